From an optimization exercise on the open Yosys and OpenROAD flow, aimed at small area, a short achievable clock period and few clock cycles; shortcuts taken in it are not production practice. Where RTL was checked, it was by simulation tests only, not by an equivalence proof against the original. The runs stand in the order in which they began. Some may have run side by side, so a run need not build on the results above it, and the first need not be the original design. Some runs may be left out. An edit can pass the tests and still lose a function that they never use. Only the layout flow was run in runs 1 and 4 to 11; the RTL was not checked for function there.

`flow/config.mk`:
```
export PLATFORM = sky130hd
export DESIGN_NAME = rs_decoder
export DESIGN_NICKNAME = rs_decoder
export VERILOG_FILES = /design/flow/design.v
export SDC_FILE = /design/flow/constraint.sdc
export NUM_CORES = 4
export LEC_CHECK = 0
export CAP_MARGIN = 20
export CORE_MARGIN = 2
export CORE_UTILIZATION = 40
export PLACE_DENSITY = 0.6
export SLEW_MARGIN = 20
```
`flow/constraint.sdc`:
```
create_clock -name core_clock -period 11.0 [get_ports {clk}]
set_input_delay 2.2000 -clock core_clock [delete_from_list [all_inputs] [get_ports {clk}]]
set_output_delay 2.2000 -clock core_clock [all_outputs]
set_load 0.01 [all_outputs]
```
`flow/design.v`:
```
`timescale 1ns/100ps
module gf256mul(
      input [7:0] a,
      input [7:0] b,
      output [7:0] z
      );
assign z[0] = a[0]&b[0] ^ a[7]&b[1] ^ a[1]&b[7] ^ a[6]&b[2] ^ a[2]&b[6] ^ a[5]&b[3] ^ a[3]&b[5] ^
              a[4]&b[4] ^ a[7]&b[5] ^ a[5]&b[7] ^ a[6]&b[6] ^ a[7]&b[6] ^ a[6]&b[7] ^ a[7]&b[7] ;
assign z[1] = a[1]&b[0] ^ a[0]&b[1] ^ a[7]&b[2] ^ a[2]&b[7] ^ a[6]&b[3] ^ a[3]&b[6] ^ a[5]&b[4] ^
              a[4]&b[5] ^ a[7]&b[6] ^ a[6]&b[7] ^ a[7]&b[7] ;
assign z[2] = a[2]&b[0] ^ a[0]&b[2] ^ a[1]&b[1] ^ a[7]&b[1] ^ a[1]&b[7] ^ a[6]&b[2] ^ a[2]&b[6] ^
              a[5]&b[3] ^ a[3]&b[5] ^ a[4]&b[4] ^ a[7]&b[3] ^ a[3]&b[7] ^ a[6]&b[4] ^ a[4]&b[6] ^
              a[5]&b[5] ^ a[7]&b[5] ^ a[5]&b[7] ^ a[6]&b[6] ^ a[7]&b[6] ^ a[6]&b[7] ;
assign z[3] = a[3]&b[0] ^ a[0]&b[3] ^ a[2]&b[1] ^ a[1]&b[2] ^ a[7]&b[1] ^ a[1]&b[7] ^ a[6]&b[2] ^ a[2]&b[6] ^
              a[5]&b[3] ^ a[3]&b[5] ^ a[4]&b[4] ^ a[7]&b[2] ^ a[2]&b[7] ^ a[6]&b[3] ^ a[3]&b[6] ^ a[5]&b[4] ^
              a[4]&b[5] ^ a[7]&b[4] ^ a[4]&b[7] ^ a[6]&b[5] ^ a[5]&b[6] ^ a[7]&b[5] ^ a[5]&b[7] ^ a[6]&b[6] ;
assign z[4] = a[4]&b[0] ^ a[0]&b[4] ^ a[3]&b[1] ^ a[1]&b[3] ^ a[2]&b[2] ^ a[7]&b[1] ^ a[1]&b[7] ^ a[6]&b[2] ^
              a[2]&b[6] ^ a[5]&b[3] ^ a[3]&b[5] ^ a[4]&b[4] ^ a[7]&b[2] ^ a[2]&b[7] ^ a[6]&b[3] ^ a[3]&b[6] ^
              a[5]&b[4] ^ a[4]&b[5] ^ a[7]&b[3] ^ a[3]&b[7] ^ a[6]&b[4] ^ a[4]&b[6] ^ a[5]&b[5] ^ a[7]&b[7] ;
assign z[5] = a[5]&b[0] ^ a[0]&b[5] ^ a[4]&b[1] ^ a[1]&b[4] ^ a[3]&b[2] ^ a[2]&b[3] ^ a[7]&b[2] ^
              a[2]&b[7] ^ a[6]&b[3] ^ a[3]&b[6] ^ a[5]&b[4] ^ a[4]&b[5] ^ a[7]&b[3] ^ a[3]&b[7] ^
              a[6]&b[4] ^ a[4]&b[6] ^ a[5]&b[5] ^ a[7]&b[4] ^ a[4]&b[7] ^ a[6]&b[5] ^ a[5]&b[6] ;
assign z[6] = a[6]&b[0] ^ a[0]&b[6] ^ a[5]&b[1] ^ a[1]&b[5] ^ a[4]&b[2] ^ a[2]&b[4] ^ a[3]&b[3] ^
              a[7]&b[3] ^ a[3]&b[7] ^ a[6]&b[4] ^ a[4]&b[6] ^ a[5]&b[5] ^ a[7]&b[4] ^ a[4]&b[7] ^
              a[6]&b[5] ^ a[5]&b[6] ^ a[7]&b[5] ^ a[5]&b[7] ^ a[6]&b[6] ;
assign z[7] = a[7]&b[0] ^ a[0]&b[7] ^ a[6]&b[1] ^ a[1]&b[6] ^ a[5]&b[2] ^ a[2]&b[5] ^ a[4]&b[3] ^
              a[3]&b[4] ^ a[7]&b[4] ^ a[4]&b[7] ^ a[6]&b[5] ^ a[5]&b[6] ^ a[7]&b[5] ^ a[5]&b[7] ^
              a[6]&b[6] ^ a[7]&b[6] ^ a[6]&b[7] ;
endmodule
`timescale 1ns/100ps
module gf256inv(
       input [7:0] a,
       output reg [7:0] z
       );
always @( * ) begin
  case (a) 
	8'h00: z = 8'h00;    
	8'h02: z = 8'h8e;    
	8'h04: z = 8'h47;    
	8'h08: z = 8'had;
	8'h10: z = 8'hd8;
	8'h20: z = 8'h6c;
	8'h40: z = 8'h36;
	8'h80: z = 8'h1b;
	8'h1d: z = 8'h83;
	8'h3a: z = 8'hcf;
	8'h74: z = 8'he9;
	8'he8: z = 8'hfa;
	8'hcd: z = 8'h7d;
	8'h87: z = 8'hb0;
	8'h13: z = 8'h58;
	8'h26: z = 8'h2c;
	8'h4c: z = 8'h16;
	8'h98: z = 8'h0b;
	8'h2d: z = 8'h8b;
	8'h5a: z = 8'hcb;
	8'hb4: z = 8'heb;
	8'h75: z = 8'hfb;
	8'hea: z = 8'hf3;
	8'hc9: z = 8'hf7;
	8'h8f: z = 8'hf5;
	8'h03: z = 8'hf4;
	8'h06: z = 8'h7a;
	8'h0c: z = 8'h3d;
	8'h18: z = 8'h90;
	8'h30: z = 8'h48;
	8'h60: z = 8'h24;
	8'hc0: z = 8'h12;
	8'h9d: z = 8'h09;
	8'h27: z = 8'h8a;
	8'h4e: z = 8'h45;
	8'h9c: z = 8'hac;
	8'h25: z = 8'h56;
	8'h4a: z = 8'h2b;
	8'h94: z = 8'h9b;
	8'h35: z = 8'hc3;
	8'h6a: z = 8'hef;
	8'hd4: z = 8'hf9;
	8'hb5: z = 8'hf2;
	8'h77: z = 8'h79;
	8'hee: z = 8'hb2;
	8'hc1: z = 8'h59;
	8'h9f: z = 8'ha2;
	8'h23: z = 8'h51;
	8'h46: z = 8'ha6;
	8'h8c: z = 8'h53;
	8'h05: z = 8'ha7;
	8'h0a: z = 8'hdd;
	8'h14: z = 8'he0;
	8'h28: z = 8'h70;
	8'h50: z = 8'h38;
	8'ha0: z = 8'h1c;
	8'h5d: z = 8'h0e;
	8'hba: z = 8'h07;
	8'h69: z = 8'h8d;
	8'hd2: z = 8'hc8;
	8'hb9: z = 8'h64;
	8'h6f: z = 8'h32;
	8'hde: z = 8'h19;
	8'ha1: z = 8'h82;
	8'h5f: z = 8'h41;
	8'hbe: z = 8'hae;
	8'h61: z = 8'h57;
	8'hc2: z = 8'ha5;
	8'h99: z = 8'hdc;
	8'h2f: z = 8'h6e;
	8'h5e: z = 8'h37;
	8'hbc: z = 8'h95;
	8'h65: z = 8'hc4;
	8'hca: z = 8'h62;
	8'h89: z = 8'h31;
	8'h0f: z = 8'h96;
	8'h1e: z = 8'h4b;
	8'h3c: z = 8'hab;
	8'h78: z = 8'hdb;
	8'hf0: z = 8'he3;
	8'hfd: z = 8'hff;
	8'he7: z = 8'hf1;
	8'hd3: z = 8'hf6;
	8'hbb: z = 8'h7b;
	8'h6b: z = 8'hb3;
	8'hd6: z = 8'hd7;
	8'hb1: z = 8'he5;
	8'h7f: z = 8'hfc;
	8'hfe: z = 8'h7e;
	8'he1: z = 8'h3f;
	8'hdf: z = 8'h91;
	8'ha3: z = 8'hc6;
	8'h5b: z = 8'h63;
	8'hb6: z = 8'hbf;
	8'h71: z = 8'hd1;
	8'he2: z = 8'he6;
	8'hd9: z = 8'h73;
	8'haf: z = 8'hb7;
	8'h43: z = 8'hd5;
	8'h86: z = 8'he4;
	8'h11: z = 8'h72;
	8'h22: z = 8'h39;
	8'h44: z = 8'h92;
	8'h88: z = 8'h49;
	8'h0d: z = 8'haa;
	8'h1a: z = 8'h55;
	8'h34: z = 8'ha4;
	8'h68: z = 8'h52;
	8'hd0: z = 8'h29;
	8'hbd: z = 8'h9a;
	8'h67: z = 8'h4d;
	8'hce: z = 8'ha8;
	8'h81: z = 8'h54;
	8'h1f: z = 8'h2a;
	8'h3e: z = 8'h15;
	8'h7c: z = 8'h84;
	8'hf8: z = 8'h42;
	8'hed: z = 8'h21;
	8'hc7: z = 8'h9e;
	8'h93: z = 8'h4f;
	8'h3b: z = 8'ha9;
	8'h76: z = 8'hda;
	8'hec: z = 8'h6d;
	8'hc5: z = 8'hb8;
	8'h97: z = 8'h5c;
	8'h33: z = 8'h2e;
	8'h66: z = 8'h17;
	8'hcc: z = 8'h85;
	8'h85: z = 8'hcc;
	8'h17: z = 8'h66;
	8'h2e: z = 8'h33;
	8'h5c: z = 8'h97;
	8'hb8: z = 8'hc5;
	8'h6d: z = 8'hec;
	8'hda: z = 8'h76;
	8'ha9: z = 8'h3b;
	8'h4f: z = 8'h93;
	8'h9e: z = 8'hc7;
	8'h21: z = 8'hed;
	8'h42: z = 8'hf8;
	8'h84: z = 8'h7c;
	8'h15: z = 8'h3e;
	8'h2a: z = 8'h1f;
	8'h54: z = 8'h81;
	8'ha8: z = 8'hce;
	8'h4d: z = 8'h67;
	8'h9a: z = 8'hbd;
	8'h29: z = 8'hd0;
	8'h52: z = 8'h68;
	8'ha4: z = 8'h34;
	8'h55: z = 8'h1a;
	8'haa: z = 8'h0d;
	8'h49: z = 8'h88;
	8'h92: z = 8'h44;
	8'h39: z = 8'h22;
	8'h72: z = 8'h11;
	8'he4: z = 8'h86;
	8'hd5: z = 8'h43;
	8'hb7: z = 8'haf;
	8'h73: z = 8'hd9;
	8'he6: z = 8'he2;
	8'hd1: z = 8'h71;
	8'hbf: z = 8'hb6;
	8'h63: z = 8'h5b;
	8'hc6: z = 8'ha3;
	8'h91: z = 8'hdf;
	8'h3f: z = 8'he1;
	8'h7e: z = 8'hfe;
	8'hfc: z = 8'h7f;
	8'he5: z = 8'hb1;
	8'hd7: z = 8'hd6;
	8'hb3: z = 8'h6b;
	8'h7b: z = 8'hbb;
	8'hf6: z = 8'hd3;
	8'hf1: z = 8'he7;
	8'hff: z = 8'hfd;
	8'he3: z = 8'hf0;
	8'hdb: z = 8'h78;
	8'hab: z = 8'h3c;
	8'h4b: z = 8'h1e;
	8'h96: z = 8'h0f;
	8'h31: z = 8'h89;
	8'h62: z = 8'hca;
	8'hc4: z = 8'h65;
	8'h95: z = 8'hbc;
	8'h37: z = 8'h5e;
	8'h6e: z = 8'h2f;
	8'hdc: z = 8'h99;
	8'ha5: z = 8'hc2;
	8'h57: z = 8'h61;
	8'hae: z = 8'hbe;
	8'h41: z = 8'h5f;
	8'h82: z = 8'ha1;
	8'h19: z = 8'hde;
	8'h32: z = 8'h6f;
	8'h64: z = 8'hb9;
	8'hc8: z = 8'hd2;
	8'h8d: z = 8'h69;
	8'h07: z = 8'hba;
	8'h0e: z = 8'h5d;
	8'h1c: z = 8'ha0;
	8'h38: z = 8'h50;
	8'h70: z = 8'h28;
	8'he0: z = 8'h14;
	8'hdd: z = 8'h0a;
	8'ha7: z = 8'h05;
	8'h53: z = 8'h8c;
	8'ha6: z = 8'h46;
	8'h51: z = 8'h23;
	8'ha2: z = 8'h9f;
	8'h59: z = 8'hc1;
	8'hb2: z = 8'hee;
	8'h79: z = 8'h77;
	8'hf2: z = 8'hb5;
	8'hf9: z = 8'hd4;
	8'hef: z = 8'h6a;
	8'hc3: z = 8'h35;
	8'h9b: z = 8'h94;
	8'h2b: z = 8'h4a;
	8'h56: z = 8'h25;
	8'hac: z = 8'h9c;
	8'h45: z = 8'h4e;
	8'h8a: z = 8'h27;
	8'h09: z = 8'h9d;
	8'h12: z = 8'hc0;
	8'h24: z = 8'h60;
	8'h48: z = 8'h30;
	8'h90: z = 8'h18;
	8'h3d: z = 8'h0c;
	8'h7a: z = 8'h06;
	8'hf4: z = 8'h03;
	8'hf5: z = 8'h8f;
	8'hf7: z = 8'hc9;
	8'hf3: z = 8'hea;
	8'hfb: z = 8'h75;
	8'heb: z = 8'hb4;
	8'hcb: z = 8'h5a;
	8'h8b: z = 8'h2d;
	8'h0b: z = 8'h98;
	8'h16: z = 8'h4c;
	8'h2c: z = 8'h26;
	8'h58: z = 8'h13;
	8'hb0: z = 8'h87;
	8'h7d: z = 8'hcd;
	8'hfa: z = 8'he8;
	8'he9: z = 8'h74;
	8'hcf: z = 8'h3a;
	8'h83: z = 8'h1d;
	8'h1b: z = 8'h80;
	8'h36: z = 8'h40;
	8'h6c: z = 8'h20;
	8'hd8: z = 8'h10;
	8'had: z = 8'h08;
	8'h47: z = 8'h04;
	8'h8e: z = 8'h02;
	8'h01: z = 8'h01;
endcase
end
endmodule
`timescale 1ns/100ps
module syndrome(
       input clk,
       input rst_n,
       input din_val,
       input din_sop,
       input din_eop,
       input [7:0] din,
       output reg syndrome_val,
       output reg [7:0] syndrome1,
       output reg [7:0] syndrome2,
       output reg [7:0] syndrome3,
       output reg [7:0] syndrome4,
       output reg [7:0] syndrome5,
       output reg [7:0] syndrome6,
       output reg [7:0] syndrome7,
       output reg [7:0] syndrome8
       );
wire [7:0] sp1, sp2, sp3, sp4, sp5, sp6, sp7, sp8 ;
gf256mul mul1(.a(8'h02), .b(syndrome1), .z(sp1));
gf256mul mul2(.a(8'h04), .b(syndrome2), .z(sp2));
gf256mul mul3(.a(8'h08), .b(syndrome3), .z(sp3));
gf256mul mul4(.a(8'h10), .b(syndrome4), .z(sp4));
gf256mul mul5(.a(8'h20), .b(syndrome5), .z(sp5));
gf256mul mul6(.a(8'h40), .b(syndrome6), .z(sp6));
gf256mul mul7(.a(8'h80), .b(syndrome7), .z(sp7));
gf256mul mul8(.a(8'h1d), .b(syndrome8), .z(sp8));
always @(posedge clk or negedge rst_n)
if (!rst_n)
begin    
  syndrome1 <= 0;
  syndrome2 <= 0;
  syndrome3 <= 0;
  syndrome4 <= 0;
  syndrome5 <= 0;
  syndrome6 <= 0;
  syndrome7 <= 0;
  syndrome8 <= 0;
end
else if (din_val)   
  if (din_sop)      
  begin
    syndrome1 <=  din;
    syndrome2 <=  din;
    syndrome3 <=  din;
    syndrome4 <=  din;
    syndrome5 <=  din;
    syndrome6 <=  din;
    syndrome7 <=  din;
    syndrome8 <=  din;
  end
  else              
  begin 
    syndrome1 <= sp1 ^ din;
    syndrome2 <= sp2 ^ din;
    syndrome3 <= sp3 ^ din;
    syndrome4 <= sp4 ^ din;
    syndrome5 <= sp5 ^ din;
    syndrome6 <= sp6 ^ din;
    syndrome7 <= sp7 ^ din;
    syndrome8 <= sp8 ^ din;
  end
always @(posedge clk or negedge rst_n)
if (!rst_n)
  syndrome_val <= 0;
else
  syndrome_val <= din_eop;
endmodule
`timescale 1ns/100ps
module euclid(
       input clk,
       input rst_n,
       input start,             
       input [7:0] syndrome1,   
       input [7:0] syndrome2,
       input [7:0] syndrome3,
       input [7:0] syndrome4,
       input [7:0] syndrome5,
       input [7:0] syndrome6,
       input [7:0] syndrome7,
       input [7:0] syndrome8,
       output reg [7:0] elp0,    
       output reg [7:0] elp1,
       output reg [7:0] elp2,
       output reg [7:0] elp3,
       output reg [7:0] elp4,
       output reg [7:0] evp0,    
       output reg [7:0] evp1,
       output reg [7:0] evp2,
       output reg [7:0] evp3,
       output reg [7:0] evp4,
       output reg [2:0] error_num,  
       output reg done,          
       output reg fail          
       );
parameter T = 4'h4;     
reg dec_en;                         
reg div_ok, div_en;                  
reg div_shift_en, div_remainder_en;  
reg mul_ok;                          
reg [3:0] div_cnt;                  
reg [3:0] devp_2, devp_1, devp;      
reg [3:0] delp_2, delp_1, delp;      
reg [3:0] dqp;                      
reg [7:0] evp   [7:0];              
reg [7:0] evp_1 [7:0];              
reg [7:0] evp_2 [8:0];              
reg [7:0] qp   [4:0];                
reg [7:0] qp_1 [4:0];               
reg [7:0] elp   [4:0];               
reg [7:0] elp_1 [4:0];              
reg [7:0] elp_2 [4:0];              
wire done_flag;                     
wire fail_flag;                     
always @(posedge clk or negedge rst_n)
if (!rst_n)
  devp <= 0;
else if (start)
  devp <= 0;
else if (div_ok)
  if (devp_1 == 7)
    if (evp[6] != 0)
      devp <= 6;
    else if (evp[5] != 0)
      devp <= 5;
    else if (evp[4] != 0)
      devp <= 4;
    else if (evp[3] != 0)
      devp <= 3;
    else if (evp[2] != 0)
      devp <= 2;
    else if (evp[1] != 0)
      devp <= 1;
    else
      devp <= 0;
  else if (devp_1 == 6)
    if (evp[5] != 0)
      devp <= 5;
    else if (evp[4] != 0)
      devp <= 4;
    else if (evp[3] != 0)
      devp <= 3;
    else if (evp[2] != 0)
      devp <= 2;
    else if (evp[1] != 0)
      devp <= 1;
    else
      devp <= 0;
  else if (devp_1 == 5)
    if (evp[4] != 0)
      devp <= 4;
    else if (evp[3] != 0)
      devp <= 3;
    else if (evp[2] != 0)
      devp <= 2;
    else if (evp[1] != 0)
      devp <= 1;
    else
      devp <= 0;
  else if (devp_1 == 4)
    if (evp[3] != 0)
      devp <= 3;
    else if (evp[2] != 0)
      devp <= 2;
    else if (evp[1] != 0)
      devp <= 1;
    else
      devp <= 0;
  else if (devp_1 == 3)
    if (evp[2] != 0)
      devp <= 2;
    else if (evp[1] != 0)
      devp <= 1;
    else
      devp <= 0;
  else if (devp_1 == 2)
    if (evp[1] != 0)
      devp <= 1;
    else
      devp <= 0;
always @(posedge clk or negedge rst_n)
if (!rst_n)
begin
  devp_1 <= 0;
end
else if (start)
  if (syndrome8 != 0)
    devp_1 <= 7;
  else if (syndrome7 != 0)
    devp_1 <= 6;
  else if (syndrome6 != 0)
    devp_1 <= 5;
  else if (syndrome5 != 0)
    devp_1 <= 4;
  else if (syndrome4 != 0)
    devp_1 <= 3;
  else if (syndrome3 != 0)
    devp_1 <= 2;
  else if (syndrome2 != 0)
    devp_1 <= 1;
  else if (syndrome1 != 0)
    devp_1 <= 0;
  else
    devp_1 <= 0;
else if (div_ok)
  if (devp_1 == 7)
    if (evp[6] != 0)
      devp_1 <= 6;
    else if (evp[5] != 0)
      devp_1 <= 5;
    else if (evp[4] != 0)
      devp_1 <= 4;
    else if (evp[3] != 0)
      devp_1 <= 3;
    else if (evp[2] != 0)
      devp_1 <= 2;
    else if (evp[1] != 0)
      devp_1 <= 1;
    else
      devp_1 <= 0;
  else if (devp_1 == 6)
    if (evp[5] != 0)
      devp_1 <= 5;
    else if (evp[4] != 0)
      devp_1 <= 4;
    else if (evp[3] != 0)
      devp_1 <= 3;
    else if (evp[2] != 0)
      devp_1 <= 2;
    else if (evp[1] != 0)
      devp_1 <= 1;
    else
      devp_1 <= 0;
  else if (devp_1 == 5)
    if (evp[4] != 0)
      devp_1 <= 4;
    else if (evp[3] != 0)
      devp_1 <= 3;
    else if (evp[2] != 0)
      devp_1 <= 2;
    else if (evp[1] != 0)
      devp_1 <= 1;
    else
      devp_1 <= 0;
  else if (devp_1 == 4)
    if (evp[3] != 0)
      devp_1 <= 3;
    else if (evp[2] != 0)
      devp_1 <= 2;
    else if (evp[1] != 0)
      devp_1 <= 1;
    else
      devp_1 <= 0;
  else if (devp_1 == 3)
    if (evp[2] != 0)
      devp_1 <= 2;
    else if (evp[1] != 0)
      devp_1 <= 1;
    else
      devp_1 <= 0;
  else if (devp_1 == 2)
    if (evp[1] != 0)
      devp_1 <= 1;
    else
      devp_1 <= 0;
always @(posedge clk or negedge rst_n)
if (!rst_n)
  devp_2 <= 0;
else if (start)
  devp_2 <= T << 1;
else if (div_ok)
  devp_2 <= devp_1;
always @(posedge clk or negedge rst_n)
if (!rst_n)
begin
  evp_2[0] <= 0;
  evp_2[1] <= 0;
  evp_2[2] <= 0;
  evp_2[3] <= 0;
  evp_2[4] <= 0;
  evp_2[5] <= 0;
  evp_2[6] <= 0;
  evp_2[7] <= 0;
  evp_2[8] <= 0;
end
else if (start)
begin
  evp_2[0] <= 0;
  evp_2[1] <= 0;
  evp_2[2] <= 0;
  evp_2[3] <= 0;
  evp_2[4] <= 0;
  evp_2[5] <= 0;
  evp_2[6] <= 0;
  evp_2[7] <= 0;
  evp_2[8] <= 1;
end
else if (mul_ok)
begin
  evp_2[0] <= evp_1[0];
  evp_2[1] <= evp_1[1];
  evp_2[2] <= evp_1[2];
  evp_2[3] <= evp_1[3];
  evp_2[4] <= evp_1[4];
  evp_2[5] <= evp_1[5];
  evp_2[6] <= evp_1[6];
  evp_2[7] <= evp_1[7];
end
always @(posedge clk or negedge rst_n)
if (!rst_n)
begin
  evp_1[0] <= 0;
  evp_1[1] <= 0;
  evp_1[2] <= 0;
  evp_1[3] <= 0;
  evp_1[4] <= 0;
  evp_1[5] <= 0;
  evp_1[6] <= 0;
  evp_1[7] <= 0;
end
else if (start)
begin
  evp_1[0] <= syndrome1;
  evp_1[1] <= syndrome2;
  evp_1[2] <= syndrome3;
  evp_1[3] <= syndrome4;
  evp_1[4] <= syndrome5;
  evp_1[5] <= syndrome6;
  evp_1[6] <= syndrome7;
  evp_1[7] <= syndrome8;
end
else if (mul_ok)
begin
  evp_1[0] <= evp[0];
  evp_1[1] <= evp[1];
  evp_1[2] <= evp[2];
  evp_1[3] <= evp[3];
  evp_1[4] <= evp[4];
  evp_1[5] <= evp[5];
  evp_1[6] <= evp[6];
  evp_1[7] <= evp[7];
end
wire [7:0] evp_p0, evp_p1, evp_p2, evp_p3, evp_p4, evp_p5, evp_p6, evp_p7 ;
wire [7:0] qp_p0;
wire [7:0] inv_evp_1;
gf256inv inv1(.a(evp_1[devp_1]), .z(inv_evp_1));
wire [3:0] evp_idx   = devp_1 - 4'd1;
wire [3:0] evp_2_idx = devp_2 - div_cnt;
wire [7:0] evp_sel   = (devp_1 != 4'd0) ? evp[evp_idx[2:0]] : 8'h00;
wire [7:0] evp_2_sel = (evp_2_idx <= 4'd8) ? evp_2[evp_2_idx] : 8'h00;
gf256mul mul8(.a(inv_evp_1), .b(evp_sel ^ evp_2_sel), .z(qp_p0));
gf256mul mul0(.a(evp_1[0]), .b(qp_p0), .z(evp_p0));
gf256mul mul1(.a(evp_1[1]), .b(qp_p0), .z(evp_p1));
gf256mul mul2(.a(evp_1[2]), .b(qp_p0), .z(evp_p2));
gf256mul mul3(.a(evp_1[3]), .b(qp_p0), .z(evp_p3));
gf256mul mul4(.a(evp_1[4]), .b(qp_p0), .z(evp_p4));
gf256mul mul5(.a(evp_1[5]), .b(qp_p0), .z(evp_p5));
gf256mul mul6(.a(evp_1[6]), .b(qp_p0), .z(evp_p6));
always @(posedge clk or negedge rst_n)
if (!rst_n)
begin
  evp[0] <= 0;
  evp[1] <= 0;
  evp[2] <= 0;
  evp[3] <= 0;
  evp[4] <= 0;
  evp[5] <= 0;
  evp[6] <= 0;
  evp[7] <= 0;
end
else if (start | (mul_ok & ~done_flag))
begin
  evp[0] <= 0;
  evp[1] <= 0;
  evp[2] <= 0;
  evp[3] <= 0;
  evp[4] <= 0;
  evp[5] <= 0;
  evp[6] <= 0;
  evp[7] <= 0;
end
else if (div_en)
  if (div_remainder_en)
  begin
    evp[0] <= evp[0] ^ evp_2[0];
    evp[1] <= evp[1] ^ evp_2[1];
    evp[2] <= evp[2] ^ evp_2[2];
    evp[3] <= evp[3] ^ evp_2[3];
    evp[4] <= evp[4] ^ evp_2[4];
    evp[5] <= evp[5] ^ evp_2[5];
    evp[6] <= evp[6] ^ evp_2[6];
  end
  else if (div_shift_en)
  begin
    evp[0] <= evp_p0 ;
    evp[1] <= evp_p1 ^ evp[0];
    evp[2] <= evp_p2 ^ evp[1];
    evp[3] <= evp_p3 ^ evp[2];
    evp[4] <= evp_p4 ^ evp[3];
    evp[5] <= evp_p5 ^ evp[4];
    evp[6] <= evp_p6 ^ evp[5];
  end
always @(posedge clk or negedge rst_n)
if (!rst_n)
begin
  qp[0] <= 0;
  qp[1] <= 0;
  qp[2] <= 0;
  qp[3] <= 0;
  qp[4] <= 0;
end
else if (start | div_ok)
begin
  qp[0] <= 0;
  qp[1] <= 0;
  qp[2] <= 0;
  qp[3] <= 0;
  qp[4] <= 0;
end
else if (div_shift_en)
begin
  qp[0] <= qp_p0;
  qp[1] <= qp[0];
  qp[2] <= qp[1];
  qp[3] <= qp[2];
  qp[4] <= qp[3];
end
always @(posedge clk or negedge rst_n)
if (!rst_n)
  delp <= 0;
else if (start)
  delp <= 0;
else if (div_ok)
  delp <= (T << 1) - devp_1;
always @(posedge clk or negedge rst_n)
if (!rst_n)
  delp_1 <= 0;
else if (start)
  delp_1 <= 0;
else if (div_ok)
  delp_1 <= delp;
wire [7:0] elp_p00, elp_p10, elp_p11, elp_p20, elp_p21, elp_p22, elp_p30 ;
wire [7:0] elp_p31, elp_p32, elp_p33, elp_p40, elp_p41, elp_p42, elp_p43, elp_p44;
gf256mul mul9 (.a(qp[0]), .b(elp_1[0]), .z(elp_p00));
gf256mul mul10(.a(qp[0]), .b(elp_1[1]), .z(elp_p10));
gf256mul mul14(.a(qp[1]), .b(elp_1[0]), .z(elp_p11));
gf256mul mul11(.a(qp[0]), .b(elp_1[2]), .z(elp_p20));
gf256mul mul16(.a(qp[2]), .b(elp_1[0]), .z(elp_p21));
gf256mul mul19(.a(qp[1]), .b(elp_1[1]), .z(elp_p22));
gf256mul mul12(.a(qp[0]), .b(elp_1[3]), .z(elp_p30));
gf256mul mul17(.a(qp[3]), .b(elp_1[0]), .z(elp_p31));
gf256mul mul20(.a(qp[1]), .b(elp_1[2]), .z(elp_p32));
gf256mul mul22(.a(qp[2]), .b(elp_1[1]), .z(elp_p33));
gf256mul mul13(.a(qp[0]), .b(elp_1[4]), .z(elp_p40));
gf256mul mul18(.a(qp[4]), .b(elp_1[0]), .z(elp_p41));
gf256mul mul21(.a(qp[1]), .b(elp_1[3]), .z(elp_p42));
gf256mul mul23(.a(qp[3]), .b(elp_1[1]), .z(elp_p43));
gf256mul mul24(.a(qp[2]), .b(elp_1[2]), .z(elp_p44));
always @(posedge clk or negedge rst_n)
if (!rst_n)
begin
  elp[0] <= 0;
  elp[1] <= 0;
  elp[2] <= 0;
  elp[3] <= 0;
  elp[4] <= 0;
end
else if (start)
begin
  elp[0] <= 0;
  elp[1] <= 0;
  elp[2] <= 0;
  elp[3] <= 0;
  elp[4] <= 0;
end
else if (div_ok)
begin
  elp[0] <= elp_2[0] ^ elp_p00 ;
  elp[1] <= elp_2[1] ^ elp_p10 ^ elp_p11;
  elp[2] <= elp_2[2] ^ elp_p20 ^ elp_p21 ^ elp_p22 ;
  elp[3] <= elp_2[3] ^ elp_p30 ^ elp_p31 ^ elp_p32 ^ elp_p33 ;
  elp[4] <= elp_2[4] ^ elp_p40 ^ elp_p41 ^ elp_p42 ^ elp_p43 ^ elp_p44 ;
end
always @(posedge clk or negedge rst_n)
if (!rst_n)
begin
  elp_1[0] <= 0;
  elp_1[1] <= 0;
  elp_1[2] <= 0;
  elp_1[3] <= 0;
  elp_1[4] <= 0;
end
else if (start)
begin
  elp_1[0] <= 1;
  elp_1[1] <= 0;
  elp_1[2] <= 0;
  elp_1[3] <= 0;
  elp_1[4] <= 0;
end
else if (mul_ok)
begin
  elp_1[0] <= elp[0];
  elp_1[1] <= elp[1];
  elp_1[2] <= elp[2];
  elp_1[3] <= elp[3];
  elp_1[4] <= elp[4];
end
always @(posedge clk or negedge rst_n)
if (!rst_n)
begin
  elp_2[0] <= 0;
  elp_2[1] <= 0;
  elp_2[2] <= 0;
  elp_2[3] <= 0;
  elp_2[4] <= 0;
end
else if (start)
begin
  elp_2[0] <= 0;
  elp_2[1] <= 0;
  elp_2[2] <= 0;
  elp_2[3] <= 0;
  elp_2[4] <= 0;
end
else if (mul_ok)
begin
  elp_2[0] <= elp_1[0];
  elp_2[1] <= elp_1[1];
  elp_2[2] <= elp_1[2];
  elp_2[3] <= elp_1[3];
  elp_2[4] <= elp_1[4];
end
assign done_flag = (T >= delp) && (delp > devp);
assign fail_flag = T < delp;
wire syndrome_zero = |(syndrome1 | syndrome2 | syndrome3 | syndrome4 | 
                       syndrome5 | syndrome6 | syndrome7 | syndrome8 );
always @(posedge clk or negedge rst_n)
if (!rst_n)
  dec_en <= 0;
else if (start & syndrome_zero)
  dec_en <= 1;
else if (done)
  dec_en <= 0;
always @(posedge clk or negedge rst_n)
if (!rst_n)
  div_en <= 0;
else if ((start & syndrome_zero) | (mul_ok && ~(done_flag | fail_flag)))
  div_en <= 1;
else if (div_cnt == (devp_2 - devp_1 + 1))
  div_en <= 0;
always @(posedge clk or negedge rst_n)
if (!rst_n)
  div_shift_en <= 0;
else if ((start & syndrome_zero) | (mul_ok & ~done_flag))
  div_shift_en <= 1;
else if (div_en && (div_cnt == (devp_2 - devp_1)))
  div_shift_en <= 0;
always @(posedge clk or negedge rst_n)
if (!rst_n)
  div_remainder_en <= 0;
else if (div_en && (div_cnt == (devp_2 - devp_1)))
  div_remainder_en <= 1;
else
  div_remainder_en <= 0;
always @(posedge clk or negedge rst_n)
if (!rst_n)
  div_ok <= 0;
else
  div_ok <= div_remainder_en;
always @(posedge clk or negedge rst_n)
if (!rst_n)
  div_cnt <= 0;
else if (start | (mul_ok & ~done_flag))
  div_cnt <= 0;
else if (div_en)
  div_cnt <= div_cnt + 1;
always @(posedge clk or negedge rst_n)
if (!rst_n)
  mul_ok <= 0;
else
  mul_ok <= div_ok;
always @(posedge clk or negedge rst_n)
if (!rst_n)
  done <= 0;
else if ((start & ~syndrome_zero) | (mul_ok & (done_flag | fail_flag)))
  done <= 1;
else
  done <= 0;
always @(posedge clk or negedge rst_n)
if (!rst_n)
  fail <= 0;
else if (start)
  fail <= 0;
else if (mul_ok & fail_flag)
  fail <= 1;
else
  fail <= 0;
always @(posedge clk or negedge rst_n)
if (!rst_n)
  error_num <= 0;
else if (start)
  error_num <= 0;
else if (mul_ok)
  error_num <= delp;
always @(posedge clk or negedge rst_n)
if (!rst_n)
begin
  elp0 <= 0;
  elp1 <= 0;
  elp2 <= 0;
  elp3 <= 0;
  elp4 <= 0;
  evp0 <= 0;
  evp1 <= 0;
  evp2 <= 0;
  evp3 <= 0;
  evp4 <= 0;
end
else if (mul_ok)
begin
  elp0 <= elp[0];
  elp1 <= elp[1];
  elp2 <= elp[2];
  elp3 <= elp[3];
  elp4 <= elp[4];
  evp0 <= evp[0];
  evp1 <= evp[1];
  evp2 <= evp[2];
  evp3 <= evp[3];
  evp4 <= evp[4];
end
endmodule
`timescale 1ns/100ps
module chien(
       input clk,
       input rst_n,
       input start,
       input [2:0] error_num,             
       input [7:0] elp0,
       input [7:0] elp1,
       input [7:0] elp2,
       input [7:0] elp3,
       input [7:0] elp4,
       output reg [7:0] el1,
       output reg [7:0] el2,
       output reg [7:0] el3,
       output reg [7:0] el4,
       output reg [7:0] gf_el1,
       output reg [7:0] gf_el2,
       output reg [7:0] gf_el3,
       output reg [7:0] gf_el4,
       output reg done
       );
reg dec_en;
reg [2:0] error_cnt;
reg [7:0] byte_cnt;
reg [7:0] alpha1, alpha2, alpha3, alpha4;
wire [7:0] palpha1, palpha2, palpha3, palpha4;
wire [7:0] term1, term2, term3, term4;
wire [7:0] elp_result;
gf256mul mul1(.a(alpha1), .b(8'h02), .z(palpha1));
gf256mul mul2(.a(alpha2), .b(8'h04), .z(palpha2));
gf256mul mul3(.a(alpha3), .b(8'h08), .z(palpha3));
gf256mul mul4(.a(alpha4), .b(8'h10), .z(palpha4));
gf256mul mul5(.a(alpha1), .b(elp1), .z(term1));
gf256mul mul6(.a(alpha2), .b(elp2), .z(term2));
gf256mul mul7(.a(alpha3), .b(elp3), .z(term3));
gf256mul mul8(.a(alpha4), .b(elp4), .z(term4));
assign elp_result = elp0 ^ term1 ^ term2 ^ term3 ^ term4;
always @(posedge clk or negedge rst_n)
if (!rst_n)
begin
  alpha1 <= 0;
  alpha2 <= 0;
  alpha3 <= 0;
  alpha4 <= 0;
end
else if (start)
begin
  alpha1 <= 8'h02;   
  alpha2 <= 8'h04;   
  alpha3 <= 8'h08;   
  alpha4 <= 8'h10;   
end
else if (dec_en)
begin
  alpha1 <= palpha1;
  alpha2 <= palpha2;
  alpha3 <= palpha3;
  alpha4 <= palpha4;
end
always @(posedge clk or negedge rst_n)
if (!rst_n)
begin
  el1 <= 0;
  el2 <= 0;
  el3 <= 0;
  el4 <= 0;
  gf_el1 <= 0;
  gf_el2 <= 0;
  gf_el3 <= 0;
  gf_el4 <= 0;
end
else if (start)
begin
  el1 <= 0;
  el2 <= 0;
  el3 <= 0;
  el4 <= 0;
  gf_el1 <= 0;
  gf_el2 <= 0;
  gf_el3 <= 0;
  gf_el4 <= 0;
end
else if ((elp_result == 0) && dec_en)
  case(error_cnt)
    0: begin el1 <= byte_cnt;  gf_el1 <= alpha1; end
    1: begin el2 <= byte_cnt;  gf_el2 <= alpha1; end
    2: begin el3 <= byte_cnt;  gf_el3 <= alpha1; end
    3: begin el4 <= byte_cnt;  gf_el4 <= alpha1; end
  endcase
always @(posedge clk or negedge rst_n)
if (!rst_n)
  error_cnt <= 0;
else if (start)
  error_cnt <= 0;
else if ((elp_result == 0) && dec_en)
  error_cnt <= error_cnt + 1;
always @(posedge clk or negedge rst_n)
if (!rst_n)
  byte_cnt <= 0;
else if (start)
  byte_cnt <= 0;
else if (dec_en)
  byte_cnt <= byte_cnt + 1;
always @(posedge clk or negedge rst_n)
if (!rst_n)
  dec_en <= 0;
else if (start & (error_num != 0))
  dec_en <= 1;
else if (((error_cnt == error_num) || (byte_cnt == 8'hfe)))
  dec_en <= 0;
always @(posedge clk or negedge rst_n)
if (!rst_n)
  done <= 0;
else if (start & (error_num == 0))
  done <= 1;
else if (dec_en && ((error_cnt == error_num) || (byte_cnt == 8'hfe)))
  done <= 1;
else
  done <= 0;
endmodule
`timescale 1ns/100ps
module forney(
       input clk,
       input rst_n,
       input start,
       input [2:0] error_num,
       input [7:0] elp0,  
       input [7:0] el1,    
       input [7:0] el2,
       input [7:0] el3,
       input [7:0] el4,
       input [7:0] evp0,
       input [7:0] evp1,
       input [7:0] evp2,
       input [7:0] evp3,
       output [7:0] ev1,
       output [7:0] ev2,
       output [7:0] ev3,
       output [7:0] ev4,
       output reg done
       );
reg dec_en;
reg [4:0] cnt;
reg [7:0] inv_a;
wire [7:0] inv_z;
reg [7:0] mul1_a, mul2_a, mul3_a, mul4_a;
reg [7:0] mul1_b, mul2_b, mul3_b, mul4_b;
wire [7:0] mul1_z, mul2_z, mul3_z, mul4_z;
reg [7:0] inv_el1, inv_el2, inv_el3, inv_el4;
reg [7:0] inv_ev1_03, inv_ev2_03, inv_ev3_03, inv_ev4_03;
reg [7:0] el1_p2, el2_p2, el3_p2, el4_p2;
reg [7:0] el1_p3, el2_p3, el3_p3, el4_p3;
reg [7:0] evp1_el1, evp1_el2, evp1_el3, evp1_el4;
reg [7:0] evp2_el1_p2, evp2_el2_p2, evp2_el3_p2, evp2_el4_p2;
reg [7:0] evp3_el1_p3, evp3_el2_p3, evp3_el3_p3, evp3_el4_p3;
reg [7:0] elp0_inv_el1, elp0_inv_el2, elp0_inv_el3, elp0_inv_el4;
reg [7:0] el1_inv_el2, el2_inv_el1, el3_inv_el1, el4_inv_el1;
reg [7:0] el1_inv_el3, el2_inv_el3, el3_inv_el2, el4_inv_el2;
reg [7:0] el1_inv_el4, el2_inv_el4, el3_inv_el4, el4_inv_el3;
reg [7:0] ev1_01, ev2_01, ev3_01, ev4_01;
reg [7:0] ev1_02, ev2_02, ev3_02, ev4_02;
reg [7:0] ev1_03, ev2_03, ev3_03, ev4_03;
reg [7:0] ev1_04, ev2_04, ev3_04, ev4_04;
assign ev1 = ev1_04;
assign ev2 = ev2_04;
assign ev3 = ev3_04;
assign ev4 = ev4_04;
gf256inv u_gf256inv( .a(inv_a), .z(inv_z));
gf256mul mul1(.a(mul1_a), .b(mul1_b), .z(mul1_z));
gf256mul mul2(.a(mul2_a), .b(mul2_b), .z(mul2_z));
gf256mul mul3(.a(mul3_a), .b(mul3_b), .z(mul3_z));
gf256mul mul4(.a(mul4_a), .b(mul4_b), .z(mul4_z));
always @(posedge clk or negedge rst_n)
if (!rst_n)
  dec_en <= 0;
else if (start & (error_num != 0))
  dec_en <= 1;
else if (cnt == 16)
  dec_en <= 0;
always @(posedge clk or negedge rst_n)
if (!rst_n)
  cnt <= 0;
else if (dec_en)
  cnt <= cnt + 1;
else
  cnt <= 0;
always @(posedge clk or negedge rst_n)
if (!rst_n)
  done <= 0;
else if (start & (error_num == 0))
  done <= 1;
else if (cnt == 16)
  done <= 1;
else
  done <= 0;
always @( * )
case(cnt)
  0 : inv_a = el1;
  1 : inv_a = el2;
  2 : inv_a = el3;
  3 : inv_a = el4;
  12: inv_a = ev1_03;
  13: inv_a = ev2_03;
  14: inv_a = ev3_03;
  15: inv_a = ev4_03;
  default: inv_a = 0;
endcase
always @( * )
case(cnt)
  0 : begin
        mul1_a = el1; mul1_b = el1;
        mul2_a = el2; mul2_b = el2;
        mul3_a = el3; mul3_b = el3;
        mul4_a = el4; mul4_b = el4;
      end
  1 : begin
        mul1_a = el1_p2; mul1_b = el1;
        mul2_a = el2_p2; mul2_b = el2;
        mul3_a = el3_p2; mul3_b = el3;
        mul4_a = el4_p2; mul4_b = el4;
      end
  2 : begin
        mul1_a = evp1; mul1_b = el1;
        mul2_a = evp1; mul2_b = el2;
        mul3_a = evp1; mul3_b = el3;
        mul4_a = evp1; mul4_b = el4;
      end
  3 : begin
        mul1_a = evp2; mul1_b = el1_p2;
        mul2_a = evp2; mul2_b = el2_p2;
        mul3_a = evp2; mul3_b = el3_p2;
        mul4_a = evp2; mul4_b = el4_p2;
      end
  4 : begin
        mul1_a = evp3; mul1_b = el1_p3;
        mul2_a = evp3; mul2_b = el2_p3;
        mul3_a = evp3; mul3_b = el3_p3;
        mul4_a = evp3; mul4_b = el4_p3;
      end
  5 : begin
        mul1_a = elp0; mul1_b = inv_el1;
        mul2_a = elp0; mul2_b = inv_el2;
        mul3_a = elp0; mul3_b = inv_el3;
        mul4_a = elp0; mul4_b = inv_el4;
      end
  6 : begin
        mul1_a = el1; mul1_b = inv_el2;
        mul2_a = el2; mul2_b = inv_el1;
        mul3_a = el3; mul3_b = inv_el1;
        mul4_a = el4; mul4_b = inv_el1;
      end
  7 : begin
        mul1_a = el1; mul1_b = inv_el3;
        mul2_a = el2; mul2_b = inv_el3;
        mul3_a = el3; mul3_b = inv_el2;
        mul4_a = el4; mul4_b = inv_el2;
      end
  8 : begin
        mul1_a = el1; mul1_b = inv_el4;
        mul2_a = el2; mul2_b = inv_el4;
        mul3_a = el3; mul3_b = inv_el4;
        mul4_a = el4; mul4_b = inv_el3;
      end
  9 : begin
        mul1_a = elp0_inv_el1; mul1_b = 8'h01 ^ el1_inv_el2;
        mul2_a = elp0_inv_el2; mul2_b = 8'h01 ^ el2_inv_el1;
        mul3_a = elp0_inv_el3; mul3_b = 8'h01 ^ el3_inv_el1;
        mul4_a = elp0_inv_el4; mul4_b = 8'h01 ^ el4_inv_el1;
      end
  10: begin
        mul1_a = ev1_01; mul1_b = 8'h01 ^ el1_inv_el3;
        mul2_a = ev2_01; mul2_b = 8'h01 ^ el2_inv_el3;
        mul3_a = ev3_01; mul3_b = 8'h01 ^ el3_inv_el2;
        mul4_a = ev4_01; mul4_b = 8'h01 ^ el4_inv_el2;
      end
  11: begin
        mul1_a = ev1_02; mul1_b = 8'h01 ^ el1_inv_el4;
        mul2_a = ev2_02; mul2_b = 8'h01 ^ el2_inv_el4;
        mul3_a = ev3_02; mul3_b = 8'h01 ^ el3_inv_el4;
        mul4_a = ev4_02; mul4_b = 8'h01 ^ el4_inv_el3;
      end
  16: begin
        mul1_a = inv_ev1_03; mul1_b = evp0 ^ evp1_el1 ^ evp2_el1_p2 ^ evp3_el1_p3;
        mul2_a = inv_ev2_03; mul2_b = evp0 ^ evp1_el2 ^ evp2_el2_p2 ^ evp3_el2_p3;
        mul3_a = inv_ev3_03; mul3_b = evp0 ^ evp1_el3 ^ evp2_el3_p2 ^ evp3_el3_p3;
        mul4_a = inv_ev4_03; mul4_b = evp0 ^ evp1_el4 ^ evp2_el4_p2 ^ evp3_el4_p3;
      end
  default: 
       begin
        mul1_a = 0; mul1_b = 0;
        mul2_a = 0; mul2_b = 0;
        mul3_a = 0; mul3_b = 0;
        mul4_a = 0; mul4_b = 0;
      end
endcase
always @(posedge clk or negedge rst_n)
if (!rst_n)
begin
  inv_el1    <= 0;
  inv_el2    <= 0;
  inv_el3    <= 0;
  inv_el4    <= 0;
  inv_ev1_03 <= 0;
  inv_ev2_03 <= 0;
  inv_ev3_03 <= 0;
  inv_ev4_03 <= 0;
end
else if (dec_en)
  case(cnt)
    0 : inv_el1    <= inv_z;
    1 : inv_el2    <= inv_z;
    2 : inv_el3    <= inv_z;
    3 : inv_el4    <= inv_z;
    12: inv_ev1_03 <= inv_z;
    13: inv_ev2_03 <= inv_z;
    14: inv_ev3_03 <= inv_z;
    15: inv_ev4_03 <= inv_z;
  endcase
always @(posedge clk or negedge rst_n)
if (!rst_n)
begin
  el1_p2 <= 0;
  el2_p2 <= 0;
  el3_p2 <= 0;
  el4_p2 <= 0;
end
else if (dec_en && (cnt == 0))
begin
  el1_p2 <= mul1_z;
  el2_p2 <= mul2_z;
  el3_p2 <= mul3_z;
  el4_p2 <= mul4_z;
end
always @(posedge clk or negedge rst_n)
if (!rst_n)
begin
  el1_p3 <= 0;
  el2_p3 <= 0;
  el3_p3 <= 0;
  el4_p3 <= 0;
end
else if (dec_en && (cnt == 1))
begin
  el1_p3 <= mul1_z;
  el2_p3 <= mul2_z;
  el3_p3 <= mul3_z;
  el4_p3 <= mul4_z;
end
always @(posedge clk or negedge rst_n)
if (!rst_n)
begin
  evp1_el1 <= 0;
  evp1_el2 <= 0;
  evp1_el3 <= 0;
  evp1_el4 <= 0;
end
else if (dec_en && (cnt == 2))
begin
  evp1_el1 <= mul1_z;
  evp1_el2 <= mul2_z;
  evp1_el3 <= mul3_z;
  evp1_el4 <= mul4_z;
end
always @(posedge clk or negedge rst_n)
if (!rst_n)
begin
  evp2_el1_p2 <= 0;
  evp2_el2_p2 <= 0;
  evp2_el3_p2 <= 0;
  evp2_el4_p2 <= 0;
end
else if (dec_en && (cnt == 3))
begin
  evp2_el1_p2 <= mul1_z;
  evp2_el2_p2 <= mul2_z;
  evp2_el3_p2 <= mul3_z;
  evp2_el4_p2 <= mul4_z;
end
always @(posedge clk or negedge rst_n)
if (!rst_n)
begin
  evp3_el1_p3 <= 0;
  evp3_el2_p3 <= 0;
  evp3_el3_p3 <= 0;
  evp3_el4_p3 <= 0;
end
else if (dec_en && (cnt == 4))
begin
  evp3_el1_p3 <= mul1_z;
  evp3_el2_p3 <= mul2_z;
  evp3_el3_p3 <= mul3_z;
  evp3_el4_p3 <= mul4_z;
end
always @(posedge clk or negedge rst_n)
if (!rst_n)
begin
  elp0_inv_el1 <= 0;
  elp0_inv_el2 <= 0;
  elp0_inv_el3 <= 0;
  elp0_inv_el4 <= 0;
end
else if (dec_en && (cnt == 5))
begin
  elp0_inv_el1 <= mul1_z;
  elp0_inv_el2 <= mul2_z;
  elp0_inv_el3 <= mul3_z;
  elp0_inv_el4 <= mul4_z;
end
always @(posedge clk or negedge rst_n)
if (!rst_n)
begin
  el1_inv_el2 <= 0;
  el2_inv_el1 <= 0;
  el3_inv_el1 <= 0;
  el4_inv_el1 <= 0;
end
else if (dec_en && (cnt == 6))
begin
  el1_inv_el2 <= mul1_z;
  el2_inv_el1 <= mul2_z;
  el3_inv_el1 <= mul3_z;
  el4_inv_el1 <= mul4_z;
end
always @(posedge clk or negedge rst_n)
if (!rst_n)
begin
  el1_inv_el3 <= 0;
  el2_inv_el3 <= 0;
  el3_inv_el2 <= 0;
  el4_inv_el2 <= 0;
end
else if (dec_en && (cnt == 7))
begin
  el1_inv_el3 <= mul1_z;
  el2_inv_el3 <= mul2_z;
  el3_inv_el2 <= mul3_z;
  el4_inv_el2 <= mul4_z;
end
always @(posedge clk or negedge rst_n)
if (!rst_n)
begin
  el1_inv_el4 <= 0;
  el2_inv_el4 <= 0;
  el3_inv_el4 <= 0;
  el4_inv_el3 <= 0;
end
else if (dec_en && (cnt == 8))
begin
  el1_inv_el4 <= mul1_z;
  el2_inv_el4 <= mul2_z;
  el3_inv_el4 <= mul3_z;
  el4_inv_el3 <= mul4_z;
end
always @(posedge clk or negedge rst_n)
if (!rst_n)
begin
  ev1_01 <= 0;
  ev2_01 <= 0;
  ev3_01 <= 0;
  ev4_01 <= 0;
end
else if (dec_en && (cnt == 9))
begin
  ev1_01 <= mul1_z;
  ev2_01 <= mul2_z;
  ev3_01 <= mul3_z;
  ev4_01 <= mul4_z;
end
always @(posedge clk or negedge rst_n)
if (!rst_n)
begin
  ev1_02 <= 0;
  ev2_02 <= 0;
  ev3_02 <= 0;
  ev4_02 <= 0;
end
else if (dec_en && (cnt == 10))
begin
  ev1_02 <= mul1_z;
  ev2_02 <= mul2_z;
  ev3_02 <= mul3_z;
  ev4_02 <= mul4_z;
end
always @(posedge clk or negedge rst_n)
if (!rst_n)
begin
  ev1_03 <= 0;
  ev2_03 <= 0;
  ev3_03 <= 0;
  ev4_03 <= 0;
end
else if (dec_en && (cnt == 11))
begin
  ev1_03 <= mul1_z;
  ev2_03 <= mul2_z;
  ev3_03 <= mul3_z;
  ev4_03 <= mul4_z;
end
always @(posedge clk or negedge rst_n)
if (!rst_n)
begin
  ev1_04 <= 0;
  ev2_04 <= 0;
  ev3_04 <= 0;
  ev4_04 <= 0;
end
else if (dec_en && (cnt == 16))
begin
  ev1_04 <= mul1_z;
  ev2_04 <= mul2_z;
  ev3_04 <= mul3_z;
  ev4_04 <= mul4_z;
end
endmodule
`timescale 1ns/100ps
module rs_decoder(
      input clk,
      input rst_n,
      input din_val,         
      input din_sop,        
      input din_eop,        
      input [7:0] din,      
      output [7:0] el1,      
      output [7:0] el2,
      output [7:0] el3,
      output [7:0] el4,
      output [7:0] ev1,      
      output [7:0] ev2,
      output [7:0] ev3,
      output [7:0] ev4,
      output [2:0] error_num,   
      output dec_done,       
      output dec_fail,      
      output busy           
      );
wire syndrome_val;          
wire dec_done2;              
wire euclid_ok;              
wire [7:0] syndrome1, syndrome2, syndrome3, syndrome4, syndrome5, syndrome6, syndrome7, syndrome8 ; 
wire [7:0] elp0, elp1, elp2, elp3, elp4 ;   
wire [7:0] evp0, evp1, evp2, evp3, evp4 ;   
wire [7:0] gf_el1, gf_el2, gf_el3, gf_el4 ; 
assign dec_done = dec_done2 | (dec_fail  & euclid_ok);
assign busy = 1'b0;
wire chien_ok;
syndrome u_syndrome(
       .clk          (clk         ) ,
       .rst_n        (rst_n       ) ,
       .din_val      (din_val     ) ,
       .din_sop      (din_sop     ) ,
       .din_eop      (din_eop     ) ,
       .din          (din         ) ,
       .syndrome_val (syndrome_val) ,
       .syndrome1    (syndrome1   ) ,
       .syndrome2    (syndrome2   ) ,
       .syndrome3    (syndrome3   ) ,
       .syndrome4    (syndrome4   ) ,
       .syndrome5    (syndrome5   ) ,
       .syndrome6    (syndrome6   ) ,
       .syndrome7    (syndrome7   ) ,
       .syndrome8    (syndrome8   ) 
       );
euclid u_euclid(
       .clk       (clk      ) ,
       .rst_n     (rst_n    ) ,
       .start     (syndrome_val) ,
       .syndrome1 (syndrome1) ,
       .syndrome2 (syndrome2) ,
       .syndrome3 (syndrome3) ,
       .syndrome4 (syndrome4) ,
       .syndrome5 (syndrome5) ,
       .syndrome6 (syndrome6) ,
       .syndrome7 (syndrome7) ,
       .syndrome8 (syndrome8) ,
       .elp0      (elp0     ) ,  
       .elp1      (elp1     ) ,
       .elp2      (elp2     ) ,
       .elp3      (elp3     ) ,
       .elp4      (elp4     ) ,
       .evp0      (evp0     ) ,  
       .evp1      (evp1     ) ,
       .evp2      (evp2     ) ,
       .evp3      (evp3     ) ,
       .evp4      (evp4     ) ,
       .error_num (error_num) ,
       .done      (euclid_ok) ,
       .fail      (dec_fail )
       );
chien u_chien(
       .clk       (clk      ) ,
       .rst_n     (rst_n    ) ,
       .start     (euclid_ok & ~dec_fail) ,
       .error_num (error_num) ,
       .elp0      (elp0     ) ,
       .elp1      (elp1     ) ,
       .elp2      (elp2     ) ,
       .elp3      (elp3     ) ,
       .elp4      (elp4     ) ,
       .el1       (el1      ) ,
       .el2       (el2      ) ,
       .el3       (el3      ) ,
       .el4       (el4      ) ,
       .gf_el1    (gf_el1   ) ,
       .gf_el2    (gf_el2   ) ,
       .gf_el3    (gf_el3   ) ,
       .gf_el4    (gf_el4   ) ,
       .done      (chien_ok ) 
       );
forney u_forney(
       .clk   (clk     ),
       .rst_n (rst_n   ),
       .error_num(error_num),
       .start (chien_ok),
       .elp0  (elp0    ),
       .el1   (gf_el1  ),
       .el2   (gf_el2  ),
       .el3   (gf_el3  ),
       .el4   (gf_el4  ),
       .evp0  (evp0    ),
       .evp1  (evp1    ),
       .evp2  (evp2    ),
       .evp3  (evp3    ),
       .ev1   (ev1     ),
       .ev2   (ev2     ),
       .ev3   (ev3     ),
       .ev4   (ev4     ),
       .done  (dec_done2)
       );
endmodule
```
`flow/run.sh`:
```
#!/bin/bash
# synth_recipe.tcl (not shown) runs the flow's synth.tcl, then flattens the netlist and writes it again
# the make line also repeats each setting of config.mk as NAME=value (left out here)
make -C /OpenROAD-flow-scripts/flow DESIGN_CONFIG=/design/flow/config.mk WORK_HOME=/design/flow/orfs CLKGATE_MAP_FILE= SYNTH_SCRIPT=/design/flow/synth_recipe.tcl finish
```
==> impl_metrics.env, run 1 <==
export IMPL_cts_sinks=1105
export IMPL_hold_viol_final=0
export IMPL_antenna_found_initial=8
export IMPL_crit_type="register to register"
export IMPL_htree_levels=4
export IMPL_clkTransAtPathRegs_ps=60
export IMPL_track_usage_pct=31.61
export IMPL_skew_ps=49.22
export IMPL_dieArea_um2=240300
export IMPL_synth_cell_type_count=108
export IMPL_setup_violations_final=0
export IMPL_grt_max_degree=172
export IMPL_syn_area_per_cell_um2=8.027
export IMPL_hp_class="register to register"
export IMPL_ys_ff_latch=1105
export IMPL_rows=178
export IMPL_cts_setup_buffers=0
export IMPL_cts_tree="built"
export IMPL_cp_num_buf_inv=3
export IMPL_slew_violations=0
export IMPL_crit_top_cell="xnor3_1"
export IMPL_min_from="u_forney.ev4_04[4]$_DFFE_PN0P_"
export IMPL_syn_to_final_growth_pct=8.893
export IMPL_yosys_warnings=19
export IMPL_synth_edff_count=0
export IMPL_grt_overflow_total=0
export IMPL_yosysSeqAreaShare_pct=29.25
export IMPL_fill_cells=23137
export IMPL_path_cells="inv_1, ha_1, or3_1, o32a_1, buf_4, ha_1, nand3_1, o31ai_1, o21ai_0, a311oi_1, a32o_1, a41o_1, o21ai_1, xnor2_1, xnor3_1, xnor3_1, xnor2_2, buf_4, nand2_1, xnor3_1, xnor3_1, xor2_2, xnor3_1, a211oi_1"
export IMPL_max_freq_mhz=98.54
export IMPL_vias_per_cell=6.013
export IMPL_post_route_period_util_pct=92.26
export IMPL_reg2reg_to="u_euclid.evp[0][3]$_DFFE_PN0P_"
export IMPL_top_level_ports=83
export IMPL_dieWidth_um=490.2
export IMPL_routed_wl_mm=393.8
export IMPL_path_delay_family="XOR/XNOR gates"
export IMPL_finalSetupTns_ps=0
export IMPL_tightest_slew_ps=1280
export IMPL_layout_commonest_cell="nand2_1"
export IMPL_cts_hold_buf=0
export IMPL_place_congestion=1.014
export IMPL_min_to="u_forney.ev4_04[4]$_DFFE_PN0P_"
export IMPL_wl_per_cell_um=27.08
export IMPL_drt_iter0_markers=11380
export IMPL_syn_num_nets=11859
export IMPL_reg2reg_slack_ps=850
export IMPL_critPathLaunchType="register"
export IMPL_worstPathRequired_ps=11680
export IMPL_cp_end_kind="register"
export IMPL_critical_path_max_fanout=33
export IMPL_min_period_ps=10150
export IMPL_clock_latency_ps=840
export IMPL_critPathSlowestCell="xnor2_2"
export IMPL_clock_root_buffer="clkbuf_16"
export IMPL_syn_area_um2=94540
export IMPL_reg2regPathDepth=24
export IMPL_synth_flop_cell="dfrtp_1"
export IMPL_status="no timing/DRC/antenna violations"
export IMPL_drtPass1Iterations=13
export IMPL_relSlewSlack_pct=14.67
export IMPL_grt_pass1_wl_mm=578.1
export IMPL_r2r_start="u_euclid.devp_1[1]$_DFFE_PN0P_"
export IMPL_drive_gt1_share_pct=8.688
export IMPL_whs_path_depth=2
export IMPL_final_cell_mix="2397 x nand2_1, 2029 x xnor2_1, 1079 x dfrtp_1"
export IMPL_initial_utilization_pct=40.20
export IMPL_dpl_cell_area_um2=98140
export IMPL_port_buffers=81
export IMPL_vias=87420
export IMPL_drc=0
export IMPL_final_area_um2=103000
export IMPL_coreArea_um2=235200
export IMPL_hpwlAfterDp_mm=258.8
export IMPL_utilization_pct=43.77
export IMPL_async_reset_ff_share_pct=100.0
export IMPL_critPathArrivalTime_ps=10830
export IMPL_synth_cells=11778
export IMPL_grt_pass1_vias=83918
export IMPL_nets=11355
export IMPL_cts_resized=0
export IMPL_slowest_delay_ps=870
export IMPL_maxCapViolations=0
export IMPL_die_y_um=490.2
export IMPL_rsz0062_at_grt="false"
export IMPL_ant_nets=0
export IMPL_numCtsBuffers=135
export IMPL_cts_buffer_depth=3
[final cells by class]
type | count | area, um2 | share of cell area (%)
Multi-Input combinational cell | 9491 | 62650 | 60.86
Sequential cell | 1105 | 27690 | 26.90
Tap cell | 3150 | 3941 | 3.828
Clock buffer | 182 | 3856 | 3.746
Timing Repair Buffer | 418 | 3447 | 3.348
Clock inverter | 64 | 883.3 | 0.8580
Inverter | 123 | 462.9 | 0.4497
Antenna cell | 6 | 15.01 | 0.01458
[synth_stat cells, types with 43 or more instances]
| cell type | n | area, um2 |
|---|---|---|
| mux2i_1 | 366 | 3664 |
| ha_1 | 66 | 825.8 |
| o22ai_1 | 96 | 600.6 |
| inv_1 | 113 | 424.2 |
| buf_1 | 193 | 724.4 |
| clkbuf_1 | 748 | 2808 |
| o21ai_0 | 698 | 3493 |
| nor3_1 | 100 | 500.5 |
| buf_2 | 89 | 445.4 |
| nand2_1 | 2412 | 9054 |
| a21oi_1 | 431 | 2157 |
| nor3b_1 | 52 | 390.4 |
| xnor2_1 | 2043 | 17890 |
| o211ai_1 | 65 | 488.0 |
| dfrtp_1 | 1105 | 27650 |
| a22oi_1 | 183 | 1374 |
| nand3_1 | 115 | 575.6 |
| nand2b_1 | 87 | 544.3 |
| a211oi_1 | 114 | 855.8 |
| xor2_1 | 657 | 5754 |
| mux2_2 | 258 | 2905 |
| nor2b_1 | 43 | 269.0 |
| a221oi_1 | 66 | 578.1 |
| nor2_1 | 925 | 3472 |
| a222oi_1 | 75 | 750.7 |
[worst max path at each step]
stage / startpoint / endpoint / slack (ps) / cells past startpoint
2_1_floorplan: u_euclid.devp_1[1]$_DFFE_PN0P_ / u_euclid.evp[6][5]$_DFFE_PN0P_ / 3900 / 27
3_3_place_gp: u_euclid.devp_1[1]$_DFFE_PN0P_ / u_euclid.evp[2][3]$_DFFE_PN0P_ / 1340 / 25
3_5_place_dp: u_euclid.devp_1[1]$_DFFE_PN0P_ / u_euclid.evp[2][3]$_DFFE_PN0P_ / 1180 / 25
4_1_cts: u_euclid.devp_1[1]$_DFFE_PN0P_ / u_euclid.evp[0][3]$_DFFE_PN0P_ / 1130 / 24
5_1_grt: u_euclid.devp_1[1]$_DFFE_PN0P_ / u_euclid.evp[2][3]$_DFFE_PN0P_ / 410 / 25
6_report: u_euclid.devp_1[1]$_DFFE_PN0P_ / u_euclid.evp[0][3]$_DFFE_PN0P_ / 850 / 24
[kinds of logic (layout without fill, tap and decap cells)]
group	count (synthesis)	in the layout	share of synthesized area [%]
simple gates	3912	3912	16.94
xor+xnor	2761	2761	26.39
compound gates	2122	2122	14.51
buf+inv	1182	787	4.967
flops	1105	1105	29.25
mux	627	627	7.019
fa+ha+maj	68	68	0.9158
other cells	1	7	0.003966
[layer usage]
layer	GRT usage, %	share of wire (%)
met1	42.73	41
met2	47.82	43
met5	0	0.019
met3	5.494	9.3
met4	17.37	6.2
[worst register-to-register path, cell delays in order, from the launching register on]
cell	delay (ps)
dfrtp_1	580
inv_1	300
ha_1	610
or3_1	780
o32a_1	430
buf_4	430
ha_1	630
nand3_1	130
o31ai_1	660
o21ai_0	190
a311oi_1	370
a32o_1	180
a41o_1	300
o21ai_1	160
xnor2_1	300
xnor3_1	480
xnor3_1	440
xnor2_2	870
buf_4	480
nand2_1	120
xnor3_1	220
xnor3_1	460
xor2_2	280
xnor3_1	350
a211oi_1	270
[per-stage QoR]
step | hold slack, ps | setup slack (ps) | std cells
2_1_floorplan | 351.9 | 3905 | 11778
3_3_place_gp | 459.7 | 1336 | 14286
6_report | 476.7 | 851.5 | 14539
5_1_grt | 494.4 | 406.3 | 14534
3_5_place_dp | 456.8 | 1184 | 14286
4_1_cts | 471.6 | 1131 | 14532
[sequential cells by signal, indices dropped and copies added, names as in the netlist, 40 cells and up]
name and count:
u_euclid.qp 40, u_euclid.elp_2 40, u_euclid.evp_2 65, u_euclid.evp 56, u_euclid.elp_1 40, u_euclid.elp 40, u_euclid.evp_1 64
Power of run 1 is left out: the tool's default activity adds up to more than one toggle a clock period on the data nets, which glitch-free logic cannot reach.
==> run 2, diff against run 1 <==
==> flow/design.v (replaced) <==
module gf256mul(
      input [7:0] a,
      input [7:0] b,
      output [7:0] z
      );
reg [14:0] c;
integer i, j;
always @* begin
  c = 15'd0;
  for (i = 0; i < 8; i = i + 1)
    for (j = 0; j < 8; j = j + 1)
      c[i+j] = c[i+j] ^ (a[i] & b[j]);
  for (i = 14; i >= 8; i = i - 1)
    if (c[i]) c = c ^ (15'h11d << (i - 8));
end
assign z = c[7:0];
endmodule
module gf256inv(input [7:0] a, output [7:0] z);
  wire [7:0] c;
  assign c[0] = a[0] ^ a[1] ^ a[2] ^ a[3] ^ a[4] ^ a[6] ^ a[7];
  assign c[1] = a[2] ^ a[3] ^ a[6] ^ a[7];
  assign c[2] = a[2] ^ a[4] ^ a[6];
  assign c[3] = a[3] ^ a[4] ^ a[5] ^ a[6];
  assign c[4] = a[4] ^ a[7];
  assign c[5] = a[1] ^ a[3] ^ a[4];
  assign c[6] = a[2] ^ a[5] ^ a[6];
  assign c[7] = a[5];
  wire [3:0] h = c[7:4], l = c[3:0];
  function [3:0] m16(input [3:0] x, input [3:0] y);
    reg [6:0] p; integer i, j;
    begin
      p = 7'd0;
      for (i = 0; i < 4; i = i + 1) for (j = 0; j < 4; j = j + 1) p[i+j] = p[i+j] ^ (x[i] & y[j]);
      m16 = p[3:0] ^ {p[6:4], 1'b0} ^ {1'b0, p[6:4]};
    end
  endfunction
  wire [3:0] h2l, l2;
  assign h2l[0] = h[2];
  assign h2l[1] = h[1] ^ h[2] ^ h[3];
  assign h2l[2] = h[1];
  assign h2l[3] = h[0] ^ h[2] ^ h[3];
  assign l2[0] = l[0] ^ l[2];
  assign l2[1] = l[2];
  assign l2[2] = l[1] ^ l[3];
  assign l2[3] = l[3];
  wire [3:0] dl = h2l ^ l2 ^ m16(h, l);
  reg [3:0] di;
  always @* case (dl)
    4'd0: di = 4'd0;
    4'd1: di = 4'd1;
    4'd2: di = 4'd9;
    4'd3: di = 4'd14;
    4'd4: di = 4'd13;
    4'd5: di = 4'd11;
    4'd6: di = 4'd7;
    4'd7: di = 4'd6;
    4'd8: di = 4'd15;
    4'd9: di = 4'd2;
    4'd10: di = 4'd12;
    4'd11: di = 4'd5;
    4'd12: di = 4'd10;
    4'd13: di = 4'd4;
    4'd14: di = 4'd3;
    4'd15: di = 4'd8;
  endcase
  wire [7:0] q = {m16(h, di), m16(h ^ l, di)};
  assign z[0] = q[0] ^ q[2] ^ q[4] ^ q[5];
  assign z[1] = q[1] ^ q[4] ^ q[5] ^ q[6] ^ q[7];
  assign z[2] = q[1] ^ q[3] ^ q[4] ^ q[7];
  assign z[3] = q[1] ^ q[2] ^ q[4];
  assign z[4] = q[2] ^ q[6] ^ q[7];
  assign z[5] = q[7];
  assign z[6] = q[1] ^ q[3] ^ q[4] ^ q[6];
  assign z[7] = q[2] ^ q[4] ^ q[6] ^ q[7];
endmodule
`timescale 1ns/100ps
module rs_decoder(
      input clk,
      input rst_n,
      input din_val,
      input din_sop,
      input din_eop,
      input [7:0] din,
      output [7:0] el1,
      output [7:0] el2,
      output [7:0] el3,
      output [7:0] el4,
      output [7:0] ev1,
      output [7:0] ev2,
      output [7:0] ev3,
      output [7:0] ev4,
      output [2:0] error_num,
      output dec_done,
      output dec_fail,
      output busy
      );
localparam P = 4;                
function [7:0] gmul(input [7:0] a, input [7:0] b);
  reg [14:0] c;
  integer i, j;
  begin
    c = 15'd0;
    for (i = 0; i < 8; i = i + 1)
      for (j = 0; j < 8; j = j + 1)
        c[i+j] = c[i+j] ^ (a[i] & b[j]);
    for (i = 14; i >= 8; i = i - 1)
      if (c[i]) c = c ^ (15'h11d << (i - 8));
    gmul = c[7:0];
  end
endfunction
function [7:0] apow(input integer e);
  integer i;
  reg [7:0] v;
  begin
    v = 8'h01;
    for (i = 0; i < e; i = i + 1)
      v = {v[6:0], 1'b0} ^ (v[7] ? 8'h1d : 8'h00);
    apow = v;
  end
endfunction
localparam [2:0] ST_IDLE = 3'd0,
                 ST_BD   = 3'd1,    
                 ST_BU   = 3'd2,    
                 ST_BS   = 3'd3,    
                 ST_OM   = 3'd4,    
                 ST_CH   = 3'd5,    
                 ST_FN   = 3'd6;    
reg [2:0] state;
reg [3:0] r;           
reg [3:0] L;           
reg [2:0] cnt;         
reg [7:0] base;        
reg [P-1:0] mask;      
reg done_r, fail_r;
reg [7:0] s [0:7];     
reg [7:0] lam [1:4];   
reg [7:0] q [1:4];     
reg [7:0] d;           
reg [7:0] xr [0:3];    
reg [7:0] elr [0:3];   
reg [7:0] evr [0:3];   
reg [7:0] xb;          
assign el1 = elr[0]; assign el2 = elr[1]; assign el3 = elr[2]; assign el4 = elr[3];
assign ev1 = evr[0]; assign ev2 = evr[1]; assign ev3 = evr[2]; assign ev4 = evr[3];
assign error_num = L[2:0];
assign dec_done = done_r;
assign dec_fail = fail_r;
assign busy = 1'b0;
wire in_fn  = (state == ST_FN);
wire use_d  = (state == ST_BU) | (state == ST_BS) | (in_fn & (r == 4'd0));
wire [7:0] la [1:4];
wire [7:0] lb [1:4];
wire [7:0] lz [1:4];
genvar gi, gj, gk;
generate
  for (gi = 1; gi <= 4; gi = gi + 1) begin : lane
    assign la[gi] = use_d ? d : lam[gi];
    assign lb[gi] = ((state == ST_BD) | (state == ST_OM)) ? s[8 - gi] :
                    ((state == ST_BU) | (state == ST_BS)) ? q[gi] :
                    (in_fn & (r == 4'd4)) ? evr[gi-1] : xr[gi-1];
    gf256mul mul(.a(la[gi]), .b(lb[gi]), .z(lz[gi]));
  end
endgenerate
wire [7:0] dsum = s[0] ^ (lz[1] & {8{r >= 4'd1}}) ^ (lz[2] & {8{r >= 4'd2}})
                       ^ (lz[3] & {8{r >= 4'd3}}) ^ lz[4] & {8{r >= 4'd4}};
wire dz = (dsum == 8'h00);
wire [7:0] inv_a = (state == ST_BU) ? d : evr[r[1:0]];
wire [7:0] inv_z;
gf256inv u_inv(.a(inv_a), .z(inv_z));
wire [7:0] ct   [0:4*P+P];     
wire [7:0] csum [1:P];
wire [7:0] codd [1:P];
wire [7:0] cx   [1:P];
wire [P:1] croot;
generate
  for (gk = 1; gk <= P; gk = gk + 1) begin : cpt
    for (gj = 1; gj <= 4; gj = gj + 1) begin : cterm
      localparam [7:0] C = apow(gj * gk);
      assign ct[gj*P+gk] = gmul(lam[gj], C);
    end
    localparam [7:0] CX = apow(gk);
    assign codd[gk] = ct[1*P+gk] ^ ct[3*P+gk];
    assign csum[gk] = 8'h01 ^ codd[gk] ^ ct[2*P+gk] ^ ct[4*P+gk];
    assign cx[gk]   = gmul(xb, CX);
    assign croot[gk] = (csum[gk] == 8'h00) & ~mask[gk-1] & ({1'b0, base} + gk - 1 <= 9'd254);
  end
endgenerate
reg [P:1] cfirst;
reg [7:0] cpos, cxv, codv;
integer pk;
always @* begin
  cfirst = {P{1'b0}};
  cpos = 8'h00; cxv = 8'h00; codv = 8'h00;
  for (pk = P; pk >= 1; pk = pk - 1)
    if (croot[pk]) begin
      cfirst = {P{1'b0}};
      cfirst[pk] = 1'b1;
      cpos = base + pk - 1;
      cxv = cx[pk];
      codv = codd[pk];
    end
end
wire c_any  = |croot;
wire c_more = |(croot & ~cfirst);
wire c_all  = c_any & ({1'b0, cnt} + 4'd1 == L);
wire c_last = ({1'b0, base} + P > 9'd254);
localparam [7:0] CXP = apow(P);
wire szero = ~|{s[0], s[1], s[2], s[3], s[4], s[5], s[6], s[7]};
wire swap  = ({L, 1'b0} < {1'b0, r});    
wire start = din_val & din_eop;
always @(posedge clk or negedge rst_n)
if (!rst_n) begin
  state  <= ST_IDLE;
  r      <= 4'd0;
  L      <= 4'd0;
  cnt    <= 3'd0;
  base   <= 8'd0;
  mask   <= {P{1'b0}};
  done_r <= 1'b0;
  fail_r <= 1'b0;
end else begin
  done_r <= 1'b0;
  case (state)
    ST_IDLE: if (start) begin
      state <= ST_BD;
      r     <= 4'd0;
      L     <= 4'd0;
    end
    ST_BD: begin
      if (r == 4'd0 && szero) begin
        state  <= ST_IDLE;
        done_r <= 1'b1;
        fail_r <= 1'b0;
      end else begin
        r <= r + 4'd1;
        if (!dz)
          state <= ST_BU;
        else if (r == 4'd7) begin
          state <= ST_OM;
          r     <= 4'd0;
        end
      end
    end
    ST_BU: begin
      if (swap) begin
        L     <= r - L;
        state <= ST_BS;
      end else if (r == 4'd8) begin
        state <= ST_OM;
        r     <= 4'd0;
      end else
        state <= ST_BD;
    end
    ST_BS: begin
      if (r == 4'd8) begin
        state <= ST_OM;
        r     <= 4'd0;
      end else
        state <= ST_BD;
    end
    ST_OM: begin
      r <= r + 4'd1;
      if (r == 4'd3) begin
        cnt  <= 3'd0;
        base <= 8'd0;
        mask <= {P{1'b0}};
        if (L > 4'd4 || L == 4'd0) begin
          state  <= ST_IDLE;
          done_r <= 1'b1;
          fail_r <= 1'b1;
        end else
          state <= ST_CH;
      end
    end
    ST_CH: begin
      if (c_any)
        cnt <= cnt + 3'd1;
      if (c_all) begin
        state <= ST_FN;
        r     <= 4'd0;
      end else if (c_more)
        mask <= mask | cfirst;
      else begin
        mask <= {P{1'b0}};
        base <= base + P;
        if (c_last) begin
          state  <= ST_IDLE;
          done_r <= 1'b1;
          fail_r <= 1'b1;
        end
      end
    end
    ST_FN: begin
      r <= r + 4'd1;
      if (r == 4'd4) begin
        state  <= ST_IDLE;
        done_r <= 1'b1;
        fail_r <= 1'b0;
      end
    end
    default: state <= ST_IDLE;
  endcase
end
integer si;
always @(posedge clk)
  if (din_val) begin
    for (si = 0; si < 8; si = si + 1)
      s[si] <= (din_sop ? 8'h00 : gmul(s[si], apow(si + 1))) ^ din;
  end else if ((state == ST_BD && !(r == 4'd0 && szero)) || (state == ST_OM && r != 4'd3)) begin
    for (si = 0; si < 8; si = si + 1)
      s[si] <= s[(si + 1) % 8];
  end
integer li;
always @(posedge clk) begin
  case (state)
    ST_BD: if (r == 4'd0) begin
      for (li = 1; li <= 4; li = li + 1) lam[li] <= 8'h00;
    end
    ST_BU: for (li = 1; li <= 4; li = li + 1) lam[li] <= lam[li] ^ lz[li];
    ST_CH: if (!c_any || (!c_all && !c_more)) begin
      lam[1] <= ct[1*P+P]; lam[2] <= ct[2*P+P]; lam[3] <= ct[3*P+P]; lam[4] <= ct[4*P+P];
    end
    ST_FN: if (r != 4'd4) begin
      for (li = 1; li <= 4; li = li + 1)
        lam[li] <= lz[li] ^ ((r == 4'd0) ? q[2] : (r == 4'd1) ? q[1] : (r == 4'd2) ? s[5] : 8'h00);
    end
    default: ;
  endcase
end
always @(posedge clk) begin
  case (state)
    ST_BD: if (r == 4'd0) begin
      q[1] <= dz ? 8'h00 : 8'h01; q[2] <= dz ? 8'h01 : 8'h00; q[3] <= 8'h00; q[4] <= 8'h00;
    end else if (dz) begin
      q[1] <= 8'h00; q[2] <= q[1]; q[3] <= q[2]; q[4] <= q[3];
    end
    ST_BU: if (swap) begin
      q[1] <= 8'h01; q[2] <= lam[1]; q[3] <= lam[2]; q[4] <= lam[3];
    end else begin
      q[1] <= 8'h00; q[2] <= q[1]; q[3] <= q[2]; q[4] <= q[3];
    end
    ST_BS: for (li = 1; li <= 4; li = li + 1) q[li] <= lz[li];
    ST_OM: if (r == 4'd1) q[1] <= dsum; else if (r == 4'd2) q[2] <= dsum;
    default: ;
  endcase
end
always @(posedge clk) begin
  case (state)
    ST_BD: d <= dsum;
    ST_BU: d <= inv_z;
    ST_OM: if (r == 4'd3) d <= dsum;
    default: ;
  endcase
end
integer ei;
always @(posedge clk) begin
  if (state == ST_CH) begin
    xb <= c_any && (c_all || c_more) ? xb : gmul(xb, CXP);
    if (c_any) begin
      elr[cnt[1:0]] <= cpos;
      xr[cnt[1:0]]  <= cxv;
      evr[cnt[1:0]] <= codv;
    end
  end else if (state == ST_OM) begin
    xb <= 8'h01;
  end else if (state == ST_FN) begin
    if (r == 4'd4) begin
      for (ei = 0; ei < 4; ei = ei + 1) evr[ei] <= lz[ei+1];
    end else
      evr[r[1:0]] <= inv_z;
  end
end
endmodule
==> run 2 against run 1 <==
Final area is 72% lower. Flip-flop and latch count is 839 lower. Hold slack better by 33 ps. Global-route usage is 0.66 points higher. Core utilization is 0.59 points higher. Clock skew is 6.3 ps lower. Synthesized cell count is 75% lower. Routed wire length is 72% lower. Area after synthesis is 73% lower. Non-clock buffer count is 268 lower. Via count is 73% lower. Die area is 72% lower.
==> impl_metrics.env, run 2 <==
export IMPL_status="no timing/DRC/antenna violations"
export IMPL_layout_commonest_cell="xnor2_1"
export IMPL_initial_utilization_pct=40.23
export IMPL_min_from="mask[3]$_DFFE_PN0P_"
export IMPL_skew_ps=42.91
export IMPL_grt_use_met3_pct=6.400
export IMPL_reg2reg_slack_ps=2030
export IMPL_synth_top_area_share_pct=27.99
export IMPL_die_y_um=257.7
export IMPL_async_reset_ff_share_pct=9.774
export IMPL_wl_per_cell_um=28.69
export IMPL_dpl_cell_area_um2=27300
export IMPL_tightest_slew_ps=1160
export IMPL_min_to="mask[3]$_DFFE_PN0P_"
export IMPL_critPathLaunchType="register"
export IMPL_multi_input_area_um2=16880
export IMPL_grt_overflow_total=0
export IMPL_place_congestion=1.024
export IMPL_reg2regPathDepth=20
export IMPL_final_area_um2=28390
export IMPL_crit_type="register to register"
export IMPL_synth_flop_cell="edfxtp_1"
export IMPL_top_level_ports=83
export IMPL_clkTransAtPathRegs_ps=60
export IMPL_cts_buffer_depth=3
export IMPL_finalSetupTns_ps=0
export IMPL_hpwlAfterDp_mm=84.78
export IMPL_track_usage_pct=32.27
export IMPL_grt_use_met2_pct=50.12
export IMPL_grt_pass1_wl_mm=158.1
export IMPL_antenna_cells=0
export IMPL_rsz0062_at_grt="false"
export IMPL_grt_max_degree=100
export IMPL_final_cell_mix="517 x xnor2_1, 388 x nor2_1, 264 x nand2_1"
export IMPL_min_period_ps=8974
export IMPL_synthTopCellsByArea="edfxtp_1 28%, xnor2_1 18%, xor2_1 5.9%, nor2_1 5.7%, a21oi_1 4.2%"
export IMPL_grt_pass1_vias=22403
export IMPL_routed_wl_mm=110.0
export IMPL_synthTopCellsByCount="518 x xnor2_1, 391 x nor2_1, 264 x nand2_1"
export IMPL_antenna_found_initial=1
export IMPL_yosysSeqAreaShare_pct=30.52
export IMPL_drc=0
export IMPL_setup_violations_final=0
export IMPL_ys_ff_latch=266
export IMPL_cts_resized=0
export IMPL_hold_viol_final=0
export IMPL_max_freq_mhz=111.4
export IMPL_critPathArrivalTime_ps=9140
export IMPL_whs_path_depth=2
export IMPL_synth_edff_count=240
export IMPL_r2r_start="r[0]$_DFFE_PN0P_"
export IMPL_syn_num_nets=3031
export IMPL_met1_usage_pct=42.39
export IMPL_synth_cells=2982
export IMPL_critical_path_max_fanout=18
export IMPL_clock_root_buffer="clkbuf_16"
export IMPL_rows=93
export IMPL_yosys_warnings=9
export IMPL_vias_per_cell=6.119
export IMPL_drtPass1Iterations=8
export IMPL_regMostFlops="s"
export IMPL_port_buffers=81
export IMPL_yosysMostFrequentCell="xnor2_1"
export IMPL_slew_violations=0
export IMPL_synth_area_leader_cell="edfxtp_1"
export IMPL_dieArea_um2=66420
export IMPL_drt_iter0_markers=2981
export IMPL_reg2reg_to="q[2][6]$_DFFE_PP_"
export IMPL_ant_nets=0
export IMPL_syn_area_um2=25750
export IMPL_largest_reg_flops=64
export IMPL_synth_cell_type_count=100
export IMPL_cts_sinks=266
export IMPL_syn_to_final_growth_pct=10.27
export IMPL_drive_gt1_share_pct=6.443
export IMPL_syn_area_per_cell_um2=8.635
export IMPL_post_route_period_util_pct=81.59
export IMPL_cts_tree="built"
export IMPL_hp_class="register to register"
export IMPL_fill_cells=6334
export IMPL_htree_levels=2
export IMPL_coreArea_um2=64000
export IMPL_worstPathRequired_ps=11170
export IMPL_numCtsBuffers=34
export IMPL_relSlewSlack_pct=22.08
export IMPL_nets=3004
export IMPL_clock_latency_ps=570
export IMPL_cts_hold_buf=0
export IMPL_busiest_layer="met2"
export IMPL_maxCapViolations=0
export IMPL_vias=23468
export IMPL_regArea_um2=7858
export IMPL_dieWidth_um=257.7
export IMPL_cts_setup_buffers=0
export IMPL_cp_end_kind="register"
## run 2: cell types whose count changed in the layout (fill, tap and decap cells not counted), moves of 211 or more
cell / previous run / this run
edfxtp_1: 0 / 240
dfrtp_1: 1079 / 26
nand2_1: 2397 / 264
buf_4: 329 / 70
mux2_2: 258 / 6
mux2i_1: 366 / 21
o21ai_0: 696 / 194
xor2_1: 654 / 174
xnor2_1: 2029 / 517
nor2_1: 914 / 388
a21oi_1: 428 / 217
## run 2: how the worst max path moves through the flow
| stage | from | to | slack (ps) | cells after the start |
|---|---|---|---|---|
| global route | r[0]$_DFFE_PN0P_ | q[1][1]$_DFFE_PP_ | 1870 | 20 |
| CTS | r[0]$_DFFE_PN0P_ | q[1][2]$_DFFE_PP_ | 2380 | 20 |
| finish | r[0]$_DFFE_PN0P_ | q[2][6]$_DFFE_PP_ | 2030 | 20 |
| detailed placement | r[0]$_DFFE_PN0P_ | q[1][2]$_DFFE_PP_ | 2450 | 20 |
| global placement | r[0]$_DFFE_PN0P_ | q[3][4]$_DFFE_PP_ | 2110 | 18 |
| floorplan | state[0]$_DFFE_PN0P_ | evr[2][6]$_DFFE_PP_ | 4590 | 28 |
## run 2: area by class of cell
cell class / count / share of cell area [%]
clock inverter: 18 / 0.5949
tap: 855 / 3.768
inverter: 50 / 0.6610
clock buffer: 43 / 3.190
sequential: 266 / 27.67
timing repair buffer: 150 / 4.653
multi-input combinational: 2453 / 59.46
## run 2: worst max-delay path, cell delays in order, from the launching register on
cell and delay, ps:
dfrtp_1 720, inv_1 410, ha_1 300, nand4bb_1 650, a21oi_1 1020, a21o_1 360, o221ai_1 230, o21ai_0 140
a22oi_1 100, xnor2_1 340, xor3_1 610, xnor2_1 750, o21ai_0 250, xnor2_1 400, xnor2_1 200, nand2b_1 180
nor4_1 230, and3_1 540, nor3_1 270, a21o_1 230, nor2_1 630
## run 2: stage by stage
| step | worst slack (ps) | instances | hold slack, ps | utilization, % |
|---|---|---|---|---|
| 2_1_floorplan | 4592 | 2982 | 462.8 | - |
| 3_3_place_gp | 2111 | 3773 | 509.6 | 42.64 |
| 3_5_place_dp | 2454 | 3773 | 500.5 | 42.66 |
| 4_1_cts | 2376 | 3834 | 523.6 | 44.34 |
| 5_1_grt | 1875 | 3835 | 548.9 | 44.37 |
| 6_report | 2026 | 3835 | 510.0 | 44.37 |
## run 2: cells by family (layout without fill, tap and decap cells)
group	Yosys count	count (layout)	synth area share [%]
and+or+nand+nor	910	910	15.52
xor gates and xnor gates	748	748	28.32
AOI/OAI and AO/OA	718	718	17.63
DFF	266	266	30.52
buffers and inverters	263	261	4.135
muxes	40	40	2.075
adders and majority gates	36	36	1.778
other	1	1	0.01456
## run 2: routing by layer
metal,vias to the layer above,wire (um)
met1,11439,44200
met4,0,6719
met3,334,10210
met5,-,0
li1,10345,-
met2,1350,48880
Testbench counts for the RTL of run 2, summed over its fixed seeds: cycles 123,859.
Power of run 2 is left out for the same reason.
==> run 3, diff against run 2 <==
--- a/flow/config.mk
+++ b/flow/config.mk
@@ -11,2 +11,3 @@
 export PLACE_DENSITY = 0.6
+export SETUP_SLACK_MARGIN = 5
 export SLEW_MARGIN = 20
==> run 3 against run 2 <==
Still clean on timing, DRC and antenna. Flip-flop and latch count is the same. Sequential share of layout area shrank 3.3 points. Core utilization increased by 6.0 points. Largest cell class unchanged.
==> impl_metrics.env, run 3 <==
export IMPL_hold_viol_final=0
export IMPL_cts_tree="built"
export IMPL_clkTransAtPathRegs_ps=70
export IMPL_cts_sinks=266
export IMPL_max_freq_mhz=158.3
export IMPL_rows=93
export IMPL_antenna_found_initial=5
export IMPL_layout_commonest_cell="xnor2_1"
export IMPL_cp_end_kind="register"
export IMPL_min_period_ps=6319
export IMPL_synth_cell_type_count=100
export IMPL_vias_per_cell=6.173
export IMPL_drtPass1Iterations=8
export IMPL_cts_buffer_depth=3
export IMPL_maxCapViolations=0
export IMPL_setup_violations_final=0
export IMPL_slew_violations=0
export IMPL_rsz0062_at_grt="true"
export IMPL_fin_cells=4028
export IMPL_largest_reg_flops=64
export IMPL_async_reset_ff_share_pct=9.774
export IMPL_ys_ff_latch=266
export IMPL_dieWidth_um=257.7
export IMPL_place_inst=3781
export IMPL_cp_num_buf_inv=2
export IMPL_synth_flop_cell="edfxtp_1"
export IMPL_finalSetupTns_ps=0
export IMPL_slowest_delay_ps=630
export IMPL_critical_path_max_fanout=5
export IMPL_syn_num_nets=3031
export IMPL_ant_nets=0
export IMPL_crit_top_cell="xnor2_2"
export IMPL_fill_cells=5900
export IMPL_worstPathRequired_ps=11370
export IMPL_clock_root_buffer="clkbuf_16"
export IMPL_skew_ps=18.74
export IMPL_drive_gt1_share_pct=20.69
export IMPL_syn_area_per_cell_um2=8.635
export IMPL_synthTopCellsByCount="518 x xnor2_1, 391 x nor2_1, 264 x nand2_1"
export IMPL_hpwlAfterDp_mm=84.06
export IMPL_tightest_slew_ps=1257
export IMPL_reg2reg_slack_ps=4680
export IMPL_critPathArrivalTime_ps=6690
export IMPL_path_delay_family="XOR/XNOR gates"
export IMPL_port_buffers=81
export IMPL_grt_pass1_vias=23461
export IMPL_min_to="mask[3]$_DFFE_PN0P_"
export IMPL_syn_to_final_growth_pct=25.20
export IMPL_yosysMostFrequentCell="xnor2_1"
export IMPL_critPathLaunchType="register"
export IMPL_htree_levels=1
export IMPL_crit_type="register to register"
export IMPL_clock_latency_ps=620
export IMPL_post_route_period_util_pct=57.44
export IMPL_synth_edff_count=240
export IMPL_min_from="mask[3]$_DFFE_PN0P_"
export IMPL_yosys_warnings=9
export IMPL_timing_hold_ws_ps=533.9
export IMPL_dieArea_um2=66420
export IMPL_coreArea_um2=64000
export IMPL_whs_path_depth=2
export IMPL_grt_overflow_total=0
export IMPL_vias=24864
export IMPL_drt_iter0_markers=3345
export IMPL_nets=3194
export IMPL_grt_pass1_wl_mm=163.1
export IMPL_place_congestion=1.064
export IMPL_hp_class="register to register"
export IMPL_fin_ws_ps=4681
export IMPL_wl_per_cell_um=28.48
export IMPL_synth_top_area_share_pct=27.99
export IMPL_status="no timing/DRC/antenna violations"
export IMPL_die_y_um=257.7
export IMPL_track_usage_pct=33.00
export IMPL_r2r_start="evr[0][4]$_DFFE_PP_"
export IMPL_syn_area_um2=25750
export IMPL_routed_wl_mm=114.7
export IMPL_yosysSeqAreaShare_pct=30.52
export IMPL_relSlewSlack_pct=15.90
export IMPL_path_cells="mux4_2, or3_1, nand3_1, and2_4, xnor3_1, ha_2, xor2_2, xnor2_2, xnor2_2, xnor2_2, ha_2, inv_2, or4_4, o211ai_4, buf_6, nand2_2, xnor3_2, xnor3_2, xnor2_4, mux2i_4, a21oi_2, a21o_1"
export IMPL_post_place_ws_ps=2246
export IMPL_synth_area_leader_cell="edfxtp_1"
export IMPL_numCtsBuffers=31
export IMPL_synthTopCellsByArea="edfxtp_1 28%, xnor2_1 18%, xor2_1 5.9%, nor2_1 5.7%, a21oi_1 4.2%"
export IMPL_reg2regPathDepth=22
export IMPL_reg2reg_to="evr[0][6]$_DFFE_PP_"
export IMPL_top_level_ports=83
export IMPL_regMostFlops="s"
export IMPL_initial_utilization_pct=40.23
export IMPL_drc=0
export IMPL_grt_max_degree=104
export IMPL_critPathSlowestCell="mux4_2"
export IMPL_synth_cells=2982
export IMPL_final_cell_mix="467 x xnor2_1, 376 x nor2_1, 251 x nand2_1"
-- run 3: cell counts after synthesis --
No cell type changed its count.
-- run 3: cell type report --
class	instances	area, um2	area share [%]
Antenna cell	3	7.507	0.02329
Clock buffer	36	814.5	2.527
Clock inverter	22	267.8	0.8306
Inverter	50	195.2	0.6054
Multi-Input combinational cell	2457	18930	58.71
Sequential cell	266	7869	24.41
Tap cell	855	1070	3.318
Timing Repair Buffer	339	3088	9.579
-- run 3: worst max-delay path by stage --
stage | from | to | slack (ps) | depth (start not counted)
CTS | state[0]$_DFFE_PN0P_ | evr[2][6]$_DFFE_PP_ | 4870 | 26
global route | state[0]$_DFFE_PN0P_ | evr[2][6]$_DFFE_PP_ | 4530 | 26
finish | evr[0][4]$_DFFE_PP_ | evr[0][6]$_DFFE_PP_ | 4680 | 22
global placement | state[0]$_DFFE_PN0P_ | q[2][1]$_DFFE_PP_ | 2310 | 20
floorplan | state[0]$_DFFE_PN0P_ | evr[2][6]$_DFFE_PP_ | 4990 | 28
detailed placement | state[0]$_DFFE_PN0P_ | q[2][1]$_DFFE_PP_ | 2250 | 20
-- run 3: worst register-to-register path, stage by stage (launching register included) --
cell,delay (ps)
edfxtp_1,580
mux4_2,630
or3_1,350
nand3_1,120
and2_4,170
xnor3_1,420
ha_2,200
xor2_2,150
xnor2_2,150
xnor2_2,160
xnor2_2,250
ha_2,220
inv_2,40
or4_4,520
o211ai_4,140
buf_6,140
nand2_2,60
xnor3_2,400
xnor3_2,450
xnor2_4,250
mux2i_4,330
a21oi_2,110
a21o_1,190
-- run 3: logic make-up after synthesis --
logic type	count (synthesis)	synth area share, %
compound gates	718	17.63
xor+xnor	748	28.32
fa+ha+maj	36	1.778
buf+inv	263	4.135
flops	266	30.52
mux	40	2.075
other cells	1	0.01456
simple gates	910	15.52
-- run 3: per-layer routing --
layer | vias up | GRT usage [%] | routed length [um]
li1 | 10740 | - | -
met1 | 12114 | 43.43 | 44900
met2 | 1606 | 49.47 | 49160
met3 | 400 | 8.284 | 12600
met4 | 4 | 18.45 | 8033
met5 | - | 0 | 29
-- run 3: repair_timing --
| action | 4_1_cts | 5_1_grt |
|---|---|---|
| gates cloned | 3 | 5 |
| buffers inserted | 99 | 79 |
| pin swaps | 38 | 43 |
| gates resized for setup | 257 | 178 |
| hold buffers | 0 | 0 |
| endpoints found under the setup margin | 118 | 102 |
-- run 3: through the flow --
stage | util (%) | cell area [um2]
CTS | 47.90 | 30650
finish | 50.37 | 32240
global route | 50.37 | 32230
floorplan | - | 25830
global placement | 42.83 | 27410
detailed placement | 42.84 | 27420
Power of run 3 is left out for the same reason.
==> run 4, diff against run 3 <==
==> flow/design.v (replaced) <==
module gf256mul(
      input [7:0] a,
      input [7:0] b,
      output [7:0] z
      );
reg [14:0] c;
integer i, j;
always @* begin
  c = 15'd0;
  for (i = 0; i < 8; i = i + 1)
    for (j = 0; j < 8; j = j + 1)
      c[i+j] = c[i+j] ^ (a[i] & b[j]);
  for (i = 14; i >= 8; i = i - 1)
    if (c[i]) c = c ^ (15'h11d << (i - 8));
end
assign z = c[7:0];
endmodule
module gf256inv(input [7:0] a, output [7:0] z);
  wire [7:0] c;
  assign c[0] = a[0] ^ a[1] ^ a[2] ^ a[3] ^ a[4] ^ a[6] ^ a[7];
  assign c[1] = a[2] ^ a[3] ^ a[6] ^ a[7];
  assign c[2] = a[2] ^ a[4] ^ a[6];
  assign c[3] = a[3] ^ a[4] ^ a[5] ^ a[6];
  assign c[4] = a[4] ^ a[7];
  assign c[5] = a[1] ^ a[3] ^ a[4];
  assign c[6] = a[2] ^ a[5] ^ a[6];
  assign c[7] = a[5];
  wire [3:0] h = c[7:4], l = c[3:0];
  function [3:0] m16(input [3:0] x, input [3:0] y);
    reg [6:0] p; integer i, j;
    begin
      p = 7'd0;
      for (i = 0; i < 4; i = i + 1) for (j = 0; j < 4; j = j + 1) p[i+j] = p[i+j] ^ (x[i] & y[j]);
      m16 = p[3:0] ^ {p[6:4], 1'b0} ^ {1'b0, p[6:4]};
    end
  endfunction
  wire [3:0] h2l, l2;
  assign h2l[0] = h[2];
  assign h2l[1] = h[1] ^ h[2] ^ h[3];
  assign h2l[2] = h[1];
  assign h2l[3] = h[0] ^ h[2] ^ h[3];
  assign l2[0] = l[0] ^ l[2];
  assign l2[1] = l[2];
  assign l2[2] = l[1] ^ l[3];
  assign l2[3] = l[3];
  wire [3:0] dl = h2l ^ l2 ^ m16(h, l);
  reg [3:0] di;
  always @* case (dl)
    4'd0: di = 4'd0;
    4'd1: di = 4'd1;
    4'd2: di = 4'd9;
    4'd3: di = 4'd14;
    4'd4: di = 4'd13;
    4'd5: di = 4'd11;
    4'd6: di = 4'd7;
    4'd7: di = 4'd6;
    4'd8: di = 4'd15;
    4'd9: di = 4'd2;
    4'd10: di = 4'd12;
    4'd11: di = 4'd5;
    4'd12: di = 4'd10;
    4'd13: di = 4'd4;
    4'd14: di = 4'd3;
    4'd15: di = 4'd8;
  endcase
  wire [7:0] q = {m16(h, di), m16(h ^ l, di)};
  assign z[0] = q[0] ^ q[2] ^ q[4] ^ q[5];
  assign z[1] = q[1] ^ q[4] ^ q[5] ^ q[6] ^ q[7];
  assign z[2] = q[1] ^ q[3] ^ q[4] ^ q[7];
  assign z[3] = q[1] ^ q[2] ^ q[4];
  assign z[4] = q[2] ^ q[6] ^ q[7];
  assign z[5] = q[7];
  assign z[6] = q[1] ^ q[3] ^ q[4] ^ q[6];
  assign z[7] = q[2] ^ q[4] ^ q[6] ^ q[7];
endmodule
`timescale 1ns/100ps
module rs_decoder(
      input clk,
      input rst_n,
      input din_val,
      input din_sop,
      input din_eop,
      input [7:0] din,
      output [7:0] el1,
      output [7:0] el2,
      output [7:0] el3,
      output [7:0] el4,
      output [7:0] ev1,
      output [7:0] ev2,
      output [7:0] ev3,
      output [7:0] ev4,
      output [2:0] error_num,
      output dec_done,
      output dec_fail,
      output busy
      );
localparam P = 4;                
function [7:0] gmul(input [7:0] a, input [7:0] b);
  reg [14:0] c;
  integer i, j;
  begin
    c = 15'd0;
    for (i = 0; i < 8; i = i + 1)
      for (j = 0; j < 8; j = j + 1)
        c[i+j] = c[i+j] ^ (a[i] & b[j]);
    for (i = 14; i >= 8; i = i - 1)
      if (c[i]) c = c ^ (15'h11d << (i - 8));
    gmul = c[7:0];
  end
endfunction
function [7:0] apow(input integer e);
  integer i;
  reg [7:0] v;
  begin
    v = 8'h01;
    for (i = 0; i < e; i = i + 1)
      v = {v[6:0], 1'b0} ^ (v[7] ? 8'h1d : 8'h00);
    apow = v;
  end
endfunction
reg st_bd, st_bu, st_bs, st_om, st_sc, st_rc, st_fn;
reg [4:0] fs;          
reg [3:0] r;           
reg [3:0] mk;          
reg [3:0] L;           
reg [2:0] cnt;         
reg [7:0] base;        
reg [P:1] rootr;       
reg [P:1] mask;        
reg done_r, fail_r;
reg [7:0] s [0:7];     
reg [7:0] lam [1:4];   
reg [7:0] q [1:4];     
reg [7:0] d;           
reg [7:0] evr [0:3];   
reg [7:0] xb;          
assign el1 = s[0]; assign el2 = s[1]; assign el3 = s[2]; assign el4 = s[3];
assign ev1 = evr[0]; assign ev2 = evr[1]; assign ev3 = evr[2]; assign ev4 = evr[3];
assign error_num = L[2:0];
assign dec_done = done_r;
assign dec_fail = fail_r;
assign busy = 1'b0;
wire use_d = st_bu | st_bs | fs[0];
wire sel_q = st_bu | st_bs;
wire sel_e = fs[4];
wire [7:0] la [1:4];
wire [7:0] lb [1:4];
wire [7:0] lz [1:4];
genvar gi, gj, gk;
generate
  for (gi = 1; gi <= 4; gi = gi + 1) begin : lane
    assign la[gi] = use_d ? d : lam[gi];
    assign lb[gi] = sel_q ? q[gi] : sel_e ? evr[gi-1] : s[8 - gi];
    gf256mul mul(.a(la[gi]), .b(lb[gi]), .z(lz[gi]));
  end
endgenerate
wire [7:0] dsum = s[0] ^ (lz[1] & {8{mk[0]}}) ^ (lz[2] & {8{mk[1]}})
                       ^ (lz[3] & {8{mk[2]}}) ^ (lz[4] & {8{mk[3]}});
wire [7:0] inv_a = st_bu ? d : fs[0] ? evr[0] : fs[1] ? evr[1] : fs[2] ? evr[2] : evr[3];
wire [7:0] inv_z;
gf256inv u_inv(.a(inv_a), .z(inv_z));
wire [7:0] ct   [0:4*P+P];     
wire [7:0] codd [1:P];
wire [7:0] cx   [1:P];
wire [P:1] croot;
generate
  for (gk = 1; gk <= P; gk = gk + 1) begin : cpt
    for (gj = 1; gj <= 4; gj = gj + 1) begin : cterm
      localparam [7:0] C = apow(gj * gk);
      assign ct[gj*P+gk] = gmul(lam[gj], C);
    end
    localparam [7:0] CX = apow(gk);
    assign codd[gk] = ct[1*P+gk] ^ ct[3*P+gk];
    assign cx[gk]   = gmul(xb, CX);
    assign croot[gk] = ((codd[gk] ^ 8'h01) == (ct[2*P+gk] ^ ct[4*P+gk])) &
                       ({1'b0, base} + gk - 1 <= 9'd254);
  end
endgenerate
wire [P:1] rrem = rootr & ~mask;
reg [P:1] cfirst;
reg [7:0] cpos, cxv, codv;
integer pk;
always @* begin
  cfirst = {P{1'b0}};
  cpos = 8'h00; cxv = 8'h00; codv = 8'h00;
  for (pk = P; pk >= 1; pk = pk - 1)
    if (rrem[pk]) begin
      cfirst = {P{1'b0}};
      cfirst[pk] = 1'b1;
      cpos = base + pk - 1;
      cxv = cx[pk];
      codv = codd[pk];
    end
end
wire c_any  = |croot;
wire c_more = |(rrem & ~cfirst);
wire c_all  = ({1'b0, cnt} + 4'd1 == L);
wire c_last = ({1'b0, base} + P > 9'd254);
wire advance = (st_sc & ~c_any) | (st_rc & ~c_all & ~c_more);
localparam [7:0] CXP = apow(P);
wire szero = ~|{s[0], s[1], s[2], s[3], s[4], s[5], s[6], s[7]};
wire dnz   = |d;
wire swap  = dnz & ({L, 1'b0} < {1'b0, r});    
wire start = din_val & din_eop;
always @(posedge clk or negedge rst_n)
if (!rst_n) begin
  st_bd <= 1'b0; st_bu <= 1'b0; st_bs <= 1'b0; st_om <= 1'b0;
  st_sc <= 1'b0; st_rc <= 1'b0; st_fn <= 1'b0;
  fs     <= 5'd0;
  r      <= 4'd0;
  mk     <= 4'd0;
  L      <= 4'd0;
  cnt    <= 3'd0;
  base   <= 8'd0;
  rootr  <= {P{1'b0}};
  mask   <= {P{1'b0}};
  done_r <= 1'b0;
  fail_r <= 1'b0;
end else begin
  done_r <= 1'b0;
  fs     <= {fs[3:0], 1'b0};
  if (start) begin
    st_bd <= 1'b1; st_bu <= 1'b0; st_bs <= 1'b0; st_om <= 1'b0;
    st_sc <= 1'b0; st_rc <= 1'b0; st_fn <= 1'b0;
    fs <= 5'd0;
    r  <= 4'd0;
    mk <= 4'd0;
    L  <= 4'd0;
  end
  if (st_bd) begin
    if (r == 4'd0 && szero) begin
      st_bd  <= 1'b0;
      done_r <= 1'b1;
      fail_r <= 1'b0;
    end else begin
      st_bd <= 1'b0;
      st_bu <= 1'b1;
      r     <= r + 4'd1;
      mk    <= {mk[2:0], 1'b1};
    end
  end
  if (st_bu) begin
    st_bu <= 1'b0;
    if (swap) begin
      L     <= r - L;
      st_bs <= 1'b1;
    end else if (r == 4'd8) begin
      st_om <= 1'b1;
      r     <= 4'd0;
      mk    <= 4'd0;
    end else
      st_bd <= 1'b1;
  end
  if (st_bs) begin
    st_bs <= 1'b0;
    if (r == 4'd8) begin
      st_om <= 1'b1;
      r     <= 4'd0;
      mk    <= 4'd0;
    end else
      st_bd <= 1'b1;
  end
  if (st_om) begin
    r  <= r + 4'd1;
    mk <= {mk[2:0], 1'b1};
    if (r == 4'd3) begin
      st_om <= 1'b0;
      cnt   <= 3'd0;
      base  <= 8'd0;
      mask  <= {P{1'b0}};
      if (L > 4'd4 || L == 4'd0) begin
        done_r <= 1'b1;
        fail_r <= 1'b1;
      end else
        st_sc <= 1'b1;
    end
  end
  if (st_sc) begin
    rootr <= croot;
    mask  <= {P{1'b0}};
    if (c_any) begin
      st_sc <= 1'b0;
      st_rc <= 1'b1;
    end
  end
  if (st_rc) begin
    cnt  <= cnt + 3'd1;
    mask <= mask | cfirst;
    if (c_all) begin
      st_rc <= 1'b0;
      st_fn <= 1'b1;
      fs    <= 5'd1;
    end else if (!c_more) begin
      st_rc <= 1'b0;
      st_sc <= 1'b1;
    end
  end
  if (advance) begin
    base <= base + P;
    if (c_last) begin
      st_sc  <= 1'b0;
      st_rc  <= 1'b0;
      done_r <= 1'b1;
      fail_r <= 1'b1;
    end
  end
  if (fs[4]) begin
    st_fn  <= 1'b0;
    done_r <= 1'b1;
    fail_r <= 1'b0;
  end
end
wire rot = (st_bd & ~(r == 4'd0 && szero)) | (st_om & (r != 4'd3));
integer si;
always @(posedge clk)
  if (din_val) begin
    for (si = 0; si < 8; si = si + 1)
      s[si] <= (din_sop ? 8'h00 : gmul(s[si], apow(si + 1))) ^ din;
  end else if (rot) begin
    for (si = 0; si < 8; si = si + 1)
      s[si] <= s[(si + 1) % 8];
  end else if (st_rc) begin
    s[cnt[1:0]]       <= cpos;
    s[7 - cnt[1:0]]   <= cxv;
  end
integer li;
always @(posedge clk) begin
  if (st_bd && r == 4'd0) begin
    for (li = 1; li <= 4; li = li + 1) lam[li] <= 8'h00;
  end
  if (st_bu) begin
    for (li = 1; li <= 4; li = li + 1) lam[li] <= lam[li] ^ lz[li];
  end
  if (advance) begin
    lam[1] <= ct[1*P+P]; lam[2] <= ct[2*P+P]; lam[3] <= ct[3*P+P]; lam[4] <= ct[4*P+P];
  end
  if (fs[0] | fs[1] | fs[2] | fs[3]) begin
    for (li = 1; li <= 4; li = li + 1)
      lam[li] <= lz[li] ^ (fs[0] ? q[2] : fs[1] ? q[1] : fs[2] ? q[3] : 8'h00);
  end
end
always @(posedge clk) begin
  if (st_bd && r == 4'd0) begin
    q[1] <= 8'h01; q[2] <= 8'h00; q[3] <= 8'h00; q[4] <= 8'h00;
  end
  if (st_bu) begin
    if (swap) begin
      q[1] <= 8'h01; q[2] <= lam[1]; q[3] <= lam[2]; q[4] <= lam[3];
    end else begin
      q[1] <= 8'h00; q[2] <= q[1]; q[3] <= q[2]; q[4] <= q[3];
    end
  end
  if (st_bs) begin
    for (li = 1; li <= 4; li = li + 1) q[li] <= lz[li];
  end
  if (st_om) begin
    if (r == 4'd0) q[3] <= dsum;
    if (r == 4'd1) q[1] <= dsum;
    if (r == 4'd2) q[2] <= dsum;
  end
end
always @(posedge clk) begin
  if (st_bd) d <= dsum;
  if (st_bu) d <= inv_z;
  if (st_om && r == 4'd3) d <= dsum;
end
integer ei;
always @(posedge clk) begin
  if (st_om) xb <= 8'h01;
  if (advance) xb <= gmul(xb, CXP);
  if (st_rc) evr[cnt[1:0]] <= codv;
  if (fs[0]) evr[0] <= inv_z;
  if (fs[1]) evr[1] <= inv_z;
  if (fs[2]) evr[2] <= inv_z;
  if (fs[3]) evr[3] <= inv_z;
  if (fs[4]) begin
    for (ei = 0; ei < 4; ei = ei + 1) evr[ei] <= lz[ei+1];
  end
end
endmodule
==> run 4 against run 3 <==
Area after synthesis down 7.7%. Critical path type unchanged. Core utilization fell by 4.1 points. Global-route usage fell by 3.5 points. Largest cell class unchanged. Critical endpoint is now evr[1][1]$_DFFE_PP_.
==> impl_metrics.env, run 4 <==
export IMPL_yosys_warnings=7
export IMPL_syn_area_um2=23780
export IMPL_syn_to_final_growth_pct=14.56
export IMPL_critPathLaunchType="register"
export IMPL_r2r_start="fs[2]$_DFF_PN0_"
export IMPL_async_reset_ff_share_pct=19.27
export IMPL_regMostFlops="s"
export IMPL_dieArea_um2=61410
export IMPL_clock_latency_ps=580
export IMPL_routed_wl_mm=93.92
export IMPL_grt_pass1_vias=21015
export IMPL_cts_tree="built"
export IMPL_drt_iter0_markers=2986
export IMPL_ys_ff_latch=218
export IMPL_numCtsBuffers=28
export IMPL_vias=22711
export IMPL_initial_utilization_pct=40.36
export IMPL_post_place_ws_ps=3738
export IMPL_whs_path_depth=2
export IMPL_worstPathRequired_ps=11320
export IMPL_rsz0062_at_grt="true"
export IMPL_reg2reg_to="evr[1][1]$_DFFE_PP_"
export IMPL_grt_overflow_total=0
export IMPL_wl_per_cell_um=24.76
export IMPL_finalSetupTns_ps=0
export IMPL_synth_top_area_share_pct=20.37
export IMPL_grt_max_degree=95
export IMPL_synth_cells=2988
export IMPL_min_period_ps=5965
export IMPL_yosysSeqAreaShare_pct=25.64
export IMPL_cp_end_kind="register"
export IMPL_place_congestion=1.004
export IMPL_ant_nets=0
export IMPL_cts_buffer_depth=3
export IMPL_yosysMostFrequentCell="xnor2_1"
export IMPL_maxCapViolations=0
export IMPL_synthTopCellsByArea="xnor2_1 20%, edfxtp_1 19%, nand2_1 8.1%, xor2_1 7.1%, dfrtp_1 4.4%"
export IMPL_synth_area_leader_cell="xnor2_1"
export IMPL_largest_reg_flops=64
export IMPL_min_from="mask[1]$_DFFE_PN0P_"
export IMPL_fill_cells=5663
export IMPL_grt_pass1_wl_mm=136.7
export IMPL_post_route_period_util_pct=54.23
export IMPL_drive_gt1_share_pct=9.506
export IMPL_critical_path_max_fanout=8
export IMPL_hold_viol_final=0
export IMPL_crit_type="register to register"
export IMPL_status="no timing/DRC/antenna violations"
export IMPL_tightest_slew_ps=1216
export IMPL_syn_area_per_cell_um2=7.957
export IMPL_drc=0
export IMPL_skew_ps=25.61
export IMPL_slew_violations=0
export IMPL_die_y_um=247.8
export IMPL_hpwlAfterDp_mm=68.61
export IMPL_setup_violations_final=0
export IMPL_drtPass1Iterations=7
export IMPL_coreArea_um2=58910
export IMPL_port_buffers=81
export IMPL_timing_hold_ws_ps=548.5
export IMPL_dieWidth_um=247.8
export IMPL_max_freq_mhz=167.6
export IMPL_synth_flop_cell="edfxtp_1"
export IMPL_track_usage_pct=29.48
export IMPL_nets=3044
export IMPL_final_cell_mix="536 x xnor2_1, 512 x nand2_1, 203 x nor2_1"
export IMPL_relSlewSlack_pct=18.05
export IMPL_critPathArrivalTime_ps=6290
export IMPL_synth_edff_count=152
export IMPL_reg2regPathDepth=24
export IMPL_reg2reg_slack_ps=5030
export IMPL_synthTopCellsByCount="553 x xnor2_1, 515 x nand2_1, 205 x nor2_1"
export IMPL_clkTransAtPathRegs_ps=60
export IMPL_vias_per_cell=5.988
export IMPL_synth_cell_type_count=91
export IMPL_htree_levels=1
export IMPL_clock_root_buffer="clkbuf_16"
export IMPL_cts_sinks=218
export IMPL_rows=89
export IMPL_top_level_ports=83
export IMPL_hp_class="register to register"
export IMPL_antenna_found_initial=0
export IMPL_min_to="mask[1]$_DFFE_PN0P_"
export IMPL_layout_commonest_cell="xnor2_1"
export IMPL_syn_num_nets=3033
export IMPL_fin_ws_ps=5035
==> run 4: cell types whose count changed in the layout (fill, tap and decap cells not counted), moves of 50 or more <==
cell,before,now
buf_4,220,98
xnor2_1,467,536
o211ai_1,19,69
edfxtp_1,240,152
nor2_1,376,203
mux2i_1,13,71
nand2_1,251,512
==> run 4: layout make-up <==
cell class	instances	area, um2	area share, %
inverter	52	200.2	0.7350
antenna	1	2.502	0.009187
clock buffer	35	768.2	2.821
tap	773	967.2	3.551
multi-input combinational	2500	17180	63.09
timing repair buffer	199	1883	6.914
sequential	218	6105	22.41
clock inverter	15	127.6	0.4686
==> run 4: logic make-up after synthesis <==
family / synth area share (%)
AO/OA/AOI/OAI: 17.97
XOR/XNOR: 29.12
adder cells (fa/ha/maj): 1.800
buffers and inverters: 4.599
flip-flops: 25.64
multiplexers: 3.594
other: 0.01577
AND/OR/NAND/NOR: 17.26
==> run 4: metal layers <==
layer | GRT usage [%] | share of wire [%] | vias to the layer above
li1 | - | - | 10241
met1 | 38.38 | 39 | 10959
met2 | 46.63 | 45 | 1254
met3 | 4.715 | 9.8 | 257
met4 | 16.15 | 6.0 | 0
met5 | 0 | 0 | -
==> run 4: repair_timing <==
| item | CTS | global route |
|---|---|---|
| gates resized for setup | 47 | 81 |
| setup buffers | 26 | 30 |
| hold buffers | 0 | 0 |
| gates cloned | 1 | 4 |
| endpoints found under the setup margin | 41 | 65 |
| pin swaps | 21 | 42 |
==> run 4: worst max path at each step <==
stage	startpoint	endpoint	slack, ps	depth (start not counted)
detailed placement	st_bu$_DFF_PN0_	evr[3][1]$_DFFE_PP_	3740	23
CTS	fs[2]$_DFF_PN0_	evr[0][6]$_DFFE_PP_	5000	25
global placement	st_bu$_DFF_PN0_	evr[3][1]$_DFFE_PP_	3860	24
global route	fs[2]$_DFF_PN0_	evr[2][1]$_DFFE_PP_	4810	27
finish	fs[2]$_DFF_PN0_	evr[1][1]$_DFFE_PP_	5030	24
floorplan	fs[0]$_DFF_PN0_	evr[0][1]$_DFFE_PP_	5010	26
==> run 4: per-stage QoR <==
stage	std cells	util, %	area [um2]
after floorplan	2988	-	23780
after global placement	3680	42.64	25120
after detailed placement	3680	42.64	25120
after CTS	3757	45.02	26520
after global routing	3792	46.23	27230
final	3793	46.24	27240
==> run 4: worst max-delay path: stages, from the launching register on <==
cell and delay (ps):
dfrtp_2 450, buf_12 150, mux2_4 310, mux2i_4 210, o21a_4 210, xnor3_1 330
or2_1 270, mux2i_2 220, xnor2_2 170, xnor3_2 430, xnor2_4 180, inv_2 90
ha_4 250, mux2_4 270, mux2i_4 160, buf_12 150, buf_12 100, nand2b_4 70
a21boi_4 180, xor2_2 210, xnor3_2 440, xor3_2 520, buf_6 160, a21oi_2 100
a21oi_1 70
Power of run 4 is left out for the same reason.
==> run 5, diff against run 4 <==
==> flow/flow/run.sh (new file) <==
#!/bin/bash
set -euo pipefail
MARGIN=$(cat flow/margin.txt)
sed "s|\"\${@:-finish}\"|SETUP_SLACK_MARGIN=${MARGIN} \"\${@:-finish}\"|" standard.sh > standard_margin.sh
grep -q "SETUP_SLACK_MARGIN=${MARGIN}" standard_margin.sh
bash standard_margin.sh > flow_make.log 2>&1
==> flow/flow/margin.txt (new file) <==
7
==> flow/standard.sh (new file) <==
#!/bin/bash
# synth_recipe.tcl (not shown) runs the flow's synth.tcl, then flattens the netlist and writes it again
# the make line also repeats each setting of config.mk as NAME=value (left out here)
make -C /OpenROAD-flow-scripts/flow DESIGN_CONFIG=/design/flow/config.mk WORK_HOME=/design/flow/orfs CLKGATE_MAP_FILE= SYNTH_SCRIPT=/design/flow/synth_recipe.tcl "${@:-finish}"
--- a/flow/config.mk
+++ b/flow/config.mk
@@ -11,3 +11,2 @@
 export PLACE_DENSITY = 0.6
-export SETUP_SLACK_MARGIN = 5
 export SLEW_MARGIN = 20
removed: flow/run.sh
==> run 5 against run 4 <==
Final area up 22%. Non-clock buffer count up 322. Via count up 11%. Sequential share of layout area down 4.0 points. Setup slack better by 220 ps. Critical path type unchanged. Critical endpoint is now evr[3][2]$_DFFE_PP_. Highest routed layer is now met5.
==> impl_metrics.env, run 5 <==
export IMPL_grt_max_degree=95
export IMPL_clock_latency_ps=570
export IMPL_max_freq_mhz=174.1
export IMPL_synth_top_family_by_area="XOR/XNOR gates"
export IMPL_wl_per_cell_um=26.23
export IMPL_synthTopCellsByCount="553 x xnor2_1, 515 x nand2_1, 205 x nor2_1"
export IMPL_r2r_start="fs[1]$_DFF_PN0_"
export IMPL_drt_iter0_markers=3218
export IMPL_fill_cells=4979
export IMPL_antenna_found_initial=1
export IMPL_path_cells="buf_12, nor3b_1, a2111o_1, and2_4, xnor3_1, or2_1, mux2i_2, xnor2_2, xnor3_2, xnor2_4, inv_2, ha_4, mux2_4, mux2i_4, buf_6, nand2_4, xnor2_4, xnor2_2, xnor3_2, xnor2_4, xor2_4, mux2i_1, o21ai_1"
export IMPL_tightest_slew_ps=1302
export IMPL_syn_to_final_growth_pct=39.54
export IMPL_critical_path_max_fanout=17
export IMPL_rsz0062_at_grt="true"
export IMPL_port_buffers=81
export IMPL_ys_ff_latch=218
export IMPL_wl_met3_mm=11.97
export IMPL_synth_flop_cell="edfxtp_1"
export IMPL_reg2reg_slack_ps=5260
export IMPL_grt_pass1_wl_mm=150.2
export IMPL_async_reset_ff_share_pct=19.27
export IMPL_rows=89
export IMPL_reg2reg_to="evr[3][2]$_DFFE_PP_"
export IMPL_yosysMostFrequentCell="xnor2_1"
export IMPL_clock_root_buffer="clkbuf_16"
export IMPL_synth_xor_area_share_pct=29.12
export IMPL_top_level_ports=83
export IMPL_yosys_area_share_simple_pct=17.26
export IMPL_initial_utilization_pct=40.36
export IMPL_grt_overflow_total=0
export IMPL_post_route_period_util_pct=52.22
export IMPL_cp_num_buf_inv=3
export IMPL_crit_path_start="fs[1]$_DFF_PN0_"
export IMPL_grt_pass1_vias=22847
export IMPL_synth_cells=2988
export IMPL_cts_tree="built"
export IMPL_clkTransAtPathRegs_ps=60
export IMPL_coreArea_um2=58910
export IMPL_drc=0
export IMPL_layout_commonest_cell="nand2_1"
export IMPL_critPathArrivalTime_ps=6150
export IMPL_worstPathRequired_ps=11400
export IMPL_largest_reg_flops=64
export IMPL_reg2regPathDepth=23
export IMPL_critPathSlowestCell="xnor3_2"
export IMPL_critPathLaunchType="register"
export IMPL_drtPass1Iterations=6
export IMPL_drt_met1_wl_mm=40.27
export IMPL_cts_sinks=218
export IMPL_timing_hold_ws_ps=558.8
export IMPL_ant_nets=0
export IMPL_synth_fa_ha_area_share_pct=1.800
export IMPL_timing_critical_path_to="evr[3][2]$_DFFE_PP_"
export IMPL_nets=3369
export IMPL_crit_top_cell="xnor2_4"
export IMPL_path_delay_family="XOR/XNOR gates"
export IMPL_regMostFlops="s"
export IMPL_setup_violations_final=0
export IMPL_hp_class="register to register"
export IMPL_syn_area_um2=23780
export IMPL_synth_top_area_share_pct=20.37
export IMPL_synth_cell_type_count=91
export IMPL_vias_per_cell=6.131
export IMPL_maxCapViolations=0
export IMPL_wl_met2_mm=47.87
export IMPL_cts_buffer_depth=3
export IMPL_final_cell_mix="472 x nand2_1, 413 x xnor2_1, 339 x buf_4"
export IMPL_place_congestion=0.9987
export IMPL_skew_ps=12.35
export IMPL_htree_levels=1
export IMPL_dieArea_um2=61410
export IMPL_slowest_delay_ps=520
export IMPL_synth_edff_count=152
export IMPL_die_y_um=247.8
export IMPL_drive_gt1_share_pct=28.76
export IMPL_routed_top_layer="met5"
export IMPL_syn_area_per_cell_um2=7.957
export IMPL_synthMuxAreaShare_pct=3.594
export IMPL_min_period_ps=5744
export IMPL_yosys_warnings=7
export IMPL_hold_viol_final=0
export IMPL_slew_violations=0
export IMPL_crit_type="register to register"
export IMPL_status="no timing/DRC/antenna violations"
export IMPL_synthTopCellsByArea="xnor2_1 20%, edfxtp_1 19%, nand2_1 8.1%, xor2_1 7.1%, dfrtp_1 4.4%"
export IMPL_hpwlAfterDp_mm=71.04
export IMPL_synth_compound_area_share_pct=17.97
export IMPL_finalSetupTns_ps=0
export IMPL_track_usage_pct=32.62
export IMPL_dieWidth_um=247.8
export IMPL_crit_cells=23
export IMPL_cp_end_kind="register"
export IMPL_vias=25260
export IMPL_relSlewSlack_pct=12.31
export IMPL_numCtsBuffers=28
export IMPL_routed_wl_mm=108.1
export IMPL_syn_num_nets=3033
export IMPL_synth_area_leader_cell="xnor2_1"
export IMPL_yosysSeqAreaShare_pct=25.64
## run 5: cell count changes in the layout (fill, tap and decap cells not counted), sizes merged
cell / delta
buf: +320
clkbuf: +6
clkinv: -6
bufbuf: +3
a21o: +2
inv: -2
bufinv: +1
clkinvlp: +1
diode: +1
nand2: +1
## run 5: timing repair
item,in CTS,in global routing
buffers inserted,193,183
cloned,11,7
hold buffers,0,0
pin swaps,87,144
endpoints found under the setup margin,297,160
gates resized for setup,355,273
## run 5: layout make-up
class / count / area, um2 / area share, %
antenna: 2 / 5.005 / 0.01508
clock buffer: 42 / 814.5 / 2.455
clock inverter: 9 / 120.1 / 0.3620
inverter: 52 / 201.4 / 0.6072
multi-input combinational: 2503 / 20020 / 60.35
sequential: 218 / 6110 / 18.41
tap: 773 / 967.2 / 2.915
timing repair buffer: 521 / 4936 / 14.88
## run 5: metal layers
metal	vias up	track usage (%)
met4	2	17.75
met3	456	6.088
met2	1779	51.55
met1	12142	42.05
li1	10881	-
met5	-	0
## run 5: kinds of logic (layout without fill, tap and decap cells)
group / count (synthesis) / in the layout
AOI/OAI and AO/OA: 665 / 668
xor gates and xnor gates: 765 / 765
adders and majority gates: 34 / 34
buffers and inverters: 271 / 624
DFF: 218 / 218
muxes: 83 / 83
other: 1 / 3
and+or+nand+nor: 951 / 952
## run 5: worst min path at each step
| stage | from | depth (start not counted) | slack [ps] | endpoint |
|---|---|---|---|---|
| final | mask[1]$_DFFE_PN0P_ | 2 | 560 | mask[1]$_DFFE_PN0P_ |
| after detailed placement | rootr[4]$_DFFE_PN0P_ | 1 | 550 | rootr[4]$_DFFE_PN0P_ |
| after global placement | rootr[4]$_DFFE_PN0P_ | 1 | 530 | rootr[4]$_DFFE_PN0P_ |
| after global routing | base[3]$_DFFE_PN0P_ | 2 | 590 | base[3]$_DFFE_PN0P_ |
| after CTS | rootr[4]$_DFFE_PN0P_ | 1 | 560 | rootr[4]$_DFFE_PN0P_ |
| after floorplan | rootr[4]$_DFFE_PN0P_ | 1 | 500 | rootr[4]$_DFFE_PN0P_ |
## run 5: stage by stage
stage | utilization (%) | area [um2] | cells | worst slack [ps]
finish | 56.32 | 33180 | 4120 | 5256
global route | 56.31 | 33170 | 4118 | 5040
CTS | 51.08 | 30090 | 3928 | 5328
detailed placement | 43.19 | 25440 | 3673 | 4230
global placement | 43.19 | 25440 | 3673 | 4388
floorplan | - | 24170 | 2988 | 5538
## run 5: tightest hold or removal path: cells and delay by family, from the launching register on
family	cells	cell delay (ps)
flops	1	380
simple gates	2	140
Power of run 5 is left out for the same reason.
==> run 6, diff against run 5 <==
--- a/flow/design.v
+++ b/flow/design.v
@@ -158,3 +158,3 @@
                        ^ (lz[3] & {8{mk[2]}}) ^ (lz[4] & {8{mk[3]}});
-wire [7:0] inv_a = st_bu ? d : fs[0] ? evr[0] : fs[1] ? evr[1] : fs[2] ? evr[2] : evr[3];
+wire [7:0] inv_a = st_bu ? d : evr[0];
 wire [7:0] inv_z;
@@ -171,6 +171,7 @@
     end
-    localparam [7:0] CX = apow(gk);
-    assign codd[gk] = ct[1*P+gk] ^ ct[3*P+gk];
-    assign cx[gk]   = gmul(xb, CX);
-    assign croot[gk] = ((codd[gk] ^ 8'h01) == (ct[2*P+gk] ^ ct[4*P+gk])) &
+    localparam [7:0] CB1 = apow(255 + gk - P);
+    localparam [7:0] CB3 = apow(255 + 3 * (gk - P));
+    assign codd[gk] = gmul(lam[1], CB1) ^ gmul(lam[3], CB3);
+    assign cx[gk]   = gmul(xb, CB1);
+    assign croot[gk] = ((ct[1*P+gk] ^ ct[3*P+gk] ^ 8'h01) == (ct[2*P+gk] ^ ct[4*P+gk])) &
                        ({1'b0, base} + gk - 1 <= 9'd254);
@@ -189,3 +190,3 @@
       cfirst[pk] = 1'b1;
-      cpos = base + pk - 1;
+      cpos = base - P + pk - 1;
       cxv = cx[pk];
@@ -198,3 +199,4 @@
 wire c_last = ({1'b0, base} + P > 9'd254);
-wire advance = (st_sc & ~c_any) | (st_rc & ~c_all & ~c_more);
+wire advance = st_sc;
+reg  lastr;           
 localparam [7:0] CXP = apow(P);
@@ -215,2 +217,3 @@
   rootr  <= {P{1'b0}};
+  lastr  <= 1'b0;
   mask   <= {P{1'b0}};
@@ -279,3 +282,5 @@
     rootr <= croot;
+    lastr <= c_last;
     mask  <= {P{1'b0}};
+    base  <= base + P;
     if (c_any) begin
@@ -283,2 +288,6 @@
       st_rc <= 1'b1;
+    end else if (c_last) begin
+      st_sc  <= 1'b0;
+      done_r <= 1'b1;
+      fail_r <= 1'b1;
     end
@@ -294,12 +303,7 @@
       st_rc <= 1'b0;
-      st_sc <= 1'b1;
-    end
-  end
-  if (advance) begin
-    base <= base + P;
-    if (c_last) begin
-      st_sc  <= 1'b0;
-      st_rc  <= 1'b0;
-      done_r <= 1'b1;
-      fail_r <= 1'b1;
+      if (lastr) begin
+        done_r <= 1'b1;
+        fail_r <= 1'b1;
+      end else
+        st_sc <= 1'b1;
     end
@@ -371,6 +375,5 @@
   if (st_rc) evr[cnt[1:0]] <= codv;
-  if (fs[0]) evr[0] <= inv_z;
-  if (fs[1]) evr[1] <= inv_z;
-  if (fs[2]) evr[2] <= inv_z;
-  if (fs[3]) evr[3] <= inv_z;
+  if (fs[0] | fs[1] | fs[2] | fs[3]) begin
+    evr[0] <= evr[1]; evr[1] <= evr[2]; evr[2] <= evr[3]; evr[3] <= inv_z;
+  end
   if (fs[4]) begin
==> flow/run.sh (new file) <==
#!/bin/bash
# synth_recipe.tcl (not shown) runs the flow's synth.tcl, then flattens the netlist and writes it again
# the make line also repeats each setting of config.mk as NAME=value (left out here)
make -C /OpenROAD-flow-scripts/flow DESIGN_CONFIG=/design/flow/config.mk WORK_HOME=/design/flow/orfs CLKGATE_MAP_FILE= SYNTH_SCRIPT=/design/flow/synth_recipe.tcl finish
--- a/flow/config.mk
+++ b/flow/config.mk
@@ -7,2 +7,3 @@
 export LEC_CHECK = 0
+export ABC_AREA = 1
 export CAP_MARGIN = 20
@@ -11,2 +12,3 @@
 export PLACE_DENSITY = 0.6
+export SETUP_SLACK_MARGIN = 5
 export SLEW_MARGIN = 20
removed: flow/flow/run.sh
removed: flow/flow/margin.txt
removed: flow/standard.sh
==> run 6 against run 5 <==
Still clean on timing, DRC and antenna. First-iteration DRC count increased by 18%. Non-clock buffer count decreased by 404. Global-route usage decreased by 2.5 points. Via count increased by 3.4%. Register-to-register slack improved by 360 ps. Sequential share of layout area increased by 3.3 points. Clock-buffer cell count increased by 6. Synthesized cell count increased by 26%. Area after synthesis increased by 8.3%. Critical path type unchanged.
==> impl_metrics.env, run 6 <==
export IMPL_vias=26122
export IMPL_htree_levels=1
export IMPL_rows=92
export IMPL_critPathLaunchType="register"
export IMPL_path_cells="nor2_4, buf_4, o21ai_0, o22ai_1, nand2_1, xor2_1, xor2_1, xor2_1, xor2_1, xor2_1, xor2_1, nor2_1, xor2_1, xnor2_2, or2_1, nand2_1"
export IMPL_wl_per_cell_um=22.22
export IMPL_drc=0
export IMPL_syn_to_final_growth_pct=9.450
export IMPL_yosysMostFrequentCell="nand2_1"
export IMPL_synthTopCellsByCount="1056 x nand2_1, 437 x xor2_1, 373 x inv_1"
export IMPL_slew_violations=0
export IMPL_synth_top_area_share_pct=17.73
export IMPL_cts_tree="built"
export IMPL_clock_latency_ps=580
export IMPL_antenna_found_initial=2
export IMPL_final_cell_mix="1055 x nand2_1, 437 x xor2_1, 373 x inv_1"
export IMPL_reg2regPathDepth=16
export IMPL_hp_class="register to register"
export IMPL_crit_top_cell="xor2_1"
export IMPL_top_level_ports=83
export IMPL_r2r_start="st_bu$_DFF_PN0_"
export IMPL_drtPass1Iterations=7
export IMPL_grt_overflow_total=0
export IMPL_min_from="lastr$_DFFE_PN0P_"
export IMPL_cts_hold_buf=0
export IMPL_skew_ps=16.16
export IMPL_synth_cells=3774
export IMPL_max_freq_mhz=185.8
export IMPL_die_y_um=257.7
export IMPL_vias_per_cell=5.618
export IMPL_critical_path_max_fanout=59
export IMPL_tightest_slew_ps=1218
export IMPL_drt_iter0_markers=3783
export IMPL_regMostFlops="s"
export IMPL_layout_commonest_cell="nand2_1"
export IMPL_whs_path_depth=1
export IMPL_port_buffers=81
export IMPL_synth_flop_cell="edfxtp_1"
export IMPL_rsz0062_at_grt="false"
export IMPL_post_place_ws_ps=5160
export IMPL_status="no timing/DRC/antenna violations"
export IMPL_syn_area_per_cell_um2=6.820
export IMPL_reg2reg_slack_ps=5620
export IMPL_setup_violations_final=0
export IMPL_grt_max_degree=60
export IMPL_async_reset_ff_share_pct=19.63
export IMPL_grt_pass1_vias=23733
export IMPL_ant_nets=0
export IMPL_min_period_ps=5382
export IMPL_fin_ws_ps=5618
export IMPL_min_to="st_sc$_DFF_PN0_"
export IMPL_synth_area_leader_cell="edfxtp_1"
export IMPL_nets=3824
export IMPL_critPathSlowestCell="xor2_1"
export IMPL_cts_sinks=219
export IMPL_grt_pass1_wl_mm=153.0
export IMPL_slowest_delay_ps=680
export IMPL_synth_edff_count=152
export IMPL_critPathArrivalTime_ps=5710
export IMPL_utilization_pct=44.50
export IMPL_clock_root_buffer="clkbuf_16"
export IMPL_relSlewSlack_pct=18.77
export IMPL_numCtsBuffers=28
export IMPL_worstPathRequired_ps=11320
export IMPL_syn_num_nets=3820
export IMPL_initial_utilization_pct=40.65
export IMPL_reg2reg_to="d[0]$_DFFE_PP_"
export IMPL_dieArea_um2=66390
export IMPL_track_usage_pct=30.10
export IMPL_cts_setup_buffers=0
export IMPL_crit_type="register to register"
export IMPL_yosysSeqAreaShare_pct=23.78
export IMPL_drive_gt1_share_pct=6.395
export IMPL_ys_ff_latch=219
export IMPL_synth_cell_type_count=69
export IMPL_synthTopCellsByArea="edfxtp_1 18%, nand2_1 15%, xor2_1 15%, xnor2_1 8.3%, inv_1 5.4%"
export IMPL_cp_end_kind="register"
export IMPL_coreArea_um2=63310
export IMPL_post_route_period_util_pct=48.93
export IMPL_routed_wl_mm=103.3
export IMPL_hpwlAfterDp_mm=80.50
export IMPL_finalSetupTns_ps=0
export IMPL_largest_reg_flops=64
export IMPL_yosys_warnings=7
export IMPL_syn_area_um2=25740
export IMPL_hold_viol_final=0
export IMPL_fill_cells=6492
export IMPL_clkTransAtPathRegs_ps=60
export IMPL_dieWidth_um=257.7
export IMPL_place_congestion=1.074
export IMPL_maxCapViolations=0
export IMPL_cts_buffer_depth=3
export IMPL_cts_resized=0
run 6: worst max path at each step:
stage	slack [ps]	start	endpoint
4_1_cts	5150	st_bu$_DFF_PN0_	d[1]$_DFFE_PP_
6_report	5620	st_bu$_DFF_PN0_	d[0]$_DFFE_PP_
3_5_place_dp	5160	st_bu$_DFF_PN0_	d[1]$_DFFE_PP_
5_1_grt	5100	st_bu$_DFF_PN0_	d[1]$_DFFE_PP_
3_3_place_gp	5250	st_bu$_DFF_PN0_	d[1]$_DFFE_PP_
2_1_floorplan	6900	st_bu$_DFF_PN0_	d[0]$_DFFE_PP_
run 6: cells by family (layout without fill, tap and decap cells):
group / after synthesis / count (layout) / synth area share (%)
fa+ha+maj: 33 / 33 / 1.633
other cells: 1 / 5 / 0.01457
simple gates: 1618 / 1618 / 26.22
xor+xnor: 707 / 707 / 24.90
flops: 219 / 219 / 23.78
buf+inv: 547 / 573 / 8.600
compound gates: 649 / 649 / 14.86
run 6: per-stage QoR:
stage | hold WS (ps) | instances | instance area (um2)
6_report | 466.0 | 4650 | 28170
5_1_grt | 485.8 | 4646 | 28160
4_1_cts | 471.6 | 4645 | 28140
3_5_place_dp | 455.0 | 4593 | 27190
3_3_place_gp | 449.0 | 4592 | 27180
2_1_floorplan | 435.2 | 3774 | 25740
run 6: layer usage:
layer	global-route usage [%]	wire, um
met4	12.32	5035
met1	42.71	43890
met2	43.45	42160
met5	0	13
met3	7.283	12210
run 6: cell type report:
type	instances	area, um2	share of cell area, %
multi-input combinational	3008	17430	61.87
clock buffer	48	930.9	3.304
antenna	4	10.01	0.03553
tap	846	1059	3.758
sequential	219	6122	21.73
clock inverter	4	18.77	0.06662
inverter	404	1519	5.392
timing repair buffer	117	1081	3.837
run 6: critical path: cells and delay by family, from the launching register on:
family                 cells  cell delay (ps)
AO/OA/AOI/OAI              2              820
XOR/XNOR                   8             2430
buffers and inverters      1              620
flip-flops                 1              580
AND/OR/NAND/NOR            5              640
Power of run 6 is left out for the same reason.
==> run 7, diff against run 6 <==
--- a/flow/config.mk
+++ b/flow/config.mk
@@ -7,3 +7,2 @@
 export LEC_CHECK = 0
-export ABC_AREA = 1
 export CAP_MARGIN = 20
==> run 7 against run 6 <==
Still clean on timing, DRC and antenna. Final cell count fell by 20%. Core utilization rose by 0.69 points. Synthesized cell count fell by 22%. Maximum frequency fell by 7.7%. Clock-buffer cell count fell by 16. Register-to-register slack got worse by 450 ps. Non-clock buffer count rose by 48. Critical path type unchanged. Highest routed layer is now met4.
==> impl_metrics.env, run 7 <==
export IMPL_cp_end_kind="register"
export IMPL_yosysSeqAreaShare_pct=25.46
export IMPL_drtPass1Iterations=6
export IMPL_hold_viol_final=0
export IMPL_die_y_um=249.2
export IMPL_grt_max_degree=97
export IMPL_synth_area_leader_cell="xnor2_1"
export IMPL_grt_overflow_total=0
export IMPL_max_freq_mhz=171.5
export IMPL_antenna_cells=0
export IMPL_yosys_warnings=7
export IMPL_vias=22183
export IMPL_synth_top_area_share_pct=22.15
export IMPL_regMostFlops="s"
export IMPL_drc=0
export IMPL_hp_class="register to register"
export IMPL_crit_type="register to register"
export IMPL_layout_commonest_cell="xnor2_1"
export IMPL_skew_ps=34.69
export IMPL_drt_iter0_markers=2746
export IMPL_tightest_slew_ps=1108
export IMPL_async_reset_ff_share_pct=19.63
export IMPL_dieArea_um2=62090
export IMPL_track_usage_pct=27.83
export IMPL_vias_per_cell=5.957
export IMPL_syn_area_per_cell_um2=8.125
export IMPL_synth_edff_count=152
export IMPL_syn_num_nets=3005
export IMPL_drt_met1_wl_mm=37.33
export IMPL_htree_levels=1
export IMPL_clkTransAtPathRegs_ps=60
export IMPL_routed_top_layer="met4"
export IMPL_syn_area_um2=24040
export IMPL_drive_gt1_share_pct=6.608
export IMPL_routed_wl_mm=90.01
export IMPL_place_congestion=1.009
export IMPL_finalSetupTns_ps=0
export IMPL_final_cell_mix="604 x xnor2_1, 524 x nand2_1, 243 x xor2_1"
export IMPL_rows=89
export IMPL_wl_met2_mm=40.36
export IMPL_cts_sinks=219
export IMPL_numCtsBuffers=28
export IMPL_ys_ff_latch=219
export IMPL_ant_nets=0
export IMPL_maxCapViolations=0
export IMPL_initial_utilization_pct=40.58
export IMPL_synth_cells=2959
export IMPL_synth_flop_cell="edfxtp_1"
export IMPL_largest_reg_flops=64
export IMPL_worstPathRequired_ps=11310
export IMPL_syn_to_final_growth_pct=11.33
export IMPL_cts_buffer_depth=3
export IMPL_relSlewSlack_pct=25.32
export IMPL_synth_cell_type_count=82
export IMPL_min_period_ps=5831
export IMPL_coreArea_um2=59240
export IMPL_top_level_ports=83
export IMPL_grt_pass1_wl_mm=134.4
export IMPL_port_buffers=81
export IMPL_antenna_found_initial=0
export IMPL_slew_violations=0
export IMPL_rsz0062_at_grt="true"
export IMPL_critical_path_max_fanout=71
export IMPL_status="no timing/DRC/antenna violations"
export IMPL_cts_tree="built"
export IMPL_yosysMostFrequentCell="xnor2_1"
export IMPL_clock_latency_ps=600
export IMPL_wl_per_cell_um=24.17
export IMPL_critPathLaunchType="register"
export IMPL_fill_cells=5805
export IMPL_cts_hold_buf=0
export IMPL_synthTopCellsByArea="xnor2_1 22%, edfxtp_1 19%, xor2_1 9.0%, nand2_1 8.2%, dfrtp_1 4.5%"
export IMPL_wl_met3_mm=8.756
export IMPL_dieWidth_um=249.2
export IMPL_critPathArrivalTime_ps=6150
export IMPL_post_route_period_util_pct=53.01
export IMPL_synthTopCellsByCount="608 x xnor2_1, 524 x nand2_1, 246 x xor2_1"
export IMPL_setup_violations_final=0
export IMPL_nets=2975
export IMPL_clock_root_buffer="clkbuf_16"
export IMPL_grt_pass1_vias=20778
export IMPL_hpwlAfterDp_mm=66.74
## run 7: cell count changes after synthesis, sizes merged, moves of 41 or more
cell | before | now
clkbuf | 110 | 177
nor2 | 216 | 119
a221oi | 7 | 60
nand2 | 1098 | 524
or2 | 48 | 5
o21ai | 310 | 216
a21o | 2 | 43
inv | 391 | 52
mux2i | 0 | 66
xor2 | 448 | 247
xnor2 | 258 | 609
nand3 | 201 | 35
## run 7: routing by layer
| layer | track usage (%) | vias to the layer above |
|---|---|---|
| met3 | 5.528 | 198 |
| met1 | 37.88 | 10846 |
| met4 | 9.639 | 0 |
| met2 | 43.85 | 1122 |
| li1 | - | 10017 |
| met5 | 0 | - |
## run 7: cell families after synthesis
group           after synthesis  share of synthesized area (%)
mux                          78                          3.429
flops                       219                          25.46
fa+ha+maj                    33                          1.749
other cells                   1                        0.01560
compound gates              627                          16.65
xor+xnor                    871                          32.73
buf+inv                     280                          4.496
simple gates                850                          15.48
## run 7: final timing paths
kind	endpoint	slack (ps)	cells after the start	from
setup / recovery	d[4]$_DFFE_PP_	5170	15	fs[4]$_DFF_PN0_
min in group asynchronous	cnt[2]$_DFFE_PN0P_	1730	2	rst_n
max in group asynchronous	fs[4]$_DFF_PN0_	8800	2	rst_n
hold / removal	mask[2]$_DFFE_PN0P_	520	2	mask[2]$_DFFE_PN0P_
hold reg to reg	mask[2]$_DFFE_PN0P_	520	2	mask[2]$_DFFE_PN0P_
setup reg to reg	d[4]$_DFFE_PP_	5170	15	fs[4]$_DFF_PN0_
## run 7: metrics by stage
stage | std cells | utilization (%) | cell area, um2 | hold slack, ps | setup slack, ps
after global routing | 3724 | 45.18 | 26770 | 540.0 | 4987
after floorplan | 2959 | - | 24040 | 464.1 | 5502
after detailed placement | 3654 | 42.98 | 25460 | 505.7 | 3171
after CTS | 3710 | 44.81 | 26540 | 519.8 | 5003
after global placement | 3654 | 42.96 | 25450 | 483.4 | 3232
final | 3724 | 45.18 | 26770 | 517.0 | 5169
## run 7: repair_timing
action,4_1_cts,5_1_grt
resized for setup,19,16
endpoints found under the setup margin,16,18
setup buffers,3,13
pin swaps,0,3
hold endpoints to repair,0,0
cloned,1,1
## run 7: critical path, cell delays in order (launching register included)
cell and delay (ps):
dfrtp_4 500, buf_6 540, mux2i_1 290, o21ai_1 730
nand2_1 150, xor2_1 190, xnor2_1 370, xnor2_1 150
xnor2_1 390, xor2_1 180, xnor2_1 810, nand2_1 160
xor2_1 190, xor2_1 170, xnor2_1 530, mux2i_1 170
## run 7: layout make-up
type / instances / area [um2] / area share [%]
Multi-Input combinational cell: 2460 / 17050 / 63.68
Sequential cell: 219 / 6128 / 22.89
Timing Repair Buffer: 165 / 1498 / 5.595
Tap cell: 773 / 967.2 / 3.613
Clock buffer: 32 / 725.7 / 2.711
Inverter: 55 / 207.7 / 0.7759
Clock inverter: 20 / 196.4 / 0.7338
Power of run 7 is left out for the same reason.
==> run 8, diff against run 7 <==
--- a/flow/design.v
+++ b/flow/design.v
@@ -17,3 +17,3 @@
 endmodule
-module gf256inv(input [7:0] a, output [7:0] z);
+module gf256inv_s1(input [7:0] a, output [11:0] p);
   wire [7:0] c;
@@ -46,2 +46,14 @@
   wire [3:0] dl = h2l ^ l2 ^ m16(h, l);
+  assign p = {h, l, dl};
+endmodule
+module gf256inv_s2(input [11:0] p, output [7:0] z);
+  wire [3:0] h = p[11:8], l = p[7:4], dl = p[3:0];
+  function [3:0] m16(input [3:0] x, input [3:0] y);
+    reg [6:0] p; integer i, j;
+    begin
+      p = 7'd0;
+      for (i = 0; i < 4; i = i + 1) for (j = 0; j < 4; j = j + 1) p[i+j] = p[i+j] ^ (x[i] & y[j]);
+      m16 = p[3:0] ^ {p[6:4], 1'b0} ^ {1'b0, p[6:4]};
+    end
+  endfunction
   reg [3:0] di;
@@ -120,4 +132,4 @@
 endfunction
-reg st_bd, st_bu, st_bs, st_om, st_sc, st_rc, st_fn;
-reg [4:0] fs;          
+reg st_bd, st_bu, st_bw, st_bs, st_om, st_sc, st_rc, st_fn;
+reg [5:0] fs;          
 reg [3:0] r;           
@@ -144,3 +156,3 @@
 wire sel_q = st_bu | st_bs;
-wire sel_e = fs[4];
+wire sel_e = fs[5];
 wire [7:0] la [1:4];
@@ -159,4 +171,8 @@
 wire [7:0] inv_a = st_bu ? d : evr[0];
+wire [11:0] inv_p;
+reg  [11:0] inv_r;
 wire [7:0] inv_z;
-gf256inv u_inv(.a(inv_a), .z(inv_z));
+gf256inv_s1 u_inv1(.a(inv_a), .p(inv_p));
+gf256inv_s2 u_inv2(.p(inv_r), .z(inv_z));
+always @(posedge clk) inv_r <= inv_p;
 wire [7:0] ct   [0:4*P+P];     
@@ -208,5 +224,5 @@
 if (!rst_n) begin
-  st_bd <= 1'b0; st_bu <= 1'b0; st_bs <= 1'b0; st_om <= 1'b0;
+  st_bd <= 1'b0; st_bu <= 1'b0; st_bw <= 1'b0; st_bs <= 1'b0; st_om <= 1'b0;
   st_sc <= 1'b0; st_rc <= 1'b0; st_fn <= 1'b0;
-  fs     <= 5'd0;
+  fs     <= 6'd0;
   r      <= 4'd0;
@@ -223,7 +239,7 @@
   done_r <= 1'b0;
-  fs     <= {fs[3:0], 1'b0};
+  fs     <= {fs[4:0], 1'b0};
   if (start) begin
-    st_bd <= 1'b1; st_bu <= 1'b0; st_bs <= 1'b0; st_om <= 1'b0;
+    st_bd <= 1'b1; st_bu <= 1'b0; st_bw <= 1'b0; st_bs <= 1'b0; st_om <= 1'b0;
     st_sc <= 1'b0; st_rc <= 1'b0; st_fn <= 1'b0;
-    fs <= 5'd0;
+    fs <= 6'd0;
     r  <= 4'd0;
@@ -248,3 +264,3 @@
       L     <= r - L;
-      st_bs <= 1'b1;
+      st_bw <= 1'b1;
     end else if (r == 4'd8) begin
@@ -256,2 +272,6 @@
   end
+  if (st_bw) begin
+    st_bw <= 1'b0;
+    st_bs <= 1'b1;
+  end
   if (st_bs) begin
@@ -300,3 +320,3 @@
       st_fn <= 1'b1;
-      fs    <= 5'd1;
+      fs    <= 6'd1;
     end else if (!c_more) begin
@@ -310,3 +330,3 @@
   end
-  if (fs[4]) begin
+  if (fs[5]) begin
     st_fn  <= 1'b0;
@@ -367,3 +387,3 @@
   if (st_bd) d <= dsum;
-  if (st_bu) d <= inv_z;
+  if (st_bw) d <= inv_z;
   if (st_om && r == 4'd3) d <= dsum;
@@ -375,6 +395,6 @@
   if (st_rc) evr[cnt[1:0]] <= codv;
-  if (fs[0] | fs[1] | fs[2] | fs[3]) begin
+  if (fs[0] | fs[1] | fs[2] | fs[3] | fs[4]) begin
     evr[0] <= evr[1]; evr[1] <= evr[2]; evr[2] <= evr[3]; evr[3] <= inv_z;
   end
-  if (fs[4]) begin
+  if (fs[5]) begin
     for (ei = 0; ei < 4; ei = ei + 1) evr[ei] <= lz[ei+1];
==> flow/flow/run.sh (new file) <==
#!/bin/bash
set -euo pipefail
MARGIN=$(cat flow/margin.txt)
sed "s|\"\${@:-finish}\"|SETUP_SLACK_MARGIN=${MARGIN} \"\${@:-finish}\"|" standard.sh > standard_margin.sh
grep -q "SETUP_SLACK_MARGIN=${MARGIN}" standard_margin.sh
bash standard_margin.sh > flow_make.log 2>&1
==> flow/flow/margin.txt (new file) <==
7
==> flow/standard.sh (new file) <==
#!/bin/bash
# synth_recipe.tcl (not shown) runs the flow's synth.tcl, then flattens the netlist and writes it again
# the make line also repeats each setting of config.mk as NAME=value (left out here)
make -C /OpenROAD-flow-scripts/flow DESIGN_CONFIG=/design/flow/config.mk WORK_HOME=/design/flow/orfs CLKGATE_MAP_FILE= SYNTH_SCRIPT=/design/flow/synth_recipe.tcl "${@:-finish}"
--- a/flow/config.mk
+++ b/flow/config.mk
@@ -11,3 +11,2 @@
 export PLACE_DENSITY = 0.6
-export SETUP_SLACK_MARGIN = 5
 export SLEW_MARGIN = 20
removed: flow/run.sh
==> run 8 against run 7 <==
First-iteration DRC count increased by 26%. Core utilization is 5.0 points higher. Sequential share of layout area down 2.9 points. Final area up 20%. Register-to-register slack better by 1600 ps. Non-clock buffer count grew 186. Clock-buffer cell count increased by 11. Synthesized cell count grew 1.9%. Critical path depth is 1 lower. Critical endpoint unchanged. Largest cell class unchanged. Highest routed layer is now met5.
==> impl_metrics.env, run 8 <==
export IMPL_antenna_found_initial=9
export IMPL_drive_gt1_share_pct=21.66
export IMPL_fin_cells=4044
export IMPL_top_level_ports=83
export IMPL_synthTopCellsByArea="edfxtp_1 18%, xnor2_1 18%, xor2_1 6.7%, nand2_1 5.0%, xnor3_1 4.6%"
export IMPL_clock_root_buffer="clkbuf_16"
export IMPL_synth_top_area_share_pct=17.68
export IMPL_drtPass1Iterations=7
export IMPL_syn_num_nets=3058
export IMPL_cts_buffer_depth=3
export IMPL_post_place_ws_ps=5477
export IMPL_drt_iter0_markers=3447
export IMPL_clkTransAtPathRegs_ps=60
export IMPL_synth_edff_count=152
export IMPL_clock_latency_ps=630
export IMPL_vias_per_cell=6.288
export IMPL_grt_max_degree=97
export IMPL_hold_viol_final=0
export IMPL_wl_per_cell_um=27.91
export IMPL_numCtsBuffers=30
export IMPL_skew_ps=49.24
export IMPL_fill_cells=5798
export IMPL_regMostFlops="s"
export IMPL_critical_path_max_fanout=7
export IMPL_place_congestion=1.055
export IMPL_hpwlAfterDp_mm=76.48
export IMPL_hp_class="register to register"
export IMPL_drc=0
export IMPL_cts_tree="built"
export IMPL_critPathLaunchType="register"
export IMPL_syn_area_um2=25810
export IMPL_ys_ff_latch=233
export IMPL_setup_violations_final=0
export IMPL_post_route_period_util_pct=38.41
export IMPL_slew_violations=0
export IMPL_port_buffers=81
export IMPL_relSlewSlack_pct=27.43
export IMPL_grt_overflow_total=0
export IMPL_synth_area_leader_cell="edfxtp_1"
export IMPL_rows=93
export IMPL_synthTopCellsByCount="520 x xnor2_1, 345 x nand2_1, 250 x nor2_1"
export IMPL_initial_utilization_pct=40.26
export IMPL_synth_cells=3015
export IMPL_worstPathRequired_ps=11440
export IMPL_async_reset_ff_share_pct=19.31
export IMPL_rsz0062_at_grt="true"
export IMPL_status="no timing/DRC/antenna violations"
export IMPL_tightest_slew_ps=1085
export IMPL_track_usage_pct=32.39
export IMPL_fin_ws_ps=6775
export IMPL_finalSetupTns_ps=0
export IMPL_largest_reg_flops=64
export IMPL_syn_area_per_cell_um2=8.562
export IMPL_dieArea_um2=66580
export IMPL_grt_pass1_vias=23872
export IMPL_coreArea_um2=64120
export IMPL_cp_end_kind="register"
export IMPL_grt_pass1_wl_mm=162.1
export IMPL_dieWidth_um=258.0
export IMPL_final_cell_mix="478 x xnor2_1, 336 x nand2_1, 235 x nor2_1"
export IMPL_max_freq_mhz=236.7
export IMPL_critPathArrivalTime_ps=4660
export IMPL_place_inst=3765
export IMPL_cts_sinks=233
export IMPL_yosysMostFrequentCell="xnor2_1"
export IMPL_nets=3204
export IMPL_htree_levels=1
export IMPL_synth_cell_type_count=92
export IMPL_maxCapViolations=0
export IMPL_die_y_um=258.0
export IMPL_yosysSeqAreaShare_pct=24.84
export IMPL_yosys_warnings=8
export IMPL_ant_nets=0
export IMPL_routed_wl_mm=112.9
export IMPL_syn_to_final_growth_pct=24.69
export IMPL_synth_flop_cell="edfxtp_1"
export IMPL_min_period_ps=4225
export IMPL_layout_commonest_cell="xnor2_1"
export IMPL_crit_type="register to register"
export IMPL_vias=25428
[run 8: cells by family (layout without fill, tap and decap cells)]
kind of cell | count (synthesis) | in the layout | share of synthesized area (%)
AO/OA/AOI/OAI | 720 | 723 | 18.66
XOR/XNOR | 800 | 800 | 31.15
adder cells (fa/ha/maj) | 30 | 30 | 1.483
buffers and inverters | 288 | 450 | 5.017
flip-flops | 233 | 233 | 24.84
multiplexers | 84 | 84 | 3.504
other | 1 | 5 | 0.01453
AND/OR/NAND/NOR | 859 | 864 | 15.33
[run 8: metrics by stage]
step                      utilization, %  hold slack (ps)  instance area [um2]
final                              50.20            515.0                32190
after global routing               50.18            527.2                32180
after CTS                          48.06            512.1                30810
after detailed placement           42.23            497.0                27080
after global placement             42.18            485.8                27040
after floorplan                        -            447.4                25810
[run 8: timing repair]
action	in CTS	in global routing
cloned	18	4
pin swaps	70	64
buffers inserted	118	79
resized for setup	283	123
endpoints found under the setup margin	249	198
hold buffers	0	0
[run 8: layer usage]
metal	vias up	share of wire, %	GRT usage, %	wire length (um)
met5	-	0.17	1.425	194
li1	10875	-	-	-
met3	457	13	10.14	14780
met2	1761	42	47.25	47160
met1	12326	39	42.88	43620
met4	9	6.3	16.44	7131
[run 8: cell type report]
class | count | area, um2 | share of cell area [%]
Timing Repair Buffer | 351 | 3535 | 10.98
Clock buffer | 43 | 882.1 | 2.741
Multi-Input combinational cell | 2502 | 20010 | 62.16
Tap cell | 855 | 1070 | 3.324
Clock inverter | 13 | 96.34 | 0.2993
Antenna cell | 4 | 10.01 | 0.03110
Sequential cell | 233 | 6424 | 19.96
Inverter | 43 | 161.4 | 0.5015
[run 8: critical path, cell delays in order (launching register included)]
cell and delay (ps):
dfrtp_4 500, buf_12 160, buf_16 130, o31a_4 410, o221ai_1 310, xor2_1 250
xnor3_1 400, xnor2_2 160, buf_4 150, o21ai_0 170, nand3_1 210, mux2i_4 330
xnor2_1 170, xnor3_2 520, o21ai_1 150
[run 8: final timing paths]
kind / slack [ps] / endpoint / cells past startpoint / start
worst max-delay path: 6780 / d[4]$_DFFE_PP_ / 14 / st_bu$_DFF_PN0_
worst min-delay path: 510 / lastr$_DFFE_PN0P_ / 1 / lastr$_DFFE_PN0P_
worst max register to register: 6780 / d[4]$_DFFE_PP_ / 14 / st_bu$_DFF_PN0_
worst min register to register: 510 / lastr$_DFFE_PN0P_ / 1 / lastr$_DFFE_PN0P_
max in group asynchronous: 8850 / st_bu$_DFF_PN0_ / 2 / rst_n
min in group asynchronous: 1670 / base[2]$_DFFE_PN0P_ / 2 / rst_n
Power of run 8 is left out for the same reason.
==> run 9, diff against run 8 <==
--- a/flow/config.mk
+++ b/flow/config.mk
@@ -7,2 +7,3 @@
 export LEC_CHECK = 0
+export ABC_AREA = 1
 export CAP_MARGIN = 20
==> run 9 against run 8 <==
Setup slack better by 190 ps. Global-route usage up 0.59 points. Core utilization down 4.6 points. Clock skew down 35 ps. Sequential share of layout area up 0.65 points. Die area up 6.2%. Non-clock buffer count down 163. Area after synthesis up 6.3%.
==> impl_metrics.env, run 9 <==
export IMPL_syn_to_final_growth_pct=13.43
export IMPL_grt_max_degree=46
export IMPL_ys_ff_latch=233
export IMPL_rsz0062_at_grt="true"
export IMPL_grt_pass1_wl_mm=174.9
export IMPL_relSlewSlack_pct=10.81
export IMPL_finalSetupTns_ps=0
export IMPL_antenna_cells=0
export IMPL_drive_gt1_share_pct=9.940
export IMPL_nets=4355
export IMPL_drc=0
export IMPL_cts_buffer_depth=3
export IMPL_crit_type="register to output port"
export IMPL_status="no timing/DRC/antenna violations"
export IMPL_cts_tree="built"
export IMPL_reg2reg_slack_ps=7140
export IMPL_synth_cell_type_count=65
export IMPL_clock_root_buffer="clkbuf_16"
export IMPL_path_delay_family="buffers and inverters"
export IMPL_reg2reg_to="s[4][2]$_DFFE_PP_"
export IMPL_synthTopCellsByArea="nand2_1 19%, edfxtp_1 17%, xor2_1 11%, xnor2_1 8.2%, nand3_1 6.1%"
export IMPL_utilization_pct=45.63
export IMPL_maxCapViolations=0
export IMPL_drt_iter0_markers=4091
export IMPL_grt_pass1_vias=26100
export IMPL_crit_cells=1
export IMPL_regMostFlops="s"
export IMPL_initial_utilization_pct=40.23
export IMPL_synth_flop_cell="edfxtp_1"
export IMPL_cp_num_buf_inv=1
export IMPL_fill_cells=7073
export IMPL_final_cell_mix="1327 x nand2_1, 398 x inv_1, 333 x xor2_1"
export IMPL_clkTransAtPathRegs_ps=60
export IMPL_critical_path_max_fanout=5
export IMPL_slowest_delay_ps=630
export IMPL_reg2regPathDepth=15
export IMPL_htree_levels=1
export IMPL_grt_overflow_total=0
export IMPL_track_usage_pct=32.98
export IMPL_syn_area_um2=27440
export IMPL_tightest_slew_ps=1324
export IMPL_min_from="lastr$_DFFE_PN0P_"
export IMPL_numCtsBuffers=31
export IMPL_vias_per_cell=5.704
export IMPL_layout_commonest_cell="nand2_1"
export IMPL_slew_violations=0
export IMPL_r2r_start="s[5][6]$_DFFE_PP_"
export IMPL_syn_area_per_cell_um2=6.462
export IMPL_dieWidth_um=265.9
export IMPL_yosys_warnings=8
export IMPL_synthTopCellsByCount="1367 x nand2_1, 404 x inv_1, 339 x xor2_1"
export IMPL_path_cells="clkdlybuf4s50_1"
export IMPL_antenna_found_initial=3
export IMPL_hold_viol_final=0
export IMPL_largest_reg_flops=64
export IMPL_vias=29761
export IMPL_coreArea_um2=68230
export IMPL_die_y_um=265.9
export IMPL_setup_violations_final=0
export IMPL_rows=96
export IMPL_clock_latency_ps=600
export IMPL_worstPathRequired_ps=8800
export IMPL_yosysSeqAreaShare_pct=23.36
export IMPL_hpwlAfterDp_mm=92.54
export IMPL_max_freq_mhz=248.1
export IMPL_post_route_period_util_pct=36.64
export IMPL_drtPass1Iterations=9
export IMPL_place_congestion=1.071
export IMPL_critPathSlowestCell="clkdlybuf4s50_1"
export IMPL_syn_num_nets=4290
export IMPL_cts_sinks=233
export IMPL_timing_critical_path_to="el3[6]"
export IMPL_synth_cells=4247
export IMPL_synth_edff_count=152
export IMPL_ant_nets=0
export IMPL_critPathArrivalTime_ps=1830
export IMPL_hp_class="register to register"
export IMPL_dieArea_um2=70720
export IMPL_cp_end_kind="output port"
export IMPL_crit_path_start="s[2][6]$_DFFE_PP_"
export IMPL_wl_per_cell_um=23.18
export IMPL_synth_area_leader_cell="nand2_1"
export IMPL_port_buffers=81
export IMPL_yosysMostFrequentCell="nand2_1"
export IMPL_critPathLaunchType="register"
export IMPL_top_level_ports=83
export IMPL_async_reset_ff_share_pct=19.31
export IMPL_min_period_ps=4031
export IMPL_routed_wl_mm=120.9
export IMPL_synth_top_area_share_pct=18.70
export IMPL_skew_ps=14.25
==> run 9: cell types whose count changed in the layout (fill, tap and decap cells not counted), moves of 59 or more <==
cell     change
xnor2_1    -223
o21ai_0     +59
xor2_1     +149
nand3_1    +280
nand2_2     +80
nand2_1    +991
inv_1      +357
nor2_1      +60
buf_4      -108
==> run 9: cells by family (layout without fill, tap and decap cells) <==
family,count (synthesis),count (layout),synth area share (%)
multiplexers,3,3,0.1094
buffers and inverters,593,679,8.813
XOR/XNOR,609,609,19.79
AND/OR/NAND/NOR,2203,2206,33.99
other,1,1,0.01366
AO/OA/AOI/OAI,575,575,12.53
adder cells (fa/ha/maj),30,30,1.395
flip-flops,233,233,23.36
==> run 9: worst min-delay path by stage <==
| stage | end | slack (ps) | cells past startpoint |
|---|---|---|---|
| 2_1_floorplan | st_sc$_DFF_PN0_ | 420 | 1 |
| 3_3_place_gp | st_sc$_DFF_PN0_ | 440 | 1 |
| 3_5_place_dp | st_sc$_DFF_PN0_ | 450 | 1 |
| 4_1_cts | st_sc$_DFF_PN0_ | 450 | 1 |
| 5_1_grt | st_sc$_DFF_PN0_ | 470 | 1 |
| 6_report | st_sc$_DFF_PN0_ | 450 | 1 |
==> run 9: metrics by stage <==
step	cells	setup WS (ps)	hold WS, ps	instance area, um2
global placement	5084	6280	436.3	28830
global route	5218	6931	465.6	31130
floorplan	4247	7553	423.9	27440
finish	5218	6969	453.5	31130
detailed placement	5085	6222	445.5	28840
CTS	5165	6978	454.8	30260
==> run 9: final cells by class <==
cell class,instances,area (um2),share of cell area (%)
inverter,434,1664,5.346
sequential,233,6415,20.61
multi-input combinational,3424,19080,61.30
clock buffer,42,887.1,2.850
clock inverter,15,198.9,0.6391
timing repair buffer,188,1778,5.712
tap,882,1104,3.545
==> run 9: routing by layer <==
layer	part of all wire, %	up-vias	global-route usage [%]
li1	-	13810	-
met4	5.3	4	14.49
met2	40	1842	46.86
met3	12	331	8.087
met5	0.023	-	0
met1	42	13774	46.94
==> run 9: repair_timing <==
item                       4_1_cts  5_1_grt
resized for setup               31       99
pin swaps                        3        9
gates cloned                     4        2
hold buffers                     0        0
buffers inserted                19       51
setup endpoints to repair      130      118
Power of run 9 is left out for the same reason.
==> run 10, diff against run 9 <==
--- a/flow/design.v
+++ b/flow/design.v
@@ -262,10 +262,11 @@
     st_bu <= 1'b0;
-    if (swap) begin
-      L     <= r - L;
-      st_bw <= 1'b1;
-    end else if (r == 4'd8) begin
+    if (swap)
+      L <= r - L;
+    if (r == 4'd8) begin
       st_om <= 1'b1;
-      r     <= 4'd0;
-      mk    <= 4'd0;
-    end else
+      r     <= 4'd1;
+      mk    <= 4'd1;
+    end else if (swap)
+      st_bw <= 1'b1;
+    else
       st_bd <= 1'b1;
@@ -278,8 +279,3 @@
     st_bs <= 1'b0;
-    if (r == 4'd8) begin
-      st_om <= 1'b1;
-      r     <= 4'd0;
-      mk    <= 4'd0;
-    end else
-      st_bd <= 1'b1;
+    st_bd <= 1'b1;
   end
@@ -336,3 +332,3 @@
 end
-wire rot = (st_bd & ~(r == 4'd0 && szero)) | (st_om & (r != 4'd3));
+wire rot = (st_bd & ~(r == 4'd0 && szero)) | (st_bu & (r == 4'd8)) | (st_om & (r != 4'd3));
 integer si;
@@ -379,4 +375,4 @@
   end
+  if (st_bu && r == 4'd8) q[3] <= s[0];
   if (st_om) begin
-    if (r == 4'd0) q[3] <= dsum;
     if (r == 4'd1) q[1] <= dsum;
==> flow/flow/run.sh (replaced) <==
#!/bin/bash
set -euo pipefail
extra=""
while IFS= read -r line; do
  [[ -z "$line" ]] && continue
  extra+="$(printf '%q' "$line") "
done < flow/knobs.txt
awk -v extra="$extra" '{ i = index($0, "\"${@:-finish}\""); if (i > 0) $0 = substr($0, 1, i - 1) extra substr($0, i); print }' standard.sh > standard_knobs.sh
grep -q "SETUP_SLACK_MARGIN" standard_knobs.sh
bash standard_knobs.sh > flow_make.log 2>&1
==> flow/flow/knobs.txt (new file) <==
SETUP_SLACK_MARGIN=7.5
BUFFER_PORTS_ARGS=-buffer_cell sky130_fd_sc_hd__buf_4
removed: flow/flow/margin.txt
==> run 10 against run 9 <==
Global-route usage grew 2.6 points. Area after synthesis grew 0.32%. Largest cell class unchanged. Core utilization grew 6.9 points. Non-clock buffer count grew 208. Clock-buffer cell count shrank 1. Die area grew 0.31%. Setup slack gained 420 ps. Still clean. Final cell count grew 4.9%. Hold slack lost 12 ps.
==> impl_metrics.env, run 10 <==
export IMPL_track_usage_pct=35.57
export IMPL_critical_path_max_fanout=3
export IMPL_cts_sinks=233
export IMPL_synthTopCellsByArea="nand2_1 19%, edfxtp_1 17%, xor2_1 11%, xnor2_1 7.3%, inv_1 5.8%"
export IMPL_setup_violations_final=0
export IMPL_status="no timing/DRC/antenna violations"
export IMPL_reg2reg_to="q[4][4]$_DFFE_PP_"
export IMPL_synth_flop_cell="edfxtp_1"
export IMPL_syn_num_nets=4323
export IMPL_async_reset_ff_share_pct=19.31
export IMPL_clkTransAtPathRegs_ps=60
export IMPL_synth_top_area_share_pct=18.56
export IMPL_cts_hold_buf=0
export IMPL_reg2reg_slack_ps=7460
export IMPL_syn_area_per_cell_um2=6.433
export IMPL_yosysSeqAreaShare_pct=23.58
export IMPL_critPathLaunchType="register"
export IMPL_synth_cell_type_count=65
export IMPL_multi_input_area_um2=21640
export IMPL_grt_pass1_vias=27334
export IMPL_hpwlAfterDp_mm=95.73
export IMPL_ys_ff_latch=233
export IMPL_syn_area_um2=27530
export IMPL_min_to="st_bw$_DFF_PN0_"
export IMPL_cts_tree="built"
export IMPL_post_place_ws_ps=5588
export IMPL_hold_viol_final=0
export IMPL_regMostFlops="s"
export IMPL_min_from="st_bw$_DFF_PN0_"
export IMPL_wl_per_cell_um=24.44
export IMPL_cts_buffer_depth=3
export IMPL_fill_cells=6736
export IMPL_whs_path_depth=1
export IMPL_drc=0
export IMPL_min_period_ps=3610
export IMPL_die_y_um=266.4
export IMPL_final_cell_mix="1089 x nand2_1, 375 x inv_1, 341 x xor2_1"
export IMPL_cp_num_buf_inv=1
export IMPL_synth_area_leader_cell="nand2_1"
export IMPL_worstPathRequired_ps=8800
export IMPL_layout_commonest_cell="nand2_1"
export IMPL_tightest_slew_ps=1119
export IMPL_grt_max_degree=50
export IMPL_slew_violations=0
export IMPL_clock_root_buffer="clkbuf_16"
export IMPL_syn_to_final_growth_pct=30.46
export IMPL_synth_cells=4280
export IMPL_critPathArrivalTime_ps=1410
export IMPL_antenna_found_initial=5
export IMPL_largest_reg_flops=64
export IMPL_drt_iter0_markers=4519
export IMPL_htree_levels=1
export IMPL_critPathSlowestCell="edfxtp_1"
export IMPL_hp_class="register to register"
export IMPL_yosysMostFrequentCell="nand2_1"
export IMPL_fin_ws_ps=7390
export IMPL_numCtsBuffers=30
export IMPL_grt_pass1_wl_mm=186.8
export IMPL_initial_utilization_pct=40.28
export IMPL_port_buffers=81
export IMPL_max_freq_mhz=277.0
export IMPL_rows=96
export IMPL_dieWidth_um=266.4
export IMPL_regArea_um2=6502
export IMPL_vias_per_cell=5.765
export IMPL_crit_type="register to output port"
export IMPL_skew_ps=59.70
export IMPL_ant_nets=0
export IMPL_grt_overflow_total=0
export IMPL_path_delay_family="flip-flops"
export IMPL_dieArea_um2=70940
export IMPL_synthTopCellsByCount="1361 x nand2_1, 424 x inv_1, 361 x xor2_1"
export IMPL_slowest_delay_ps=570
export IMPL_maxCapViolations=0
export IMPL_top_level_ports=83
export IMPL_routed_wl_mm=133.8
export IMPL_clock_latency_ps=640
export IMPL_relSlewSlack_pct=25.40
export IMPL_drive_gt1_share_pct=26.25
export IMPL_drtPass1Iterations=8
export IMPL_r2r_start="st_bu$_DFF_PN0_"
export IMPL_synth_edff_count=160
export IMPL_cp_end_kind="output port"
export IMPL_yosys_warnings=8
export IMPL_finalSetupTns_ps=0
export IMPL_vias=31556
export IMPL_reg2regPathDepth=22
export IMPL_coreArea_um2=68350
export IMPL_place_congestion=1.058
export IMPL_rsz0062_at_grt="true"
export IMPL_path_cells="buf_6"
export IMPL_post_route_period_util_pct=32.82
export IMPL_nets=4609
==> run 10: worst max path at each step <==
stage | cells past startpoint | slack [ps] | startpoint | end
after floorplan | 7 | 7500 | din_val | s[5][6]$_DFFE_PP_
after global placement | 24 | 5650 | st_bu$_DFF_PN0_ | d[0]$_DFFE_PP_
after detailed placement | 24 | 5590 | st_bu$_DFF_PN0_ | d[0]$_DFFE_PP_
after CTS | 1 | 7400 | evr[3][7]$_DFFE_PP_ | ev4[7]
after global routing | 25 | 7300 | st_bu$_DFF_PN0_ | d[7]$_DFFE_PP_
final | 1 | 7390 | s[0][3]$_DFFE_PP_ | el1[3]
==> run 10: final cells by class <==
type,count,share of cell area [%]
multi-input combinational,3427,60.24
sequential,233,18.10
timing repair buffer,396,10.27
inverter,475,5.438
tap,882,3.073
clock buffer,41,2.439
clock inverter,15,0.3414
timing repair inverter,3,0.08361
antenna,2,0.01393
==> run 10: through the flow <==
step / hold WS, ps / utilization, % / std cells / cell area [um2]
floorplan: 410.9 / - / 4280 / 27530
CTS: 437.2 / 47.75 / 5346 / 32640
detailed placement: 428.6 / 42.03 / 5117 / 28720
global placement: 420.5 / 42.01 / 5116 / 28720
global route: 461.3 / 52.54 / 5472 / 35910
finish: 441.6 / 52.55 / 5474 / 35920
==> run 10: logic make-up after synthesis <==
| group | synth area share, % |
|---|---|
| flip-flops | 23.58 |
| XOR/XNOR | 19.49 |
| AO/OA/AOI/OAI | 12.78 |
| adder cells (fa/ha/maj) | 1.391 |
| AND/OR/NAND/NOR | 33.51 |
| buffers and inverters | 9.198 |
| multiplexers | 0.03636 |
| other | 0.01362 |
==> run 10: routing by layer <==
layer | part of all wire, % | GRT usage (%) | vias up
met4 | 6.5 | 17.42 | 2
met5 | 0.0097 | 0 | -
met2 | 42 | 52.34 | 2017
met3 | 12 | 8.078 | 421
met1 | 40 | 48.81 | 14779
li1 | - | - | 14337
==> run 10: timing repair <==
item | CTS | global route
pin swaps | 57 | 210
setup endpoints to repair | 316 | 192
gates resized for setup | 324 | 575
setup buffers | 157 | 117
cloned | 16 | 9
Power of run 10 is left out for the same reason.
==> run 11, diff against run 10 <==
==> flow/flow/knobs.txt (replaced) <==
SETUP_SLACK_MARGIN=7
BUFFER_PORTS_ARGS=-buffer_cell sky130_fd_sc_hd__buf_4
==> run 11 against run 10 <==
Still clean. Maximum frequency fell by 7.5%. Core utilization fell by 8.2 points. Setup slack got worse by 290 ps. Sequential share of layout area is 3.4 points higher. Clock skew is 39 ps lower. Critical path depth rose by 22. Non-clock buffer count down 251. Die area unchanged. Hold slack got worse by 5.8 ps. Synthesized cell count stayed put.
==> impl_metrics.env, run 11 <==
export IMPL_finalSetupTns_ps=0
export IMPL_hold_viol_final=0
export IMPL_maxCapViolations=0
export IMPL_grt_pass1_wl_mm=174.4
export IMPL_synthTopCellsByCount="1361 x nand2_1, 424 x inv_1, 361 x xor2_1"
export IMPL_cts_sinks=233
export IMPL_path_delay_family="simple AND/OR/NAND/NOR gates"
export IMPL_routed_wl_mm=120.6
export IMPL_syn_num_nets=4323
export IMPL_cts_hold_buf=0
export IMPL_drtPass1Iterations=6
export IMPL_grt_overflow_total=0
export IMPL_track_usage_pct=32.97
export IMPL_clock_latency_ps=610
export IMPL_cp_end_kind="register"
export IMPL_skew_ps=20.42
export IMPL_vias_per_cell=5.677
export IMPL_layout_commonest_cell="nand2_1"
export IMPL_top_level_ports=83
export IMPL_hpwlAfterDp_mm=94.32
export IMPL_yosysSeqAreaShare_pct=23.58
export IMPL_place_congestion=1.057
export IMPL_wl_met2_mm=48.84
export IMPL_path_cells="nor2_8, buf_4, bufbuf_16, nor2_1, a21oi_1, nor2_1, nand2_1, nand2_1, inv_1, nand2_1, nand2_1, nand2_1, nand2_2, xor2_1, nand2_1, nand2_1, nand2_1, inv_1, nand2_1, nand2_1, nand2_1, nand3_1, o21ai_1"
export IMPL_max_freq_mhz=256.1
export IMPL_critPathArrivalTime_ps=4230
export IMPL_drt_met1_wl_mm=50.67
export IMPL_drive_gt1_share_pct=9.797
export IMPL_clkTransAtPathRegs_ps=70
export IMPL_fill_cells=7230
export IMPL_multi_input_area_um2=18700
export IMPL_htree_levels=1
export IMPL_nets=4349
export IMPL_dieWidth_um=266.4
export IMPL_final_cell_mix="1355 x nand2_1, 418 x inv_1, 357 x xor2_1"
export IMPL_routed_top_layer="met5"
export IMPL_synthTopCellsByArea="nand2_1 19%, edfxtp_1 17%, xor2_1 11%, xnor2_1 7.3%, inv_1 5.8%"
export IMPL_async_reset_ff_share_pct=19.31
export IMPL_syn_area_um2=27530
export IMPL_post_route_period_util_pct=35.49
export IMPL_crit_type="register to register"
export IMPL_yosys_warnings=8
export IMPL_largest_reg_flops=64
export IMPL_slew_violations=0
export IMPL_critPathSlowestCell="dfrtp_4"
export IMPL_regMostFlops="s"
export IMPL_drc=0
export IMPL_numCtsBuffers=28
export IMPL_worstPathRequired_ps=11330
export IMPL_synth_area_leader_cell="nand2_1"
export IMPL_initial_utilization_pct=40.28
export IMPL_rows=96
export IMPL_synth_cells=4280
export IMPL_coreArea_um2=68350
export IMPL_regArea_um2=6502
export IMPL_wl_met3_mm=14.49
export IMPL_setup_violations_final=0
export IMPL_critPathLaunchType="register"
export IMPL_relSlewSlack_pct=17.04
export IMPL_synth_top_area_share_pct=18.56
export IMPL_cp_num_buf_inv=4
export IMPL_clock_root_buffer="clkbuf_16"
export IMPL_status="no timing/DRC/antenna violations"
export IMPL_critical_path_max_fanout=28
export IMPL_yosysMostFrequentCell="nand2_1"
export IMPL_drt_iter0_markers=3943
export IMPL_synth_flop_cell="edfxtp_1"
export IMPL_slowest_delay_ps=520
export IMPL_wl_per_cell_um=23.15
export IMPL_ys_ff_latch=233
export IMPL_cts_tree="built"
export IMPL_grt_max_degree=66
export IMPL_synth_edff_count=160
export IMPL_min_period_ps=3904
export IMPL_synth_cell_type_count=65
export IMPL_tightest_slew_ps=1240
export IMPL_antenna_found_initial=3
export IMPL_crit_top_cell="nand2_1"
export IMPL_rsz0062_at_grt="true"
export IMPL_syn_area_per_cell_um2=6.433
export IMPL_port_buffers=81
export IMPL_syn_to_final_growth_pct=10.05
export IMPL_ant_nets=0
export IMPL_dieArea_um2=70940
export IMPL_vias=29577
export IMPL_cts_buffer_depth=3
export IMPL_antenna_cells=0
export IMPL_die_y_um=266.4
export IMPL_grt_pass1_vias=26164
export IMPL_hp_class="register to register"
## run 11: cell counts after synthesis
No cell type changed its count.
## run 11: repair_timing
item	in CTS	in global routing
endpoints found under the setup margin	173	126
buffers inserted	4	31
endpoints found under the hold margin	0	0
resized for setup	22	47
gates cloned	3	5
pin swaps	1	2
## run 11: cell type report
class                   instances  area share [%]
flip-flops and latches        233           21.46
repair inverters                1         0.02478
inverters                     475           6.008
clock inverters                13          0.6194
well taps                     882           3.642
clock buffers                  39           2.581
multi-input cells            3422           61.72
repair buffers                145           3.944
## run 11: layer usage
layer | global-route usage, % | vias to the layer above
li1 | - | 13779
met1 | 46.93 | 13795
met2 | 47.43 | 1679
met3 | 6.941 | 322
met4 | 14.91 | 2
met5 | 0 | -
## run 11: final timing paths
kind | to | slack [ps] | cells past startpoint | startpoint
min in group asynchronous | mask[2]$_DFFE_PN0P_ | 1630 | 1 | rst_n
worst min register to register | st_bw$_DFF_PN0_ | 440 | 1 | st_bw$_DFF_PN0_
worst min-delay path | st_bw$_DFF_PN0_ | 440 | 1 | st_bw$_DFF_PN0_
worst max-delay path | d[0]$_DFFE_PP_ | 7100 | 23 | st_bu$_DFF_PN0_
worst max register to register | d[0]$_DFFE_PP_ | 7100 | 23 | st_bu$_DFF_PN0_
max in group asynchronous | fs[0]$_DFF_PN0_ | 8840 | 1 | rst_n
## run 11: metrics by stage
step	worst slack [ps]	hold WS (ps)	instance area [um2]	utilization, %	instances
final	7096	435.9	30300	44.33	5210
after global routing	6889	451.2	30300	44.33	5210
after CTS	6929	436.1	29820	43.63	5174
after detailed placement	5724	427.8	28700	41.99	5115
after global placement	5782	422.8	28700	41.99	5115
after floorplan	7496	410.9	27530	-	4280
## run 11: cell families after synthesis
kind of cell    count (synthesis)  share of synthesized area, %
compound gates                598                         12.78
xor+xnor                      601                         19.49
fa+ha+maj                      30                         1.391
buf+inv                       629                         9.198
flops                         233                         23.58
mux                             1                       0.03636
other cells                     1                       0.01362
simple gates                 2187                         33.51
Power of run 11 is left out for the same reason.
==> run 12, diff against run 11 <==
--- a/flow/design.v
+++ b/flow/design.v
@@ -13,3 +13,3 @@
   for (i = 14; i >= 8; i = i - 1)
-    if (c[i]) c = c ^ (15'h11d << (i - 8));
+    c = c ^ ({15{c[i]}} & (15'h11d << (i - 8)));
 end
@@ -118,3 +118,3 @@
     for (i = 14; i >= 8; i = i - 1)
-      if (c[i]) c = c ^ (15'h11d << (i - 8));
+      c = c ^ ({15{c[i]}} & (15'h11d << (i - 8)));
     gmul = c[7:0];
==> flow/flow/knobs.txt (replaced) <==
SETUP_SLACK_MARGIN=7.25
BUFFER_PORTS_ARGS=-buffer_cell sky130_fd_sc_hd__buf_4
==> run 12 against run 11 <==
Via count shrank 1.3%. Final cell count is 2.9% lower. Clock-buffer cell count up 10. Synthesized cell count down 6.4%. Largest cell class unchanged. Final area grew 5.5%. Highest routed layer is now met4. Area after synthesis down 3.7%. Clock skew up 31 ps.
==> impl_metrics.env, run 12 <==
export IMPL_clock_root_buffer="clkbuf_16"
export IMPL_synth_cell_type_count=60
export IMPL_drtPass1Iterations=7
export IMPL_worstPathRequired_ps=11340
export IMPL_whs_path_depth=1
export IMPL_reg2reg_slack_ps=7220
export IMPL_max_freq_mhz=264.2
export IMPL_slowest_delay_ps=550
export IMPL_cp_end_kind="register"
export IMPL_min_from="st_bw$_DFF_PN0_"
export IMPL_cts_tree="built"
export IMPL_finalSetupTns_ps=0
export IMPL_synth_edff_count=160
export IMPL_vias=29192
export IMPL_port_buffers=81
export IMPL_routed_wl_mm=118.8
export IMPL_min_period_ps=3785
export IMPL_initial_utilization_pct=40.34
export IMPL_critical_path_max_fanout=14
export IMPL_status="no timing/DRC/antenna violations"
export IMPL_slew_violations=0
export IMPL_top_level_ports=83
export IMPL_skew_ps=51.28
export IMPL_hold_viol_final=0
export IMPL_synth_cells=4006
export IMPL_syn_area_um2=26520
export IMPL_yosys_warnings=8
export IMPL_yosysMostFrequentCell="nand2_1"
export IMPL_reg2regPathDepth=20
export IMPL_min_to="st_bw$_DFF_PN0_"
export IMPL_post_route_period_util_pct=34.41
export IMPL_clkTransAtPathRegs_ps=60
export IMPL_antenna_found_initial=2
export IMPL_drt_iter0_markers=4066
export IMPL_relSlewSlack_pct=10.06
export IMPL_critPathSlowestCell="dfrtp_4"
export IMPL_htree_levels=1
export IMPL_yosysSeqAreaShare_pct=24.48
export IMPL_numCtsBuffers=30
export IMPL_dieWidth_um=261.5
export IMPL_multi_input_area_um2=19350
export IMPL_synthTopCellsByArea="edfxtp_1 18%, nand2_1 16%, xor2_1 12%, xnor2_1 8.9%, inv_1 5.5%"
export IMPL_largest_reg_flops=64
export IMPL_async_reset_ff_share_pct=19.31
export IMPL_rows=94
export IMPL_drive_gt1_share_pct=16.81
export IMPL_syn_area_per_cell_um2=6.620
export IMPL_grt_max_degree=56
export IMPL_critPathLaunchType="register"
export IMPL_drc=0
export IMPL_synth_flop_cell="edfxtp_1"
export IMPL_layout_commonest_cell="nand2_1"
export IMPL_syn_to_final_growth_pct=20.57
export IMPL_regMostFlops="s"
export IMPL_final_cell_mix="1038 x nand2_1, 371 x inv_1, 339 x xor2_1"
export IMPL_cts_sinks=233
export IMPL_tightest_slew_ps=1349
export IMPL_synth_top_area_share_pct=18.12
export IMPL_reg2reg_to="d[4]$_DFFE_PP_"
export IMPL_syn_num_nets=4049
export IMPL_critPathArrivalTime_ps=4120
export IMPL_path_cells="nor2_8, buf_12, buf_4, nand2_8, o21ai_1, nand2_1, xor2_1, xnor2_1, xor2_2, nand2_1, nand2_4, nand2_1, nand2_1, inv_1, nand2_2, nand3_4, inv_2, nand3_1, nand3_1, nand2_1"
export IMPL_dieArea_um2=68370
export IMPL_clock_latency_ps=630
export IMPL_grt_overflow_total=0
export IMPL_regArea_um2=6501
export IMPL_grt_pass1_vias=25359
export IMPL_cts_buffer_depth=3
export IMPL_rsz0062_at_grt="true"
export IMPL_hp_class="register to register"
export IMPL_die_y_um=261.5
export IMPL_ys_ff_latch=233
export IMPL_grt_pass1_wl_mm=168.0
export IMPL_r2r_start="st_bu$_DFF_PN0_"
export IMPL_synthTopCellsByCount="1148 x nand2_1, 390 x inv_1, 357 x xor2_1"
export IMPL_synth_area_leader_cell="edfxtp_1"
export IMPL_crit_type="register to register"
export IMPL_wl_per_cell_um=23.49
export IMPL_nets=4213
export IMPL_hpwlAfterDp_mm=86.66
export IMPL_setup_violations_final=0
export IMPL_crit_top_cell="nand2_1"
export IMPL_track_usage_pct=32.92
export IMPL_fill_cells=6630
export IMPL_maxCapViolations=0
export IMPL_ant_nets=0
export IMPL_place_congestion=1.032
export IMPL_vias_per_cell=5.770
export IMPL_coreArea_um2=65750
run 12: changes by cell type in the layout (fill, tap and decap cells not counted), sizes merged, moves of 9 or more:
cell    change
nand4       +9
o211ai     -18
a21oi      +29
nand3      -34
nand2     -254
inv        -43
xnor2      +42
buf       +131
clkbuf     +11
run 12: area by class of cell:
type / count / share of cell area [%]
flip-flops and latches: 233 / 20.33
repair buffers: 276 / 7.329
diodes: 1 / 0.007826
clock buffers: 49 / 2.794
inverters: 429 / 5.310
repair inverters: 5 / 0.1096
well taps: 864 / 3.381
multi-input cells: 3195 / 60.53
clock inverters: 7 / 0.2074
run 12: metrics by stage:
stage	instance area, um2	util (%)	hold slack [ps]	setup WS [ps]	instances
CTS	29450	44.80	466.3	7103	4911
global route	31970	48.63	482.9	7102	5058
global placement	27690	42.12	455.3	5709	4818
finish	31970	48.63	464.8	7215	5059
floorplan	26520	-	423.9	7486	4006
detailed placement	27700	42.13	457.8	5624	4819
run 12: worst max path at each step:
stage / start / depth (start not counted) / end / slack [ps]
after global placement: st_bs$_DFF_PN0_ / 21 / d[2]$_DFFE_PP_ / 5710
after floorplan: din_val / 7 / s[6][5]$_DFFE_PP_ / 7490
after detailed placement: st_bs$_DFF_PN0_ / 21 / d[2]$_DFFE_PP_ / 5620
after global routing: st_bu$_DFF_PN0_ / 18 / d[2]$_DFFE_PP_ / 7100
final: st_bu$_DFF_PN0_ / 20 / d[4]$_DFFE_PP_ / 7220
after CTS: st_bu$_DFF_PN0_ / 24 / d[2]$_DFFE_PP_ / 7100
run 12: cells by family (layout without fill, tap and decap cells):
family | after synthesis | in the layout | share of synthesized area (%)
buf+inv | 586 | 766 | 8.757
compound gates | 619 | 619 | 13.87
xor+xnor | 645 | 645 | 21.86
flops | 233 | 233 | 24.48
other cells | 1 | 2 | 0.01414
simple gates | 1891 | 1899 | 29.54
fa+ha+maj | 30 | 30 | 1.444
mux | 1 | 1 | 0.03775
run 12: layer usage:
metal | up-vias | share of wire, % | track usage, %
met5 | - | 0 | 0
met4 | 0 | 5.7 | 14.50
met3 | 371 | 13 | 7.549
met2 | 1976 | 41 | 48.13
met1 | 13580 | 40 | 46.06
li1 | 13265 | - | -
run 12: repair_timing:
item / 4_1_cts / 5_1_grt
pin swaps: 8 / 87
hold buffers: 0 / 0
buffers inserted: 28 / 136
gates resized for setup: 135 / 290
cloned: 8 / 9
setup endpoints to repair: 240 / 204
endpoints found under the hold margin: 0 / 0
run 12: worst max-delay path: cells and delay by family (launching register included):
kind	cells	cell delay [ps]
AND/OR/NAND/NOR	12	1450
AO/OA/AOI/OAI	1	340
XOR/XNOR	3	650
buffers and inverters	4	460
flip-flops	1	550
Testbench counts for the RTL of run 12, summed over its fixed seeds: cycles 126,409.
Power of run 12 is left out for the same reason.
==> run 13, diff against run 12 <==
==> flow/flow/knobs.txt (replaced) <==
SETUP_SLACK_MARGIN=7
BUFFER_PORTS_ARGS=-buffer_cell sky130_fd_sc_hd__buf_4
==> run 13 against run 12 <==
Highest routed layer is now met5. Flip-flop and latch count did not move. Routed wire length down 1.9%. Clock-buffer cell count did not move. Maximum frequency decreased by 4.3%. Final area fell by 5.3%. Critical path type unchanged. Still clean. Register-to-register slack got worse by 170 ps. Global-route usage down 0.096 points. Final cell count shrank 1.9%. Critical path depth is the same. Die area unchanged. Core utilization is 2.6 points lower.
==> impl_metrics.env, run 13 <==
export IMPL_status="no timing/DRC/antenna violations"
export IMPL_fin_cells=4965
export IMPL_critical_path_max_fanout=12
export IMPL_cts_tree="built"
export IMPL_path_cells="nor2_8, nand2_8, buf_4, o21ai_4, inv_2, nand2_1, xnor2_2, xor2_4, xnor2_1, nand2_1, nand2_2, nand2_1, nand2_1, inv_1, nand2_1, nand3_2, inv_1, nand3_1, nand3_1, nand2_1"
export IMPL_crit_top_cell="nand2_1"
export IMPL_drtPass1Iterations=6
export IMPL_synthTopCellsByArea="edfxtp_1 18%, nand2_1 16%, xor2_1 12%, xnor2_1 8.9%, inv_1 5.5%"
export IMPL_port_buffers=81
export IMPL_critPathArrivalTime_ps=4290
export IMPL_final_cell_mix="1088 x nand2_1, 376 x inv_1, 343 x xor2_1"
export IMPL_nets=4120
export IMPL_antenna_found_initial=3
export IMPL_syn_num_nets=4049
export IMPL_min_period_ps=3954
export IMPL_rsz0062_at_grt="true"
export IMPL_clkTransAtPathRegs_ps=70
export IMPL_grt_pass1_wl_mm=167.4
export IMPL_setup_violations_final=0
export IMPL_yosys_warnings=8
export IMPL_critPathSlowestCell="dfrtp_4"
export IMPL_grt_overflow_total=0
export IMPL_drt_iter0_markers=4143
export IMPL_yosysMostFrequentCell="nand2_1"
export IMPL_syn_to_final_growth_pct=14.23
export IMPL_layout_commonest_cell="nand2_1"
export IMPL_cp_end_kind="register"
export IMPL_fill_cells=6794
export IMPL_relSlewSlack_pct=13.05
export IMPL_slowest_delay_ps=530
export IMPL_yosysSeqAreaShare_pct=24.48
export IMPL_skew_ps=64.86
export IMPL_numCtsBuffers=30
export IMPL_rows=94
export IMPL_syn_area_per_cell_um2=6.620
export IMPL_cts_sinks=233
export IMPL_ant_nets=0
export IMPL_initial_utilization_pct=40.34
export IMPL_wl_per_cell_um=23.49
export IMPL_post_route_period_util_pct=35.94
export IMPL_synth_edff_count=160
export IMPL_place_inst=4819
export IMPL_vias=28358
export IMPL_htree_levels=1
export IMPL_routed_wl_mm=116.6
export IMPL_clock_latency_ps=640
export IMPL_grt_max_degree=56
export IMPL_finalSetupTns_ps=0
export IMPL_worstPathRequired_ps=11330
export IMPL_antenna_cells=0
export IMPL_synth_flop_cell="edfxtp_1"
export IMPL_hpwlAfterDp_mm=86.66
export IMPL_synth_top_area_share_pct=18.12
export IMPL_largest_reg_flops=64
export IMPL_async_reset_ff_share_pct=19.31
export IMPL_tightest_slew_ps=1304
export IMPL_place_congestion=1.032
export IMPL_cts_buffer_depth=3
export IMPL_ys_ff_latch=233
export IMPL_drc=0
export IMPL_syn_area_um2=26520
export IMPL_synth_cell_type_count=60
export IMPL_synth_cells=4006
export IMPL_vias_per_cell=5.712
export IMPL_multi_input_area_um2=18520
export IMPL_synthTopCellsByCount="1148 x nand2_1, 390 x inv_1, 357 x xor2_1"
export IMPL_track_usage_pct=32.82
export IMPL_maxCapViolations=0
export IMPL_critPathLaunchType="register"
export IMPL_grt_pass1_vias=25137
export IMPL_cts_hold_buf=0
export IMPL_cp_num_buf_inv=4
export IMPL_hp_class="register to register"
export IMPL_hold_viol_final=0
export IMPL_dieArea_um2=68370
export IMPL_dieWidth_um=261.5
export IMPL_die_y_um=261.5
export IMPL_max_freq_mhz=252.9
export IMPL_coreArea_um2=65750
export IMPL_slew_violations=0
export IMPL_crit_type="register to register"
export IMPL_clock_root_buffer="clkbuf_16"
export IMPL_synth_area_leader_cell="edfxtp_1"
export IMPL_top_level_ports=83
export IMPL_regMostFlops="s"
export IMPL_drive_gt1_share_pct=12.31
export IMPL_regArea_um2=6501
export IMPL_path_delay_family="simple AND/OR/NAND/NOR gates"
[run 13: worst paths after layout]
check                                      from                  end  slack (ps)  cells after the start
worst min-delay path            st_bw$_DFF_PN0_      st_bw$_DFF_PN0_         470                      1
max in group asynchronous                 rst_n      st_bu$_DFF_PN0_        8960                      1
min in group asynchronous                 rst_n  base[4]$_DFFE_PN0P_        1580                      1
worst min register to register  st_bw$_DFF_PN0_      st_bw$_DFF_PN0_         470                      1
worst max register to register  st_bs$_DFF_PN0_       d[4]$_DFFE_PP_        7050                     20
worst max-delay path            st_bs$_DFF_PN0_       d[4]$_DFFE_PP_        7050                     20
[run 13: logic make-up after synthesis]
group,after synthesis,synth area share [%]
AND/OR/NAND/NOR,1891,29.54
XOR/XNOR,645,21.86
AO/OA/AOI/OAI,619,13.87
buffers and inverters,586,8.757
flip-flops,233,24.48
adder cells (fa/ha/maj),30,1.444
other,1,0.01414
multiplexers,1,0.03775
[run 13: repair_timing]
action / in CTS / in global routing
setup endpoints to repair: 230 / 185
setup buffers: 18 / 58
hold endpoints to repair: 0 / 0
cloned: 7 / 5
gates resized for setup: 75 / 145
pin swaps: 5 / 18
[run 13: metal layers]
layer | wire length, um | vias up | part of all wire [%] | global-route usage, %
met3 | 15300 | 315 | 13 | 7.656
met1 | 47860 | 13164 | 41 | 45.93
met2 | 47200 | 1808 | 40 | 48.04
li1 | - | 13065 | - | -
met4 | 6187 | 6 | 5.3 | 14.11
met5 | 67 | - | 0.057 | 0
[run 13: layout make-up]
type	count	area share, %
Clock buffer	49	2.949
Inverter	429	5.481
Tap cell	864	3.569
Multi-Input combinational cell	3192	61.14
Timing Repair inverter	5	0.1156
Sequential cell	233	21.46
Timing Repair Buffer	186	5.068
Clock inverter	7	0.2189
[run 13: metrics by stage]
| step | instance area (um2) | util, % | hold slack, ps | setup WS (ps) |
|---|---|---|---|---|
| after floorplan | 26520 | - | 423.9 | 7486 |
| after global placement | 27690 | 42.12 | 455.3 | 5709 |
| after detailed placement | 27700 | 42.13 | 457.8 | 5624 |
| after CTS | 29160 | 44.35 | 466.3 | 6946 |
| after global routing | 30290 | 46.08 | 482.9 | 6903 |
| final | 30290 | 46.08 | 469.2 | 7046 |
Power of run 13 is left out for the same reason.
==> run 14, diff against run 13 <==
--- a/flow/config.mk
+++ b/flow/config.mk
@@ -10,4 +10,4 @@
 export CORE_MARGIN = 2
-export CORE_UTILIZATION = 40
-export PLACE_DENSITY = 0.6
+export CORE_UTILIZATION = 55
+export PLACE_DENSITY = 0.7
 export SLEW_MARGIN = 20
==> run 14 against run 13 <==
Critical path depth is 11 lower. Final cell count decreased by 4.6%. Clock-buffer cell count shrank 3. Maximum frequency fell by 1.8%. Final area grew 0.72%. Non-clock buffer count rose by 22. Setup slack got worse by 71 ps. Hold slack got worse by 19 ps. Highest routed layer unchanged. Sequential share of layout area decreased by 0.18 points.
==> impl_metrics.env, run 14 <==
export IMPL_reg2reg_slack_ps=6970
export IMPL_antenna_found_initial=4
export IMPL_syn_area_um2=26520
export IMPL_critical_path_max_fanout=34
export IMPL_setup_violations_final=0
export IMPL_grt_overflow_total=0
export IMPL_synth_area_leader_cell="edfxtp_1"
export IMPL_grt_max_degree=58
export IMPL_rsz0062_at_grt="true"
export IMPL_fill_cells=4468
export IMPL_hpwlAfterDp_mm=86.48
export IMPL_finalSetupTns_ps=0
export IMPL_grt_pass1_wl_mm=167.5
export IMPL_skew_ps=21.74
export IMPL_worstPathRequired_ps=11240
export IMPL_min_period_ps=4025
export IMPL_grt_pass1_vias=25765
export IMPL_drc=0
export IMPL_synth_edff_count=160
export IMPL_tightest_slew_ps=1160
export IMPL_ant_nets=0
export IMPL_crit_type="register to register"
export IMPL_post_route_period_util_pct=36.59
export IMPL_regMostFlops="s"
export IMPL_htree_levels=1
export IMPL_wl_per_cell_um=24.73
export IMPL_min_from="lastr$_DFFE_PN0P_"
export IMPL_critPathLaunchType="register"
export IMPL_clock_root_buffer="clkbuf_16"
export IMPL_routed_wl_mm=117.2
export IMPL_min_to="st_sc$_DFF_PN0_"
export IMPL_whs_path_depth=1
export IMPL_cts_sinks=233
export IMPL_syn_to_final_growth_pct=15.05
export IMPL_port_buffers=81
export IMPL_regArea_um2=6492
export IMPL_final_cell_mix="1079 x nand2_1, 376 x inv_1, 345 x xor2_1"
export IMPL_synth_cells=4006
export IMPL_cts_buffer_depth=3
export IMPL_yosysMostFrequentCell="nand2_1"
export IMPL_maxCapViolations=0
export IMPL_reg2reg_to="evr[0][3]$_DFFE_PP_"
export IMPL_async_reset_ff_share_pct=19.31
export IMPL_die_y_um=223.6
export IMPL_synthTopCellsByArea="edfxtp_1 18%, nand2_1 16%, xor2_1 12%, xnor2_1 8.9%, inv_1 5.5%"
export IMPL_synth_top_area_share_pct=18.12
export IMPL_yosys_warnings=8
export IMPL_syn_num_nets=4049
export IMPL_dieWidth_um=223.6
export IMPL_status="no timing/DRC/antenna violations"
export IMPL_critPathArrivalTime_ps=4270
export IMPL_hold_viol_final=0
export IMPL_max_freq_mhz=248.4
export IMPL_r2r_start="fs[1]$_DFF_PN0_"
export IMPL_layout_commonest_cell="nand2_1"
export IMPL_drt_iter0_markers=4816
export IMPL_numCtsBuffers=29
export IMPL_dieArea_um2=49990
export IMPL_clkTransAtPathRegs_ps=60
export IMPL_top_level_ports=83
export IMPL_reg2regPathDepth=9
export IMPL_coreArea_um2=47650
export IMPL_drtPass1Iterations=13
export IMPL_cp_end_kind="register"
export IMPL_place_congestion=1.170
export IMPL_synth_cell_type_count=60
export IMPL_vias=29422
export IMPL_cts_tree="built"
export IMPL_yosysSeqAreaShare_pct=24.48
export IMPL_track_usage_pct=44.84
export IMPL_hp_class="register to register"
export IMPL_initial_utilization_pct=55.66
export IMPL_slew_violations=0
export IMPL_largest_reg_flops=64
export IMPL_syn_area_per_cell_um2=6.620
export IMPL_multi_input_area_um2=18820
export IMPL_clock_latency_ps=610
export IMPL_relSlewSlack_pct=22.38
export IMPL_vias_per_cell=6.211
export IMPL_rows=80
export IMPL_nets=4141
export IMPL_synthTopCellsByCount="1148 x nand2_1, 390 x inv_1, 357 x xor2_1"
export IMPL_synth_flop_cell="edfxtp_1"
export IMPL_ys_ff_latch=233
export IMPL_drive_gt1_share_pct=13.22
-- run 14: changes by cell type in the layout (fill, tap and decap cells not counted), sizes merged, moves of 3 or more --
cell and delta:
bufinv +3, inv +3, clkinv -4, buf +20
nand2 +3, nor2 -3
-- run 14: cells by family after synthesis --
kind of cell	Yosys count	share of synthesized area [%]
adder cells (fa/ha/maj)	30	1.444
AND/OR/NAND/NOR	1891	29.54
XOR/XNOR	645	21.86
buffers and inverters	586	8.757
AO/OA/AOI/OAI	619	13.87
flip-flops	233	24.48
multiplexers	1	0.03775
other	1	0.01414
-- run 14: metrics by stage --
step	area, um2	util (%)	hold WS [ps]	setup slack [ps]	cells
floorplan	26520	-	423.9	7486	4006
global placement	27440	57.59	432.2	5861	4577
detailed placement	27440	57.59	443.7	5904	4577
CTS	28920	60.69	451.8	6994	4653
global route	30510	64.03	457.3	6883	4736
finish	30510	64.04	450.2	6975	4737
-- run 14: worst max-delay path by stage --
stage,from,endpoint,slack [ps],cells after the start
finish,fs[1]$_DFF_PN0_,evr[0][3]$_DFFE_PP_,6970,9
global route,st_bs$_DFF_PN0_,d[4]$_DFFE_PP_,6880,28
CTS,fs[5]$_DFF_PN0_,d[4]$_DFFE_PP_,6990,25
detailed placement,fs[0]$_DFF_PN0_,d[3]$_DFFE_PP_,5900,26
global placement,fs[0]$_DFF_PN0_,d[1]$_DFFE_PP_,5860,25
floorplan,din_val,s[6][5]$_DFFE_PP_,7490,7
-- run 14: per-layer routing --
layer	up-vias	GRT usage [%]	part of all wire (%)
li1	13121	-	-
met1	13546	60.60	38
met2	2242	61.85	39
met3	511	15.49	16
met4	2	25.70	7.5
met5	-	0	0.046
-- run 14: critical path, cell delays in order (launching register included) --
cell	delay, ps
dfrtp_1	600
nor4_4	380
buf_6	320
inv_2	360
nor2_2	310
inv_1	200
nand2_2	330
clkinvlp_4	430
nand2_1	370
o211ai_1	320
-- run 14: what timing repair did --
item                                    4_1_cts  5_1_grt
endpoints found under the hold margin         0        0
gates resized for setup                      75      205
setup buffers                                16       72
hold buffers                                  0        0
pin swaps                                     7       27
gates cloned                                  6       10
endpoints found under the setup margin      229      199
-- run 14: area by class of cell --
type | instances | area share, %
flip-flops and latches | 233 | 21.28
well taps | 615 | 2.522
repair buffers | 208 | 5.864
clock inverters | 8 | 0.4224
multi-input cells | 3192 | 61.68
repair inverters | 5 | 0.1148
inverters | 429 | 5.421
diodes | 1 | 0.008202
clock buffers | 46 | 2.686
Power of run 14 is left out for the same reason.
==> run 15, diff against run 14 <==
==> flow/flow/knobs.txt (replaced) <==
SETUP_SLACK_MARGIN=6.75
BUFFER_PORTS_ARGS=-buffer_cell sky130_fd_sc_hd__buf_4
--- a/flow/config.mk
+++ b/flow/config.mk
@@ -10,4 +10,4 @@
 export CORE_MARGIN = 2
-export CORE_UTILIZATION = 55
-export PLACE_DENSITY = 0.7
+export CORE_UTILIZATION = 40
+export PLACE_DENSITY = 0.6
 export SLEW_MARGIN = 20
==> run 15 against run 14 <==
Non-clock buffer count down 69. Final area down 3.8%. Routed wire length down 1.7%. Register-to-register slack worse by 190 ps. Critical path depth up 16. Flip-flop and latch count unchanged. First-iteration DRC count down 13%. Area after synthesis unchanged. Final cell count up 3.8%. Global-route usage down 12 points. Clock skew up 29 ps. Clock-buffer cell count up 3. Critical path type unchanged. Critical endpoint is now d[4]$_DFFE_PP_.
==> impl_metrics.env, run 15 <==
export IMPL_reg2regPathDepth=25
export IMPL_grt_pass1_vias=24964
export IMPL_hpwlAfterDp_mm=86.66
export IMPL_setup_violations_final=0
export IMPL_grt_overflow_total=0
export IMPL_utilization_pct=44.66
export IMPL_cp_num_buf_inv=5
export IMPL_critPathArrivalTime_ps=4550
export IMPL_grt_max_degree=56
export IMPL_yosysSeqAreaShare_pct=24.48
export IMPL_top_level_ports=83
export IMPL_cts_sinks=233
export IMPL_skew_ps=51.15
export IMPL_tightest_slew_ps=1308
export IMPL_routed_wl_mm=115.1
export IMPL_critPathSlowestCell="edfxtp_1"
export IMPL_slowest_delay_ps=880
export IMPL_post_place_ws_ps=5624
export IMPL_critPathLaunchType="register"
export IMPL_initial_utilization_pct=40.34
export IMPL_path_delay_family="simple AND/OR/NAND/NOR gates"
export IMPL_cp_end_kind="register"
export IMPL_syn_num_nets=4049
export IMPL_synthTopCellsByCount="1148 x nand2_1, 390 x inv_1, 357 x xor2_1"
export IMPL_htree_levels=1
export IMPL_coreArea_um2=65750
export IMPL_min_from="st_bw$_DFF_PN0_"
export IMPL_async_reset_ff_share_pct=19.31
export IMPL_worstPathRequired_ps=11330
export IMPL_post_route_period_util_pct=38.35
export IMPL_rsz0062_at_grt="true"
export IMPL_hp_class="register to register"
export IMPL_dieWidth_um=261.5
export IMPL_slew_violations=0
export IMPL_ant_nets=0
export IMPL_synth_flop_cell="edfxtp_1"
export IMPL_syn_to_final_growth_pct=10.72
export IMPL_timing_critical_path_to="d[4]$_DFFE_PP_"
export IMPL_synthTopCellsByArea="edfxtp_1 18%, nand2_1 16%, xor2_1 12%, xnor2_1 8.9%, inv_1 5.5%"
export IMPL_cts_buffer_depth=3
export IMPL_synth_cell_type_count=60
export IMPL_rows=94
export IMPL_relSlewSlack_pct=12.80
export IMPL_drt_iter0_markers=4189
export IMPL_min_period_ps=4218
export IMPL_place_congestion=1.032
export IMPL_finalSetupTns_ps=0
export IMPL_drc=0
export IMPL_crit_cells=25
export IMPL_yosysMostFrequentCell="nand2_1"
export IMPL_drive_gt1_share_pct=9.556
export IMPL_crit_path_start="lam[3][0]$_DFFE_PP_"
export IMPL_crit_top_cell="nand2_1"
export IMPL_crit_type="register to register"
export IMPL_cts_tree="built"
export IMPL_clock_latency_ps=630
export IMPL_layout_commonest_cell="nand2_1"
export IMPL_reg2reg_slack_ps=6780
export IMPL_nets=4069
export IMPL_clkTransAtPathRegs_ps=70
export IMPL_die_y_um=261.5
export IMPL_port_buffers=81
export IMPL_syn_area_per_cell_um2=6.620
export IMPL_synth_top_area_share_pct=18.12
export IMPL_synth_cells=4006
export IMPL_clock_root_buffer="clkbuf_16"
export IMPL_vias_per_cell=5.747
export IMPL_drtPass1Iterations=8
export IMPL_synth_edff_count=160
export IMPL_fin_ws_ps=6782
export IMPL_final_cell_mix="1124 x nand2_1, 382 x inv_1, 351 x xor2_1"
export IMPL_ys_ff_latch=233
export IMPL_regMostFlops="s"
export IMPL_syn_area_um2=26520
export IMPL_dieArea_um2=68370
export IMPL_track_usage_pct=32.55
export IMPL_hold_viol_final=0
export IMPL_timing_hold_ws_ps=474.2
export IMPL_maxCapViolations=0
export IMPL_vias=28246
export IMPL_critical_path_max_fanout=9
export IMPL_grt_pass1_wl_mm=166.2
export IMPL_whs_path_depth=1
export IMPL_reg2reg_to="d[4]$_DFFE_PP_"
export IMPL_numCtsBuffers=30
export IMPL_wl_per_cell_um=23.42
export IMPL_largest_reg_flops=64
export IMPL_status="no timing/DRC/antenna violations"
export IMPL_yosys_warnings=8
export IMPL_synth_area_leader_cell="edfxtp_1"
export IMPL_max_freq_mhz=237.1
export IMPL_antenna_found_initial=1
export IMPL_r2r_start="lam[3][0]$_DFFE_PP_"
## run 15: cell count changes in the layout (fill, tap and decap cells not counted), moves of 7 or more
cell,previous run,this run
nand2_1,1079,1124
nand2_2,53,45
nand2_4,45,11
buf_4,187,128
nand3_2,13,0
nand2_8,10,3
nand3_1,257,275
## run 15: cells by family (layout without fill, tap and decap cells)
family	Yosys count	after routing	share of synthesized area [%]
xor gates and xnor gates	645	645	21.86
other	1	2	0.01414
DFF	233	233	24.48
AOI/OAI and AO/OA	619	619	13.87
buffers and inverters	586	627	8.757
and+or+nand+nor	1891	1894	29.54
muxes	1	1	0.03775
adders and majority gates	30	30	1.444
## run 15: area by class of cell
type / instances / area [um2]
flip-flops and latches: 233 / 6500
clock buffers: 49 / 893.4
repair inverters: 3 / 22.52
diodes: 1 / 2.502
fillers: 6859 / 36380
clock inverters: 7 / 66.31
inverters: 429 / 1640
repair buffers: 139 / 1111
multi-input cells: 3190 / 18040
well taps: 864 / 1081
## run 15: per-layer routing
metal / global-route usage [%] / up-vias / wire length (um)
met3: 7.133 / 319 / 14690
met4: 13.26 / 2 / 5869
met1: 45.95 / 13092 / 47860
met2: 47.85 / 1877 / 46680
met5: 0 / - / 14
li1: - / 12956 / -
## run 15: repair_timing
item,CTS,global route
pin swaps,1,7
setup endpoints to repair,162,163
hold buffers,0,0
setup buffers,2,28
gates cloned,5,2
resized for setup,39,60
## run 15: metrics by stage
step | instance area [um2] | std cells
finish | 29360 | 4915
global route | 29360 | 4914
CTS | 28850 | 4882
detailed placement | 27700 | 4819
global placement | 27690 | 4818
floorplan | 26520 | 4006
## run 15: worst min-delay path by stage
stage | to
after floorplan | st_sc$_DFF_PN0_
after global placement | st_bw$_DFF_PN0_
after detailed placement | st_bw$_DFF_PN0_
after CTS | st_bw$_DFF_PN0_
after global routing | st_bw$_DFF_PN0_
final | st_bw$_DFF_PN0_
Power of run 15 is left out for the same reason.
==> run 16, diff against run 15 <==
==> flow/flow/knobs.txt (replaced) <==
SETUP_SLACK_MARGIN=7
BUFFER_PORTS_ARGS=-buffer_cell sky130_fd_sc_hd__buf_4
--- a/flow/config.mk
+++ b/flow/config.mk
@@ -7,3 +7,2 @@
 export LEC_CHECK = 0
-export ABC_AREA = 1
 export CAP_MARGIN = 20
==> run 16 against run 15 <==
Via count shrank 15%. Flip-flop and latch count unchanged. Final area is 2.6% higher. Critical path type unchanged.
==> impl_metrics.env, run 16 <==
export IMPL_synthMuxAreaShare_pct=3.219
export IMPL_port_buffers=81
export IMPL_synth_cell_type_count=94
export IMPL_drtPass1Iterations=10
export IMPL_cts_buffer_depth=3
export IMPL_crit_path_start="st_bs$_DFF_PN0_"
export IMPL_ant_nets=0
export IMPL_synthTopCellsByArea="xnor2_1 20%, edfxtp_1 19%, xor2_1 7.0%, nand2_1 6.8%, dfrtp_1 4.5%"
export IMPL_yosysSeqAreaShare_pct=25.85
export IMPL_syn_num_nets=3058
export IMPL_syn_area_per_cell_um2=8.327
export IMPL_syn_area_um2=25110
export IMPL_tightest_slew_ps=1182
export IMPL_yosysMostFrequentCell="xnor2_1"
export IMPL_skew_ps=67.03
export IMPL_numCtsBuffers=30
export IMPL_drc=0
export IMPL_clkTransAtPathRegs_ps=70
export IMPL_vias_per_cell=6.062
export IMPL_dieArea_um2=64790
export IMPL_hold_viol_final=0
export IMPL_post_route_period_util_pct=38.31
export IMPL_setup_violations_final=0
export IMPL_ys_ff_latch=233
export IMPL_synth_edff_count=160
export IMPL_min_period_ps=4214
export IMPL_relSlewSlack_pct=21.23
export IMPL_reg2reg_slack_ps=6790
export IMPL_place_congestion=1.004
export IMPL_htree_levels=1
export IMPL_hpwlAfterDp_mm=73.10
export IMPL_synthTopCellsByCount="559 x xnor2_1, 454 x nand2_1, 236 x nor2_1"
export IMPL_dieWidth_um=254.5
export IMPL_crit_type="register to register"
export IMPL_yosys_area_share_simple_pct=16.06
export IMPL_rows=91
export IMPL_critPathLaunchType="register"
export IMPL_die_y_um=254.5
export IMPL_synth_xor_area_share_pct=31.30
export IMPL_critPathArrivalTime_ps=4510
export IMPL_cts_sinks=233
export IMPL_drt_iter0_markers=3269
export IMPL_vias=24077
export IMPL_drive_gt1_share_pct=18.89
export IMPL_status="no timing/DRC/antenna violations"
export IMPL_antenna_found_initial=5
export IMPL_timing_critical_path_to="d[3]$_DFFE_PP_"
export IMPL_routed_wl_mm=105.9
export IMPL_yosys_warnings=8
export IMPL_clock_root_buffer="clkbuf_16"
export IMPL_r2r_start="st_bs$_DFF_PN0_"
export IMPL_synth_top_area_share_pct=19.50
export IMPL_nets=3153
export IMPL_coreArea_um2=61830
export IMPL_finalSetupTns_ps=0
export IMPL_synth_area_leader_cell="xnor2_1"
export IMPL_synth_top_family_by_area="XOR/XNOR gates"
export IMPL_cts_tree="built"
export IMPL_rsz0062_at_grt="true"
export IMPL_synth_fa_ha_area_share_pct=1.525
export IMPL_grt_pass1_vias=22250
export IMPL_clock_latency_ps=640
export IMPL_syn_to_final_growth_pct=19.93
export IMPL_regMostFlops="s"
export IMPL_grt_overflow_total=0
export IMPL_final_cell_mix="523 x xnor2_1, 451 x nand2_1, 252 x buf_4"
export IMPL_synth_flop_cell="edfxtp_1"
export IMPL_layout_commonest_cell="xnor2_1"
export IMPL_wl_per_cell_um=26.66
export IMPL_maxCapViolations=0
export IMPL_synth_cells=3015
export IMPL_track_usage_pct=31.64
export IMPL_fill_cells=5829
export IMPL_max_freq_mhz=237.3
export IMPL_reg2reg_to="d[3]$_DFFE_PP_"
export IMPL_largest_reg_flops=64
export IMPL_worstPathRequired_ps=11300
export IMPL_grt_pass1_wl_mm=152.0
export IMPL_async_reset_ff_share_pct=19.31
export IMPL_initial_utilization_pct=40.61
export IMPL_grt_max_degree=97
export IMPL_synth_compound_area_share_pct=17.37
export IMPL_reg2regPathDepth=14
export IMPL_top_level_ports=83
export IMPL_hp_class="register to register"
export IMPL_slew_violations=0
export IMPL_critical_path_max_fanout=11
export IMPL_cp_end_kind="register"
[run 16: logic make-up after synthesis]
group / after synthesis
AOI/OAI and AO/OA: 665
buffers and inverters: 273
DFF: 233
xor gates and xnor gates: 816
adders and majority gates: 30
other: 1
muxes: 74
and+or+nand+nor: 923
[run 16: critical path, stage by stage, from the launching register on]
cell	delay (ps)
dfrtp_2	450
buf_12	150
clkbuf_16	170
o31a_4	430
a21oi_2	270
nor2_1	110
xnor2_1	150
xnor2_1	310
xor2_2	220
xnor3_2	510
xnor2_4	260
nand2_1	90
xnor3_2	450
xor2_2	200
mux2i_1	90
[run 16: stage by stage]
| stage | hold slack [ps] | cells | instance area (um2) | setup WS [ps] | util, % |
|---|---|---|---|---|---|
| after floorplan | 456.2 | 3015 | 25110 | 7174 | - |
| final | 478.5 | 3972 | 30110 | 6786 | 48.70 |
| after detailed placement | 508.4 | 3746 | 26120 | 5240 | 42.24 |
| after CTS | 477.3 | 3903 | 29070 | 6907 | 47.03 |
| after global routing | 508.7 | 3971 | 30110 | 6690 | 48.70 |
| after global placement | 488.3 | 3746 | 26120 | 5253 | 42.24 |
[run 16: layer usage]
metal  up-vias  wire length [um]  track usage [%]
li1      10585                 -                -
met1     11684             42500            43.30
met3       322             12120            6.603
met2      1480             45150            47.31
met5         -                39                0
met4         6              6091            15.56
[run 16: repair_timing]
| action | 4_1_cts | 5_1_grt |
|---|---|---|
| pin swaps | 34 | 30 |
| endpoints found under the setup margin | 238 | 84 |
| cloned | 8 | 3 |
| buffers inserted | 93 | 65 |
| hold buffers | 0 | 0 |
| gates resized for setup | 194 | 92 |
[run 16: layout make-up]
cell class | count | area (um2) | area share [%]
antenna | 1 | 2.502 | 0.008310
clock buffer | 33 | 772.0 | 2.564
clock inverter | 23 | 274.0 | 0.9100
inverter | 40 | 150.1 | 0.4986
multi-input combinational | 2513 | 18770 | 62.35
sequential | 233 | 6500 | 21.59
tap | 837 | 1047 | 3.478
timing repair buffer | 292 | 2591 | 8.606
[run 16: how the worst min path moves through the flow]
stage	startpoint	endpoint	slack, ps	cells after the start
after floorplan	st_bw$_DFF_PN0_	st_bw$_DFF_PN0_	460	1
after global placement	mask[4]$_DFFE_PN0P_	mask[4]$_DFFE_PN0P_	490	2
after detailed placement	mask[4]$_DFFE_PN0P_	mask[4]$_DFFE_PN0P_	510	2
final	fs[4]$_DFF_PN0_	fs[5]$_DFF_PN0_	480	1
after CTS	fs[4]$_DFF_PN0_	fs[5]$_DFF_PN0_	480	1
after global routing	fs[4]$_DFF_PN0_	fs[5]$_DFF_PN0_	510	1
Power of run 16 is left out for the same reason.
==> run 17, diff against run 16 <==
--- a/flow/config.mk
+++ b/flow/config.mk
@@ -7,6 +7,7 @@
 export LEC_CHECK = 0
+export ABC_AREA = 1
 export CAP_MARGIN = 20
 export CORE_MARGIN = 2
-export CORE_UTILIZATION = 40
-export PLACE_DENSITY = 0.6
+export CORE_UTILIZATION = 35
+export PLACE_DENSITY = 0.5
 export SLEW_MARGIN = 20
==> run 17 against run 16 <==
Still clean. Die area rose by 20%. Core utilization fell by 8.1 points. Non-clock buffer count fell by 123. First-iteration DRC count rose by 12%. Largest cell class unchanged.
==> impl_metrics.env, run 17 <==
export IMPL_status="no timing/DRC/antenna violations"
export IMPL_drive_gt1_share_pct=11.63
export IMPL_yosysSeqAreaShare_pct=24.48
export IMPL_die_y_um=279.3
export IMPL_synthTopCellsByCount="1148 x nand2_1, 390 x inv_1, 357 x xor2_1"
export IMPL_critPathLaunchType="register"
export IMPL_top_level_ports=83
export IMPL_numCtsBuffers=34
export IMPL_clock_latency_ps=580
export IMPL_yosys_warnings=8
export IMPL_worstPathRequired_ps=11300
export IMPL_coreArea_um2=74700
export IMPL_clkTransAtPathRegs_ps=60
export IMPL_r2r_start="fs[0]$_DFF_PN0_"
export IMPL_antenna_found_initial=4
export IMPL_post_route_period_util_pct=35.81
export IMPL_yosys_area_share_simple_pct=29.54
export IMPL_routed_top_layer="met5"
export IMPL_wl_met3_mm=12.79
export IMPL_synth_fa_ha_area_share_pct=1.444
export IMPL_port_buffers=81
export IMPL_min_to="st_sc$_DFF_PN0_"
export IMPL_reg2regPathDepth=18
export IMPL_reg2reg_slack_ps=7060
export IMPL_synth_edff_count=160
export IMPL_min_period_ps=3939
export IMPL_wl_per_cell_um=24.09
export IMPL_vias_per_cell=5.527
export IMPL_nets=4103
export IMPL_drt_iter0_markers=3666
export IMPL_maxCapViolations=0
export IMPL_synth_cell_type_count=60
export IMPL_synth_top_family_by_area="simple AND/OR/NAND/NOR gates"
export IMPL_hpwlAfterDp_mm=93.31
export IMPL_hold_viol_final=0
export IMPL_async_reset_ff_share_pct=19.31
export IMPL_ant_nets=0
export IMPL_largest_reg_flops=64
export IMPL_synth_cells=4006
export IMPL_syn_area_per_cell_um2=6.620
export IMPL_rows=100
export IMPL_grt_overflow_total=0
export IMPL_critPathArrivalTime_ps=4240
export IMPL_fin_ws_ps=7061
export IMPL_place_congestion=1.043
export IMPL_max_freq_mhz=253.8
export IMPL_dieArea_um2=77990
export IMPL_cts_hold_buf=0
export IMPL_initial_utilization_pct=35.50
export IMPL_track_usage_pct=30.37
export IMPL_routed_wl_mm=121.8
export IMPL_synth_top_area_share_pct=18.12
export IMPL_yosysMostFrequentCell="nand2_1"
export IMPL_skew_ps=36.76
export IMPL_htree_levels=2
export IMPL_grt_max_degree=56
export IMPL_slew_violations=0
export IMPL_final_cell_mix="1099 x nand2_1, 373 x inv_1, 344 x xor2_1"
export IMPL_dieWidth_um=279.3
export IMPL_syn_area_um2=26520
export IMPL_synthTopCellsByArea="edfxtp_1 18%, nand2_1 16%, xor2_1 12%, xnor2_1 8.9%, inv_1 5.5%"
export IMPL_reg2reg_to="d[0]$_DFFE_PP_"
export IMPL_drtPass1Iterations=8
export IMPL_cp_end_kind="register"
export IMPL_wl_met2_mm=51.04
export IMPL_layout_commonest_cell="nand2_1"
export IMPL_synth_area_leader_cell="edfxtp_1"
export IMPL_syn_num_nets=4049
export IMPL_tightest_slew_ps=1191
export IMPL_drt_met1_wl_mm=53.48
export IMPL_min_from="lastr$_DFFE_PN0P_"
export IMPL_hp_class="register to register"
export IMPL_ys_ff_latch=233
export IMPL_relSlewSlack_pct=20.62
export IMPL_whs_path_depth=1
export IMPL_cts_buffer_depth=3
export IMPL_cts_tree="built"
export IMPL_synthMuxAreaShare_pct=0.03774
export IMPL_drc=0
export IMPL_synth_flop_cell="edfxtp_1"
export IMPL_cts_sinks=233
export IMPL_syn_to_final_growth_pct=14.31
export IMPL_critical_path_max_fanout=22
export IMPL_vias=27948
export IMPL_clock_root_buffer="clkbuf_16"
export IMPL_crit_type="register to register"
export IMPL_grt_pass1_wl_mm=175.6
export IMPL_finalSetupTns_ps=0
export IMPL_rsz0062_at_grt="true"
export IMPL_synth_xor_area_share_pct=21.86
export IMPL_regMostFlops="s"
export IMPL_synth_compound_area_share_pct=13.87
export IMPL_setup_violations_final=0
export IMPL_post_place_ws_ps=5952
export IMPL_grt_pass1_vias=25238
run 17: cell types whose count changed in the layout (fill, tap and decap cells not counted), sizes merged, moves of 119 or more:
cell | before | now
inv | 39 | 416
xor2 | 202 | 366
nand3 | 44 | 275
nand2 | 455 | 1182
xnor2 | 571 | 277
buf | 287 | 168
run 17: per-stage QoR:
stage	instance area, um2	cells	utilization [%]	hold slack (ps)
after global placement	27930	4938	37.40	448.9
after CTS	29500	5018	39.50	450.6
after floorplan	26520	4006	-	423.9
after global routing	30310	5055	40.58	493.0
final	30320	5057	40.58	448.4
after detailed placement	27930	4938	37.40	448.9
run 17: layer usage:
metal  up-vias  GRT usage, %
met5         -             0
met2      1499         44.87
met3       219         6.016
met1     13199         43.81
li1      13029             -
met4         2         10.16
run 17: logic make-up (layout without fill, tap and decap cells):
group,count (synthesis),in the layout
compound gates,619,619
xor+xnor,645,645
fa+ha+maj,30,30
buf+inv,586,665
flops,233,233
mux,1,1
other cells,1,3
simple gates,1891,1892
run 17: timing repair:
| action | 4_1_cts | 5_1_grt |
|---|---|---|
| buffers inserted | 12 | 34 |
| cloned | 6 | 1 |
| pin swaps | 2 | 13 |
| endpoints found under the setup margin | 161 | 187 |
| gates resized for setup | 65 | 126 |
run 17: layout make-up:
type,count,area (um2)
fillers,7960,44380
multi-input cells,3188,18390
flip-flops and latches,233,6496
inverters,429,1655
repair buffers,169,1374
well taps,969,1212
clock buffers,47,1002
clock inverters,15,147.6
repair inverters,5,37.54
diodes,2,5.005
run 17: critical path, stage by stage (launching register included):
cell,delay [ps]
dfrtp_2,400
clkinvlp_4,180
nand2_4,210
buf_16,260
nand2_2,200
o21ai_1,300
nand2_1,120
xor2_1,180
xnor2_1,190
xor2_1,210
inv_1,60
nand2_1,90
nand2_2,130
xnor2_2,470
nor2_1,240
nand3_1,190
nand2_1,70
nand2_1,60
nand2_1,60
run 17: how the worst max path moves through the flow:
stage          depth (start not counted)  slack, ps             from           endpoint
2_1_floorplan                          7       7490          din_val  s[6][5]$_DFFE_PP_
3_3_place_gp                          24       5980  fs[0]$_DFF_PN0_     d[0]$_DFFE_PP_
3_5_place_dp                          21       5950  fs[0]$_DFF_PN0_     d[5]$_DFFE_PP_
4_1_cts                               24       6970  st_bu$_DFF_PN0_     d[0]$_DFFE_PP_
5_1_grt                               25       6910  st_bs$_DFF_PN0_     d[0]$_DFFE_PP_
6_report                              18       7060  fs[0]$_DFF_PN0_     d[0]$_DFFE_PP_
Power of run 17 is left out for the same reason.
==> run 18, diff against run 17 <==
--- a/flow/config.mk
+++ b/flow/config.mk
@@ -10,4 +10,5 @@
 export CORE_MARGIN = 2
-export CORE_UTILIZATION = 35
-export PLACE_DENSITY = 0.5
+export CORE_UTILIZATION = 40
+export PLACE_DENSITY = 0.6
 export SLEW_MARGIN = 20
+export TNS_END_PERCENT = 20
==> run 18 against run 17 <==
Still clean on timing, DRC and antenna. Maximum frequency down 0.19%. Non-clock buffer count rose by 11. Critical path depth rose by 2. Critical path type unchanged. Critical endpoint is now d[4]$_DFFE_PP_. Highest routed layer unchanged.
==> impl_metrics.env, run 18 <==
export IMPL_status="no timing/DRC/antenna violations"
export IMPL_layout_commonest_cell="nand2_1"
export IMPL_initial_utilization_pct=40.34
export IMPL_skew_ps=56.68
export IMPL_largest_reg_flops=64
export IMPL_clock_root_buffer="clkbuf_16"
export IMPL_drt_iter0_markers=4168
export IMPL_final_cell_mix="1098 x nand2_1, 378 x inv_1, 343 x xor2_1"
export IMPL_htree_levels=1
export IMPL_synth_cells=4006
export IMPL_critPathLaunchType="register"
export IMPL_timing_hold_ws_ps=465.6
export IMPL_port_buffers=81
export IMPL_utilization_pct=45.77
export IMPL_synthTopCellsByArea="edfxtp_1 18%, nand2_1 16%, xor2_1 12%, xnor2_1 8.9%, inv_1 5.5%"
export IMPL_regArea_um2=6500
export IMPL_drtPass1Iterations=9
export IMPL_post_route_period_util_pct=35.88
export IMPL_critical_path_max_fanout=12
export IMPL_syn_to_final_growth_pct=13.46
export IMPL_grt_pass1_wl_mm=167.4
export IMPL_die_y_um=261.5
export IMPL_wl_per_cell_um=23.48
export IMPL_synth_flop_cell="edfxtp_1"
export IMPL_dieWidth_um=261.5
export IMPL_synth_top_area_share_pct=18.12
export IMPL_routed_wl_mm=116.4
export IMPL_fill_cells=6808
export IMPL_vias_per_cell=5.711
export IMPL_yosys_warnings=8
export IMPL_track_usage_pct=32.81
export IMPL_min_period_ps=3947
export IMPL_async_reset_ff_share_pct=19.31
export IMPL_numCtsBuffers=30
export IMPL_drt_met1_wl_mm=48.32
export IMPL_clock_latency_ps=640
export IMPL_nets=4112
export IMPL_drive_gt1_share_pct=11.80
export IMPL_synth_area_leader_cell="edfxtp_1"
export IMPL_drc=0
export IMPL_vias=28313
export IMPL_clkTransAtPathRegs_ps=60
export IMPL_cts_hold_buf=0
export IMPL_setup_violations_final=0
export IMPL_wl_met3_mm=14.59
export IMPL_tightest_slew_ps=1341
export IMPL_yosysMostFrequentCell="nand2_1"
export IMPL_worstPathRequired_ps=11340
export IMPL_relSlewSlack_pct=10.57
export IMPL_dieArea_um2=68370
export IMPL_place_congestion=1.032
export IMPL_synth_edff_count=160
export IMPL_critPathArrivalTime_ps=4280
export IMPL_rows=94
export IMPL_antenna_found_initial=3
export IMPL_rsz0062_at_grt="true"
export IMPL_top_level_ports=83
export IMPL_hpwlAfterDp_mm=86.66
export IMPL_ant_nets=0
export IMPL_ys_ff_latch=233
export IMPL_synth_cell_type_count=60
export IMPL_crit_type="register to register"
export IMPL_synth_xor_area_share_pct=21.86
export IMPL_finalSetupTns_ps=0
export IMPL_synthTopCellsByCount="1148 x nand2_1, 390 x inv_1, 357 x xor2_1"
export IMPL_hp_class="register to register"
export IMPL_wl_met2_mm=46.89
export IMPL_routed_top_layer="met5"
export IMPL_hold_viol_final=0
export IMPL_grt_pass1_vias=25131
export IMPL_cts_buffer_depth=3
export IMPL_multi_input_area_um2=18400
export IMPL_cts_sinks=233
export IMPL_synth_compound_area_share_pct=13.87
export IMPL_grt_max_degree=56
export IMPL_slew_violations=0
export IMPL_syn_num_nets=4049
export IMPL_grt_overflow_total=0
export IMPL_cts_tree="built"
export IMPL_yosysSeqAreaShare_pct=24.48
export IMPL_max_freq_mhz=253.4
export IMPL_syn_area_per_cell_um2=6.620
export IMPL_coreArea_um2=65750
export IMPL_synth_fa_ha_area_share_pct=1.444
export IMPL_cp_end_kind="register"
export IMPL_synth_top_family_by_area="simple AND/OR/NAND/NOR gates"
export IMPL_regMostFlops="s"
export IMPL_yosys_area_share_simple_pct=29.54
export IMPL_maxCapViolations=0
export IMPL_synthMuxAreaShare_pct=0.03774
export IMPL_syn_area_um2=26520
run 18: cell counts after synthesis:
Identical to the previous run, type by type.
run 18: what timing repair did:
item | in CTS | in global routing
setup buffers | 14 | 56
resized for setup | 74 | 113
gates cloned | 7 | 3
pin swaps | 4 | 13
endpoints found under the setup margin | 230 | 187
run 18: area by class of cell:
| class | count | area share [%] |
|---|---|---|
| well taps | 864 | 3.593 |
| repair inverters | 4 | 0.09980 |
| inverters | 429 | 5.510 |
| diodes | 1 | 0.008317 |
| clock buffers | 49 | 2.969 |
| flip-flops and latches | 233 | 21.60 |
| multi-input cells | 3191 | 61.15 |
| clock inverters | 7 | 0.2204 |
| repair buffers | 180 | 4.849 |
run 18: cells by family (layout without fill, tap and decap cells):
logic type,after synthesis,after routing
mux,1,1
flops,233,233
simple gates,1891,1895
buf+inv,586,669
fa+ha+maj,30,30
other cells,1,2
compound gates,619,619
xor+xnor,645,645
run 18: routing by layer:
layer / global-route usage (%) / up-vias
li1: - / 13057
met1: 45.86 / 13146
met2: 47.96 / 1766
met3: 7.714 / 338
met4: 14.32 / 6
met5: 0 / -
run 18: final timing paths:
check	to	slack (ps)	depth (start not counted)	from
min in group asynchronous	base[7]$_DFFE_PN0P_	1580	1	rst_n
max in group asynchronous	st_bu$_DFF_PN0_	8960	1	rst_n
max reg2reg	d[4]$_DFFE_PP_	7050	20	st_bs$_DFF_PN0_
min	st_bw$_DFF_PN0_	470	1	st_bw$_DFF_PN0_
min reg2reg	st_bw$_DFF_PN0_	470	1	st_bw$_DFF_PN0_
max	d[4]$_DFFE_PP_	7050	20	st_bs$_DFF_PN0_
run 18: stage by stage:
step | cell area (um2) | worst slack (ps) | instances
global route | 30090 | 6898 | 4957
floorplan | 26520 | 7486 | 4006
detailed placement | 27700 | 5624 | 4819
CTS | 29130 | 6848 | 4896
finish | 30090 | 7053 | 4958
global placement | 27690 | 5709 | 4818
run 18: worst max-delay path, cell delays in order, from the launching register on:
cell	delay, ps
dfrtp_4	530
nor2_8	250
nand2_8	180
buf_4	240
o21ai_4	290
inv_2	70
nand2_1	120
xnor2_2	160
xor2_4	290
xnor2_1	190
nand2_1	120
nand2_2	170
nand2_1	70
nand2_1	80
inv_1	40
nand2_1	120
nand3_2	250
inv_1	150
nand3_1	110
nand3_1	120
nand2_1	70
Power of run 18 is left out for the same reason.
==> run 19, diff against run 18 <==
==> flow/flow/knobs.txt (replaced) <==
SETUP_SLACK_MARGIN=7.1
BUFFER_PORTS_ARGS=-buffer_cell sky130_fd_sc_hd__buf_4
==> run 19 against run 18 <==
Still clean. Clock skew down 8.4 ps. Hold slack about the same. Global-route usage is 0.13 points higher. First-iteration DRC count decreased by 4.1%. Final cell count is 0.26% lower. Core utilization barely moved. Register-to-register slack got worse by 60 ps. Via count increased by 0.44%. Synthesized cell count did not move.
==> impl_metrics.env, run 19 <==
export IMPL_status="no timing/DRC/antenna violations"
export IMPL_cp_end_kind="register"
export IMPL_async_reset_ff_share_pct=19.31
export IMPL_top_level_ports=83
export IMPL_rows=94
export IMPL_grt_max_degree=56
export IMPL_vias_per_cell=5.751
export IMPL_synth_cells=4006
export IMPL_synth_edff_count=160
export IMPL_synth_flop_cell="edfxtp_1"
export IMPL_synth_top_family_by_area="simple AND/OR/NAND/NOR gates"
export IMPL_largest_reg_flops=64
export IMPL_cts_buffer_depth=3
export IMPL_drtPass1Iterations=10
export IMPL_yosysSeqAreaShare_pct=24.48
export IMPL_maxCapViolations=0
export IMPL_fill_cells=6791
export IMPL_clkTransAtPathRegs_ps=70
export IMPL_synth_area_leader_cell="edfxtp_1"
export IMPL_dieWidth_um=261.5
export IMPL_numCtsBuffers=30
export IMPL_wl_per_cell_um=23.56
export IMPL_slew_violations=0
export IMPL_worstPathRequired_ps=11300
export IMPL_port_buffers=81
export IMPL_ys_ff_latch=233
export IMPL_max_freq_mhz=249.7
export IMPL_final_cell_mix="1091 x nand2_1, 379 x inv_1, 346 x xor2_1"
export IMPL_critPathLaunchType="register"
export IMPL_finalSetupTns_ps=0
export IMPL_final_area_um2=30120
export IMPL_syn_num_nets=4049
export IMPL_tightest_slew_ps=1315
export IMPL_dieArea_um2=68370
export IMPL_ant_nets=0
export IMPL_track_usage_pct=32.94
export IMPL_cts_hold_buf=0
export IMPL_synth_compound_area_share_pct=13.87
export IMPL_critical_path_max_fanout=34
export IMPL_cts_tree="built"
export IMPL_reg2reg_to="evr[2][4]$_DFFE_PP_"
export IMPL_skew_ps=48.26
export IMPL_clock_root_buffer="clkbuf_16"
export IMPL_synthMuxAreaShare_pct=0.03774
export IMPL_critPathArrivalTime_ps=4310
export IMPL_syn_to_final_growth_pct=13.58
export IMPL_vias=28437
export IMPL_regMostFlops="s"
export IMPL_clock_latency_ps=630
export IMPL_whs_path_depth=1
export IMPL_syn_area_um2=26520
export IMPL_cts_sinks=233
export IMPL_layout_commonest_cell="nand2_1"
export IMPL_synth_top_area_share_pct=18.12
export IMPL_reg2regPathDepth=9
export IMPL_synthTopCellsByArea="edfxtp_1 18%, nand2_1 16%, xor2_1 12%, xnor2_1 8.9%, inv_1 5.5%"
export IMPL_drive_gt1_share_pct=11.64
export IMPL_r2r_start="fs[1]$_DFF_PN0_"
export IMPL_hp_class="register to register"
export IMPL_yosys_warnings=8
export IMPL_min_to="st_bw$_DFF_PN0_"
export IMPL_routed_wl_mm=116.5
export IMPL_min_from="st_bw$_DFF_PN0_"
export IMPL_drc=0
export IMPL_post_route_period_util_pct=36.41
export IMPL_die_y_um=261.5
export IMPL_grt_overflow_total=0
export IMPL_nets=4099
export IMPL_hold_viol_final=0
export IMPL_syn_area_per_cell_um2=6.620
export IMPL_initial_utilization_pct=40.34
export IMPL_dpl_cell_area_um2=27700
export IMPL_reg2reg_slack_ps=7000
export IMPL_setup_violations_final=0
export IMPL_grt_pass1_vias=25289
export IMPL_place_congestion=1.032
export IMPL_synth_xor_area_share_pct=21.86
export IMPL_synth_fa_ha_area_share_pct=1.444
export IMPL_antenna_found_initial=2
export IMPL_rsz0062_at_grt="true"
export IMPL_crit_type="register to register"
export IMPL_synthTopCellsByCount="1148 x nand2_1, 390 x inv_1, 357 x xor2_1"
export IMPL_yosysMostFrequentCell="nand2_1"
export IMPL_drt_iter0_markers=3999
export IMPL_synth_cell_type_count=60
export IMPL_htree_levels=1
export IMPL_grt_pass1_wl_mm=168.0
export IMPL_min_period_ps=4005
export IMPL_coreArea_um2=65750
export IMPL_hpwlAfterDp_mm=86.66
export IMPL_relSlewSlack_pct=12.33
export IMPL_yosys_area_share_simple_pct=29.54
==> run 19: critical path: stages (launching register included) <==
cell	delay, ps
dfrtp_1	630
nor4_2	350
buf_4	510
inv_1	170
nor2_1	350
inv_1	140
nand2_1	460
inv_1	600
nand2_1	220
nand3_1	190
==> run 19: per-stage QoR <==
| step | worst slack, ps | instances | utilization (%) | hold WS [ps] |
|---|---|---|---|---|
| finish | 6995 | 4945 | 45.81 | 465.6 |
| global route | 6940 | 4944 | 45.81 | 482.9 |
| CTS | 6945 | 4906 | 44.58 | 466.3 |
| detailed placement | 5624 | 4819 | 42.13 | 457.8 |
| global placement | 5709 | 4818 | 42.12 | 455.3 |
| floorplan | 7486 | 4006 | - | 423.9 |
==> run 19: worst max path at each step <==
stage	startpoint	endpoint	slack, ps	cells past startpoint
2_1_floorplan	din_val	s[6][5]$_DFFE_PP_	7490	7
3_3_place_gp	st_bs$_DFF_PN0_	d[2]$_DFFE_PP_	5710	21
3_5_place_dp	st_bs$_DFF_PN0_	d[2]$_DFFE_PP_	5620	21
4_1_cts	r[1]$_DFF_PN0_	s[0][7]$_DFFE_PP_	6950	13
5_1_grt	st_bu$_DFF_PN0_	d[1]$_DFFE_PP_	6940	24
6_report	fs[1]$_DFF_PN0_	evr[2][4]$_DFFE_PP_	7000	9
==> run 19: cell families after synthesis <==
kind of cell / Yosys count
AND/OR/NAND/NOR: 1891
XOR/XNOR: 645
AO/OA/AOI/OAI: 619
buffers and inverters: 586
flip-flops: 233
adder cells (fa/ha/maj): 30
other: 1
multiplexers: 1
==> run 19: what timing repair did <==
item,in CTS,in global routing
gates cloned,9,2
setup endpoints to repair,230,201
setup buffers,22,34
pin swaps,6,12
gates resized for setup,90,114
==> run 19: cell type report <==
| cell class | instances | area, um2 | share of cell area (%) |
|---|---|---|---|
| Multi-Input combinational cell | 3192 | 18480 | 61.34 |
| Clock inverter | 7 | 66.31 | 0.2202 |
| Sequential cell | 233 | 6501 | 21.58 |
| Inverter | 429 | 1659 | 5.508 |
| Tap cell | 864 | 1081 | 3.589 |
| Timing Repair inverter | 4 | 27.53 | 0.09139 |
| Clock buffer | 49 | 893.4 | 2.966 |
| Timing Repair Buffer | 166 | 1414 | 4.694 |
| Antenna cell | 1 | 2.502 | 0.008308 |
==> run 19: per-layer routing <==
layer	track usage, %	routed length (um)
met1	45.85	48320
met2	48.03	46940
met3	8.130	14650
met4	14.49	6579
met5	0	28
Power of run 19 is left out for the same reason.
==> run 20, diff against run 19 <==
==> flow/flow/knobs.txt (replaced) <==
SETUP_SLACK_MARGIN=7
BUFFER_PORTS_ARGS=-buffer_cell sky130_fd_sc_hd__buf_4
--- a/flow/config.mk
+++ b/flow/config.mk
@@ -10,4 +10,4 @@
 export CORE_MARGIN = 2
-export CORE_UTILIZATION = 40
-export PLACE_DENSITY = 0.6
+export CORE_UTILIZATION = 35
+export PLACE_DENSITY = 0.5
 export SLEW_MARGIN = 20
==> run 20 against run 19 <==
Still clean. Final area up 0.29%. Hold slack worse by 17 ps. Via count fell by 2.1%. Synthesized cell count unchanged. Flip-flop and latch count unchanged. Clock skew decreased by 6.7 ps. Global-route usage decreased by 2.6 points. Maximum frequency fell by 1.8%. Critical path depth unchanged. Non-clock buffer count increased by 7. Core utilization shrank 5.4 points.
==> impl_metrics.env, run 20 <==
export IMPL_status="no timing/DRC/antenna violations"
export IMPL_maxCapViolations=0
export IMPL_die_y_um=279.3
export IMPL_ant_nets=0
export IMPL_cts_buffer_depth=3
export IMPL_dieArea_um2=77990
export IMPL_syn_to_final_growth_pct=13.91
export IMPL_finalSetupTns_ps=0
export IMPL_min_period_ps=4078
export IMPL_max_freq_mhz=245.2
export IMPL_antenna_found_initial=1
export IMPL_grt_overflow_total=0
export IMPL_track_usage_pct=30.32
export IMPL_yosys_warnings=8
export IMPL_wl_per_cell_um=24.15
export IMPL_htree_levels=2
export IMPL_relSlewSlack_pct=17.70
export IMPL_synthTopCellsByCount="1148 x nand2_1, 390 x inv_1, 357 x xor2_1"
export IMPL_clock_latency_ps=580
export IMPL_synth_flop_cell="edfxtp_1"
export IMPL_regMostFlops="s"
export IMPL_critical_path_max_fanout=31
export IMPL_cts_tree="built"
export IMPL_cts_sinks=233
export IMPL_syn_area_um2=26520
export IMPL_cts_hold_buf=0
export IMPL_critPathLaunchType="register"
export IMPL_largest_reg_flops=64
export IMPL_skew_ps=41.58
export IMPL_clock_root_buffer="clkbuf_16"
export IMPL_hp_class="register to register"
export IMPL_drtPass1Iterations=6
export IMPL_syn_num_nets=4049
export IMPL_path_cells="inv_1, ha_1, a21o_1, a2111oi_0, nand2_1, inv_1, a21oi_1, o21ai_0, a31oi_1"
export IMPL_rsz0062_at_grt="true"
export IMPL_synth_cells=4006
export IMPL_coreArea_um2=74700
export IMPL_tightest_slew_ps=1235
export IMPL_critPathSlowestCell="inv_1"
export IMPL_synth_top_area_share_pct=18.12
export IMPL_dieWidth_um=279.3
export IMPL_fill_cells=7964
export IMPL_async_reset_ff_share_pct=19.31
export IMPL_drc=0
export IMPL_vias_per_cell=5.503
export IMPL_drive_gt1_share_pct=11.10
export IMPL_layout_commonest_cell="nand2_1"
export IMPL_synth_area_leader_cell="edfxtp_1"
export IMPL_post_route_period_util_pct=37.07
export IMPL_syn_area_per_cell_um2=6.620
export IMPL_slew_violations=0
export IMPL_place_congestion=1.043
export IMPL_routed_wl_mm=122.2
export IMPL_cp_end_kind="register"
export IMPL_grt_pass1_vias=25241
export IMPL_rows=100
export IMPL_worstPathRequired_ps=11300
export IMPL_grt_max_degree=56
export IMPL_synth_edff_count=160
export IMPL_port_buffers=81
export IMPL_initial_utilization_pct=35.50
export IMPL_yosysSeqAreaShare_pct=24.48
export IMPL_top_level_ports=83
export IMPL_yosysMostFrequentCell="nand2_1"
export IMPL_vias=27843
export IMPL_numCtsBuffers=34
export IMPL_setup_violations_final=0
export IMPL_hold_viol_final=0
export IMPL_nets=4107
export IMPL_synth_cell_type_count=60
export IMPL_drt_iter0_markers=3773
export IMPL_final_cell_mix="1113 x nand2_1, 376 x inv_1, 347 x xor2_1"
export IMPL_hpwlAfterDp_mm=93.31
export IMPL_crit_type="register to register"
export IMPL_slowest_delay_ps=920
export IMPL_clkTransAtPathRegs_ps=60
export IMPL_critPathArrivalTime_ps=4380
export IMPL_ys_ff_latch=233
export IMPL_synthTopCellsByArea="edfxtp_1 18%, nand2_1 16%, xor2_1 12%, xnor2_1 8.9%, inv_1 5.5%"
export IMPL_grt_pass1_wl_mm=175.3
export IMPL_crit_top_cell="inv_1"
-- run 20: cell counts after synthesis --
No cell type changed its count.
-- run 20: final cells by class --
| type | count | area (um2) | share of cell area, % |
|---|---|---|---|
| timing repair buffer | 173 | 1426 | 4.722 |
| clock buffer | 47 | 1002 | 3.318 |
| sequential | 233 | 6496 | 21.51 |
| multi-input combinational | 3188 | 18230 | 60.34 |
| clock inverter | 15 | 147.6 | 0.4888 |
| inverter | 429 | 1655 | 5.480 |
| timing repair inverter | 5 | 37.54 | 0.1243 |
| tap | 969 | 1212 | 4.014 |
| antenna | 1 | 2.502 | 0.008284 |
-- run 20: timing repair --
item | 4_1_cts | 5_1_grt
resized for setup | 59 | 87
endpoints found under the setup margin | 161 | 196
pin swaps | 1 | 10
buffers inserted | 9 | 40
gates cloned | 5 | 4
-- run 20: per-layer routing --
| metal | vias to the layer above | global-route usage, % | share of wire, % |
|---|---|---|---|
| li1 | 13018 | - | - |
| met4 | 0 | 10.37 | 3.8 |
| met3 | 210 | 5.841 | 10 |
| met2 | 1488 | 44.72 | 42 |
| met1 | 13127 | 43.81 | 44 |
| met5 | - | 0 | 0 |
-- run 20: metrics by stage --
| stage | utilization [%] | setup WS, ps | hold slack (ps) | std cells | area (um2) |
|---|---|---|---|---|---|
| 2_1_floorplan | - | 7486 | 423.9 | 4006 | 26520 |
| 3_3_place_gp | 37.40 | 5975 | 448.9 | 4938 | 27930 |
| 3_5_place_dp | 37.40 | 5952 | 448.9 | 4938 | 27930 |
| 4_1_cts | 39.41 | 6815 | 450.6 | 5014 | 29440 |
| 5_1_grt | 40.44 | 6795 | 493.0 | 5059 | 30210 |
| 6_report | 40.44 | 6922 | 448.3 | 5060 | 30210 |
-- run 20: logic make-up after synthesis --
logic type               synth area share [%]
flip-flops                              24.48
adder cells (fa/ha/maj)                 1.444
XOR/XNOR                                21.86
multiplexers                          0.03775
AND/OR/NAND/NOR                         29.54
AO/OA/AOI/OAI                           13.87
buffers and inverters                   8.757
other                                 0.01414
-- run 20: critical path: cells and delay by family, from the launching register on --
family,cells,cell delay (ps)
compound gates,5,1160
fa+ha+maj,1,300
buf+inv,2,1000
flops,1,510
simple gates,1,850
-- run 20: path summary, 6_finish.rpt --
check / start / end / slack, ps / depth (start not counted)
worst max-delay path: r[2]$_DFF_PN0_ / q[3][6]$_DFFE_PP_ / 6920 / 9
worst min-delay path: lastr$_DFFE_PN0P_ / st_sc$_DFF_PN0_ / 450 / 1
worst max register to register: r[2]$_DFF_PN0_ / q[3][6]$_DFFE_PP_ / 6920 / 9
worst min register to register: lastr$_DFFE_PN0P_ / st_sc$_DFF_PN0_ / 450 / 1
max in group asynchronous: rst_n / fs[0]$_DFF_PN0_ / 8890 / 1
min in group asynchronous: rst_n / base[7]$_DFFE_PN0P_ / 1650 / 1
Power of run 20 is left out for the same reason.

## static timing again, ports no longer ideal
No port has a modelled driver above. Below, the same layouts with a new extraction and two added sets of constraints.
Step 1 sets driving cells, clkbuf_16 on the clock port and buf_2 on the other inputs (assumed; they add their load-dependent delay and slew).
Step 2 also shifts input and output timing later by t, the mid clock arrival at the registers, as if the neighbouring blocks saw the same clock.
a / b / c = ideal ports / drivers / drivers and shift; a / b = the first two.
run	shift t [ns]	setup slack, ns	pins driven straight from the clock port
run 1	0.903	0.851 / 0.851 / 0.851	1
run 2	0.610	2.026 / 2.026 / 2.026	1
run 3	0.676	4.681 / 4.681 / 4.681	1
run 4	0.627	5.035 / 5.035 / 5.035	1
run 5	0.623	5.256 / 5.256 / 5.256	1
run 6	0.632	5.618 / 5.618 / 5.618	1
run 7	0.639	5.169 / 5.169 / 5.169	1
run 8	0.663	6.775 / 6.775 / 6.569	1
run 9	0.656	6.969 / 6.906 / 6.565	1
run 10	0.669	7.390 / 7.330 / 7.080	1
run 11	0.653	7.096 / 7.096 / 6.758	1
run 12	0.666	7.215 / 7.215 / 6.946	1
run 13	0.675	7.046 / 7.019 / 6.909	1
run 14	0.666	6.975 / 6.975 / 6.671	1
run 15	0.669	6.782 / 6.782 / 6.782	1
run 16	0.665	6.786 / 6.786 / 6.786	1
run 17	0.621	7.061 / 7.061 / 6.783	1
run 18	0.674	7.053 / 7.024 / 6.917	1
run 19	0.670	6.995 / 6.995 / 6.910	1
run 20	0.623	6.922 / 6.922 / 6.785	1
After both steps every run listed still meets setup and hold. The setup slack of run 9, which loses most, moves by -0.063 ns with the drivers and by -0.404 ns with both steps.
